From an optimization exercise on the open Yosys and OpenROAD flow, aimed at small area; shortcuts taken in it are not production practice. RTL that was checked went through simulation tests only; none was proved equivalent to the original. Order is by start time. A run may have started before the one above it ended, and the first run may already hold edits. Not every run is shown, and edits may drop behaviour that the tests do not exercise. The RTL of runs 1, 2 and 4 to 9 was laid out without a check of its function. The flow treats the clock pin as an ideal source. Dropping or thinning the clock tree relies on that and would not hold on a real chip. Power figures rest on the tool's default switching activity, not on a simulated workload.

<file path="config.mk">
export PLATFORM = sky130hd
export DESIGN_NAME = filter_lut
export DESIGN_NICKNAME = filter_lut
export VERILOG_FILES = /design/flow/design.v
export SDC_FILE = /design/flow/constraint.sdc
export NUM_CORES = 4
export LEC_CHECK = 0
export CAP_MARGIN = 20
export CORE_MARGIN = 2
export CORE_UTILIZATION = 40
export SLEW_MARGIN = 20
</file>
<file path="constraint.sdc">
create_clock -name core_clock -period 10.0 [get_ports {clk}]
set_input_delay 2.0000 -clock core_clock [delete_from_list [all_inputs] [get_ports {clk}]]
set_output_delay 2.0000 -clock core_clock [all_outputs]
set_load 0.01 [all_outputs]
</file>
<file path="design.v">
`timescale 1ns / 1ps
module aoi_cell(output out,
					 input inl,
					 input inr,
					 input sl,
					 input sr);
assign out = ~((inl & sl) | (inr & sr));					 
endmodule
`timescale 1ns / 1ps
module nor_cell(output [11:0] prtprod,
					 input [11:0] shifted,
					 input rst);
assign prtprod = ~(shifted | {12{rst}});					 
endmodule
`timescale 1ns / 1ps
module encdec(output reg [7:0] address,
				  input [3:0] inp);
reg [2:0] enc;
always @(*) begin
	enc[0]= (~((~(inp[0] & inp[1])) & (~(inp[1] & inp[2])))) | ( ~((~(inp[2] & inp[3]))| inp[0]));
	enc[1]=  ~((~(inp[0] & inp[2])) & ((~(inp[1] & inp[3])) | inp[0]));
	enc[2]=  inp[0] & inp[3] ;
	case (enc)
	0: address=1;
	1: address=2;
	2: address=4;
	3: address=8;
	4: address=16;
	5: address=32;
	6: address=64;
	7: address=128;
	endcase
end
endmodule
`timescale 1ns / 1ps
module ctrl_ckt(output s0,
					 output s1,
					 output rst,
					 input [3:0] inp);
assign s0= ~((~(inp[1] | (~inp[2]))) | inp[0]);
assign s1= ~(inp[0] | inp[1]);
assign rst=  (~(inp[0] | inp[1])) & (~(inp[2] | inp[3])) ;
endmodule
`timescale 1ns / 1ps
module mem_arr(output reg [11:0] memwrd0,
					output reg [11:0] memwrd1,
					input [7:0] address0,
					input [7:0] address1,
					input [7:0] h);
wire [11:0] memory [7:0];
parameter z = 1'b0;
wire [11:0] a = {h[7],{4{z}},h[6:0]};
assign memory[0]= ~ a;
assign memory[1]= ~(3 * a);
assign memory[2]= ~(5 * a);
assign memory[3]= ~(7 * a);
assign memory[4]= ~(9 * a);
assign memory[5]= ~(11 * a);
assign memory[6]= ~(13 * a);
assign memory[7]= ~(15 * a);
always @(*) begin
	case (address1)
		1: memwrd1=memory[0];
		2: memwrd1=memory[1];
		4: memwrd1=memory[2];
		8: memwrd1=memory[3];
		16: memwrd1=memory[4];
		32: memwrd1=memory[5];
		64: memwrd1=memory[6];
		128: memwrd1=memory[7];
		default: memwrd1=0;
	endcase
	case (address0)
		1: memwrd0=memory[0];
		2: memwrd0=memory[1];
		4: memwrd0=memory[2];
		8: memwrd0=memory[3];
		16: memwrd0=memory[4];
		32: memwrd0=memory[5];
		64: memwrd0=memory[6];
		128: memwrd0=memory[7];
		default: memwrd0=0;
	endcase
end	
endmodule
`timescale 1ns / 1ps
module barrel_shift(output [11:0] shifted,
						  input [11:0] toshift,
						  input s0,
						  input s1);
wire [11:0] mid;
wire s0b = ~s0;
wire s1b = ~s1;
assign shifted[11]=toshift[11];
aoi_cell aoi_0_10(mid[10],toshift[10],toshift[9],s0b,s0);
aoi_cell aoi_0_9(mid[9],toshift[9],toshift[8],s0b,s0);
aoi_cell aoi_0_8(mid[8],toshift[8],toshift[7],s0b,s0);
aoi_cell aoi_0_7(mid[7],toshift[7],toshift[6],s0b,s0);
aoi_cell aoi_0_6(mid[6],toshift[6],toshift[5],s0b,s0);
aoi_cell aoi_0_5(mid[5],toshift[5],toshift[4],s0b,s0);
aoi_cell aoi_0_4(mid[4],toshift[4],toshift[3],s0b,s0);
aoi_cell aoi_0_3(mid[3],toshift[3],toshift[2],s0b,s0);
aoi_cell aoi_0_2(mid[2],toshift[2],toshift[1],s0b,s0);
aoi_cell aoi_0_1(mid[1],toshift[1],toshift[0],s0b,s0);
aoi_cell aoi_0_0(mid[0],toshift[0],s0,s0b,s0);
aoi_cell aoi_1_10(shifted[10],mid[10],mid[8],s1b,s1);
aoi_cell aoi_1_9(shifted[9],mid[9],mid[7],s1b,s1);
aoi_cell aoi_1_8(shifted[8],mid[8],mid[6],s1b,s1);
aoi_cell aoi_1_7(shifted[7],mid[7],mid[5],s1b,s1);
aoi_cell aoi_1_6(shifted[6],mid[6],mid[4],s1b,s1);
aoi_cell aoi_1_5(shifted[5],mid[5],mid[3],s1b,s1);
aoi_cell aoi_1_4(shifted[4],mid[4],mid[2],s1b,s1);
aoi_cell aoi_1_3(shifted[3],mid[3],mid[1],s1b,s1);
aoi_cell aoi_1_2(shifted[2],mid[2],mid[0],s1b,s1);
aoi_cell aoi_1_1(shifted[1],mid[1],s1b,s1b,s1);
aoi_cell aoi_1_0(shifted[0],mid[0],s1b,s1b,s1);
endmodule
`timescale 1ns / 1ps
module filter_lut(output reg [11:0] filtop,
						input [7:0] x,
						input clk);
parameter h0=8'b10001111,		 
			 h1=8'b10001010,		 
			 h2=8'b00001001,		 
			 h3=8'b00000101;		 
parameter zero=4'b0000;
wire [7:0] address0,address1;
wire [11:0] m0_0,m0_1,m1_0,m1_1,m2_0,m2_1,m3_0,m3_1;
wire [11:0] yp0_0,yp0_1,yp1_0,yp1_1,yp2_0,yp2_1,yp3_0,yp3_1;
wire [11:0] yps0_0,yps0_1,yps1_0,yps1_1,yps2_0,yps2_1,yps3_0,yps3_1;
wire [11:0] y0,y1,y2,y3;
reg [11:0] ry1,ry2,ry3;
wire s00,s01,s10,s11,rst0,rst1;
encdec encdec_0(address0,x[3:0]);
encdec encdec_1(address1,x[7:4]);
mem_arr mem_blk_0(m0_0,m0_1,address0,address1,h0);
mem_arr mem_blk_1(m1_0,m1_1,address0,address1,h1);
mem_arr mem_blk_2(m2_0,m2_1,address0,address1,h2);
mem_arr mem_blk_3(m3_0,m3_1,address0,address1,h3);
ctrl_ckt ctrl_ckt_0(s00,s01,rst0,x[3:0]);
ctrl_ckt ctrl_ckt_1(s10,s11,rst1,x[7:4]);
barrel_shift bs_0_0(yps0_0,m0_0,s00,s01);
barrel_shift bs_0_1(yps0_1,m0_1,s10,s11);
barrel_shift bs_1_0(yps1_0,m1_0,s00,s01);
barrel_shift bs_1_1(yps1_1,m1_1,s10,s11);
barrel_shift bs_2_0(yps2_0,m2_0,s00,s01);
barrel_shift bs_2_1(yps2_1,m2_1,s10,s11);
barrel_shift bs_3_0(yps3_0,m3_0,s00,s01);
barrel_shift bs_3_1(yps3_1,m3_1,s10,s11);
nor_cell nor_0_0(yp0_0,yps0_0,rst0);
nor_cell nor_0_1(yp0_1,yps0_1,rst1);
nor_cell nor_1_0(yp1_0,yps1_0,rst0);
nor_cell nor_1_1(yp1_1,yps1_1,rst1);
nor_cell nor_2_0(yp2_0,yps2_0,rst0);
nor_cell nor_2_1(yp2_1,yps2_1,rst1);
nor_cell nor_3_0(yp3_0,yps3_0,rst0);
nor_cell nor_3_1(yp3_1,yps3_1,rst1);
assign y0[11]=yp0_1[11] | yp0_0[11];
assign y0[10:0]={yp0_1[10:0],zero}+yp0_0[10:0];
assign y1[11]=yp1_1[11] | yp1_0[11];
assign y1[10:0]={yp1_1[10:0],zero}+yp1_0[10:0];
assign y2[11]=yp2_1[11] | yp2_0[11];
assign y2[10:0]={yp2_1[10:0],zero}+yp2_0[10:0];
assign y3[11]=yp3_1[11] |yp3_0[11];
assign y3[10:0]={yp3_1[10:0],zero}+yp3_0[10:0];
always @(posedge clk) begin
	ry3<=y3;
	if (ry3[11] != y2[11]) begin
		if (ry3[10:0]>y2[10:0]) begin
		ry2[10:0]<=ry3[10:0]+ ~(y2[10:0]) + 1;
		ry2[11]<=ry3[11];
		end	
		else begin
		ry2[10:0]<= y2[10:0] + ~(ry3[10:0]) + 1;
		ry2[11]<=y2[11];
		end
	end
	else begin
		ry2[10:0]<=ry3[10:0]+ y2[10:0];
		ry2[11]<=ry3[11];
	end
	if (ry2[11] != y1[11]) begin
		if (ry2[10:0]>y1[10:0]) begin
		ry1[10:0]<=ry2[10:0]+ ~(y1[10:0]) + 1;
		ry1[11]<=ry2[11];
		end	
		else begin
		ry1[10:0]<= y1[10:0] + ~(ry2[10:0]) + 1;
		ry1[11]<=y1[11];
		end
	end
	else begin
		ry1[10:0]<=ry2[10:0]+ y1[10:0];
		ry1[11]<=ry2[11];
	end	
end
always @(*) begin
	if (ry1[11] != y0[11]) begin
		if (ry1[10:0]>y0[10:0]) begin
		filtop[10:0]=ry1[10:0]+ ~(y0[10:0]) + 1;
		filtop[11]=ry1[11];
		end	
		else begin
		filtop[10:0]= y0[10:0] + ~(ry1[10:0]) + 1;
		filtop[11]=y0[11];
	end
	end
	else begin
		filtop[10:0]=ry1[10:0]+ y0[10:0];
		filtop[11]=ry1[11];
	end
end
endmodule
</file>
<file path="run.sh">
#!/bin/bash
# synth_recipe.tcl (not shown) runs the flow's synth.tcl, then flattens the netlist and writes it again
# the make line also repeats each setting of config.mk as NAME=value (left out here)
make -C /OpenROAD-flow-scripts/flow DESIGN_CONFIG=/design/flow/config.mk WORK_HOME=/design/flow/orfs CLKGATE_MAP_FILE= SYNTH_SCRIPT=/design/flow/synth_recipe.tcl finish
</file>
==> impl_metrics.py, run 1 <==
metrics = {
    "sta": {
        "setup_slack_ns": 0.862,
        "fin_worst_skew_ns": 0.00375,
        "drv_slew": 0,
        "hold_viol_final": 0,
        "grt_setup_unrepaired": "false",
        "tns_ns": 0,
        "period_share_pct": 91.4,
        "max-slew-margin-rel_pct": 36.6,
        "setup-violations-final": 0,
        "tightestPinTransition_ns": 0.928,
        "min_period_ns": 9.14,
        "fmax_ghz": 0.109,
    },
    "power": {
        "total_power_mw": 2.10,
        "p_seq_share_pct": 12.5,
        "p_leak_nw": 3.15,
        "p_sw_mw": 1.02,
        "power.share.clock_pct": 9.4,
        "pwr-share-comb_pct": 78.1,
        "peakVddDrop_mv": 0.130,
        "p_int_mw": 1.08,
        "powerDensity_mw_per_mm2": 314,
        "switching_share_pct": 48.4,
    },
    "logic_synthesis": {
        "synth_fa_ha_area_share_pct": 28.5,
        "synth_cell_type_count": 64,
        "ys_warn_count": 3,
        "syn_inst": 793,
        "synth_compound_area_share_pct": 22.8,
        "ys.flop_type": "dfxtp_1",
        "syn_area_per_cell_sq_um": 7.79,
        "synthXorXnorAreaFrac_pct": 9.92,
        "muxShareOfSynthArea_pct": 3.77,
        "ys_seq_area_share_pct": 11.7,
        "synth_top_family_by_area": "adder cells",
        "synth-simple-area-share_pct": 13.8,
        "synth_area_sq_mm": 0.00618,
        "ys_async_sr_fraction_pct": 0,
        "synth_edf_count": 0,
        "synth-seq-cells": 36,
    },
    "clocking": {
        "postCtsSetupRepairBufs": 0,
        "cts_repair_resize_count": 0,
        "cts_buffers": 5,
        "path_clk_slew_ns": 0.06,
        "postCtsHoldBufs": 0,
        "cts_sinks": 36,
        "clockBufferDepth": 2,
        "root_buffer": "clkbuf_16",
        "clkLatencyLatePin_ns": 0.29,
        "h-tree-depth": 2,
        "cts_tree": "yes",
    },
    "run_status": {
        "status": "finished clean",
    },
    "placed_design": {
        "routabilityCongestion": 0.883,
        "dp_slack_ns": 0.864,
        "place_hpwl_um": 11900,
        "dp.cells": 974,
        "portBuffers": 20,
    },
    "hold_path": {
        "hold_path_class": "reg -> reg",
    },
    "routing": {
        "drt-total-wl_um": 14700,
        "first_iter_violations": 273,
        "drt-pass1-iter-count": 5,
        "routedWlPerCell_um": 15.0,
        "num_vias": 5231,
        "routed_via_density": 5.33,
        "drc": 0,
        "ant_nets": 0,
    },
    "global_route": {
        "grt_max_degree": 20,
        "grt_overflow_total": 0,
        "grtUsageTotal_pct": 18.4,
        "grt_pass1_wl_um": 24700,
        "antenna_found_initial": 0,
        "grt_pass1_vias": 5175,
    },
    "finish": {
        "final_nets": 934,
        "drive_gt1_share_pct": 4.03,
        "fillCellCount": 1581,
        "area_growth_pct": 8.00,
        "antennaDiodeCount": 0,
        "final-instance-count-excl-fill": 982,
    },
    "critical_path": {
        "critPathRequiredTime_ns": 8.00,
        "end_kind": "output pin",
        "crit_type": "in -> out",
        "cp.arrival_ns": 7.14,
        "rrSetupSlack_ns": 6.59,
        "crit_fanout": 18,
        "critPathLaunchType": "input pin",
    },
    "floorplan": {
        "io_pins": 21,
        "die_h_um": 128,
        "core.rowCount": 45,
        "die_w_um": 128,
        "dieArea_sq_mm": 0.0165,
        "core_area_sq_mm": 0.0151,
        "initial_core_util_pct": 40.8,
    },
    "flow_run": {
        "drv_cap": 0,
    },
}
-- critical path, stage by stage --
cell and delay (ns):
clkdlybuf4s50_1 0.75, inv_1 0.22, o211ai_1 0.14, o21ai_0 0.20, fa_1 0.47, a21o_1 0.18, a21oi_1 0.27, o21bai_1 0.10
a21oi_1 0.18, xnor2_1 0.12, ha_1 0.38, and4_1 0.24, o211ai_1 0.09, a211oi_1 0.20, nor2_1 0.12, buf_4 0.22
o311ai_0 0.38, o31a_1 0.22, xnor2_1 0.11, clkdlybuf4s50_1 0.54
-- state kept, by name, summed over array words and instances (netlist names) --
name,flops
ry1,12
ry2,12
ry3,12
-- final cells by class --
cell class | instances | area (sq um) | share of cell area, %
Tap cell | 188 | 235 | 3.52
Multi-Input combinational cell | 622 | 4910 | 73.5
Sequential cell | 36 | 721 | 10.8
Timing Repair Buffer | 26 | 245 | 3.67
Clock buffer | 7 | 153 | 2.29
Clock inverter | 1 | 30.0 | 0.450
Inverter | 102 | 383 | 5.74
-- cells by family after synthesis --
kind of cell    Yosys count
compound gates          219
simple gates            166
flops                    36
mux                      22
buf+inv                 145
other cells               2
fa+ha+maj               133
xor+xnor                 70
-- layer usage --
metal	vias to the layer above	share of wire, %	global-route usage, %
li1	2706	-	-
met1	2411	48	23.8
met2	95	48	32.2
met3	19	3.3	2.25
met4	0	1.6	4.98
met5	-	0	0
-- Yosys cell counts (all sizes together) (4+ instances only) --
cell type	count	area, sq um
a21o	15	113
a21oi	79	399
a31oi	10	62.6
o21bai	16	120
o31ai	9	67.6
a211oi	5	42.5
xnor2	55	482
inv	102	383
nand2	31	116
nor4	5	31.3
ha	119	1490
nand3	10	55.1
and2	6	37.5
clkbuf	23	88.8
nand4	5	31.3
mux2i	15	150
nand2b	10	62.6
xor2	15	131
nor3	24	130
o21a	6	45.0
fa	13	260
o21ai	36	180
mux2	7	82.6
or3	7	43.8
o211ai	11	82.6
o311ai	4	35.0
buf	20	118
dfxtp	36	721
o41ai	8	70.1
nor2b	12	75.1
nor2	43	161
-- metrics by stage --
stage / area, sq um / utilization (%) / hold slack [ns]
final: 6680 / 44.1 / 0.554
after global routing: 6680 / 44.1 / 0.593
after CTS: 6680 / 44.1 / 0.548
after detailed placement: 6490 / 42.9 / 0.538
after global placement: 6490 / 42.9 / 0.536
after floorplan: 6220 / - / 0.484
-- cells in the final DEF, fill, tap and decap left out, types with 9 or more instances in the layout --
cell and n:
inv_1 101, nand2b_1 10, a21o_1 15, conb_1 12, dfxtp_1 36, xnor2_1 55, fa_1 13, mux2i_1 15
o31ai_1 9, o211ai_1 11, nand3_1 9, nor2_1 43, o21bai_1 16, a21oi_1 78, nor3_1 22, nor2b_1 12
xor2_1 15, a31oi_1 10, nand2_1 31, clkdlybuf4s50_1 20, o21ai_0 36, ha_1 119
-- power by group through the flow --
stage / clock [mW] / combinational, mW / sequential (mW)
floorplan: 0 / 1.24 / 0.248
global placement: 0 / 1.62 / 0.265
detailed placement: 0 / 1.62 / 0.265
CTS: 0.203 / 1.63 / 0.262
global route: 0.208 / 1.82 / 0.272
finish: 0.197 / 1.64 / 0.262
-- final timing paths --
path                                 startpoint               to  depth (start not counted)
worst max-delay path                       x[0]        filtop[6]                         20
worst min-delay path            ry2[11]$_DFF_P_  ry1[11]$_DFF_P_                          2
worst min register to register  ry2[11]$_DFF_P_  ry1[11]$_DFF_P_                          2
worst max register to register   ry2[4]$_DFF_P_  ry1[10]$_DFF_P_                         10
==> inputs of run 2 (changes only) <==
==> design.v (replaced) <==
module fa(input a, input b, input ci, output s, output co);
assign s = a ^ b ^ ci;
assign co = (a & b) | (a & ci) | (b & ci);
endmodule
module ha(input a, input b, output s, output co);
assign s = a ^ b;
assign co = a & b;
endmodule
module filter_lut(output [11:0] filtop,
                  input  [7:0]  x,
                  input         clk);
reg [7:0] x1, x2, x3;
always @(posedge clk) begin
  x1 <= x;
  x2 <= x1;
  x3 <= x2;
end
wire [7:0] x0n = ~x;
wire c1 = x1 >= 8'd205;   
wire c0 = x  >= 8'd137;   
wire s1, c2;
ha u_s1 (.a(x3[0]), .b(x2[0]), .s(s1), .co(c2));
wire s3, c4;
fa u_s3 (.a(x3[1]), .b(x2[1]), .ci(c2), .s(s3), .co(c4));
wire s5, c6;
fa u_s5 (.a(x3[0]), .b(x3[2]), .ci(x2[2]), .s(s5), .co(c6));
wire s7, c8;
ha u_s7 (.a(s5), .b(c4), .s(s7), .co(c8));
wire s9, c10;
fa u_s9 (.a(x2[0]), .b(x3[1]), .ci(x3[3]), .s(s9), .co(c10));
wire s11, c12;
fa u_s11 (.a(x2[3]), .b(c6), .ci(s9), .s(s11), .co(c12));
wire s13, c14;
ha u_s13 (.a(c8), .b(s11), .s(s13), .co(c14));
wire s15, c16;
fa u_s15 (.a(x2[1]), .b(x3[2]), .ci(x3[4]), .s(s15), .co(c16));
wire s17, c18;
fa u_s17 (.a(x2[4]), .b(c10), .ci(s15), .s(s17), .co(c18));
wire s19, c20;
fa u_s19 (.a(c12), .b(s17), .ci(c14), .s(s19), .co(c20));
wire s21, c22;
fa u_s21 (.a(x2[2]), .b(x3[3]), .ci(x3[5]), .s(s21), .co(c22));
wire s23, c24;
fa u_s23 (.a(x2[5]), .b(c16), .ci(s21), .s(s23), .co(c24));
wire s25, c26;
fa u_s25 (.a(c18), .b(s23), .ci(c20), .s(s25), .co(c26));
wire s27, c28;
fa u_s27 (.a(x2[3]), .b(x3[4]), .ci(x3[6]), .s(s27), .co(c28));
wire s29, c30;
fa u_s29 (.a(x2[6]), .b(c22), .ci(s27), .s(s29), .co(c30));
wire s31, c32;
fa u_s31 (.a(c24), .b(s29), .ci(c26), .s(s31), .co(c32));
wire s33, c34;
fa u_s33 (.a(x2[4]), .b(x3[5]), .ci(x3[7]), .s(s33), .co(c34));
wire s35, c36;
fa u_s35 (.a(x2[7]), .b(c28), .ci(s33), .s(s35), .co(c36));
wire s37, c38;
fa u_s37 (.a(c30), .b(s35), .ci(c32), .s(s37), .co(c38));
wire s39, c40;
fa u_s39 (.a(x2[5]), .b(x3[6]), .ci(c34), .s(s39), .co(c40));
wire s41, c42;
fa u_s41 (.a(c36), .b(s39), .ci(c38), .s(s41), .co(c42));
wire s43, c44;
fa u_s43 (.a(x2[6]), .b(x3[7]), .ci(c40), .s(s43), .co(c44));
wire s45, c46;
ha u_s45 (.a(s43), .b(c42), .s(s45), .co(c46));
wire s47 = x2[7] ^ c44 ^ c46;
wire tn0 = ~s1;
wire tn1 = ~s3;
wire tn2 = ~s7;
wire tn3 = ~s13;
wire tn4 = ~s19;
wire tn5 = ~s25;
wire tn6 = ~s31;
wire tn7 = ~s37;
wire tn8 = ~s41;
wire tn9 = ~s45;
wire tn10 = ~s47;
wire s48, c49;
ha u_s48 (.a(tn0), .b(x0n[0]), .s(s48), .co(c49));
wire s50, c51;
fa u_s50 (.a(x1[0]), .b(x0n[1]), .ci(tn1), .s(s50), .co(c51));
wire s52 = ~(c49 ^ s50);
wire c53 = c49 | s50;
wire s54, c55;
fa u_s54 (.a(x1[1]), .b(x0n[2]), .ci(tn2), .s(s54), .co(c55));
wire s56, c57;
fa u_s56 (.a(c51), .b(s54), .ci(c53), .s(s56), .co(c57));
wire s58, c59;
fa u_s58 (.a(x1[0]), .b(x1[2]), .ci(x0n[3]), .s(s58), .co(c59));
wire s60, c61;
fa u_s60 (.a(s58), .b(c55), .ci(tn3), .s(s60), .co(c61));
wire s62, c63;
ha u_s62 (.a(s60), .b(c57), .s(s62), .co(c63));
wire s64, c65;
fa u_s64 (.a(x1[1]), .b(x1[3]), .ci(x[0]), .s(s64), .co(c65));
wire s66, c67;
fa u_s66 (.a(x0n[4]), .b(c59), .ci(s64), .s(s66), .co(c67));
wire s68, c69;
fa u_s68 (.a(s66), .b(c61), .ci(tn4), .s(s68), .co(c69));
wire s70, c71;
ha u_s70 (.a(c63), .b(s68), .s(s70), .co(c71));
wire s72, c73;
fa u_s72 (.a(x1[2]), .b(x1[4]), .ci(x[1]), .s(s72), .co(c73));
wire s74, c75;
fa u_s74 (.a(x0n[5]), .b(c65), .ci(s72), .s(s74), .co(c75));
wire s76, c77;
fa u_s76 (.a(c67), .b(s74), .ci(c69), .s(s76), .co(c77));
wire s78, c79;
fa u_s78 (.a(tn5), .b(c71), .ci(s76), .s(s78), .co(c79));
wire s80, c81;
fa u_s80 (.a(x1[3]), .b(x1[5]), .ci(x[2]), .s(s80), .co(c81));
wire s82, c83;
fa u_s82 (.a(x0n[6]), .b(c73), .ci(s80), .s(s82), .co(c83));
wire s84, c85;
fa u_s84 (.a(c75), .b(s82), .ci(c77), .s(s84), .co(c85));
wire s86, c87;
fa u_s86 (.a(tn6), .b(c79), .ci(s84), .s(s86), .co(c87));
wire s88, c89;
fa u_s88 (.a(x1[4]), .b(x1[6]), .ci(x[3]), .s(s88), .co(c89));
wire s90, c91;
fa u_s90 (.a(x0n[7]), .b(c81), .ci(s88), .s(s90), .co(c91));
wire s92, c93;
fa u_s92 (.a(c83), .b(s90), .ci(c85), .s(s92), .co(c93));
wire s94, c95;
fa u_s94 (.a(tn7), .b(c87), .ci(s92), .s(s94), .co(c95));
wire s96, c97;
fa u_s96 (.a(x1[5]), .b(x1[7]), .ci(x[4]), .s(s96), .co(c97));
wire s98, c99;
fa u_s98 (.a(c89), .b(s96), .ci(c91), .s(s98), .co(c99));
wire s100, c101;
fa u_s100 (.a(s98), .b(c93), .ci(tn8), .s(s100), .co(c101));
wire s102 = ~(c95 ^ s100);
wire c103 = c95 | s100;
wire s104, c105;
fa u_s104 (.a(x1[6]), .b(x[5]), .ci(c97), .s(s104), .co(c105));
wire s106, c107;
fa u_s106 (.a(s104), .b(c99), .ci(tn9), .s(s106), .co(c107));
wire s108, c109;
fa u_s108 (.a(c101), .b(s106), .ci(c103), .s(s108), .co(c109));
wire s110 = ~s108;
wire s111, c112;
fa u_s111 (.a(x1[7]), .b(x[6]), .ci(c105), .s(s111), .co(c112));
wire s113, c114;
fa u_s113 (.a(s111), .b(c107), .ci(tn10), .s(s113), .co(c114));
wire s115, c116;
fa u_s115 (.a(c109), .b(s113), .ci(s108), .s(s115), .co(c116));
wire s117 = ~s115;
wire s118, c119;
fa u_s118 (.a(~c1), .b(x[7]), .ci(~c0), .s(s118), .co(c119));
wire s120, c121;
fa u_s120 (.a(s118), .b(c112), .ci(c114), .s(s120), .co(c121));
wire s122, c123;
fa u_s122 (.a(s120), .b(c116), .ci(s115), .s(s122), .co(c123));
wire s124 = c119 ^ c121 ^ c123;
wire [10:0] L = {s117, s110, s102, s94, s86, s78, s70, s62, s56, s52, s48};
wire fneg = s124;   
wire [10:0] lor;   
assign lor[0] = L[0];
genvar i;
generate for (i = 1; i < 11; i = i + 1) begin : g_or
  assign lor[i] = lor[i-1] | L[i];
end endgenerate
wire [10:0] mag = L ^ ({lor[9:0], 1'b0} & {11{fneg}});
wire f11 = s122;
assign filtop = {~fneg & (lor[10] | f11 | (x != 8'd0)), mag};
endmodule
--- a/config.mk
+++ b/config.mk
@@ -9,3 +9,5 @@
 export CORE_MARGIN = 2
 export CORE_UTILIZATION = 40
 export SLEW_MARGIN = 20
+export SYNTH_HIERARCHICAL = 1
+export SYNTH_MINIMUM_KEEP_SIZE = 0
==> impl_metrics.py, run 2 <==
metrics = {
    "run_status": {
        "status": "finished clean",
    },
    "logic_synthesis": {
        "ys.flop_type": "dfxtp_1",
        "synthTopCellsByArea": "fa_1, dfxtp_1, ha_1",
        "synth_edf_count": 0,
        "synth_top_area_share_pct": 50.4,
        "ys_async_sr_fraction_pct": 0,
        "ys_seq_area_share_pct": 23.7,
        "synth_area_sq_mm": 0.00203,
        "synth_cell_type_count": 24,
        "yosysMostFrequentCell": "fa_1",
        "synthTopCellsByCount": "fa_1, dfxtp_1, inv_1",
        "synth_top_cell_by_area": "fa_1",
        "syn_area_per_cell_sq_um": 13.9,
        "ys_warn_count": 7,
        "syn_inst": 146,
        "synth-seq-cells": 24,
    },
    "global_route": {
        "grt_pass1_wl_um": 6530,
        "antenna_found_initial": 0,
        "grtUsageTotal_pct": 15.8,
        "grt_pass1_vias": 1379,
        "grt_overflow_total": 0,
        "grt_max_degree": 13,
    },
    "sta": {
        "setup_slack_ns": 0.183,
        "period_share_pct": 98.2,
        "max-slew-margin-rel_pct": 27.1,
        "drv_slew": 0,
        "setup-violations-final": 0,
        "hold_viol_final": 0,
        "fin_worst_skew_ns": 0.00678,
        "tightestPinTransition_ns": 1.08,
        "fmax_ghz": 0.102,
        "min_period_ns": 9.82,
    },
    "critical_path": {
        "cp.arrival_ns": 7.82,
        "crit_fanout": 3,
        "critPathLaunchType": "input pin",
        "end_kind": "output pin",
        "crit_type": "in -> out",
        "critPathRequiredTime_ns": 8.00,
    },
    "placed_design": {
        "routabilityCongestion": 0.858,
        "portBuffers": 20,
        "dp_slack_ns": -0.622,
        "place_hpwl_um": 3340,
        "dp.cells": 241,
    },
    "finish": {
        "final-instance-count-excl-fill": 248,
        "mostFrequentLayoutCells": "fa_1, dfxtp_1, inv_1",
        "area_growth_pct": 20.6,
        "drive_gt1_share_pct": 24.3,
        "antennaDiodeCount": 0,
        "reg_top3": "x1 (8), x2 (8), x3 (8)",
        "mostFrequentLayoutCell": "fa_1",
        "final_nets": 252,
    },
    "routing": {
        "routed_via_density": 4.61,
        "drc": 0,
        "ant_nets": 0,
        "first_iter_violations": 41,
        "drt-pass1-iter-count": 4,
        "num_vias": 1144,
        "routedWlPerCell_um": 14.6,
        "drt-total-wl_um": 3630,
    },
    "floorplan": {
        "die_w_um": 75.2,
        "io_pins": 21,
        "initial_core_util_pct": 42.1,
        "core_area_sq_mm": 0.00482,
        "core.rowCount": 25,
        "dieArea_sq_mm": 0.00565,
        "die_h_um": 75.2,
    },
    "flow_run": {
        "drv_cap": 0,
    },
    "clocking": {
        "root_buffer": "clkbuf_8",
        "cts_tree": "yes",
        "cts_sinks": 24,
        "h-tree-depth": 1,
        "path_clk_slew_ns": 0.08,
        "cts_buffers": 3,
        "clockBufferDepth": 2,
        "clkLatencyLatePin_ns": 0.26,
    },
    "hold_path": {
        "hold_path_class": "reg -> reg",
    },
}
-- run 2: cell count changes in the layout (fill, tap and decap cells not counted), sizes merged, moves of 16 or more --
cell	previous run	this run
ha	119	9
a21oi	79	1
inv	102	24
xnor2	55	10
nor2	43	0
fa	13	51
o21ai	36	3
nand2	31	4
nor3	24	2
o21bai	16	0
-- run 2: final timing paths --
path | cells after the start | start | end | slack (ns)
max | 20 | x[3] | filtop[9] | 0.18
min | 0 | x2[0]$_DFF_P_ | x3[0]$_DFF_P_ | 0.40
max reg2reg | 0 | x1[4]$_DFF_P_ | x2[4]$_DFF_P_ | 9.46
min reg2reg | 0 | x2[0]$_DFF_P_ | x3[0]$_DFF_P_ | 0.40
-- run 2: final cells by class --
type                            instances  area, sq um
Timing Repair Buffer                   33          245
Multi-Input combinational cell         97         1500
Fill cell                             438         2370
Tap cell                               67         83.8
Clock buffer                            3         41.3
Sequential cell                        24          480
Inverter                               24         90.1
-- run 2: cells by family after synthesis --
logic type               after synthesis  share of synthesized area [%]
AO/OA/AOI/OAI                         11                           4.26
XOR/XNOR                              14                           7.47
adder cells (fa/ha/maj)               60                           55.9
buffers and inverters                 25                           4.82
flip-flops                            24                           23.7
AND/OR/NAND/NOR                       12                           3.83
-- run 2: through the flow --
| stage | instance area (sq um) | util [%] | TNS (ns) | hold WS [ns] |
|---|---|---|---|---|
| final | 2440 | 50.7 | 0 | 0.401 |
| after global routing | 2440 | 50.7 | -0.000223 | 0.427 |
| after CTS | 2420 | 50.3 | 0 | 0.407 |
| after detailed placement | 2370 | 49.2 | -5.49 | 0.396 |
| after global placement | 2370 | 49.2 | -3.71 | 0.395 |
| after floorplan | 2030 | - | 0 | 0.379 |
-- run 2: metal layers --
| metal | vias to the layer above | wire (um) | track usage, % |
|---|---|---|---|
| li1 | 532 | - | - |
| met1 | 593 | 1610 | 21.5 |
| met2 | 17 | 1890 | 27.5 |
| met3 | 2 | 113 | 3.21 |
| met4 | 0 | 12 | 1.75 |
| met5 | - | 0 | 0 |
-- run 2: repair_timing --
item	CTS	global route
resized for setup	48	9
hold endpoints to repair	0	0
endpoints found under the setup margin	11	11
hold buffers	0	0
pin swaps	10	4
buffers inserted	4	0
-- run 2: worst max-delay path: stages --
cell	delay (ns)
clkdlybuf4s50_1	0.50
inv_2	0.07
fa_2	0.34
fa_1	0.46
fa_2	0.35
fa_2	0.42
fa_2	0.35
fa_2	0.37
fa_1	0.38
inv_1	0.07
ha_1	0.14
inv_1	0.05
fa_1	0.54
fa_1	0.46
fa_2	0.38
buf_4	0.14
xnor3_2	0.28
a31oi_4	0.17
xnor2_1	0.16
buf_2	0.17
-- run 2: Yosys stat by module, one instance, submodules excluded --
module,area [sq um],flip-flops and latches
ha,12.5,0
fa,20.0,0
filter_lut,918,24
Power of run 2 is not shown: default switching activity piles up to over one toggle a cycle in this logic, so the estimate is an artifact.
==> inputs of run 3 (changes only) <==
==> design.v (replaced) <==
module fa(input a, input b, input ci, output s, output co);
assign s = a ^ b ^ ci;
assign co = (a & b) | (a & ci) | (b & ci);
endmodule
module ha(input a, input b, output s, output co);
assign s = a ^ b;
assign co = a & b;
endmodule
module filter_lut(output [11:0] filtop,
                  input  [7:0]  x,
                  input         clk);
reg [7:0] x1, x2, x3;
always @(posedge clk) begin
  x1 <= x;
  x2 <= x1;
  x3 <= x2;
end
wire [7:0] x1n = ~x1;
wire [7:0] x0n = ~x;
wire c1 = x1 >= 8'd205;   
wire c0 = x  >= 8'd137;   
wire s1, c2;
ha u_s1 (.a(x3[0]), .b(x2[0]), .s(s1), .co(c2));
wire s3, c4;
fa u_s3 (.a(x3[1]), .b(x2[1]), .ci(c2), .s(s3), .co(c4));
wire s5, c6;
fa u_s5 (.a(x3[0]), .b(x3[2]), .ci(x2[2]), .s(s5), .co(c6));
wire s7, c8;
ha u_s7 (.a(s5), .b(c4), .s(s7), .co(c8));
wire s9, c10;
fa u_s9 (.a(x2[0]), .b(x3[1]), .ci(x3[3]), .s(s9), .co(c10));
wire s11, c12;
fa u_s11 (.a(x2[3]), .b(c6), .ci(s9), .s(s11), .co(c12));
wire s13, c14;
ha u_s13 (.a(c8), .b(s11), .s(s13), .co(c14));
wire s15, c16;
fa u_s15 (.a(x2[1]), .b(x3[2]), .ci(x3[4]), .s(s15), .co(c16));
wire s17, c18;
fa u_s17 (.a(x2[4]), .b(c10), .ci(s15), .s(s17), .co(c18));
wire s19, c20;
fa u_s19 (.a(c12), .b(s17), .ci(c14), .s(s19), .co(c20));
wire s21, c22;
fa u_s21 (.a(x2[2]), .b(x3[3]), .ci(x3[5]), .s(s21), .co(c22));
wire s23, c24;
fa u_s23 (.a(x2[5]), .b(c16), .ci(s21), .s(s23), .co(c24));
wire s25, c26;
fa u_s25 (.a(c18), .b(s23), .ci(c20), .s(s25), .co(c26));
wire s27, c28;
fa u_s27 (.a(x2[3]), .b(x3[4]), .ci(x3[6]), .s(s27), .co(c28));
wire s29, c30;
fa u_s29 (.a(x2[6]), .b(c22), .ci(s27), .s(s29), .co(c30));
wire s31, c32;
fa u_s31 (.a(c24), .b(s29), .ci(c26), .s(s31), .co(c32));
wire s33, c34;
fa u_s33 (.a(x2[4]), .b(x3[5]), .ci(x3[7]), .s(s33), .co(c34));
wire s35, c36;
fa u_s35 (.a(x2[7]), .b(c28), .ci(s33), .s(s35), .co(c36));
wire s37, c38;
fa u_s37 (.a(c30), .b(s35), .ci(c32), .s(s37), .co(c38));
wire s39, c40;
fa u_s39 (.a(x2[5]), .b(x3[6]), .ci(c34), .s(s39), .co(c40));
wire s41, c42;
fa u_s41 (.a(c36), .b(s39), .ci(c38), .s(s41), .co(c42));
wire s43, c44;
fa u_s43 (.a(x2[6]), .b(x3[7]), .ci(c40), .s(s43), .co(c44));
wire s45, c46;
ha u_s45 (.a(s43), .b(c42), .s(s45), .co(c46));
wire s47 = x2[7] ^ c44 ^ c46;
wire s48, c49;
ha u_s48 (.a(s1), .b(x[0]), .s(s48), .co(c49));
wire s50, c51;
fa u_s50 (.a(x1n[0]), .b(x[1]), .ci(s3), .s(s50), .co(c51));
wire s52 = ~(c49 ^ s50);
wire c53 = c49 | s50;
wire s54, c55;
fa u_s54 (.a(x1n[1]), .b(x[2]), .ci(s7), .s(s54), .co(c55));
wire s56, c57;
fa u_s56 (.a(c51), .b(s54), .ci(c53), .s(s56), .co(c57));
wire s58, c59;
fa u_s58 (.a(x1n[0]), .b(x1n[2]), .ci(x[3]), .s(s58), .co(c59));
wire s60, c61;
fa u_s60 (.a(s58), .b(c55), .ci(s13), .s(s60), .co(c61));
wire s62 = ~(s60 ^ c57);
wire c63 = s60 | c57;
wire s64, c65;
fa u_s64 (.a(x1n[1]), .b(x1n[3]), .ci(x[4]), .s(s64), .co(c65));
wire s66, c67;
fa u_s66 (.a(x0n[0]), .b(c59), .ci(s64), .s(s66), .co(c67));
wire s68, c69;
fa u_s68 (.a(s66), .b(c61), .ci(s19), .s(s68), .co(c69));
wire s70 = ~(c63 ^ s68);
wire c71 = c63 | s68;
wire s72, c73;
fa u_s72 (.a(x1n[2]), .b(x1n[4]), .ci(x[5]), .s(s72), .co(c73));
wire s74, c75;
fa u_s74 (.a(x0n[1]), .b(c65), .ci(s72), .s(s74), .co(c75));
wire s76, c77;
fa u_s76 (.a(c67), .b(s74), .ci(s25), .s(s76), .co(c77));
wire s78, c79;
fa u_s78 (.a(c69), .b(c71), .ci(s76), .s(s78), .co(c79));
wire s80, c81;
fa u_s80 (.a(x1n[3]), .b(x1n[5]), .ci(x[6]), .s(s80), .co(c81));
wire s82, c83;
fa u_s82 (.a(x0n[2]), .b(c73), .ci(s80), .s(s82), .co(c83));
wire s84, c85;
fa u_s84 (.a(c75), .b(s82), .ci(s31), .s(s84), .co(c85));
wire s86, c87;
fa u_s86 (.a(c77), .b(c79), .ci(s84), .s(s86), .co(c87));
wire s88, c89;
fa u_s88 (.a(x1n[4]), .b(x1n[6]), .ci(x[7]), .s(s88), .co(c89));
wire s90, c91;
fa u_s90 (.a(x0n[3]), .b(c81), .ci(s88), .s(s90), .co(c91));
wire s92, c93;
fa u_s92 (.a(c83), .b(s90), .ci(s37), .s(s92), .co(c93));
wire s94, c95;
fa u_s94 (.a(c85), .b(c87), .ci(s92), .s(s94), .co(c95));
wire s96, c97;
fa u_s96 (.a(x1n[5]), .b(x1n[7]), .ci(x0n[4]), .s(s96), .co(c97));
wire s98, c99;
fa u_s98 (.a(c89), .b(s96), .ci(c91), .s(s98), .co(c99));
wire s100, c101;
fa u_s100 (.a(s98), .b(s41), .ci(c93), .s(s100), .co(c101));
wire s102, c103;
ha u_s102 (.a(c95), .b(s100), .s(s102), .co(c103));
wire s104, c105;
fa u_s104 (.a(x1n[6]), .b(x0n[5]), .ci(c97), .s(s104), .co(c105));
wire s106, c107;
fa u_s106 (.a(s104), .b(c99), .ci(s45), .s(s106), .co(c107));
wire s108, c109;
fa u_s108 (.a(c101), .b(s106), .ci(c103), .s(s108), .co(c109));
wire s110 = ~s108;
wire s111, c112;
fa u_s111 (.a(x1n[7]), .b(x0n[6]), .ci(c105), .s(s111), .co(c112));
wire s113, c114;
fa u_s113 (.a(s111), .b(c107), .ci(s47), .s(s113), .co(c114));
wire s115, c116;
fa u_s115 (.a(c109), .b(s113), .ci(s108), .s(s115), .co(c116));
wire s117 = ~s115;
wire s118, c119;
fa u_s118 (.a(c1), .b(x0n[7]), .ci(c0), .s(s118), .co(c119));
wire s120, c121;
fa u_s120 (.a(s118), .b(c112), .ci(c114), .s(s120), .co(c121));
wire s122, c123;
fa u_s122 (.a(s120), .b(c116), .ci(s115), .s(s122), .co(c123));
wire s124 = c119 ^ c121 ^ c123;
wire [10:0] L = {s117, s110, s102, s94, s86, s78, s70, s62, s56, s52, s48};
wire neg = s124;   
wire [10:0] lor;   
assign lor[0] = L[0];
genvar i;
generate for (i = 1; i < 11; i = i + 1) begin : g_or
  assign lor[i] = lor[i-1] | L[i];
end endgenerate
wire [10:0] mag = L ^ ({lor[9:0], 1'b0} & {11{neg}});
assign filtop = {neg | (~lor[10] & (x != 8'd0)), mag};
endmodule
==> impl_metrics.py, run 3 <==
metrics = {
    "critical_path": {
        "path_buf_inv": 6,
        "crit_fanout": 5,
        "critPathRequiredTime_ns": 8.00,
        "worstSetupStartpoint": "x[4]",
        "cp.arrival_ns": 7.72,
        "reg2reg_from": "x2[3]$_DFF_P_",
        "rrSetupSlack_ns": 9.47,
        "critPathLaunchType": "input pin",
        "path_delay_family": "adder cells",
        "cp_common_cell": "fa_1",
        "end_kind": "output pin",
        "crit_type": "in -> out",
        "path_cells": "clkdlybuf4s15_1 -> fa_1 -> fa_1 -> fa_1 -> inv_1 -> ha_1 -> inv_1 -> fa_2 -> fa_2 -> fa_1 -> ha_1 -> fa_1 -> fa_1 -> fa_2 -> xnor2_2 -> xnor2_2 -> buf_4 -> buf_4 -> nand2_1 -> xor2_1 -> dlygate4sd2_1",
        "slowest_delay_ns": 0.53,
        "crit_slowest_cell": "fa_1",
    },
    "sta": {
        "setup-violations-final": 0,
        "max-slew-margin-rel_pct": 75.7,
        "grt_setup_unrepaired": "false",
        "drv_slew": 0,
        "tightestPinTransition_ns": 0.362,
        "hold_ws_ns": 0.353,
        "min_period_ns": 9.72,
        "fmax_ghz": 0.103,
        "tns_ns": 0,
        "period_share_pct": 97.2,
        "hold_viol_final": 0,
        "fin_worst_skew_ns": 0.00652,
    },
    "routing": {
        "drt-total-wl_um": 3390,
        "routed_via_density": 4.48,
        "first_iter_violations": 27,
        "routedWlPerCell_um": 13.4,
        "num_vias": 1129,
        "drt-pass1-iter-count": 4,
        "ant_nets": 0,
        "drc": 0,
    },
    "floorplan": {
        "core_area_sq_mm": 0.00479,
        "initial_core_util_pct": 41.8,
        "io_pins": 21,
        "core.rowCount": 25,
        "dieArea_sq_mm": 0.00558,
        "die_w_um": 74.7,
        "die_h_um": 74.7,
    },
    "logic_synthesis": {
        "ys_warn_count": 7,
        "synth_top_cell_by_area": "fa_1",
        "synth-simple-area-share_pct": 4.76,
        "syn_inst": 149,
        "ys.flop_type": "dfxtp_1",
        "synth_top_area_share_pct": 51.1,
        "synth_fa_ha_area_share_pct": 56.7,
        "synth_top_family_by_area": "adder cells",
        "synth_area_sq_mm": 0.00200,
        "yosysMostFrequentCell": "fa_1",
        "synth-seq-cells": 24,
        "syn_area_per_cell_sq_um": 13.4,
        "synth_compound_area_share_pct": 3.44,
        "synthTopCellsByCount": "fa_1, dfxtp_1, inv_1",
        "synthTopCellsByArea": "fa_1, dfxtp_1, ha_1",
        "ys_async_sr_fraction_pct": 0,
        "synthXorXnorAreaFrac_pct": 6.13,
        "ys_seq_area_share_pct": 24.0,
        "synth_cell_type_count": 22,
        "muxShareOfSynthArea_pct": 0,
        "synth_edf_count": 0,
    },
    "clocking": {
        "h-tree-depth": 1,
        "clockBufferDepth": 2,
        "cts_tree": "yes",
        "root_buffer": "clkbuf_8",
        "path_clk_slew_ns": 0.07,
        "cts_buffers": 3,
        "cts_sinks": 24,
        "postCtsHoldBufs": 0,
        "clkLatencyLatePin_ns": 0.26,
    },
    "finish": {
        "post-route-util_pct": 50.9,
        "final_nets": 255,
        "mostFrequentLayoutCells": "fa_1, dfxtp_1, inv_1",
        "drive_gt1_share_pct": 15.1,
        "reg_top3": "x1 (8), x2 (8), x3 (8)",
        "fillCellCount": 426,
        "antennaDiodeCount": 0,
        "area_growth_pct": 21.8,
        "mostFrequentLayoutCell": "fa_1",
    },
    "global_route": {
        "grt_max_degree": 14,
        "grtUsageTotal_pct": 14.9,
        "grt_overflow_total": 0,
        "grt_pass1_wl_um": 6130,
        "grt_pass1_vias": 1293,
        "antenna_found_initial": 0,
    },
    "placed_design": {
        "place_hpwl_um": 3060,
        "portBuffers": 20,
        "routabilityCongestion": 0.859,
    },
    "hold_path": {
        "hold_path_class": "reg -> reg",
        "hold_start": "x1[5]$_DFF_P_",
    },
    "flow_run": {
        "drv_cap": 0,
    },
    "run_status": {
        "status": "finished clean",
    },
}
## run 3: cell types whose count changed in the layout (fill, tap and decap cells not counted), moves of 3 or more
cell,previous run,this run
dlygate4sd2_1,2,11
buf_2,8,1
fa_1,41,47
fa_2,10,4
o21ai_1,0,5
xnor2_1,10,7
xor2_1,2,5
## run 3: final timing paths
check                                endpoint  depth (start not counted)
worst max-delay path                filtop[1]                         21
worst min-delay path            x2[5]$_DFF_P_                          0
worst max register to register  x3[3]$_DFF_P_                          0
worst min register to register  x2[5]$_DFF_P_                          0
## run 3: cell type report
cell class | count | area, sq um | area share (%)
multi-input combinational | 100 | 1450 | 59.4
sequential | 24 | 480 | 19.7
tap | 67 | 83.8 | 3.44
clock buffer | 4 | 55.1 | 2.26
timing repair buffer | 34 | 284 | 11.7
inverter | 23 | 86.3 | 3.55
## run 3: cells by family (layout without fill, tap and decap cells)
logic type | Yosys count | in the layout
AO/OA/AOI/OAI | 10 | 10
XOR/XNOR | 14 | 14
adder cells (fa/ha/maj) | 60 | 60
buffers and inverters | 25 | 61
flip-flops | 24 | 24
AND/OR/NAND/NOR | 16 | 16
## run 3: per-module statistics from Yosys (local to each module, per instance)
| module | flops+latches | copies in the design | cell area [sq um] | cells |
|---|---|---|---|---|
| ha | 0 | 6 | 12.5 | 1 |
| filter_lut | 24 | 1 | 903 | 92 |
| fa | 0 | 51 | 20.0 | 1 |
## run 3: what timing repair did
item | 4_1_cts | 5_1_grt
gates cloned | 1 | 0
buffers inserted | 4 | 1
endpoints found under the setup margin | 11 | 11
pin swaps | 5 | 4
gates resized for setup | 17 | 8
endpoints found under the hold margin | 0 | 0
## run 3: stage by stage
step,setup WS (ns),area (sq um),std cells
floorplan,0.680,2000,149
global placement,-0.282,2330,242
detailed placement,-0.398,2330,242
CTS,0.00940,2420,251
global route,0.0253,2430,252
finish,0.278,2430,252
## run 3: layer usage
layer,vias up,GRT usage (%),share of wire (%)
li1,531,-,-
met1,579,21.2,45
met4,0,1.19,0
met2,19,24.6,51
met5,-,0,0
met3,0,3.35,4.0
Power of run 3 is left out for the same reason.
==> inputs of run 4 (changes only) <==
--- a/design.v
+++ b/design.v
@@ -69,43 +69,43 @@
 wire s48, c49;
 ha u_s48 (.a(s1), .b(x[0]), .s(s48), .co(c49));
 wire s50, c51;
-fa u_s50 (.a(x1n[0]), .b(x[1]), .ci(s3), .s(s50), .co(c51));
+fa u_s50 (.a(x1n[0]), .b(s3), .ci(x[1]), .s(s50), .co(c51));
 wire s52 = ~(c49 ^ s50);
 wire c53 = c49 | s50;
 wire s54, c55;
-fa u_s54 (.a(x1n[1]), .b(x[2]), .ci(s7), .s(s54), .co(c55));
+fa u_s54 (.a(x1n[1]), .b(s7), .ci(x[2]), .s(s54), .co(c55));
 wire s56, c57;
 fa u_s56 (.a(c51), .b(s54), .ci(c53), .s(s56), .co(c57));
 wire s58, c59;
-fa u_s58 (.a(x1n[0]), .b(x1n[2]), .ci(x[3]), .s(s58), .co(c59));
+fa u_s58 (.a(x1n[0]), .b(x1n[2]), .ci(s13), .s(s58), .co(c59));
 wire s60, c61;
-fa u_s60 (.a(s58), .b(c55), .ci(s13), .s(s60), .co(c61));
+fa u_s60 (.a(x[3]), .b(s58), .ci(c55), .s(s60), .co(c61));
 wire s62 = ~(s60 ^ c57);
 wire c63 = s60 | c57;
 wire s64, c65;
 fa u_s64 (.a(x1n[1]), .b(x1n[3]), .ci(x[4]), .s(s64), .co(c65));
 wire s66, c67;
-fa u_s66 (.a(x0n[0]), .b(c59), .ci(s64), .s(s66), .co(c67));
+fa u_s66 (.a(x0n[0]), .b(c59), .ci(s19), .s(s66), .co(c67));
 wire s68, c69;
-fa u_s68 (.a(s66), .b(c61), .ci(s19), .s(s68), .co(c69));
-wire s70 = ~(c63 ^ s68);
-wire c71 = c63 | s68;
+fa u_s68 (.a(s64), .b(s66), .ci(c61), .s(s68), .co(c69));
+wire s70 = ~(s68 ^ c63);
+wire c71 = s68 | c63;
 wire s72, c73;
 fa u_s72 (.a(x1n[2]), .b(x1n[4]), .ci(x[5]), .s(s72), .co(c73));
 wire s74, c75;
 fa u_s74 (.a(x0n[1]), .b(c65), .ci(s72), .s(s74), .co(c75));
 wire s76, c77;
-fa u_s76 (.a(c67), .b(s74), .ci(s25), .s(s76), .co(c77));
+fa u_s76 (.a(s25), .b(c67), .ci(s74), .s(s76), .co(c77));
 wire s78, c79;
-fa u_s78 (.a(c69), .b(c71), .ci(s76), .s(s78), .co(c79));
+fa u_s78 (.a(c69), .b(s76), .ci(c71), .s(s78), .co(c79));
 wire s80, c81;
 fa u_s80 (.a(x1n[3]), .b(x1n[5]), .ci(x[6]), .s(s80), .co(c81));
 wire s82, c83;
 fa u_s82 (.a(x0n[2]), .b(c73), .ci(s80), .s(s82), .co(c83));
 wire s84, c85;
-fa u_s84 (.a(c75), .b(s82), .ci(s31), .s(s84), .co(c85));
+fa u_s84 (.a(c75), .b(s31), .ci(s82), .s(s84), .co(c85));
 wire s86, c87;
-fa u_s86 (.a(c77), .b(c79), .ci(s84), .s(s86), .co(c87));
+fa u_s86 (.a(c77), .b(s84), .ci(c79), .s(s86), .co(c87));
 wire s88, c89;
 fa u_s88 (.a(x1n[4]), .b(x1n[6]), .ci(x[7]), .s(s88), .co(c89));
 wire s90, c91;
@@ -113,7 +113,7 @@
 wire s92, c93;
 fa u_s92 (.a(c83), .b(s90), .ci(s37), .s(s92), .co(c93));
 wire s94, c95;
-fa u_s94 (.a(c85), .b(c87), .ci(s92), .s(s94), .co(c95));
+fa u_s94 (.a(c85), .b(s92), .ci(c87), .s(s94), .co(c95));
 wire s96, c97;
 fa u_s96 (.a(x1n[5]), .b(x1n[7]), .ci(x0n[4]), .s(s96), .co(c97));
 wire s98, c99;
@@ -121,7 +121,7 @@
 wire s100, c101;
 fa u_s100 (.a(s98), .b(s41), .ci(c93), .s(s100), .co(c101));
 wire s102, c103;
-ha u_s102 (.a(c95), .b(s100), .s(s102), .co(c103));
+ha u_s102 (.a(s100), .b(c95), .s(s102), .co(c103));
 wire s104, c105;
 fa u_s104 (.a(x1n[6]), .b(x0n[5]), .ci(c97), .s(s104), .co(c105));
 wire s106, c107;
@@ -134,7 +134,7 @@
 wire s113, c114;
 fa u_s113 (.a(s111), .b(c107), .ci(s47), .s(s113), .co(c114));
 wire s115, c116;
-fa u_s115 (.a(c109), .b(s113), .ci(s108), .s(s115), .co(c116));
+fa u_s115 (.a(s113), .b(c109), .ci(s108), .s(s115), .co(c116));
 wire s117 = ~s115;
 wire s118, c119;
 fa u_s118 (.a(c1), .b(x0n[7]), .ci(c0), .s(s118), .co(c119));
==> impl_metrics.py, run 4 <==
metrics = {
    "clocking": {
        "h-tree-depth": 1,
        "cts_sinks": 24,
        "clkLatencyLatePin_ns": 0.26,
        "cts_tree": "yes",
        "postCtsHoldBufs": 0,
        "cts_buffers": 3,
        "path_clk_slew_ns": 0.07,
        "root_buffer": "clkbuf_8",
        "clockBufferDepth": 2,
    },
    "sta": {
        "fmax_ghz": 0.102,
        "drv_slew": 0,
        "period_share_pct": 97.8,
        "hold_ws_ns": 0.353,
        "hold_viol_final": 0,
        "fin_worst_skew_ns": 0.00695,
        "max-slew-margin-rel_pct": 70.5,
        "setup_slack_ns": 0.217,
        "min_period_ns": 9.78,
        "setup-violations-final": 0,
        "tightestPinTransition_ns": 0.439,
    },
    "finish": {
        "multi_input_area_sq_mm": 0.00142,
        "drive_gt1_share_pct": 9.94,
        "fin_area_sq_mm": 0.00239,
        "final_nets": 252,
        "reg_top3": "x1 (8), x2 (8), x3 (8)",
        "mostFrequentLayoutCell": "fa_1",
        "mostFrequentLayoutCells": "fa_1, dfxtp_1, inv_1",
        "fillCellCount": 439,
        "final-instance-count-excl-fill": 248,
        "area_growth_pct": 19.6,
        "seq_area_sq_um": 480,
        "antennaDiodeCount": 0,
    },
    "placed_design": {
        "routabilityCongestion": 0.824,
        "dp.cells": 241,
        "placed_area_sq_mm": 0.00232,
        "place_hpwl_um": 3080,
        "portBuffers": 20,
        "dp_slack_ns": -0.0281,
    },
    "routing": {
        "routedWlPerCell_um": 13.5,
        "drt-total-wl_um": 3350,
        "num_vias": 1119,
        "drt-pass1-iter-count": 4,
        "ant_nets": 0,
        "first_iter_violations": 29,
        "routed_via_density": 4.51,
        "drc": 0,
    },
    "global_route": {
        "grt_overflow_total": 0,
        "grt_max_degree": 13,
        "grt_pass1_vias": 1282,
        "grt_pass1_wl_um": 5760,
        "antenna_found_initial": 0,
        "grtUsageTotal_pct": 14.2,
    },
    "critical_path": {
        "end_kind": "output pin",
        "path_buf_inv": 4,
        "critPathLaunchType": "input pin",
        "path_cells": "clkdlybuf4s50_1 -> fa_1 -> fa_1 -> fa_1 -> fa_1 -> fa_1 -> fa_1 -> ha_1 -> fa_1 -> fa_1 -> fa_1 -> xnor2_1 -> xnor2_1 -> buf_4 -> buf_4 -> o21ai_1 -> xor2_1 -> dlygate4sd2_1",
        "slowest_delay_ns": 0.52,
        "cp.arrival_ns": 7.78,
        "crit_fanout": 6,
        "crit_type": "in -> out",
        "path_delay_family": "adder cells",
        "crit_slowest_cell": "fa_1",
        "cp_common_cell": "fa_1",
        "critPathRequiredTime_ns": 8.00,
        "rrSetupSlack_ns": 9.49,
    },
    "logic_synthesis": {
        "synthTopCellsByCount": "fa_1, dfxtp_1, inv_1",
        "ys_async_sr_fraction_pct": 0,
        "synthTopCellsByArea": "fa_1, dfxtp_1, ha_1",
        "yosysMostFrequentCell": "fa_1",
        "ys.flop_type": "dfxtp_1",
        "synth_top_cell_by_area": "fa_1",
        "syn_area_per_cell_sq_um": 13.4,
        "synth_top_area_share_pct": 51.1,
        "synth_edf_count": 0,
        "syn_inst": 149,
        "synth_area_sq_mm": 0.00200,
        "synth_cell_type_count": 22,
        "ys_seq_area_share_pct": 24.0,
        "ys_warn_count": 7,
        "synth-seq-cells": 24,
    },
    "floorplan": {
        "core_area_sq_mm": 0.00479,
        "core.rowCount": 25,
        "die_w_um": 74.7,
        "initial_core_util_pct": 41.8,
        "io_pins": 21,
        "dieArea_sq_mm": 0.00558,
        "die_h_um": 74.7,
    },
    "hold_path": {
        "hold_path_class": "reg -> reg",
    },
    "flow_run": {
        "drv_cap": 0,
    },
    "run_status": {
        "status": "finished clean",
    },
}
## run 4: cell counts after synthesis
Identical to the previous run, type by type.
## run 4: worst paths after layout
path / startpoint / endpoint / cells past startpoint
worst max register to register: x2[3]$_DFF_P_ / x3[3]$_DFF_P_ / 0
worst max-delay path: x[5] / filtop[4] / 18
worst min register to register: x1[4]$_DFF_P_ / x2[4]$_DFF_P_ / 0
worst min-delay path: x1[4]$_DFF_P_ / x2[4]$_DFF_P_ / 0
## run 4: cells by family (layout without fill, tap and decap cells)
family | Yosys count | count (layout) | synth area share (%)
XOR/XNOR | 14 | 14 | 6.13
buffers and inverters | 25 | 57 | 4.94
AND/OR/NAND/NOR | 16 | 16 | 4.76
AO/OA/AOI/OAI | 10 | 10 | 3.44
flip-flops | 24 | 24 | 24.0
adder cells (fa/ha/maj) | 60 | 60 | 56.7
## run 4: modules after synthesis, one instance, submodules excluded
| module | cells inside | area [sq um] | flops+latches |
|---|---|---|---|
| ha | 1 | 12.5 | 0 |
| filter_lut | 92 | 903 | 24 |
| fa | 1 | 20.0 | 0 |
## run 4: area by class of cell
cell class	instances	share of cell area, %
clock buffers	3	1.73
inverters	23	3.61
multi-input cells	100	59.4
flip-flops and latches	24	20.1
well taps	67	3.50
repair buffers	31	11.7
## run 4: layer usage
metal	GRT usage, %	wire length [um]	vias up
met1	19.2	1510	566
met5	0	0	-
met4	2.58	42	0
met3	3.48	143	4
li1	-	-	525
met2	23.9	1660	24
## run 4: stage by stage
step | TNS [ns] | utilization (%)
floorplan | 0 | -
global placement | 0 | 48.5
detailed placement | -0.0778 | 48.5
CTS | 0 | 49.2
global route | -0.00914 | 50.0
finish | 0 | 50.0
## run 4: what timing repair did
action | CTS | global route
buffers inserted | 0 | 4
gates resized for setup | 7 | 6
endpoints found under the hold margin | 0 | 0
endpoints found under the setup margin | 7 | 4
Power of run 4 is left out for the same reason.
==> inputs of run 5 (changes only) <==
--- a/config.mk
+++ b/config.mk
@@ -8,6 +8,7 @@
 export CAP_MARGIN = 20
 export CORE_MARGIN = 2
 export CORE_UTILIZATION = 40
+export GPL_TIMING_DRIVEN = 0
 export SLEW_MARGIN = 20
 export SYNTH_HIERARCHICAL = 1
 export SYNTH_MINIMUM_KEEP_SIZE = 0
==> impl_metrics.py, run 5 <==
metrics = {
    "placed_design": {
        "routabilityCongestion": 0.821,
        "portBuffers": 20,
        "place_hpwl_um": 3010,
        "dp.cells": 236,
        "dp_slack_ns": -0.279,
        "placed_area_sq_mm": 0.00228,
    },
    "routing": {
        "ant_nets": 0,
        "routedWlPerCell_um": 13.5,
        "num_vias": 1118,
        "routed_via_density": 4.62,
        "drc": 0,
        "drt-pass1-iter-count": 4,
        "first_iter_violations": 25,
        "drt-total-wl_um": 3260,
    },
    "logic_synthesis": {
        "ys_warn_count": 7,
        "synthTopCellsByArea": "fa_1, dfxtp_1, ha_1",
        "synth-seq-cells": 24,
        "yosysMostFrequentCell": "fa_1",
        "synth_top_area_share_pct": 51.1,
        "synth_area_sq_mm": 0.00200,
        "synth_top_cell_by_area": "fa_1",
        "synth_edf_count": 0,
        "ys_seq_area_share_pct": 24.0,
        "ys_async_sr_fraction_pct": 0,
        "synth_cell_type_count": 22,
        "syn_area_per_cell_sq_um": 13.4,
        "syn_inst": 149,
        "ys.flop_type": "dfxtp_1",
        "synthTopCellsByCount": "fa_1, dfxtp_1, inv_1",
    },
    "sta": {
        "tightestPinTransition_ns": 0.394,
        "hold_viol_final": 0,
        "fmax_ghz": 0.103,
        "period_share_pct": 97.3,
        "min_period_ns": 9.73,
        "setup_slack_ns": 0.270,
        "drv_slew": 0,
        "max-slew-margin-rel_pct": 73.5,
        "grt_setup_unrepaired": "false",
        "setup-violations-final": 0,
        "fin_worst_skew_ns": 0.000978,
        "hold_ws_ns": 0.353,
    },
    "finish": {
        "fillCellCount": 446,
        "area_growth_pct": 17.8,
        "antennaDiodeCount": 0,
        "mostFrequentLayoutCells": "fa_1, dfxtp_1, inv_1",
        "mostFrequentLayoutCell": "fa_1",
        "reg_top3": "x1 (8), x2 (8), x3 (8)",
        "final_nets": 246,
        "final-instance-count-excl-fill": 242,
        "drive_gt1_share_pct": 8.57,
        "fin_area_sq_mm": 0.00235,
    },
    "floorplan": {
        "io_pins": 21,
        "core.rowCount": 25,
        "die_w_um": 74.7,
        "die_h_um": 74.7,
        "initial_core_util_pct": 41.8,
        "dieArea_sq_mm": 0.00558,
        "core_area_sq_mm": 0.00479,
    },
    "global_route": {
        "grtUsageTotal_pct": 14.4,
        "grt_max_degree": 13,
        "grt_pass1_vias": 1304,
        "grt_pass1_wl_um": 5840,
        "grt_overflow_total": 0,
        "antenna_found_initial": 0,
    },
    "clocking": {
        "root_buffer": "clkbuf_8",
        "path_clk_slew_ns": 0.07,
        "clkLatencyLatePin_ns": 0.26,
        "cts_buffers": 3,
        "cts_tree": "yes",
        "cts_sinks": 24,
        "clockBufferDepth": 2,
        "postCtsHoldBufs": 0,
        "h-tree-depth": 1,
    },
    "critical_path": {
        "cp.arrival_ns": 7.73,
        "end_kind": "output pin",
        "crit_type": "in -> out",
        "critPathLaunchType": "input pin",
        "crit_fanout": 4,
        "critPathRequiredTime_ns": 8.00,
    },
    "hold_path": {
        "hold_path_class": "reg -> reg",
    },
    "flow_run": {
        "drv_cap": 0,
    },
    "run_status": {
        "status": "finished clean",
    },
}
==> run 5: cell counts after synthesis <==
No cell type changed its count.
==> run 5: critical path, stage by stage <==
cell	delay [ns]
dlygate4sd2_1	0.30
fa_1	0.41
fa_1	0.39
fa_1	0.43
inv_1	0.06
ha_1	0.13
inv_1	0.04
fa_1	0.37
fa_1	0.38
fa_1	0.37
ha_1	0.22
fa_2	0.57
fa_2	0.48
fa_2	0.37
xnor2_2	0.14
xnor2_1	0.12
buf_4	0.14
o21ai_1	0.08
xor2_1	0.15
clkdlybuf4s50_1	0.55
==> run 5: routing by layer <==
metal / track usage, % / up-vias / wire length [um]
li1: - / 512 / -
met1: 19.5 / 577 / 1400
met2: 23.8 / 25 / 1680
met3: 3.35 / 4 / 143
met4: 3.17 / 0 / 42
met5: 0 / - / 0
==> run 5: repair_timing <==
item | CTS | global route
buffers inserted | 2 | 0
pin swaps | 4 | 0
gates cloned | 1 | 0
setup endpoints to repair | 10 | 6
gates resized for setup | 17 | 4
==> run 5: cells by family (layout without fill, tap and decap cells) <==
logic type	Yosys count	after routing	share of synthesized area, %
fa+ha+maj	60	60	56.7
compound gates	10	10	3.44
flops	24	24	24.0
simple gates	16	16	4.76
xor+xnor	14	14	6.13
buf+inv	25	51	4.94
==> run 5: final timing paths <==
check	startpoint	to	slack, ns	cells past startpoint
worst min register to register	x1[4]$_DFF_P_	x2[4]$_DFF_P_	0.35	0
worst max-delay path	x[2]	filtop[10]	0.27	20
worst min-delay path	x1[4]$_DFF_P_	x2[4]$_DFF_P_	0.35	0
worst max register to register	x2[2]$_DFF_P_	x3[2]$_DFF_P_	9.48	0
==> run 5: cell type report <==
type	count	area, sq um	area share [%]
Multi-Input combinational cell	100	1440	60.9
Sequential cell	24	480	20.4
Timing Repair Buffer	23	213	9.03
Inverter	23	86.3	3.67
Tap cell	67	83.8	3.56
Clock buffer	3	41.3	1.75
Buffer	2	15.0	0.638
==> run 5: through the flow <==
step           TNS, ns  util (%)
5_1_grt              0      49.2
3_5_place_dp     -2.30      47.7
2_1_floorplan        0         -
6_report             0      49.2
4_1_cts              0      48.9
3_3_place_gp     -1.55      47.7
==> run 5: per-module statistics from Yosys (local to each module, per instance) <==
module | cells inside | flops+latches
fa | 1 | 0
filter_lut | 92 | 24
ha | 1 | 0
Power of run 5 is left out for the same reason.
==> inputs of run 6 (changes only) <==
--- a/config.mk
+++ b/config.mk
@@ -8,7 +8,7 @@
 export CAP_MARGIN = 20
 export CORE_MARGIN = 2
 export CORE_UTILIZATION = 40
-export GPL_TIMING_DRIVEN = 0
+export CTS_BUF_LIST = sky130_fd_sc_hd__clkbuf_4
 export SLEW_MARGIN = 20
 export SYNTH_HIERARCHICAL = 1
 export SYNTH_MINIMUM_KEEP_SIZE = 0
==> impl_metrics.py, run 6 <==
metrics = {
    "critical_path": {
        "slowest_delay_ns": 0.52,
        "crit_type": "in -> out",
        "critPathRequiredTime_ns": 8.00,
        "cp_common_cell": "fa_1",
        "crit_slowest_cell": "fa_1",
        "cp.arrival_ns": 7.78,
        "crit_fanout": 6,
        "path_buf_inv": 4,
        "path_cells": "clkdlybuf4s50_1 -> fa_1 -> fa_1 -> fa_1 -> fa_1 -> fa_1 -> fa_1 -> ha_1 -> fa_1 -> fa_1 -> fa_1 -> xnor2_1 -> xnor2_1 -> buf_4 -> buf_4 -> o21ai_1 -> xor2_1 -> dlygate4sd2_1",
        "path_delay_family": "adder cells",
        "end_kind": "output pin",
        "critPathLaunchType": "input pin",
    },
    "global_route": {
        "antenna_found_initial": 0,
        "grt_pass1_vias": 1278,
        "grt_overflow_total": 0,
        "grt_pass1_wl_um": 5790,
        "grtUsageTotal_pct": 14.4,
        "grt_max_degree": 13,
    },
    "placed_design": {
        "dp.cells": 241,
        "portBuffers": 20,
        "routabilityCongestion": 0.824,
        "dp_slack_ns": -0.0281,
        "place_hpwl_um": 3080,
    },
    "sta": {
        "fin_worst_skew_ns": 0.00729,
        "fmax_ghz": 0.102,
        "min_period_ns": 9.78,
        "period_share_pct": 97.8,
        "setup-violations-final": 0,
        "max-slew-margin-rel_pct": 70.5,
        "setup_slack_ns": 0.218,
        "tightestPinTransition_ns": 0.439,
        "drv_slew": 0,
        "hold_viol_final": 0,
    },
    "logic_synthesis": {
        "yosysMostFrequentCell": "fa_1",
        "ys_seq_area_share_pct": 24.0,
        "synth_top_area_share_pct": 51.1,
        "muxShareOfSynthArea_pct": 0,
        "ys_async_sr_fraction_pct": 0,
        "synth_fa_ha_area_share_pct": 56.7,
        "ys_warn_count": 7,
        "synth_compound_area_share_pct": 3.44,
        "synth_cell_type_count": 22,
        "synth-seq-cells": 24,
        "ys.flop_type": "dfxtp_1",
        "synth_area_sq_mm": 0.00200,
        "synth_top_family_by_area": "adder cells",
        "syn_area_per_cell_sq_um": 13.4,
        "synth_top_cell_by_area": "fa_1",
        "synthTopCellsByCount": "fa_1, dfxtp_1, inv_1",
        "synth_edf_count": 0,
        "syn_inst": 149,
        "synthXorXnorAreaFrac_pct": 6.13,
        "synth-simple-area-share_pct": 4.76,
        "synthTopCellsByArea": "fa_1, dfxtp_1, ha_1",
    },
    "run_status": {
        "status": "finished clean",
    },
    "routing": {
        "num_vias": 1121,
        "ant_nets": 0,
        "drt-pass1-iter-count": 4,
        "routedWlPerCell_um": 13.5,
        "drc": 0,
        "drt-total-wl_um": 3360,
        "first_iter_violations": 32,
        "routed_via_density": 4.52,
    },
    "finish": {
        "reg_top3": "x1 (8), x2 (8), x3 (8)",
        "final-instance-count-excl-fill": 248,
        "drive_gt1_share_pct": 9.94,
        "area_growth_pct": 18.7,
        "antennaDiodeCount": 0,
        "post-route-util_pct": 49.6,
        "final_nets": 252,
        "mostFrequentLayoutCell": "fa_1",
        "mostFrequentLayoutCells": "fa_1, dfxtp_1, inv_1",
    },
    "clocking": {
        "cts_buffers": 3,
        "path_clk_slew_ns": 0.11,
        "cts_sinks": 24,
        "postCtsHoldBufs": 0,
        "cts_tree": "yes",
        "h-tree-depth": 1,
        "clkLatencyLatePin_ns": 0.31,
        "root_buffer": "clkbuf_4",
        "clockBufferDepth": 2,
    },
    "floorplan": {
        "initial_core_util_pct": 41.8,
        "core_area_sq_mm": 0.00479,
        "die_h_um": 74.7,
        "core.rowCount": 25,
        "die_w_um": 74.7,
        "dieArea_sq_mm": 0.00558,
        "io_pins": 21,
    },
    "hold_path": {
        "hold_path_class": "reg -> reg",
    },
    "flow_run": {
        "drv_cap": 0,
    },
}
-- run 6: cell counts after synthesis --
No cell type changed its count.
-- run 6: metal layers --
layer  global-route usage (%)  up-vias  share of wire, %
met5                        0        -                 0
li1                         -      523                 -
met2                     23.9       24                50
met3                     3.48        6               4.4
met4                     3.77        0               1.6
met1                     19.2      568                44
-- run 6: cells by family after synthesis --
| group | Yosys count |
|---|---|
| xor+xnor | 14 |
| buf+inv | 25 |
| flops | 24 |
| simple gates | 16 |
| fa+ha+maj | 60 |
| compound gates | 10 |
-- run 6: area by class of cell --
cell class,instances,area [sq um]
fill,442,2410
multi-input combinational,100,1420
sequential,24,480
timing repair buffer,31,280
inverter,23,86.3
tap,67,83.8
clock buffer,3,22.5
-- run 6: final timing paths --
path,start,end,slack (ns),cells after the start
max,x[5],filtop[4],0.22,18
min,x1[4]$_DFF_P_,x2[4]$_DFF_P_,0.36,0
max reg2reg,x2[3]$_DFF_P_,x3[3]$_DFF_P_,9.47,0
min reg2reg,x1[4]$_DFF_P_,x2[4]$_DFF_P_,0.36,0
-- run 6: stage by stage --
stage	hold WS, ns	cell area [sq um]	TNS, ns
3_5_place_dp	0.339	2320	-0.0778
2_1_floorplan	0.331	2000	0
5_1_grt	0.370	2370	-0.00914
6_report	0.358	2370	0
3_3_place_gp	0.341	2320	0
4_1_cts	0.361	2340	0
-- run 6: Yosys stat by module, one instance, submodules excluded --
module,cells,times used
filter_lut,92,1
fa,1,51
ha,1,6
-- run 6: repair_timing --
| action | CTS | global route |
|---|---|---|
| gates resized for setup | 7 | 6 |
| hold endpoints to repair | 0 | 0 |
| cloned | 0 | 0 |
| setup endpoints to repair | 7 | 4 |
| buffers inserted | 0 | 4 |
Power of run 6 is left out for the same reason.
==> inputs of run 7 (changes only) <==
--- a/config.mk
+++ b/config.mk
@@ -9,6 +9,7 @@
 export CORE_MARGIN = 2
 export CORE_UTILIZATION = 40
 export CTS_BUF_LIST = sky130_fd_sc_hd__clkbuf_4
+export GPL_TIMING_DRIVEN = 0
 export SLEW_MARGIN = 20
 export SYNTH_HIERARCHICAL = 1
 export SYNTH_MINIMUM_KEEP_SIZE = 0
==> impl_metrics.py, run 7 <==
metrics = {
    "routing": {
        "drt-total-wl_um": 3280,
        "drt-pass1-iter-count": 4,
        "routed_via_density": 4.62,
        "first_iter_violations": 14,
        "routedWlPerCell_um": 13.5,
        "drc": 0,
        "num_vias": 1117,
        "ant_nets": 0,
    },
    "critical_path": {
        "cp_common_cell": "fa_1",
        "crit_slowest_cell": "fa_2",
        "crit_type": "in -> out",
        "cp-endpoint": "filtop[10]",
        "rrSetupSlack_ns": 9.47,
        "slowest_delay_ns": 0.57,
        "rr_worst_depth": 0,
        "critPathLaunchType": "input pin",
        "crit_fanout": 4,
        "end_kind": "output pin",
        "critPathRequiredTime_ns": 8.00,
        "path_cells": "dlygate4sd2_1 -> fa_1 -> fa_1 -> fa_1 -> inv_1 -> ha_1 -> inv_1 -> fa_1 -> fa_1 -> fa_1 -> ha_1 -> fa_2 -> fa_2 -> fa_2 -> xnor2_2 -> xnor2_1 -> buf_4 -> o21ai_1 -> xor2_1 -> clkdlybuf4s50_1",
        "path_buf_inv": 5,
        "cp.depth": 20,
        "worstSetupStartpoint": "x[2]",
        "cp.arrival_ns": 7.73,
        "path_delay_family": "adder cells",
        "reg2reg_from": "x2[4]$_DFF_P_",
        "r2r-end": "x3[4]$_DFF_P_",
    },
    "finish": {
        "fin_area_sq_mm": 0.00234,
        "mostFrequentLayoutCells": "fa_1, dfxtp_1, inv_1",
        "mostFrequentLayoutCell": "fa_1",
        "drive_gt1_share_pct": 8.57,
        "antennaDiodeCount": 0,
        "seq_area_sq_um": 480,
        "reg_top3": "x1 (8), x2 (8), x3 (8)",
        "area_growth_pct": 16.8,
        "final_nets": 246,
        "fillCellCount": 448,
        "multi_input_area_sq_mm": 0.00144,
    },
    "sta": {
        "drv_slew": 0,
        "max-slew-margin-rel_pct": 73.5,
        "fin_worst_skew_ns": 0.00410,
        "hold_viol_final": 0,
        "grt_setup_unrepaired": "false",
        "period_share_pct": 97.3,
        "tightestPinTransition_ns": 0.394,
        "fmax_ghz": 0.103,
        "setup-violations-final": 0,
        "min_period_ns": 9.73,
    },
    "clocking": {
        "path_clk_slew_ns": 0.12,
        "cts_sinks": 24,
        "root_buffer": "clkbuf_4",
        "cts_tree": "yes",
        "clkLatencyLatePin_ns": 0.30,
        "h-tree-depth": 1,
        "cts_buffers": 3,
        "clockBufferDepth": 2,
    },
    "logic_synthesis": {
        "ys_seq_area_share_pct": 24.0,
        "synth_area_sq_mm": 0.00200,
        "yosysMostFrequentCell": "fa_1",
        "synth_top_area_share_pct": 51.1,
        "synth_edf_count": 0,
        "synthTopCellsByCount": "fa_1, dfxtp_1, inv_1",
        "syn_area_per_cell_sq_um": 13.4,
        "synthTopCellsByArea": "fa_1, dfxtp_1, ha_1",
        "synth_cell_type_count": 22,
        "ys_warn_count": 7,
        "ys.flop_type": "dfxtp_1",
        "syn_inst": 149,
        "ys_async_sr_fraction_pct": 0,
        "synth_top_cell_by_area": "fa_1",
        "synth-seq-cells": 24,
    },
    "placed_design": {
        "portBuffers": 20,
        "routabilityCongestion": 0.821,
        "placed_area_sq_mm": 0.00228,
        "place_hpwl_um": 3010,
    },
    "run_status": {
        "status": "finished clean",
    },
    "floorplan": {
        "initial_core_util_pct": 41.8,
        "core_area_sq_mm": 0.00479,
        "core.rowCount": 25,
        "io_pins": 21,
        "die_w_um": 74.7,
        "dieArea_sq_mm": 0.00558,
        "die_h_um": 74.7,
    },
    "global_route": {
        "grt_max_degree": 13,
        "antenna_found_initial": 0,
        "grt_pass1_vias": 1307,
        "grt_overflow_total": 0,
        "grt_pass1_wl_um": 5850,
        "grtUsageTotal_pct": 14.4,
    },
    "hold_path": {
        "hold_start": "x1[4]$_DFF_P_",
        "hold_path_class": "reg -> reg",
    },
    "flow_run": {
        "drv_cap": 0,
    },
}
-- run 7: logic make-up after synthesis --
kind of cell	Yosys count	share of synthesized area, %
adders and majority gates	60	56.7
AOI/OAI and AO/OA	10	3.44
DFF	24	24.0
buffers and inverters	25	4.94
and+or+nand+nor	16	4.76
xor gates and xnor gates	14	6.13
-- run 7: per-module statistics from Yosys, one instance, submodules excluded --
module | flops+latches | times used | cell area [sq um] | cells inside
fa | 0 | 51 | 20.0 | 1
filter_lut | 24 | 1 | 903 | 92
ha | 0 | 6 | 12.5 | 1
-- run 7: layer usage --
layer | share of wire (%) | global-route usage [%] | vias to the layer above
met1 | 42 | 19.6 | 572
met3 | 4.8 | 3.35 | 4
met4 | 1.3 | 3.17 | 0
li1 | - | - | 514
met5 | 0 | 0 | -
met2 | 51 | 23.8 | 27
-- run 7: layout make-up --
type | count | share of cell area [%]
plain buffers | 2 | 0.643
clock buffers | 3 | 0.964
inverters | 23 | 3.70
multi-input cells | 100 | 61.4
flip-flops and latches | 24 | 20.6
well taps | 67 | 3.59
repair buffers | 23 | 9.11
-- run 7: how the worst min path moves through the flow --
stage | endpoint | cells past startpoint | slack (ns)
finish | x2[4]$_DFF_P_ | 0 | 0.36
global route | x2[5]$_DFF_P_ | 0 | 0.37
CTS | x2[4]$_DFF_P_ | 0 | 0.36
detailed placement | x2[5]$_DFF_P_ | 0 | 0.34
global placement | x2[4]$_DFF_P_ | 0 | 0.34
floorplan | x2[4]$_DFF_P_ | 0 | 0.33
-- run 7: stage by stage --
stage	utilization, %	hold slack, ns	cells	worst slack (ns)	setup TNS [ns]
after global routing	48.8	0.367	242	0.0231	0
after global placement	47.7	0.341	236	-0.193	-1.55
after detailed placement	47.7	0.339	236	-0.279	-2.30
after floorplan	-	0.331	149	1.01	0
after CTS	48.5	0.361	242	0.0411	0
final	48.8	0.359	242	0.270	0
-- run 7: repair_timing --
| action | 4_1_cts | 5_1_grt |
|---|---|---|
| setup buffers | 2 | 0 |
| resized for setup | 17 | 4 |
| hold buffers | 0 | 0 |
| cloned | 1 | 0 |
| setup endpoints to repair | 10 | 6 |
| pin swaps | 4 | 0 |
Power of run 7 is left out for the same reason.
==> inputs of run 8 (changes only) <==
==> flow/run.sh (new file) <==
#!/bin/bash
# The standard ORFS layout (standard.sh), except that the port buffers that
# buffer_ports inserts on every input and output use the smallest buffer cell
# (buf_1) instead of the delay-buffer cell it picks by default.
set -euo pipefail
export BUFFER_PORTS_ARGS="-buffer_cell sky130_fd_sc_hd__buf_1"
bash standard.sh > standard.log 2>&1
==> standard.sh (new file) <==
#!/bin/bash
# synth_recipe.tcl (not shown) runs the flow's synth.tcl, then flattens the netlist and writes it again
# the make line also repeats each setting of config.mk as NAME=value (left out here)
make -C /OpenROAD-flow-scripts/flow DESIGN_CONFIG=/design/flow/config.mk WORK_HOME=/design/flow/orfs CLKGATE_MAP_FILE= SYNTH_SCRIPT=/design/flow/synth_recipe.tcl "${@:-finish}"
--- a/config.mk
+++ b/config.mk
@@ -8,7 +8,6 @@
 export CAP_MARGIN = 20
 export CORE_MARGIN = 2
 export CORE_UTILIZATION = 40
-export CTS_BUF_LIST = sky130_fd_sc_hd__clkbuf_4
 export GPL_TIMING_DRIVEN = 0
 export SLEW_MARGIN = 20
 export SYNTH_HIERARCHICAL = 1
removed: run.sh
==> impl_metrics.py, run 8 <==
metrics = {
    "logic_synthesis": {
        "synth_top_area_share_pct": 51.1,
        "synthTopCellsByArea": "fa_1, dfxtp_1, ha_1",
        "synth_edf_count": 0,
        "muxShareOfSynthArea_pct": 0,
        "ys_warn_count": 7,
        "syn_area_per_cell_sq_um": 13.4,
        "synth_top_cell_by_area": "fa_1",
        "ys_seq_area_share_pct": 24.0,
        "synth_top_family_by_area": "adder cells",
        "synthTopCellsByCount": "fa_1, dfxtp_1, inv_1",
        "synth-simple-area-share_pct": 4.76,
        "ys.flop_type": "dfxtp_1",
        "synth_cell_type_count": 22,
        "synth_fa_ha_area_share_pct": 56.7,
        "yosysMostFrequentCell": "fa_1",
        "synth-seq-cells": 24,
        "ys_async_sr_fraction_pct": 0,
        "synth_compound_area_share_pct": 3.44,
        "synthXorXnorAreaFrac_pct": 6.13,
        "synth_area_sq_mm": 0.00200,
        "syn_inst": 149,
    },
    "critical_path": {
        "crit_slowest_cell": "fa_1",
        "cp_common_cell": "fa_1",
        "cp.arrival_ns": 7.49,
        "critPathRequiredTime_ns": 8.00,
        "path_delay_family": "adder cells",
        "end_kind": "output pin",
        "path_cells": "buf_1 -> fa_1 -> fa_1 -> fa_1 -> fa_1 -> fa_1 -> fa_1 -> ha_1 -> fa_1 -> fa_1 -> fa_1 -> xnor2_1 -> xnor2_1 -> buf_2 -> o21ai_1 -> xnor2_1 -> buf_1",
        "path_buf_inv": 3,
        "crit_type": "in -> out",
        "slowest_delay_ns": 0.58,
        "critPathLaunchType": "input pin",
        "crit_fanout": 10,
    },
    "clocking": {
        "postCtsSetupRepairBufs": 0,
        "h-tree-depth": 1,
        "clkLatencyLatePin_ns": 0.26,
        "cts_buffers": 3,
        "cts_repair_resize_count": 0,
        "cts_sinks": 24,
        "cts_tree": "yes",
        "clockBufferDepth": 2,
        "path_clk_slew_ns": 0.08,
        "postCtsHoldBufs": 0,
        "root_buffer": "clkbuf_8",
    },
    "routing": {
        "drt-pass1-iter-count": 4,
        "routed_via_density": 4.65,
        "num_vias": 1112,
        "first_iter_violations": 19,
        "ant_nets": 0,
        "drc": 0,
        "routedWlPerCell_um": 13.8,
        "drt-total-wl_um": 3290,
    },
    "placed_design": {
        "place_hpwl_um": 3070,
        "dp.cells": 236,
        "portBuffers": 20,
        "routabilityCongestion": 0.819,
        "placed_area_sq_mm": 0.00216,
    },
    "sta": {
        "max-slew-margin-rel_pct": 75.4,
        "tightestPinTransition_ns": 0.366,
        "tns_ns": 0,
        "min_period_ns": 9.49,
        "hold_ws_ns": 0.356,
        "fin_worst_skew_ns": 0.00537,
        "drv_slew": 0,
        "grt_setup_unrepaired": "false",
        "setup-violations-final": 0,
        "hold_viol_final": 0,
        "fmax_ghz": 0.105,
        "period_share_pct": 94.9,
    },
    "floorplan": {
        "core_area_sq_mm": 0.00479,
        "io_pins": 21,
        "dieArea_sq_mm": 0.00558,
        "die_w_um": 74.7,
        "die_h_um": 74.7,
        "core.rowCount": 25,
        "initial_core_util_pct": 41.8,
    },
    "finish": {
        "reg_top3": "x1 (8), x2 (8), x3 (8)",
        "antennaDiodeCount": 0,
        "mostFrequentLayoutCell": "fa_1",
        "fin_area_sq_mm": 0.00220,
        "mostFrequentLayoutCells": "fa_1, dfxtp_1, inv_1",
        "drive_gt1_share_pct": 4.65,
        "final_nets": 243,
        "area_growth_pct": 10.0,
        "final-instance-count-excl-fill": 239,
    },
    "hold_path": {
        "hold_path_class": "reg -> reg",
    },
    "global_route": {
        "grtUsageTotal_pct": 14.6,
        "grt_pass1_vias": 1269,
        "grt_max_degree": 13,
        "grt_overflow_total": 0,
        "antenna_found_initial": 0,
        "grt_pass1_wl_um": 5930,
    },
    "flow_run": {
        "drv_cap": 0,
    },
    "run_status": {
        "status": "finished clean",
    },
}
## run 8: cell counts after synthesis
No cell type changed its count.
## run 8: per-layer routing
metal / vias up / share of wire (%) / track usage (%)
met5: - / 0 / 0
met4: 0 / 0.67 / 2.98
met3: 2 / 4.0 / 3.61
met2: 20 / 53 / 24.9
met1: 585 / 42 / 19.2
li1: 505 / - / -
## run 8: final cells by class
type | count | area [sq um]
inverters | 23 | 86.3
fillers | 457 | 2590
multi-input cells | 100 | 1420
repair buffers | 20 | 75.1
plain buffers | 2 | 12.5
well taps | 67 | 83.8
clock buffers | 3 | 41.3
flip-flops and latches | 24 | 480
## run 8: per-stage QoR
| step | utilization [%] | setup slack [ns] |
|---|---|---|
| floorplan | - | 1.01 |
| global placement | 45.1 | 0.563 |
| detailed placement | 45.1 | 0.464 |
| CTS | 46.0 | 0.455 |
| global route | 46.0 | 0.186 |
| finish | 46.0 | 0.508 |
## run 8: cells by family (layout without fill, tap and decap cells)
kind of cell | count (synthesis) | count (layout)
compound gates | 10 | 10
xor+xnor | 14 | 14
fa+ha+maj | 60 | 60
buf+inv | 25 | 48
flops | 24 | 24
simple gates | 16 | 16
## run 8: worst paths after layout
kind,from,to,slack [ns],cells past startpoint
setup / recovery,x[5],filtop[6],0.51,17
hold / removal,x1[4]$_DFF_P_,x2[4]$_DFF_P_,0.36,0
setup reg to reg,x2[4]$_DFF_P_,x3[4]$_DFF_P_,9.47,0
hold reg to reg,x1[4]$_DFF_P_,x2[4]$_DFF_P_,0.36,0
## run 8: modules after synthesis, one instance, submodules excluded
| module | times used | area (sq um) | flip-flops and latches | cells |
|---|---|---|---|---|
| filter_lut | 1 | 903 | 24 | 92 |
| ha | 6 | 12.5 | 0 | 1 |
| fa | 51 | 20.0 | 0 | 1 |
Power of run 8 is left out for the same reason.
==> inputs of run 9 (changes only) <==
--- a/config.mk
+++ b/config.mk
@@ -8,6 +8,9 @@
 export CAP_MARGIN = 20
 export CORE_MARGIN = 2
 export CORE_UTILIZATION = 40
+export CTS_BUF_LIST = sky130_fd_sc_hd__clkbuf_8
+export CTS_CLUSTER_DIAMETER = 200
+export CTS_CLUSTER_SIZE = 30
 export GPL_TIMING_DRIVEN = 0
 export SLEW_MARGIN = 20
 export SYNTH_HIERARCHICAL = 1
==> impl_metrics.py, run 9 <==
metrics = {
    "run_status": {
        "status": "finished clean",
    },
    "floorplan": {
        "initial_core_util_pct": 41.8,
        "core_area_sq_mm": 0.00479,
        "io_pins": 21,
        "die_w_um": 74.7,
        "core.rowCount": 25,
        "dieArea_sq_mm": 0.00558,
        "die_h_um": 74.7,
    },
    "logic_synthesis": {
        "yosysMostFrequentCell": "fa_1",
        "syn_inst": 149,
        "synthTopCellsByCount": "fa_1, dfxtp_1, inv_1",
        "synth-simple-area-share_pct": 4.76,
        "syn_area_per_cell_sq_um": 13.4,
        "ys_warn_count": 7,
        "synthTopCellsByArea": "fa_1, dfxtp_1, ha_1",
        "synth_area_sq_mm": 0.00200,
        "synth_top_area_share_pct": 51.1,
        "synth_edf_count": 0,
        "synth_compound_area_share_pct": 3.44,
        "synth_fa_ha_area_share_pct": 56.7,
        "synthXorXnorAreaFrac_pct": 6.13,
        "muxShareOfSynthArea_pct": 0,
        "synth_top_cell_by_area": "fa_1",
        "synth_top_family_by_area": "adder cells",
        "ys_async_sr_fraction_pct": 0,
        "ys.flop_type": "dfxtp_1",
        "synth-seq-cells": 24,
        "synth_cell_type_count": 22,
        "ys_seq_area_share_pct": 24.0,
    },
    "finish": {
        "fin_area_sq_mm": 0.00220,
        "mostFrequentLayoutCells": "fa_1, dfxtp_1, inv_1",
        "antennaDiodeCount": 0,
        "final_nets": 243,
        "reg_top3": "x1 (8), x2 (8), x3 (8)",
        "mostFrequentLayoutCell": "fa_1",
        "seq_area_sq_um": 480,
        "area_growth_pct": 10.0,
        "drive_gt1_share_pct": 4.65,
        "multi_input_area_sq_mm": 0.00142,
        "fillCellCount": 457,
    },
    "clocking": {
        "clockBufferDepth": 2,
        "h-tree-depth": 1,
        "postCtsHoldBufs": 0,
        "root_buffer": "clkbuf_8",
        "clkLatencyLatePin_ns": 0.26,
        "cts_repair_resize_count": 0,
        "cts_buffers": 3,
        "cts_tree": "yes",
        "path_clk_slew_ns": 0.08,
        "cts_sinks": 24,
        "postCtsSetupRepairBufs": 0,
    },
    "critical_path": {
        "critPathLaunchType": "input pin",
        "crit_type": "in -> out",
        "end_kind": "output pin",
        "rr_worst_depth": 0,
        "r2r-end": "x3[4]$_DFF_P_",
        "cp_common_cell": "fa_1",
        "reg2reg_from": "x2[4]$_DFF_P_",
        "critPathRequiredTime_ns": 8.00,
        "crit_slowest_cell": "fa_1",
        "slowest_delay_ns": 0.58,
        "cp.arrival_ns": 7.49,
        "path_cells": "buf_1 -> fa_1 -> fa_1 -> fa_1 -> fa_1 -> fa_1 -> fa_1 -> ha_1 -> fa_1 -> fa_1 -> fa_1 -> xnor2_1 -> xnor2_1 -> buf_2 -> o21ai_1 -> xnor2_1 -> buf_1",
        "crit_fanout": 10,
        "rrSetupSlack_ns": 9.47,
    },
    "sta": {
        "hold_viol_final": 0,
        "setup_slack_ns": 0.508,
        "fin_worst_skew_ns": 0.00537,
        "tightestPinTransition_ns": 0.366,
        "fmax_ghz": 0.105,
        "grt_setup_unrepaired": "false",
        "period_share_pct": 94.9,
        "drv_slew": 0,
        "max-slew-margin-rel_pct": 75.4,
        "tns_ns": 0,
        "min_period_ns": 9.49,
        "setup-violations-final": 0,
    },
    "global_route": {
        "grt_max_degree": 13,
        "grt_overflow_total": 0,
        "grt_pass1_vias": 1269,
        "grt_pass1_wl_um": 5930,
        "antenna_found_initial": 0,
        "grtUsageTotal_pct": 14.6,
    },
    "hold_path": {
        "hold_path_class": "reg -> reg",
        "worstHoldEndpoint": "x2[4]$_DFF_P_",
        "hold_start": "x1[4]$_DFF_P_",
        "holdPathStages": 0,
    },
    "placed_design": {
        "portBuffers": 20,
        "place_hpwl_um": 3070,
        "routabilityCongestion": 0.819,
        "dp_slack_ns": 0.464,
        "placed_area_sq_mm": 0.00216,
    },
    "flow_run": {
        "drv_cap": 0,
    },
    "routing": {
        "routedWlPerCell_um": 13.8,
        "ant_nets": 0,
        "num_vias": 1112,
        "drt-pass1-iter-count": 4,
        "first_iter_violations": 19,
        "routed_via_density": 4.65,
        "drc": 0,
        "drt-total-wl_um": 3290,
    },
}
## run 9: cell counts after synthesis
No cell type changed its count.
## run 9: per-layer routing
| layer | vias up | wire [um] | global-route usage, % |
|---|---|---|---|
| met2 | 20 | 1740 | 24.9 |
| met5 | - | 0 | 0 |
| met3 | 2 | 132 | 3.61 |
| met1 | 585 | 1390 | 19.2 |
| li1 | 505 | - | - |
| met4 | 0 | 22 | 2.98 |
## run 9: stage by stage
step | instances | hold slack (ns) | utilization, %
2_1_floorplan | 149 | 0.331 | -
3_3_place_gp | 236 | 0.340 | 45.1
3_5_place_dp | 236 | 0.343 | 45.1
4_1_cts | 239 | 0.358 | 46.0
5_1_grt | 239 | 0.367 | 46.0
6_report | 239 | 0.356 | 46.0
## run 9: logic make-up (layout without fill, tap and decap cells)
logic type                 Yosys count  after routing
adders and majority gates           60             60
buffers and inverters               25             48
DFF                                 24             24
and+or+nand+nor                     16             16
xor gates and xnor gates            14             14
AOI/OAI and AO/OA                   10             10
## run 9: worst max path at each step
stage,depth (start not counted),to,slack [ns],from
after global routing,23,filtop[9],0.19,x[1]
after global placement,17,filtop[4],0.56,x[5]
after floorplan,15,filtop[6],1.01,x[5]
after detailed placement,17,filtop[6],0.46,x[5]
after CTS,23,filtop[6],0.46,x[1]
final,17,filtop[6],0.51,x[5]
## run 9: modules after synthesis, one instance, submodules excluded
module / area (sq um) / flops+latches / cells inside
filter_lut: 903 / 24 / 92
fa: 20.0 / 0 / 1
ha: 12.5 / 0 / 1
## run 9: area by class of cell
cell class / instances / area share [%]
Buffer: 2 / 0.569
Clock buffer: 3 / 1.88
Inverter: 23 / 3.92
Multi-Input combinational cell: 100 / 64.6
Sequential cell: 24 / 21.8
Tap cell: 67 / 3.81
Timing Repair Buffer: 20 / 3.41
## run 9: critical path, delay by kind of cell
family	cells	cell delay, ns
compound gates	1	0.11
xor+xnor	3	0.47
fa+ha+maj	10	4.29
buf+inv	3	0.60
Power of run 9 is left out for the same reason.
==> inputs of run 10 (changes only) <==
==> design.v (replaced) <==
module fa(input a, input b, input ci, output s, output co);
assign s = a ^ b ^ ci;
assign co = (a & b) | (a & ci) | (b & ci);
endmodule
module ha(input a, input b, output s, output co);
assign s = a ^ b;
assign co = a & b;
endmodule
module filter_lut(output [11:0] filtop,
                  input  [7:0]  x,
                  input         clk);
reg [7:0] x1, x2, x3;
always @(posedge clk) begin
  x1 <= x;
  x2 <= x1;
  x3 <= x2;
end
wire c1 = x1 >= 8'd205;   
wire c0 = x  >= 8'd137;   
wire s1, c2;
ha u_s1 (.a(x3[0]), .b(x2[0]), .s(s1), .co(c2));
wire s3, c4;
fa u_s3 (.a(x3[1]), .b(x2[1]), .ci(c2), .s(s3), .co(c4));
wire s5, c6;
fa u_s5 (.a(x3[0]), .b(x3[2]), .ci(x2[2]), .s(s5), .co(c6));
wire s7, c8;
ha u_s7 (.a(s5), .b(c4), .s(s7), .co(c8));
wire s9, c10;
fa u_s9 (.a(x2[0]), .b(x3[1]), .ci(x3[3]), .s(s9), .co(c10));
wire s11, c12;
fa u_s11 (.a(x2[3]), .b(c6), .ci(s9), .s(s11), .co(c12));
wire s13, c14;
ha u_s13 (.a(c8), .b(s11), .s(s13), .co(c14));
wire s15, c16;
fa u_s15 (.a(x2[1]), .b(x3[2]), .ci(x3[4]), .s(s15), .co(c16));
wire s17, c18;
fa u_s17 (.a(x2[4]), .b(c10), .ci(s15), .s(s17), .co(c18));
wire s19, c20;
fa u_s19 (.a(c12), .b(s17), .ci(c14), .s(s19), .co(c20));
wire s21, c22;
fa u_s21 (.a(x2[2]), .b(x3[3]), .ci(x3[5]), .s(s21), .co(c22));
wire s23, c24;
fa u_s23 (.a(x2[5]), .b(c16), .ci(s21), .s(s23), .co(c24));
wire s25, c26;
fa u_s25 (.a(c18), .b(s23), .ci(c20), .s(s25), .co(c26));
wire s27, c28;
fa u_s27 (.a(x2[3]), .b(x3[4]), .ci(x3[6]), .s(s27), .co(c28));
wire s29, c30;
fa u_s29 (.a(x2[6]), .b(c22), .ci(s27), .s(s29), .co(c30));
wire s31, c32;
fa u_s31 (.a(c24), .b(s29), .ci(c26), .s(s31), .co(c32));
wire s33, c34;
fa u_s33 (.a(x2[4]), .b(x3[5]), .ci(x3[7]), .s(s33), .co(c34));
wire s35, c36;
fa u_s35 (.a(x2[7]), .b(c28), .ci(s33), .s(s35), .co(c36));
wire s37, c38;
fa u_s37 (.a(c30), .b(s35), .ci(c32), .s(s37), .co(c38));
wire s39, c40;
fa u_s39 (.a(x2[5]), .b(x3[6]), .ci(c34), .s(s39), .co(c40));
wire s41, c42;
fa u_s41 (.a(c36), .b(s39), .ci(c38), .s(s41), .co(c42));
wire s43, c44;
fa u_s43 (.a(x2[6]), .b(x3[7]), .ci(c40), .s(s43), .co(c44));
wire s45, c46;
ha u_s45 (.a(s43), .b(c42), .s(s45), .co(c46));
wire s47 = x2[7] ^ c44 ^ c46;
wire s48, c49;
ha u_s48 (.a(x1[0]), .b(x1[2]), .s(s48), .co(c49));
wire s50, c51;
fa u_s50 (.a(x1[1]), .b(x1[3]), .ci(c49), .s(s50), .co(c51));
wire s52, c53;
ha u_s52 (.a(s50), .b(x[0]), .s(s52), .co(c53));
wire s54, c55;
fa u_s54 (.a(x1[2]), .b(x1[4]), .ci(c51), .s(s54), .co(c55));
wire s56, c57;
fa u_s56 (.a(s54), .b(x[1]), .ci(c53), .s(s56), .co(c57));
wire s58, c59;
fa u_s58 (.a(x1[3]), .b(x1[5]), .ci(c55), .s(s58), .co(c59));
wire s60, c61;
fa u_s60 (.a(s58), .b(x[2]), .ci(c57), .s(s60), .co(c61));
wire s62, c63;
fa u_s62 (.a(x1[4]), .b(x1[6]), .ci(c59), .s(s62), .co(c63));
wire s64, c65;
fa u_s64 (.a(x[3]), .b(s62), .ci(c61), .s(s64), .co(c65));
wire s66, c67;
fa u_s66 (.a(x1[5]), .b(x1[7]), .ci(x[4]), .s(s66), .co(c67));
wire s68, c69;
fa u_s68 (.a(c63), .b(s66), .ci(c65), .s(s68), .co(c69));
wire s70, c71;
fa u_s70 (.a(x1[6]), .b(x[5]), .ci(c67), .s(s70), .co(c71));
wire s72, c73;
ha u_s72 (.a(s70), .b(c69), .s(s72), .co(c73));
wire s74, c75;
fa u_s74 (.a(x1[7]), .b(x[6]), .ci(c71), .s(s74), .co(c75));
wire s76, c77;
ha u_s76 (.a(s74), .b(c73), .s(s76), .co(c77));
wire s78, c79;
fa u_s78 (.a(x[7]), .b(c75), .ci(c77), .s(s78), .co(c79));
wire nn1 = ~x1[0];
wire nn2 = ~x1[1];
wire nn3 = ~s48;
wire nn4 = ~s52;
wire nn5 = ~s56;
wire nn6 = ~s60;
wire nn7 = ~s64;
wire nn8 = ~s68;
wire nn9 = ~s72;
wire nn10 = ~s76;
wire nn11 = ~s78;
wire nn12 = ~c79;
wire s80, c81;
ha u_s80 (.a(s1), .b(x[0]), .s(s80), .co(c81));
wire s82, c83;
fa u_s82 (.a(nn1), .b(s3), .ci(x[1]), .s(s82), .co(c83));
wire s84 = ~(c81 ^ s82);
wire c85 = c81 | s82;
wire s86, c87;
fa u_s86 (.a(nn2), .b(s7), .ci(x[2]), .s(s86), .co(c87));
wire s88, c89;
fa u_s88 (.a(c83), .b(s86), .ci(c85), .s(s88), .co(c89));
wire s90, c91;
fa u_s90 (.a(nn3), .b(s13), .ci(x[3]), .s(s90), .co(c91));
wire s92, c93;
fa u_s92 (.a(c87), .b(s90), .ci(c89), .s(s92), .co(c93));
wire s94, c95;
fa u_s94 (.a(x[4]), .b(s19), .ci(nn4), .s(s94), .co(c95));
wire s96, c97;
fa u_s96 (.a(c91), .b(s94), .ci(c93), .s(s96), .co(c97));
wire s98, c99;
fa u_s98 (.a(x[5]), .b(s25), .ci(c95), .s(s98), .co(c99));
wire s100, c101;
fa u_s100 (.a(nn5), .b(s98), .ci(c97), .s(s100), .co(c101));
wire s102, c103;
fa u_s102 (.a(x[6]), .b(s31), .ci(c99), .s(s102), .co(c103));
wire s104, c105;
fa u_s104 (.a(nn6), .b(s102), .ci(c101), .s(s104), .co(c105));
wire s106, c107;
fa u_s106 (.a(x[7]), .b(s37), .ci(c103), .s(s106), .co(c107));
wire s108, c109;
fa u_s108 (.a(nn7), .b(s106), .ci(c105), .s(s108), .co(c109));
wire s110, c111;
fa u_s110 (.a(s41), .b(c107), .ci(nn8), .s(s110), .co(c111));
wire s112, c113;
ha u_s112 (.a(s110), .b(c109), .s(s112), .co(c113));
wire s114, c115;
fa u_s114 (.a(s45), .b(nn9), .ci(c111), .s(s114), .co(c115));
wire s116, c117;
ha u_s116 (.a(s114), .b(c113), .s(s116), .co(c117));
wire s118, c119;
fa u_s118 (.a(s47), .b(nn10), .ci(c115), .s(s118), .co(c119));
wire s120, c121;
ha u_s120 (.a(s118), .b(c117), .s(s120), .co(c121));
wire s122, c123;
fa u_s122 (.a(c1), .b(c0), .ci(nn11), .s(s122), .co(c123));
wire s124, c125;
fa u_s124 (.a(c119), .b(s122), .ci(c121), .s(s124), .co(c125));
wire s126 = nn12 ^ c123 ^ c125;
wire [10:0] L = {s120, s116, s112, s108, s104, s100, s96, s92, s88, s84, s80};
wire neg = s126;   
wire [10:0] lor;   
assign lor[0] = L[0];
genvar i;
generate for (i = 1; i < 11; i = i + 1) begin : g_or
  assign lor[i] = lor[i-1] | L[i];
end endgenerate
wire [10:0] mag = L ^ ({lor[9:0], 1'b0} & {11{neg}});
assign filtop = {neg | (~lor[10] & (x != 8'd0)), mag};
endmodule
--- a/config.mk
+++ b/config.mk
@@ -8,9 +8,6 @@
 export CAP_MARGIN = 20
 export CORE_MARGIN = 2
 export CORE_UTILIZATION = 40
-export CTS_BUF_LIST = sky130_fd_sc_hd__clkbuf_8
-export CTS_CLUSTER_DIAMETER = 200
-export CTS_CLUSTER_SIZE = 30
 export GPL_TIMING_DRIVEN = 0
 export SLEW_MARGIN = 20
 export SYNTH_HIERARCHICAL = 1
==> impl_metrics.py, run 10 <==
metrics = {
    "run_status": {
        "status": "finished clean",
    },
    "hold_path": {
        "hold_start": "x1[0]$_DFF_P_",
        "hold_path_class": "reg -> reg",
        "worstHoldEndpoint": "x2[0]$_DFF_P_",
        "holdPathStages": 0,
    },
    "logic_synthesis": {
        "ys.flop_type": "dfxtp_1",
        "yosysMostFrequentCell": "fa_1",
        "synth_cell_type_count": 22,
        "synthXorXnorAreaFrac_pct": 6.21,
        "ys_seq_area_share_pct": 24.3,
        "synthTopCellsByArea": "fa_1, dfxtp_1, ha_1",
        "synth-simple-area-share_pct": 4.43,
        "synth_top_cell_by_area": "fa_1",
        "synth_edf_count": 0,
        "syn_area_per_cell_sq_um": 14.0,
        "muxShareOfSynthArea_pct": 0,
        "ys_warn_count": 7,
        "synth_compound_area_share_pct": 3.74,
        "synth-seq-cells": 24,
        "synth_top_family_by_area": "adder cells",
        "synth_top_area_share_pct": 49.7,
        "ys_async_sr_fraction_pct": 0,
        "synth_fa_ha_area_share_pct": 57.9,
        "synth_area_sq_mm": 0.00198,
        "syn_inst": 141,
        "synthTopCellsByCount": "fa_1, dfxtp_1, inv_1",
    },
    "clocking": {
        "postCtsHoldBufs": 0,
        "clockBufferDepth": 2,
        "cts_buffers": 3,
        "cts_sinks": 24,
        "cts_repair_resize_count": 0,
        "path_clk_slew_ns": 0.08,
        "h-tree-depth": 1,
        "postCtsSetupRepairBufs": 0,
        "cts_tree": "yes",
        "root_buffer": "clkbuf_8",
        "clkLatencyLatePin_ns": 0.27,
    },
    "global_route": {
        "grt_pass1_vias": 1361,
        "antenna_found_initial": 0,
        "grt_max_degree": 14,
        "grt_pass1_wl_um": 6110,
        "grt_overflow_total": 0,
        "grtUsageTotal_pct": 15.1,
    },
    "routing": {
        "drt-pass1-iter-count": 4,
        "num_vias": 1094,
        "drc": 0,
        "ant_nets": 0,
        "routed_via_density": 4.72,
        "first_iter_violations": 31,
        "drt-total-wl_um": 3360,
        "routedWlPerCell_um": 14.5,
    },
    "critical_path": {
        "slowest_delay_ns": 0.46,
        "end_kind": "output pin",
        "rrSetupSlack_ns": 9.44,
        "rr_worst_depth": 0,
        "critPathRequiredTime_ns": 8.00,
        "reg2reg_from": "x1[3]$_DFF_P_",
        "cp.depth": 21,
        "path_cells": "buf_1 -> fa_1 -> inv_1 -> ha_1 -> inv_1 -> fa_1 -> fa_1 -> fa_1 -> fa_1 -> fa_1 -> fa_1 -> ha_1 -> ha_1 -> ha_1 -> fa_1 -> xor2_1 -> xnor2_1 -> clkbuf_1 -> o21ai_0 -> xnor2_1 -> buf_1",
        "worstSetupStartpoint": "x[1]",
        "cp_common_cell": "fa_1",
        "critPathLaunchType": "input pin",
        "cp.arrival_ns": 7.47,
        "r2r-end": "x2[3]$_DFF_P_",
        "path_buf_inv": 5,
        "crit_slowest_cell": "fa_1",
        "crit_type": "in -> out",
        "path_delay_family": "adder cells",
        "crit_fanout": 10,
    },
    "finish": {
        "drive_gt1_share_pct": 4.85,
        "mostFrequentLayoutCell": "fa_1",
        "fillCellCount": 466,
        "mostFrequentLayoutCells": "fa_1, dfxtp_1, buf_1",
        "antennaDiodeCount": 0,
        "final_nets": 237,
        "reg_top3": "x1 (8), x2 (8), x3 (8)",
        "area_growth_pct": 10.8,
    },
    "sta": {
        "tns_ns": 0,
        "grt_setup_unrepaired": "false",
        "min_period_ns": 9.47,
        "tightestPinTransition_ns": 0.451,
        "setup-violations-final": 0,
        "fmax_ghz": 0.106,
        "fin_worst_skew_ns": 0.00147,
        "hold_viol_final": 0,
        "max-slew-margin-rel_pct": 70.0,
        "drv_slew": 0,
        "period_share_pct": 94.7,
    },
    "floorplan": {
        "core_area_sq_mm": 0.00475,
        "die_h_um": 74.3,
        "initial_core_util_pct": 41.6,
        "die_w_um": 74.3,
        "io_pins": 21,
        "dieArea_sq_mm": 0.00552,
        "core.rowCount": 25,
    },
    "placed_design": {
        "portBuffers": 20,
        "routabilityCongestion": 0.839,
        "place_hpwl_um": 3110,
    },
    "flow_run": {
        "drv_cap": 0,
    },
}
-- run 10: cell count changes after synthesis, moves of 4 or more --
| cell | before | now |
|---|---|---|
| ha_1 | 9 | 13 |
| inv_1 | 23 | 15 |
| xnor2_1 | 9 | 13 |
| xor2_1 | 5 | 1 |
-- run 10: routing by layer --
layer / GRT usage [%] / share of wire, % / vias to the layer above
li1: - / - / 495
met1: 18.2 / 40 / 570
met2: 27.7 / 55 / 23
met3: 3.25 / 3.7 / 6
met4: 3.57 / 1.3 / 0
met5: 0 / 0 / -
-- run 10: final cells by class --
type	instances	area (sq um)	area share, %
buffer	2	11.3	0.514
inverter	15	56.3	2.57
timing repair buffer	20	75.1	3.43
clock buffer	4	55.1	2.51
multi-input combinational	100	1430	65.2
tap	67	83.8	3.83
sequential	24	480	21.9
-- run 10: kinds of logic (layout without fill, tap and decap cells) --
logic type | Yosys count | after routing
and+or+nand+nor | 14 | 14
AOI/OAI and AO/OA | 10 | 10
adders and majority gates | 62 | 62
buffers and inverters | 17 | 41
DFF | 24 | 24
xor gates and xnor gates | 14 | 14
-- run 10: modules after synthesis (local to each module, per instance) --
module | flip-flops and latches | copies in the design | cell area, sq um
ha | 0 | 12 | 12.5
filter_lut | 24 | 1 | 845
fa | 0 | 49 | 20.0
-- run 10: stage by stage --
step	instance area, sq um	cells	setup WS, ns	util [%]	hold WS [ns]
finish	2190	232	0.528	46.1	0.405
global route	2190	232	0.171	46.1	0.425
CTS	2190	232	0.463	46.1	0.407
detailed placement	2130	228	0.475	44.9	0.393
global placement	2130	228	0.620	44.9	0.396
floorplan	1980	141	1.16	-	0.368
-- run 10: worst max path at each step --
stage	end	slack, ns
floorplan	filtop[2]	1.16
global placement	filtop[2]	0.62
detailed placement	filtop[2]	0.48
CTS	filtop[2]	0.46
global route	filtop[2]	0.17
finish	filtop[2]	0.53
Power of run 10 is left out for the same reason.
==> inputs of run 11 (changes only) <==
--- a/config.mk
+++ b/config.mk
@@ -8,6 +8,7 @@
 export CAP_MARGIN = 20
 export CORE_MARGIN = 2
 export CORE_UTILIZATION = 40
+export CTS_BUF_LIST = sky130_fd_sc_hd__clkbuf_4 sky130_fd_sc_hd__clkbuf_8
 export GPL_TIMING_DRIVEN = 0
 export SLEW_MARGIN = 20
 export SYNTH_HIERARCHICAL = 1
==> impl_metrics.py, run 11 <==
metrics = {
    "run_status": {
        "status": "finished clean",
    },
    "critical_path": {
        "path_buf_inv": 5,
        "path_delay_family": "adder cells",
        "end_kind": "output pin",
        "path_cells": "buf_1 -> fa_1 -> inv_1 -> ha_1 -> inv_1 -> fa_1 -> fa_1 -> fa_1 -> fa_1 -> fa_1 -> fa_1 -> ha_1 -> ha_1 -> ha_1 -> fa_1 -> xor2_1 -> xnor2_1 -> clkbuf_1 -> o21ai_0 -> xnor2_1 -> buf_1",
        "slowest_delay_ns": 0.46,
        "critPathLaunchType": "input pin",
        "crit_type": "in -> out",
        "critPathRequiredTime_ns": 8.00,
        "cp_common_cell": "fa_1",
        "cp.arrival_ns": 7.47,
        "crit_slowest_cell": "fa_1",
        "crit_fanout": 10,
    },
    "routing": {
        "drt-total-wl_um": 3360,
        "ant_nets": 0,
        "drc": 0,
        "num_vias": 1094,
        "first_iter_violations": 31,
        "drt-pass1-iter-count": 4,
        "routed_via_density": 4.72,
        "routedWlPerCell_um": 14.5,
    },
    "sta": {
        "drv_slew": 0,
        "setup-violations-final": 0,
        "grt_setup_unrepaired": "false",
        "max-slew-margin-rel_pct": 70.0,
        "tns_ns": 0,
        "hold_viol_final": 0,
        "fmax_ghz": 0.106,
        "tightestPinTransition_ns": 0.451,
        "min_period_ns": 9.47,
        "fin_worst_skew_ns": 0.00147,
        "period_share_pct": 94.7,
    },
    "logic_synthesis": {
        "ys.flop_type": "dfxtp_1",
        "synth-seq-cells": 24,
        "syn_inst": 141,
        "syn_area_per_cell_sq_um": 14.0,
        "ys_async_sr_fraction_pct": 0,
        "synth_edf_count": 0,
        "yosysMostFrequentCell": "fa_1",
        "ys_seq_area_share_pct": 24.3,
        "synth_area_sq_mm": 0.00198,
        "ys_warn_count": 7,
        "synth_top_area_share_pct": 49.7,
        "synthTopCellsByCount": "fa_1, dfxtp_1, inv_1",
        "synthTopCellsByArea": "fa_1, dfxtp_1, ha_1",
        "synth_cell_type_count": 22,
        "synth_top_cell_by_area": "fa_1",
    },
    "global_route": {
        "grt_pass1_vias": 1361,
        "grt_pass1_wl_um": 6110,
        "grt_overflow_total": 0,
        "grtUsageTotal_pct": 15.1,
        "antenna_found_initial": 0,
        "grt_max_degree": 14,
    },
    "clocking": {
        "h-tree-depth": 1,
        "clockBufferDepth": 2,
        "clkLatencyLatePin_ns": 0.27,
        "postCtsSetupRepairBufs": 0,
        "root_buffer": "clkbuf_8",
        "cts_buffers": 3,
        "cts_repair_resize_count": 0,
        "path_clk_slew_ns": 0.08,
        "cts_tree": "yes",
        "cts_sinks": 24,
        "postCtsHoldBufs": 0,
    },
    "floorplan": {
        "die_h_um": 74.3,
        "core_area_sq_mm": 0.00475,
        "dieArea_sq_mm": 0.00552,
        "die_w_um": 74.3,
        "core.rowCount": 25,
        "io_pins": 21,
        "initial_core_util_pct": 41.6,
    },
    "finish": {
        "drive_gt1_share_pct": 4.85,
        "mostFrequentLayoutCell": "fa_1",
        "area_growth_pct": 10.8,
        "reg_top3": "x1 (8), x2 (8), x3 (8)",
        "mostFrequentLayoutCells": "fa_1, dfxtp_1, buf_1",
        "fillCellCount": 466,
        "antennaDiodeCount": 0,
        "final_nets": 237,
        "final-instance-count-excl-fill": 232,
    },
    "placed_design": {
        "dp.cells": 228,
        "portBuffers": 20,
        "place_hpwl_um": 3110,
        "routabilityCongestion": 0.839,
    },
    "flow_run": {
        "drv_cap": 0,
    },
    "hold_path": {
        "hold_path_class": "reg -> reg",
    },
}
-- run 11: cell counts in the layout (fill, tap and decap cells not counted) --
Identical to the previous run, type by type.
-- run 11: area by class of cell --
cell class	instances	area [sq um]	area share, %
multi-input cells	100	1430	65.2
repair buffers	20	75.1	3.43
plain buffers	2	11.3	0.514
flip-flops and latches	24	480	21.9
inverters	15	56.3	2.57
clock buffers	4	55.1	2.51
well taps	67	83.8	3.83
-- run 11: kinds of logic (layout without fill, tap and decap cells) --
logic type,Yosys count,after routing,synth area share [%]
adders and majority gates,62,62,57.9
buffers and inverters,17,41,3.42
DFF,24,24,24.3
xor gates and xnor gates,14,14,6.21
and+or+nand+nor,14,14,4.43
AOI/OAI and AO/OA,10,10,3.74
-- run 11: per-layer routing --
metal / vias up / share of wire (%) / GRT usage [%]
met5: - / 0 / 0
li1: 495 / - / -
met2: 23 / 55 / 27.7
met1: 570 / 40 / 18.2
met4: 0 / 1.3 / 3.57
met3: 6 / 3.7 / 3.25
-- run 11: per-module statistics from Yosys, one instance, submodules excluded --
module / flip-flops and latches / cells
fa: 0 / 1
filter_lut: 24 / 80
ha: 0 / 1
-- run 11: path summary, 6_finish.rpt --
check,start,end,slack [ns],cells past startpoint
worst max register to register,x1[3]$_DFF_P_,x2[3]$_DFF_P_,9.44,0
worst min register to register,x1[0]$_DFF_P_,x2[0]$_DFF_P_,0.41,0
worst min-delay path,x1[0]$_DFF_P_,x2[0]$_DFF_P_,0.41,0
worst max-delay path,x[1],filtop[2],0.53,21
-- run 11: through the flow --
| stage | setup WS, ns | hold slack (ns) | utilization, % | area, sq um |
|---|---|---|---|---|
| 6_report | 0.528 | 0.405 | 46.1 | 2190 |
| 3_5_place_dp | 0.475 | 0.393 | 44.9 | 2130 |
| 5_1_grt | 0.171 | 0.425 | 46.1 | 2190 |
| 3_3_place_gp | 0.620 | 0.396 | 44.9 | 2130 |
| 4_1_cts | 0.463 | 0.407 | 46.1 | 2190 |
| 2_1_floorplan | 1.16 | 0.368 | - | 1980 |
Power of run 11 is left out for the same reason.
==> inputs of run 12 (changes only) <==
==> flow/run.sh (replaced) <==
#!/bin/bash
# The standard ORFS layout (standard.sh) with three changes:
#  - the port buffers that buffer_ports puts on every input and output use the
#    smallest buffer cell (buf_1) instead of the delay-buffer cell it picks by
#    default;
#  - the buffers ABC inserted are removed at floorplan (REMOVE_ABC_BUFFERS);
#  - after floorplan, cells that ABC upsized are set back to their smallest
#    drive strength (flow/downsize.tcl); later repair steps size up as needed.
set -euo pipefail
here=$(pwd)
export BUFFER_PORTS_ARGS="-buffer_cell sky130_fd_sc_hd__buf_1"
export REMOVE_ABC_BUFFERS=1
export POST_FLOORPLAN_TCL="$here/flow/downsize.tcl"
bash standard.sh > standard.log 2>&1
==> flow/downsize.tcl (new file) <==
# POST_FLOORPLAN hook: give every combinational cell that synthesis (ABC)
# upsized the smallest cell of the same function (same name, lowest drive
# strength), and let the later repair steps size up what timing needs.
set n 0
foreach inst [get_cells *] {
  set master [get_property $inst ref_name]
  if { ![regexp {^(sky130_fd_sc_hd__[a-z0-9]+)_([0-9]+)$} $master -> base drive] } { continue }
  if { [regexp {df|dl|sdf|edf|clk|conb|tap|fill|decap} $base] } { continue }
  set best $master
  set best_area [get_property [get_lib_cells */$master] area]
  foreach d {0 1 2} {
    if { $d >= $drive } { break }
    set cand ${base}_$d
    set lc [get_lib_cells -quiet */$cand]
    if { [llength $lc] == 0 } { continue }
    set a [get_property $lc area]
    if { $a < $best_area } { set best $cand; set best_area $a }
  }
  if { $best ne $master } {
    puts "downsize [get_full_name $inst]: $master -> $best"
    replace_cell $inst $best
    incr n
  }
}
puts "downsized $n cells"
--- a/config.mk
+++ b/config.mk
@@ -8,7 +8,6 @@
 export CAP_MARGIN = 20
 export CORE_MARGIN = 2
 export CORE_UTILIZATION = 40
-export CTS_BUF_LIST = sky130_fd_sc_hd__clkbuf_4 sky130_fd_sc_hd__clkbuf_8
 export GPL_TIMING_DRIVEN = 0
 export SLEW_MARGIN = 20
 export SYNTH_HIERARCHICAL = 1
==> impl_metrics.py, run 12 <==
metrics = {
    "sta": {
        "period_share_pct": 93.1,
        "hold_ws_ns": 0.412,
        "setup-violations-final": 0,
        "drv_slew": 0,
        "fmax_ghz": 0.107,
        "min_period_ns": 9.31,
        "tns_ns": 0,
        "max-slew-margin-rel_pct": 66.4,
        "fin_worst_skew_ns": 0.00431,
        "tightestPinTransition_ns": 0.501,
        "hold_viol_final": 0,
        "grt_setup_unrepaired": "false",
    },
    "logic_synthesis": {
        "yosysMostFrequentCell": "fa_1",
        "synth_cell_type_count": 22,
        "synth_top_area_share_pct": 49.7,
        "ys_warn_count": 7,
        "synthTopCellsByArea": "fa_1, dfxtp_1, ha_1",
        "ys_seq_area_share_pct": 24.3,
        "ys_async_sr_fraction_pct": 0,
        "synth_edf_count": 0,
        "syn_inst": 141,
        "synthTopCellsByCount": "fa_1, dfxtp_1, inv_1",
        "synth_area_sq_mm": 0.00198,
        "synth-seq-cells": 24,
        "ys.flop_type": "dfxtp_1",
        "syn_area_per_cell_sq_um": 14.0,
        "synth_top_cell_by_area": "fa_1",
    },
    "finish": {
        "area_growth_pct": 8.87,
        "mostFrequentLayoutCell": "fa_1",
        "mostFrequentLayoutCells": "fa_1, dfxtp_1, buf_1",
        "final_nets": 235,
        "reg_top3": "x1 (8), x2 (8), x3 (8)",
        "drive_gt1_share_pct": 2.47,
        "antennaDiodeCount": 0,
        "fin_area_sq_mm": 0.00215,
        "fillCellCount": 460,
    },
    "critical_path": {
        "crit_slowest_cell": "fa_1",
        "critPathRequiredTime_ns": 8.00,
        "rrSetupSlack_ns": 9.47,
        "crit_fanout": 11,
        "r2r-end": "x2[6]$_DFF_P_",
        "rr_worst_depth": 0,
        "path_cells": "buf_1 -> fa_1 -> inv_1 -> ha_1 -> inv_1 -> fa_1 -> fa_1 -> fa_1 -> fa_1 -> fa_1 -> fa_1 -> ha_1 -> ha_1 -> ha_1 -> fa_1 -> xor2_1 -> xnor2_2 -> o21ai_0 -> xnor2_1 -> buf_1",
        "reg2reg_from": "x1[6]$_DFF_P_",
        "crit_type": "in -> out",
        "end_kind": "output pin",
        "cp.arrival_ns": 7.31,
        "cp_common_cell": "fa_1",
        "slowest_delay_ns": 0.44,
        "critPathLaunchType": "input pin",
    },
    "global_route": {
        "grt_pass1_wl_um": 5750,
        "grt_max_degree": 13,
        "grt_pass1_vias": 1225,
        "antenna_found_initial": 0,
        "grtUsageTotal_pct": 14.4,
        "grt_overflow_total": 0,
    },
    "routing": {
        "drc": 0,
        "ant_nets": 0,
        "first_iter_violations": 26,
        "drt-total-wl_um": 3120,
        "num_vias": 1058,
        "drt-pass1-iter-count": 3,
        "routed_via_density": 4.62,
        "routedWlPerCell_um": 13.6,
    },
    "clocking": {
        "clkLatencyLatePin_ns": 0.26,
        "root_buffer": "clkbuf_8",
        "path_clk_slew_ns": 0.08,
        "clockBufferDepth": 2,
        "cts_sinks": 24,
        "postCtsHoldBufs": 0,
        "postCtsSetupRepairBufs": 0,
        "cts_tree": "yes",
        "cts_buffers": 3,
        "h-tree-depth": 1,
    },
    "placed_design": {
        "routabilityCongestion": 0.831,
        "portBuffers": 20,
        "placed_area_sq_mm": 0.00210,
        "place_hpwl_um": 2910,
    },
    "hold_path": {
        "holdPathStages": 0,
        "hold_start": "x2[0]$_DFF_P_",
        "worstHoldEndpoint": "x3[0]$_DFF_P_",
        "hold_path_class": "reg -> reg",
    },
    "floorplan": {
        "die_h_um": 74.3,
        "io_pins": 21,
        "dieArea_sq_mm": 0.00552,
        "die_w_um": 74.3,
        "core_area_sq_mm": 0.00475,
        "initial_core_util_pct": 41.6,
        "core.rowCount": 25,
    },
    "run_status": {
        "status": "finished clean",
    },
    "flow_run": {
        "drv_cap": 0,
    },
}
run 12: cell counts after synthesis:
Identical to the previous run, type by type.
run 12: Yosys stat by module, one instance, submodules excluded:
module | flops+latches | copies in the design | area, sq um | cells
fa | 0 | 49 | 20.0 | 1
ha | 0 | 12 | 12.5 | 1
filter_lut | 24 | 1 | 845 | 80
run 12: layer usage:
metal  GRT usage, %  share of wire [%]
met1           18.2                 42
met2           24.2                 52
met4           4.56                1.8
met5              0                  0
met3           4.34                4.0
run 12: how the worst max path moves through the flow:
| stage | slack, ns | startpoint | end | cells past startpoint |
|---|---|---|---|---|
| after floorplan | 1.01 | x[1] | filtop[2] | 18 |
| after global placement | 0.54 | x[1] | filtop[2] | 20 |
| after detailed placement | 0.33 | x[1] | filtop[2] | 20 |
| after CTS | 0.33 | x[1] | filtop[2] | 20 |
| after global routing | 0.26 | x[1] | filtop[2] | 20 |
| final | 0.69 | x[1] | filtop[2] | 20 |
run 12: final cells by class:
class                   count  area (sq um)  share of cell area, %
multi-input cells         100          1410                   65.7
flip-flops and latches     24           480                   22.3
well taps                  67          83.8                   3.90
repair buffers             20          75.1                   3.49
inverters                  15          56.3                   2.62
clock buffers               3          41.3                   1.92
run 12: worst max-delay path, delay by kind of cell:
family / cells / cell delay, ns
AO/OA/AOI/OAI: 1 / 0.22
buffers and inverters: 4 / 0.47
adder cells (fa/ha/maj): 12 / 3.82
XOR/XNOR: 3 / 0.78
run 12: logic make-up (layout without fill, tap and decap cells):
| kind of cell | count (synthesis) | after routing | synth area share [%] |
|---|---|---|---|
| buffers and inverters | 17 | 38 | 3.42 |
| adders and majority gates | 62 | 62 | 57.9 |
| xor gates and xnor gates | 14 | 14 | 6.21 |
| DFF | 24 | 24 | 24.3 |
| AOI/OAI and AO/OA | 10 | 10 | 3.74 |
| and+or+nand+nor | 14 | 14 | 4.43 |
run 12: repair_timing:
action | 4_1_cts | 5_1_grt
setup endpoints to repair | 0 | 2
gates resized for setup | 0 | 1
hold endpoints to repair | 0 | 0
run 12: metrics by stage:
step	setup WS, ns	cells	utilization [%]
5_1_grt	0.257	229	45.2
6_report	0.689	229	45.2
2_1_floorplan	1.01	139	-
3_3_place_gp	0.536	226	44.2
3_5_place_dp	0.335	226	44.2
4_1_cts	0.328	229	45.1
Power of run 12 is not shown: the default activity estimate is doubtful for this run.
==> inputs of run 13 (changes only) <==
==> flow/run.sh (replaced) <==
#!/bin/bash
# The standard ORFS layout (standard.sh) with these changes:
#  - the port buffers that buffer_ports puts on every input and output use the
#    smallest buffer cell (buf_1) instead of the delay-buffer cell it picks by
#    default;
#  - the buffers ABC inserted are removed at floorplan (REMOVE_ABC_BUFFERS);
#  - after floorplan, cells that ABC upsized are set back to their smallest
#    drive strength (flow/downsize.tcl); later repair steps size up as needed;
#  - the clock tree (24 flip-flops) is one clkbuf_16 driven by the clock port
#    (flow/onebuf.tcl, after CTS) instead of a root and two leaf buffers.
set -euo pipefail
here=$(pwd)
export BUFFER_PORTS_ARGS="-buffer_cell sky130_fd_sc_hd__buf_1"
export REMOVE_ABC_BUFFERS=1
export POST_FLOORPLAN_TCL="$here/flow/downsize.tcl"
export CTS_ARGS="-sink_clustering_enable -repair_clock_nets -dont_use_dummy_load"
export POST_CTS_TCL="$here/flow/onebuf.tcl"
bash standard.sh > standard.log 2>&1
==> flow/onebuf.tcl (new file) <==
# POST_CTS hook.
# Collapse the clock tree CTS built into one buffer: every flip-flop clock pin
# is moved to the output of the root buffer, the other clock buffers (and any
# dummy loads) are deleted, and the root buffer is sized to drive them all.
set block [ord::get_db_block]
set clkport [$block findBTerm clk]
set rootnet [$clkport getNet]
set root ""
foreach it [$rootnet getITerms] {
  if { [$it isInputSignal] } { set root [$it getInst] }
}
set n_roots 0
foreach it [$rootnet getITerms] { incr n_roots }
puts "clock port feeds $n_roots pins; root buffer [$root getName] ([[$root getMaster] getName])"
set rootout ""
foreach it [$root getITerms] {
  if { [$it isOutputSignal] } { set rootout [$it getNet] }
}
# walk the tree below the root
set bufs {}
set sinks {}
set todo [list $rootout]
while { [llength $todo] } {
  set net [lindex $todo 0]
  set todo [lrange $todo 1 end]
  foreach it [$net getITerms] {
    if { [$it isOutputSignal] } { continue }
    set inst [$it getInst]
    set m [[$inst getMaster] getName]
    if { [string match "*clkbuf*" $m] || [string match "*clkinv*" $m] } {
      lappend bufs $inst
      foreach o [$inst getITerms] {
        if { [$o isOutputSignal] && [$o getNet] ne "NULL" } { lappend todo [$o getNet] }
      }
    } else {
      lappend sinks $it
    }
  }
}
puts "tree: [llength $bufs] buffers below the root, [llength $sinks] sinks"
foreach it $sinks {
  if { [$it getNet] ne $rootout } {
    $it disconnect
    $it connect $rootout
  }
}
foreach inst $bufs {
  set nets {}
  foreach o [$inst getITerms] {
    if { [$o isOutputSignal] && [$o getNet] ne "NULL" } { lappend nets [$o getNet] }
  }
  odb::dbInst_destroy $inst
  foreach net $nets {
    if { [llength [$net getITerms]] == 0 } { odb::dbNet_destroy $net }
  }
}
replace_cell [get_cells [$root getName]] sky130_fd_sc_hd__clkbuf_16
detailed_placement
estimate_parasitics -placement
set mx 0
foreach p [get_pins -hierarchical */CLK] {
  set s [get_property $p slew_max]
  if { $s > $mx } { set mx $s }
}
puts "one clock buffer: largest flip-flop clock-pin slew $mx"
==> impl_metrics.py, run 13 <==
metrics = {
    "run_status": {
        "status": "finished clean",
    },
    "routing": {
        "ant_nets": 0,
        "drc": 0,
        "first_iter_violations": 85,
        "routed_via_density": 4.74,
        "drt-total-wl_um": 3150,
        "routedWlPerCell_um": 13.9,
        "drt-pass1-iter-count": 4,
        "num_vias": 1076,
    },
    "logic_synthesis": {
        "yosysMostFrequentCell": "fa_1",
        "ys_seq_area_share_pct": 24.3,
        "syn_inst": 141,
        "synthTopCellsByArea": "fa_1, dfxtp_1, ha_1",
        "synth_compound_area_share_pct": 3.74,
        "synthTopCellsByCount": "fa_1, dfxtp_1, inv_1",
        "ys_warn_count": 7,
        "synthXorXnorAreaFrac_pct": 6.21,
        "synth_edf_count": 0,
        "muxShareOfSynthArea_pct": 0,
        "synth_area_sq_mm": 0.00198,
        "ys.flop_type": "dfxtp_1",
        "synth_top_area_share_pct": 49.7,
        "synth_cell_type_count": 22,
        "synth_top_family_by_area": "adder cells",
        "syn_area_per_cell_sq_um": 14.0,
        "synth_fa_ha_area_share_pct": 57.9,
        "ys_async_sr_fraction_pct": 0,
        "synth-seq-cells": 24,
        "synth-simple-area-share_pct": 4.43,
        "synth_top_cell_by_area": "fa_1",
    },
    "sta": {
        "fmax_ghz": 0.107,
        "tightestPinTransition_ns": 0.501,
        "hold_ws_ns": 0.414,
        "max-slew-margin-rel_pct": 66.4,
        "min_period_ns": 9.32,
        "drv_slew": 0,
        "period_share_pct": 93.2,
        "setup-violations-final": 0,
        "fin_worst_skew_ns": 0.000928,
        "grt_setup_unrepaired": "false",
        "hold_viol_final": 0,
        "tns_ns": 0,
    },
    "floorplan": {
        "io_pins": 21,
        "dieArea_sq_mm": 0.00552,
        "initial_core_util_pct": 41.6,
        "die_w_um": 74.3,
        "core_area_sq_mm": 0.00475,
        "core.rowCount": 25,
        "die_h_um": 74.3,
    },
    "clocking": {
        "clkLatencyLatePin_ns": 0.15,
        "path_clk_slew_ns": 0.09,
        "cts_sinks": 24,
    },
    "finish": {
        "drive_gt1_share_pct": 1.25,
        "mostFrequentLayoutCells": "fa_1, dfxtp_1, buf_1",
        "seq_area_sq_um": 480,
        "mostFrequentLayoutCell": "fa_1",
        "multi_input_area_sq_mm": 0.00141,
        "fin_area_sq_mm": 0.00213,
        "area_growth_pct": 8.04,
        "fillCellCount": 465,
        "reg_top3": "x1 (8), x2 (8), x3 (8)",
        "antennaDiodeCount": 0,
        "final_nets": 233,
    },
    "critical_path": {
        "cp_common_cell": "fa_1",
        "path_cells": "buf_1 -> fa_1 -> inv_1 -> ha_1 -> inv_1 -> fa_1 -> fa_1 -> fa_1 -> fa_1 -> fa_1 -> fa_1 -> ha_1 -> ha_1 -> ha_1 -> fa_1 -> xor2_1 -> xnor2_2 -> o21ai_0 -> xnor2_1 -> buf_1",
        "crit_type": "in -> out",
        "critPathLaunchType": "input pin",
        "crit_slowest_cell": "fa_1",
        "end_kind": "output pin",
        "critPathRequiredTime_ns": 8.00,
        "crit_fanout": 11,
        "cp.arrival_ns": 7.32,
        "slowest_delay_ns": 0.45,
    },
    "flow_run": {
        "drv_cap": 0,
    },
    "placed_design": {
        "routabilityCongestion": 0.831,
        "portBuffers": 20,
        "placed_area_sq_mm": 0.00210,
        "place_hpwl_um": 2910,
    },
    "global_route": {
        "grt_pass1_vias": 1208,
        "antenna_found_initial": 0,
        "grt_pass1_wl_um": 5710,
        "grt_overflow_total": 0,
        "grt_max_degree": 25,
        "grtUsageTotal_pct": 15.3,
    },
    "hold_path": {
        "hold_path_class": "reg -> reg",
    },
}
==> run 13: cell counts after synthesis <==
No cell type changed its count.
==> run 13: Yosys stat by module, one instance, submodules excluded <==
module	copies in the design	area [sq um]	cells
fa	49	20.0	1
ha	12	12.5	1
filter_lut	1	845	80
==> run 13: cells by family after synthesis <==
family / Yosys count
adder cells (fa/ha/maj): 62
XOR/XNOR: 14
flip-flops: 24
AND/OR/NAND/NOR: 14
buffers and inverters: 17
AO/OA/AOI/OAI: 10
==> run 13: final timing paths <==
kind / from / endpoint / cells after the start / slack (ns)
min: x2[0]$_DFF_P_ / x3[0]$_DFF_P_ / 0 / 0.41
max: x[1] / filtop[2] / 20 / 0.68
max reg2reg: x1[6]$_DFF_P_ / x2[6]$_DFF_P_ / 0 / 9.46
min reg2reg: x2[0]$_DFF_P_ / x3[0]$_DFF_P_ / 0 / 0.41
==> run 13: per-stage QoR <==
stage               setup slack (ns)  utilization (%)  cells
detailed placement             0.335             44.2    226
floorplan                       1.01                -    139
finish                         0.682             44.9    227
global route                   0.257             44.9    227
global placement               0.536             44.2    226
==> run 13: worst max-delay path, delay by kind of cell <==
family	cells	cell delay [ns]
buffers and inverters	4	0.48
AOI/OAI and AO/OA	1	0.22
xor gates and xnor gates	3	0.78
adders and majority gates	12	3.83
==> run 13: metal layers <==
| metal | track usage, % | up-vias | wire length, um |
|---|---|---|---|
| met5 | 0 | - | 0 |
| met3 | 2.30 | 4 | 149 |
| met1 | 20.9 | 558 | 1270 |
| li1 | - | 485 | - |
| met2 | 26.4 | 29 | 1680 |
| met4 | 2.78 | 0 | 40 |
==> run 13: final cells by class <==
type / instances / share of cell area [%]
clock buffers: 1 / 1.17
inverters: 15 / 2.64
multi-input cells: 100 / 66.2
flip-flops and latches: 24 / 22.5
well taps: 67 / 3.93
repair buffers: 20 / 3.52
Power of run 13 is not shown: the default activity estimate is doubtful for this run.
==> inputs of run 14 (changes only) <==
--- a/config.mk
+++ b/config.mk
@@ -7,7 +7,7 @@
 export LEC_CHECK = 0
 export CAP_MARGIN = 20
 export CORE_MARGIN = 2
-export CORE_UTILIZATION = 40
+export CORE_UTILIZATION = 60
 export GPL_TIMING_DRIVEN = 0
 export SLEW_MARGIN = 20
 export SYNTH_HIERARCHICAL = 1
==> impl_metrics.py, run 14 <==
metrics = {
    "routing": {
        "drc": 0,
        "drt-total-wl_um": 2860,
        "routed_via_density": 5.24,
        "num_vias": 1069,
        "ant_nets": 0,
        "routedWlPerCell_um": 14.0,
        "drt-pass1-iter-count": 7,
        "first_iter_violations": 71,
    },
    "critical_path": {
        "path_cells": "buf_1 -> fa_1 -> inv_1 -> ha_1 -> inv_1 -> fa_1 -> fa_1 -> fa_1 -> fa_1 -> fa_1 -> fa_1 -> ha_1 -> ha_1 -> ha_1 -> fa_1 -> xor2_1 -> xnor2_1 -> o21ai_0 -> xnor2_1 -> buf_1",
        "critPathRequiredTime_ns": 8.00,
        "cp_common_cell": "fa_1",
        "cp.depth": 20,
        "crit_type": "in -> out",
        "path_delay_family": "adder cells",
        "critPathLaunchType": "input pin",
        "path_buf_inv": 4,
        "crit_slowest_cell": "xnor2_1",
        "cp.arrival_ns": 7.47,
        "crit_fanout": 11,
        "slowest_delay_ns": 0.60,
        "end_kind": "output pin",
        "rr_worst_depth": 0,
    },
    "placed_design": {
        "place_hpwl_um": 2710,
        "portBuffers": 20,
        "dp.cells": 203,
        "routabilityCongestion": 0.749,
    },
    "floorplan": {
        "dieArea_sq_mm": 0.00377,
        "core.rowCount": 20,
        "initial_core_util_pct": 63.7,
        "die_h_um": 61.4,
        "die_w_um": 61.4,
        "core_area_sq_mm": 0.00310,
        "io_pins": 21,
    },
    "finish": {
        "final-instance-count-excl-fill": 204,
        "seq_area_sq_um": 480,
        "drive_gt1_share_pct": 0.625,
        "reg_top3": "x1 (8), x2 (8), x3 (8)",
        "mostFrequentLayoutCell": "fa_1",
        "mostFrequentLayoutCells": "fa_1, dfxtp_1, buf_1",
        "multi_input_area_sq_mm": 0.00141,
        "final_nets": 233,
        "antennaDiodeCount": 0,
        "fillCellCount": 265,
        "area_growth_pct": 6.21,
    },
    "logic_synthesis": {
        "ys.flop_type": "dfxtp_1",
        "ys_seq_area_share_pct": 24.3,
        "ys_warn_count": 7,
        "synth_top_area_share_pct": 49.7,
        "syn_inst": 141,
        "synth_top_cell_by_area": "fa_1",
        "synthTopCellsByArea": "fa_1, dfxtp_1, ha_1",
        "synth-seq-cells": 24,
        "syn_area_per_cell_sq_um": 14.0,
        "yosysMostFrequentCell": "fa_1",
        "synthTopCellsByCount": "fa_1, dfxtp_1, inv_1",
        "synth_cell_type_count": 22,
        "synth_area_sq_mm": 0.00198,
        "synth_edf_count": 0,
        "ys_async_sr_fraction_pct": 0,
    },
    "sta": {
        "tns_ns": 0,
        "period_share_pct": 94.7,
        "max-slew-margin-rel_pct": 49.5,
        "drv_slew": 0,
        "fmax_ghz": 0.106,
        "grt_setup_unrepaired": "false",
        "tightestPinTransition_ns": 0.752,
        "hold_viol_final": 0,
        "min_period_ns": 9.47,
        "fin_worst_skew_ns": 0.00128,
        "setup-violations-final": 0,
    },
    "clocking": {
        "cts_sinks": 24,
        "clkLatencyLatePin_ns": 0.15,
        "path_clk_slew_ns": 0.09,
    },
    "hold_path": {
        "holdPathStages": 0,
        "hold_path_class": "reg -> reg",
    },
    "global_route": {
        "grt_overflow_total": 0,
        "grt_pass1_wl_um": 5040,
        "grt_pass1_vias": 1125,
        "antenna_found_initial": 0,
        "grt_max_degree": 25,
        "grtUsageTotal_pct": 20.4,
    },
    "flow_run": {
        "drv_cap": 0,
    },
    "run_status": {
        "status": "finished clean",
    },
}
[run 14: cell counts after synthesis]
No cell type changed its count.
[run 14: logic make-up after synthesis]
kind of cell	after synthesis	synth area share [%]
and+or+nand+nor	14	4.43
buffers and inverters	17	3.42
AOI/OAI and AO/OA	10	3.74
adders and majority gates	62	57.9
xor gates and xnor gates	14	6.21
DFF	24	24.3
[run 14: path summary, 6_finish.rpt]
check                     start  slack, ns            end
setup reg to reg  x2[4]$_DFF_P_       9.47  x3[4]$_DFF_P_
hold / removal    x2[0]$_DFF_P_       0.40  x3[0]$_DFF_P_
setup / recovery           x[1]       0.53      filtop[2]
hold reg to reg   x2[0]$_DFF_P_       0.40  x3[0]$_DFF_P_
[run 14: per-module statistics from Yosys, one instance, submodules excluded]
module	flops+latches	cells
fa	0	1
filter_lut	24	80
ha	0	1
[run 14: metrics by stage]
step | setup slack (ns) | hold WS, ns | instance area (sq um) | utilization (%)
finish | 0.531 | 0.402 | 2100 | 67.6
global placement | 0.603 | 0.390 | 2070 | 66.8
floorplan | 1.01 | 0.368 | 1960 | -
global route | 0.133 | 0.427 | 2100 | 67.6
detailed placement | 0.488 | 0.394 | 2070 | 66.8
[run 14: routing by layer]
metal | track usage (%) | share of wire [%]
met1 | 28.8 | 40
met2 | 35.6 | 54
met3 | 2.31 | 4.6
met4 | 2.74 | 1.2
met5 | 0 | 0
[run 14: cell type report]
type                    count  share of cell area (%)
multi-input cells         100                    67.0
flip-flops and latches     24                    22.9
repair buffers             20                    3.58
clock buffers               1                    1.19
inverters                  15                    2.68
well taps                  44                    2.62
Power of run 14 is not shown: the default activity estimate is doubtful for this run.
==> inputs of run 15 (changes only) <==
--- a/config.mk
+++ b/config.mk
@@ -7,7 +7,7 @@
 export LEC_CHECK = 0
 export CAP_MARGIN = 20
 export CORE_MARGIN = 2
-export CORE_UTILIZATION = 60
+export CORE_UTILIZATION = 75
 export GPL_TIMING_DRIVEN = 0
 export SLEW_MARGIN = 20
 export SYNTH_HIERARCHICAL = 1
==> impl_metrics.py, run 15 <==
metrics = {
    "critical_path": {
        "cp_common_cell": "fa_1",
        "crit_type": "in -> out",
        "cp.arrival_ns": 7.46,
        "crit_slowest_cell": "fa_1",
        "critPathLaunchType": "input pin",
        "crit_fanout": 11,
        "path_cells": "buf_1 -> fa_1 -> inv_1 -> ha_1 -> inv_1 -> fa_1 -> fa_1 -> fa_1 -> fa_1 -> fa_1 -> fa_1 -> ha_1 -> ha_1 -> ha_1 -> fa_1 -> xor2_1 -> xnor2_2 -> o21ai_0 -> xnor2_1 -> buf_1",
        "end_kind": "output pin",
        "critPathRequiredTime_ns": 8.00,
        "slowest_delay_ns": 0.46,
    },
    "floorplan": {
        "initial_core_util_pct": 79.7,
        "core_area_sq_mm": 0.00248,
        "die_w_um": 55.3,
        "io_pins": 21,
        "die_h_um": 55.3,
        "core.rowCount": 18,
        "dieArea_sq_mm": 0.00306,
    },
    "clocking": {
        "clkLatencyLatePin_ns": 0.15,
        "cts_sinks": 24,
        "path_clk_slew_ns": 0.09,
    },
    "logic_synthesis": {
        "synth-seq-cells": 24,
        "ys_warn_count": 7,
        "synth_top_area_share_pct": 49.7,
        "synthTopCellsByCount": "fa_1, dfxtp_1, inv_1",
        "yosysMostFrequentCell": "fa_1",
        "synth_area_sq_mm": 0.00198,
        "syn_inst": 141,
        "syn_area_per_cell_sq_um": 14.0,
        "synth_edf_count": 0,
        "ys_seq_area_share_pct": 24.3,
        "ys_async_sr_fraction_pct": 0,
        "synth_top_cell_by_area": "fa_1",
        "synth_cell_type_count": 22,
        "synthTopCellsByArea": "fa_1, dfxtp_1, ha_1",
        "ys.flop_type": "dfxtp_1",
    },
    "routing": {
        "drt-pass1-iter-count": 4,
        "drc": 0,
        "ant_nets": 0,
        "routed_via_density": 6.07,
        "num_vias": 1153,
        "drt-total-wl_um": 3550,
        "routedWlPerCell_um": 18.7,
        "first_iter_violations": 78,
    },
    "hold_path": {
        "hold_path_class": "reg -> reg",
    },
    "finish": {
        "final_nets": 233,
        "drive_gt1_share_pct": 1.25,
        "reg_top3": "x1 (8), x2 (8), x3 (8)",
        "area_growth_pct": 5.70,
        "mostFrequentLayoutCells": "fa_1, dfxtp_1, buf_1",
        "mostFrequentLayoutCell": "fa_1",
        "antennaDiodeCount": 0,
        "fillCellCount": 138,
    },
    "run_status": {
        "status": "finished clean",
    },
    "sta": {
        "tns_ns": 0,
        "hold_viol_final": 0,
        "fin_worst_skew_ns": 0.000753,
        "tightestPinTransition_ns": 0.493,
        "min_period_ns": 9.46,
        "setup-violations-final": 0,
        "fmax_ghz": 0.106,
        "max-slew-margin-rel_pct": 66.9,
        "period_share_pct": 94.6,
        "grt_setup_unrepaired": "false",
        "drv_slew": 0,
    },
    "placed_design": {
        "place_hpwl_um": 3130,
        "portBuffers": 20,
        "routabilityCongestion": 0.806,
    },
    "global_route": {
        "grt_pass1_wl_um": 6290,
        "grt_pass1_vias": 1329,
        "antenna_found_initial": 0,
        "grtUsageTotal_pct": 29.5,
        "grt_max_degree": 25,
        "grt_overflow_total": 0,
    },
    "flow_run": {
        "drv_cap": 0,
    },
}
[run 15: cell counts after synthesis]
No cell type changed its count.
[run 15: cell families (layout without fill, tap and decap cells)]
group | Yosys count | count (layout) | synth area share [%]
adders and majority gates | 62 | 62 | 57.9
DFF | 24 | 24 | 24.3
buffers and inverters | 17 | 36 | 3.42
xor gates and xnor gates | 14 | 14 | 6.21
and+or+nand+nor | 14 | 14 | 4.43
AOI/OAI and AO/OA | 10 | 10 | 3.74
[run 15: worst max-delay path, delay by kind of cell]
family / cells / cell delay [ns]
buf+inv: 4 / 0.52
compound gates: 1 / 0.24
xor+xnor: 3 / 0.85
fa+ha+maj: 12 / 3.86
[run 15: routing by layer]
metal,wire (um),track usage (%),share of wire [%]
met1,1250,40.2,35
met2,2010,51.0,57
met3,179,2.81,5.0
met4,114,8.71,3.2
met5,0,0,0
[run 15: stage by stage]
stage | area [sq um] | std cells | hold WS (ns) | util [%] | worst slack (ns)
5_1_grt | 2090 | 190 | 0.429 | 84.3 | 0.200
3_3_place_gp | 2060 | 189 | 0.388 | 83.0 | 0.638
2_1_floorplan | 1960 | 139 | 0.368 | - | 1.01
3_5_place_dp | 2060 | 189 | 0.400 | 83.0 | 0.263
6_report | 2090 | 190 | 0.411 | 84.3 | 0.537
[run 15: area by class of cell]
cell class / instances / area (sq um) / area share [%]
clock buffers: 1 / 25.0 / 1.20
inverters: 15 / 56.3 / 2.70
multi-input cells: 100 / 1410 / 67.7
flip-flops and latches: 24 / 480 / 23.0
well taps: 30 / 37.5 / 1.80
repair buffers: 20 / 75.1 / 3.59
[run 15: worst paths after layout]
| kind | end | startpoint | slack [ns] | depth (start not counted) |
|---|---|---|---|---|
| min reg2reg | x3[0]$_DFF_P_ | x2[0]$_DFF_P_ | 0.41 | 0 |
| max | filtop[5] | x[1] | 0.54 | 20 |
| max reg2reg | x2[3]$_DFF_P_ | x1[3]$_DFF_P_ | 9.46 | 0 |
| min | x3[0]$_DFF_P_ | x2[0]$_DFF_P_ | 0.41 | 0 |
[run 15: Yosys stat by module, one instance, submodules excluded]
module | area, sq um | cells inside | times used | flops+latches
ha | 12.5 | 1 | 12 | 0
fa | 20.0 | 1 | 49 | 0
filter_lut | 845 | 80 | 1 | 24
Power of run 15 is left out: the tool's default activity adds up to more than one toggle a clock period on the data nets, which glitch-free logic cannot reach.
==> inputs of run 16 (changes only) <==
--- a/config.mk
+++ b/config.mk
@@ -7,8 +7,9 @@
 export LEC_CHECK = 0
 export CAP_MARGIN = 20
 export CORE_MARGIN = 2
-export CORE_UTILIZATION = 75
+export CORE_UTILIZATION = 40
 export GPL_TIMING_DRIVEN = 0
+export SETUP_SLACK_MARGIN = -0.3
 export SLEW_MARGIN = 20
 export SYNTH_HIERARCHICAL = 1
 export SYNTH_MINIMUM_KEEP_SIZE = 0
==> impl_metrics.py, run 16 <==
metrics = {
    "logic_synthesis": {
        "ys_async_sr_fraction_pct": 0,
        "yosysMostFrequentCell": "fa_1",
        "muxShareOfSynthArea_pct": 0,
        "synthTopCellsByCount": "fa_1, dfxtp_1, inv_1",
        "synth_top_cell_by_area": "fa_1",
        "ys_seq_area_share_pct": 24.3,
        "synthTopCellsByArea": "fa_1, dfxtp_1, ha_1",
        "synth_edf_count": 0,
        "ys.flop_type": "dfxtp_1",
        "synth-seq-cells": 24,
        "synth_fa_ha_area_share_pct": 57.9,
        "synth_top_family_by_area": "adder cells",
        "synth_top_area_share_pct": 49.7,
        "ys_warn_count": 7,
        "synth_area_sq_mm": 0.00198,
        "synthXorXnorAreaFrac_pct": 6.21,
        "syn_area_per_cell_sq_um": 14.0,
        "synth_compound_area_share_pct": 3.74,
        "synth-simple-area-share_pct": 4.43,
        "syn_inst": 141,
        "synth_cell_type_count": 22,
    },
    "finish": {
        "mostFrequentLayoutCells": "fa_1, dfxtp_1, buf_1",
        "fin_area_sq_mm": 0.00213,
        "final_nets": 233,
        "mostFrequentLayoutCell": "fa_1",
        "area_growth_pct": 7.66,
        "reg_top3": "x1 (8), x2 (8), x3 (8)",
        "antennaDiodeCount": 0,
        "drive_gt1_share_pct": 0.625,
    },
    "global_route": {
        "grt_max_degree": 25,
        "grt_pass1_vias": 1208,
        "grt_overflow_total": 0,
        "grtUsageTotal_pct": 15.3,
        "antenna_found_initial": 0,
        "grt_pass1_wl_um": 5710,
    },
    "sta": {
        "tightestPinTransition_ns": 0.815,
        "fmax_ghz": 0.104,
        "hold_ws_ns": 0.414,
        "tns_ns": 0,
        "setup-violations-final": 0,
        "min_period_ns": 9.59,
        "hold_viol_final": 0,
        "period_share_pct": 95.9,
        "max-slew-margin-rel_pct": 45.2,
        "fin_worst_skew_ns": 0.000948,
        "drv_slew": 0,
        "setup_slack_ns": 0.406,
    },
    "critical_path": {
        "critPathRequiredTime_ns": 8.00,
        "crit_fanout": 11,
        "end_kind": "output pin",
        "crit_type": "in -> out",
        "cp.arrival_ns": 7.59,
        "critPathLaunchType": "input pin",
    },
    "routing": {
        "drt-pass1-iter-count": 4,
        "drt-total-wl_um": 3110,
        "wl_met2_um": 1650,
        "drc": 0,
        "first_iter_violations": 85,
        "routed.top_layer": "met4",
        "wl_met1_um": 1280,
        "num_vias": 1075,
        "routedWlPerCell_um": 13.7,
        "dr_wl_met3_um": 149,
        "routed_via_density": 4.74,
        "ant_nets": 0,
    },
    "hold_path": {
        "hold_path_class": "reg -> reg",
    },
    "placed_design": {
        "routabilityCongestion": 0.831,
        "place_hpwl_um": 2910,
        "placed_area_sq_mm": 0.00210,
        "dp_slack_ns": 0.335,
        "portBuffers": 20,
    },
    "floorplan": {
        "die_w_um": 74.3,
        "core.rowCount": 25,
        "initial_core_util_pct": 41.6,
        "core_area_sq_mm": 0.00475,
        "dieArea_sq_mm": 0.00552,
        "io_pins": 21,
        "die_h_um": 74.3,
    },
    "clocking": {
        "clkLatencyLatePin_ns": 0.15,
        "path_clk_slew_ns": 0.09,
        "cts_sinks": 24,
    },
    "flow_run": {
        "drv_cap": 0,
    },
    "run_status": {
        "status": "finished clean",
    },
}
## run 16: cell types whose count changed in the layout (fill, tap and decap cells not counted)
cell	previous run	this run
xnor2_1	12	13
xnor2_2	1	0
## run 16: critical path: stages
cell and delay [ns]:
buf_1 0.20, fa_1 0.45, inv_1 0.07, ha_1 0.14, inv_1 0.05, fa_1 0.37
fa_1 0.39, fa_1 0.39, fa_1 0.39, fa_1 0.39, fa_1 0.38, ha_1 0.20
ha_1 0.18, ha_1 0.19, fa_1 0.37, xor2_1 0.16, xnor2_1 0.65, o21ai_0 0.27
xnor2_1 0.20, buf_1 0.17
## run 16: worst paths after layout
kind	start	endpoint	slack (ns)	depth (start not counted)
min reg2reg	x2[0]$_DFF_P_	x3[0]$_DFF_P_	0.41	0
max reg2reg	x1[6]$_DFF_P_	x2[6]$_DFF_P_	9.47	0
max	x[1]	filtop[2]	0.41	20
min	x2[0]$_DFF_P_	x3[0]$_DFF_P_	0.41	0
## run 16: final cells by class
type,count,area (sq um)
well taps,67,83.8
fillers,465,2630
inverters,15,56.3
repair buffers,20,75.1
clock buffers,1,25.0
flip-flops and latches,24,480
multi-input cells,100,1410
## run 16: cells by family (layout without fill, tap and decap cells)
logic type	after synthesis	count (layout)
fa+ha+maj	62	62
flops	24	24
buf+inv	17	36
xor+xnor	14	14
simple gates	14	14
compound gates	10	10
## run 16: through the flow
stage | util (%) | std cells
final | 44.7 | 227
after global routing | 44.7 | 227
after detailed placement | 44.2 | 226
after global placement | 44.2 | 226
after floorplan | - | 139
## run 16: Yosys stat by module (local to each module, per instance)
| module | area, sq um | cells |
|---|---|---|
| fa | 20.0 | 1 |
| ha | 12.5 | 1 |
| filter_lut | 845 | 80 |
## run 16: layer usage
metal	global-route usage (%)	vias to the layer above
li1	-	485
met1	20.9	555
met2	26.4	31
met3	2.30	4
met4	2.78	0
met5	0	-
Power of run 16 is not shown: the default activity estimate is doubtful for this run.
==> inputs of run 17 (changes only) <==
==> design.v (replaced) <==
module fa(input a, input b, input ci, output s, output co);
assign s = a ^ b ^ ci;
assign co = (a & b) | (a & ci) | (b & ci);
endmodule
module ha(input a, input b, output s, output co);
assign s = a ^ b;
assign co = a & b;
endmodule
module filter_lut(output [11:0] filtop,
                  input  [7:0]  x,
                  input         clk);
reg  [7:0]  x1;       
reg  [10:0] ra, rb;   
wire [10:0] u;        
always @(posedge clk) begin
  x1 <= x;
  ra <= u;
  rb <= ra;
end
wire c1 = x1 >= 8'd205;   
wire c0 = x  >= 8'd137;   
wire s1, c2;
ha u_s1 (.a(x1[0]), .b(x1[2]), .s(s1), .co(c2));
wire s3, c4;
fa u_s3 (.a(x1[1]), .b(x1[3]), .ci(c2), .s(s3), .co(c4));
wire s5, c6;
ha u_s5 (.a(s3), .b(x[0]), .s(s5), .co(c6));
wire s7, c8;
fa u_s7 (.a(x1[2]), .b(x1[4]), .ci(c4), .s(s7), .co(c8));
wire s9, c10;
fa u_s9 (.a(s7), .b(x[1]), .ci(c6), .s(s9), .co(c10));
wire s11, c12;
fa u_s11 (.a(x1[3]), .b(x1[5]), .ci(c8), .s(s11), .co(c12));
wire s13, c14;
fa u_s13 (.a(s11), .b(x[2]), .ci(c10), .s(s13), .co(c14));
wire s15, c16;
fa u_s15 (.a(x1[4]), .b(x1[6]), .ci(c12), .s(s15), .co(c16));
wire s17, c18;
fa u_s17 (.a(x[3]), .b(s15), .ci(c14), .s(s17), .co(c18));
wire s19, c20;
fa u_s19 (.a(x1[5]), .b(x1[7]), .ci(x[4]), .s(s19), .co(c20));
wire s21, c22;
fa u_s21 (.a(c16), .b(s19), .ci(c18), .s(s21), .co(c22));
wire s23, c24;
fa u_s23 (.a(x1[6]), .b(x[5]), .ci(c20), .s(s23), .co(c24));
wire s25, c26;
ha u_s25 (.a(s23), .b(c22), .s(s25), .co(c26));
wire s27, c28;
fa u_s27 (.a(x1[7]), .b(x[6]), .ci(c24), .s(s27), .co(c28));
wire s29, c30;
ha u_s29 (.a(s27), .b(c26), .s(s29), .co(c30));
wire s31, c32;
fa u_s31 (.a(x[7]), .b(c28), .ci(c30), .s(s31), .co(c32));
wire s33, c34;
ha u_s33 (.a(x1[0]), .b(x[0]), .s(s33), .co(c34));
wire s35, c36;
fa u_s35 (.a(x1[1]), .b(x[1]), .ci(c34), .s(s35), .co(c36));
wire s37, c38;
fa u_s37 (.a(s1), .b(x[2]), .ci(c36), .s(s37), .co(c38));
wire s39, c40;
fa u_s39 (.a(x[3]), .b(s5), .ci(c38), .s(s39), .co(c40));
wire s41, c42;
fa u_s41 (.a(x[4]), .b(s9), .ci(c40), .s(s41), .co(c42));
wire s43, c44;
fa u_s43 (.a(x[5]), .b(s13), .ci(c42), .s(s43), .co(c44));
wire s45, c46;
fa u_s45 (.a(x[6]), .b(s17), .ci(c44), .s(s45), .co(c46));
wire s47, c48;
fa u_s47 (.a(x[7]), .b(s21), .ci(c46), .s(s47), .co(c48));
wire s49, c50;
ha u_s49 (.a(s25), .b(c48), .s(s49), .co(c50));
wire s51, c52;
ha u_s51 (.a(s29), .b(c50), .s(s51), .co(c52));
wire s53 = s31 ^ c52;
wire s54, c55;
ha u_s54 (.a(rb[0]), .b(x[0]), .s(s54), .co(c55));
wire s56, c57;
fa u_s56 (.a(rb[1]), .b(nn1), .ci(x[1]), .s(s56), .co(c57));
wire s58 = ~(c55 ^ s56);
wire c59 = c55 | s56;
wire s60, c61;
fa u_s60 (.a(rb[2]), .b(nn2), .ci(x[2]), .s(s60), .co(c61));
wire s62, c63;
fa u_s62 (.a(c57), .b(s60), .ci(c59), .s(s62), .co(c63));
wire s64, c65;
fa u_s64 (.a(rb[3]), .b(nn3), .ci(x[3]), .s(s64), .co(c65));
wire s66, c67;
fa u_s66 (.a(c61), .b(s64), .ci(c63), .s(s66), .co(c67));
wire s68, c69;
fa u_s68 (.a(rb[4]), .b(x[4]), .ci(nn4), .s(s68), .co(c69));
wire s70, c71;
fa u_s70 (.a(c65), .b(s68), .ci(c67), .s(s70), .co(c71));
wire s72, c73;
fa u_s72 (.a(rb[5]), .b(x[5]), .ci(c69), .s(s72), .co(c73));
wire s74, c75;
fa u_s74 (.a(nn5), .b(s72), .ci(c71), .s(s74), .co(c75));
wire s76, c77;
fa u_s76 (.a(rb[6]), .b(x[6]), .ci(c73), .s(s76), .co(c77));
wire s78, c79;
fa u_s78 (.a(nn6), .b(s76), .ci(c75), .s(s78), .co(c79));
wire s80, c81;
fa u_s80 (.a(rb[7]), .b(x[7]), .ci(c77), .s(s80), .co(c81));
wire s82, c83;
fa u_s82 (.a(nn7), .b(s80), .ci(c79), .s(s82), .co(c83));
wire s84, c85;
fa u_s84 (.a(rb[8]), .b(c81), .ci(nn8), .s(s84), .co(c85));
wire s86, c87;
ha u_s86 (.a(s84), .b(c83), .s(s86), .co(c87));
wire s88, c89;
fa u_s88 (.a(rb[9]), .b(nn9), .ci(c85), .s(s88), .co(c89));
wire s90, c91;
ha u_s90 (.a(s88), .b(c87), .s(s90), .co(c91));
wire s92, c93;
fa u_s92 (.a(rb[10]), .b(nn10), .ci(c89), .s(s92), .co(c93));
wire s94, c95;
ha u_s94 (.a(s92), .b(c91), .s(s94), .co(c95));
wire s96, c97;
fa u_s96 (.a(c1), .b(c0), .ci(nn11), .s(s96), .co(c97));
wire s98, c99;
fa u_s98 (.a(c93), .b(s96), .ci(c95), .s(s98), .co(c99));
wire s100 = nn12 ^ c97 ^ c99;
wire nn1 = ~x1[0];
wire nn2 = ~x1[1];
wire nn3 = ~s1;
wire nn4 = ~s5;
wire nn5 = ~s9;
wire nn6 = ~s13;
wire nn7 = ~s17;
wire nn8 = ~s21;
wire nn9 = ~s25;
wire nn10 = ~s29;
wire nn11 = ~s31;
wire nn12 = ~c32;
assign u = {s53, s51, s49, s47, s45, s43, s41, s39, s37, s35, s33};
wire [10:0] L = {s94, s90, s86, s82, s78, s74, s70, s66, s62, s58, s54};   
wire neg = s100;   
wire [10:0] lor;   
assign lor[0] = L[0];
genvar i;
generate for (i = 1; i < 11; i = i + 1) begin : g_or
  assign lor[i] = lor[i-1] | L[i];
end endgenerate
wire [10:0] mag = L ^ ({lor[9:0], 1'b0} & {11{neg}});
assign filtop = {neg | (~lor[10] & (x != 8'd0)), mag};
endmodule
--- a/config.mk
+++ b/config.mk
@@ -9,7 +9,6 @@
 export CORE_MARGIN = 2
 export CORE_UTILIZATION = 40
 export GPL_TIMING_DRIVEN = 0
-export SETUP_SLACK_MARGIN = -0.3
 export SLEW_MARGIN = 20
 export SYNTH_HIERARCHICAL = 1
 export SYNTH_MINIMUM_KEEP_SIZE = 0
==> impl_metrics.py, run 17 <==
metrics = {
    "placed_design": {
        "routabilityCongestion": 0.763,
        "portBuffers": 20,
        "placed_area_sq_mm": 0.00196,
        "place_hpwl_um": 2560,
        "dp.cells": 206,
    },
    "critical_path": {
        "crit_type": "in -> out",
        "end_kind": "output pin",
        "crit_fanout": 9,
        "critPathLaunchType": "input pin",
        "critPathRequiredTime_ns": 8.00,
        "cp.arrival_ns": 7.45,
    },
    "logic_synthesis": {
        "synth_area_sq_mm": 0.00184,
        "synth_edf_count": 0,
        "syn_area_per_cell_sq_um": 13.6,
        "synth_cell_type_count": 21,
        "synthTopCellsByCount": "fa_1, dfxtp_1, inv_1",
        "synthTopCellsByArea": "fa_1, dfxtp_1, ha_1",
        "synth_top_cell_by_area": "fa_1",
        "ys.flop_type": "dfxtp_1",
        "syn_inst": 135,
        "synth_top_area_share_pct": 40.4,
        "ys_async_sr_fraction_pct": 0,
        "ys_warn_count": 7,
        "ys_seq_area_share_pct": 32.7,
        "synth-seq-cells": 30,
        "yosysMostFrequentCell": "fa_1",
    },
    "global_route": {
        "grt_pass1_wl_um": 5060,
        "grtUsageTotal_pct": 14.3,
        "grt_overflow_total": 0,
        "grt_pass1_vias": 1117,
        "antenna_found_initial": 0,
        "grt_max_degree": 31,
    },
    "routing": {
        "routedWlPerCell_um": 13.7,
        "ant_nets": 0,
        "drt-pass1-iter-count": 7,
        "first_iter_violations": 45,
        "drt-total-wl_um": 2830,
        "routed_via_density": 4.98,
        "drc": 0,
        "num_vias": 1030,
    },
    "finish": {
        "mostFrequentLayoutCells": "fa_1, dfxtp_1, buf_1",
        "seq_area_sq_um": 601,
        "fillCellCount": 412,
        "drive_gt1_share_pct": 1.29,
        "area_growth_pct": 8.38,
        "antennaDiodeCount": 0,
        "fin_area_sq_mm": 0.00199,
        "final_nets": 215,
        "mostFrequentLayoutCell": "fa_1",
        "multi_input_area_sq_mm": 0.00117,
        "reg_top3": "ra (11), rb (11), x1 (8)",
        "post-route-util_pct": 45.4,
        "final-instance-count-excl-fill": 207,
    },
    "floorplan": {
        "initial_core_util_pct": 41.9,
        "die_w_um": 71.7,
        "core_area_sq_mm": 0.00438,
        "die_h_um": 71.7,
        "dieArea_sq_mm": 0.00515,
        "io_pins": 21,
        "core.rowCount": 24,
    },
    "clocking": {
        "cts_sinks": 30,
        "path_clk_slew_ns": 0.10,
        "clkLatencyLatePin_ns": 0.16,
    },
    "sta": {
        "drv_slew": 0,
        "max-slew-margin-rel_pct": 69.5,
        "fmax_ghz": 0.106,
        "fin_worst_skew_ns": 0.00225,
        "period_share_pct": 94.5,
        "setup-violations-final": 0,
        "grt_setup_unrepaired": "false",
        "tns_ns": 0,
        "min_period_ns": 9.45,
        "tightestPinTransition_ns": 0.457,
        "hold_viol_final": 0,
    },
    "run_status": {
        "status": "finished clean",
    },
    "hold_path": {
        "hold_path_class": "reg -> reg",
    },
    "flow_run": {
        "drv_cap": 0,
    },
}
[run 17: final timing paths]
| kind | from | to | slack, ns | cells past startpoint |
|---|---|---|---|---|
| hold reg to reg | ra[6]$_DFF_P_ | rb[6]$_DFF_P_ | 0.34 | 0 |
| setup reg to reg | x1[0]$_DFF_P_ | ra[10]$_DFF_P_ | 5.79 | 11 |
| setup / recovery | x[1] | filtop[2] | 0.55 | 20 |
| hold / removal | ra[6]$_DFF_P_ | rb[6]$_DFF_P_ | 0.34 | 0 |
[run 17: logic make-up (layout without fill, tap and decap cells)]
logic type	after synthesis	after routing	share of synthesized area [%]
adders and majority gates	49	49	48.5
DFF	30	30	32.7
and+or+nand+nor	16	16	5.18
buffers and inverters	16	36	3.48
xor gates and xnor gates	14	14	6.68
AOI/OAI and AO/OA	10	10	3.41
[run 17: metal layers]
layer  up-vias  track usage (%)  wire, um
li1        466                -         -
met1       521             21.5      1240
met2        37             22.3      1400
met3         6             1.27       131
met4         0             3.77        61
met5         -                0         0
[run 17: modules after synthesis, one instance, submodules excluded]
module,times used,cells inside,flip-flops and latches,cell area [sq um]
filter_lut,1,87,30,957
ha,11,1,0,12.5
fa,37,1,0,20.0
[run 17: cell type report]
cell class / count / area share (%)
multi-input combinational: 89 / 58.7
tap: 52 / 3.27
sequential: 30 / 30.2
timing repair buffer: 20 / 3.77
inverter: 15 / 2.83
clock buffer: 1 / 1.26
[run 17: critical path: stages]
cell and delay (ns):
buf_1 0.27, fa_1 0.49, inv_1 0.07, ha_1 0.13, inv_1 0.05, fa_1 0.39
fa_1 0.40, fa_1 0.39, fa_1 0.39, fa_1 0.39, fa_1 0.37, ha_1 0.20
ha_1 0.18, ha_1 0.19, fa_1 0.37, xnor2_1 0.32, xor2_2 0.34, o21ai_0 0.18
xnor2_1 0.17, buf_1 0.17
[run 17: through the flow]
| step | worst slack (ns) | hold slack [ns] |
|---|---|---|
| final | 0.548 | 0.339 |
| after global routing | 0.158 | 0.341 |
| after detailed placement | 0.329 | 0.312 |
| after global placement | 0.483 | 0.310 |
| after floorplan | 1.08 | 0.310 |
Power of run 17 is left out: the tool's default activity adds up to more than one toggle a clock period on the data nets, which glitch-free logic cannot reach.
==> inputs of run 18 (changes only) <==
--- a/config.mk
+++ b/config.mk
@@ -9,6 +9,7 @@
 export CORE_MARGIN = 2
 export CORE_UTILIZATION = 40
 export GPL_TIMING_DRIVEN = 0
+export SETUP_SLACK_MARGIN = -0.3
 export SLEW_MARGIN = 20
 export SYNTH_HIERARCHICAL = 1
 export SYNTH_MINIMUM_KEEP_SIZE = 0
==> impl_metrics.py, run 18 <==
metrics = {
    "logic_synthesis": {
        "synth_edf_count": 0,
        "ys_warn_count": 7,
        "synth_area_sq_mm": 0.00184,
        "synthTopCellsByArea": "fa_1, dfxtp_1, ha_1",
        "syn_inst": 135,
        "yosysMostFrequentCell": "fa_1",
        "synthTopCellsByCount": "fa_1, dfxtp_1, inv_1",
        "synth_cell_type_count": 21,
        "ys_async_sr_fraction_pct": 0,
        "synth_top_area_share_pct": 40.4,
        "ys_seq_area_share_pct": 32.7,
        "synth_top_cell_by_area": "fa_1",
        "syn_area_per_cell_sq_um": 13.6,
        "synth-seq-cells": 30,
        "ys.flop_type": "dfxtp_1",
    },
    "critical_path": {
        "critPathLaunchType": "input pin",
        "r2r-end": "ra[10]$_DFF_P_",
        "crit_type": "in -> out",
        "rr_worst_depth": 11,
        "crit_slowest_cell": "fa_1",
        "cp_common_cell": "fa_1",
        "crit_fanout": 9,
        "end_kind": "output pin",
        "reg2reg_from": "x1[0]$_DFF_P_",
        "slowest_delay_ns": 0.49,
        "path_cells": "buf_1 -> fa_1 -> inv_1 -> ha_1 -> inv_1 -> fa_1 -> fa_1 -> fa_1 -> fa_1 -> fa_1 -> fa_1 -> ha_1 -> ha_1 -> ha_1 -> fa_1 -> xnor2_1 -> xor2_1 -> o21ai_0 -> xnor2_1 -> buf_1",
        "rrSetupSlack_ns": 5.79,
        "worstSetupStartpoint": "x[1]",
        "cp.arrival_ns": 7.59,
        "critPathRequiredTime_ns": 8.00,
    },
    "finish": {
        "mostFrequentLayoutCell": "fa_1",
        "reg_top3": "ra (11), rb (11), x1 (8)",
        "fin_area_sq_mm": 0.00198,
        "area_growth_pct": 7.98,
        "antennaDiodeCount": 0,
        "fillCellCount": 414,
        "final_nets": 215,
        "drive_gt1_share_pct": 0.645,
        "mostFrequentLayoutCells": "fa_1, dfxtp_1, buf_1",
    },
    "clocking": {
        "path_clk_slew_ns": 0.10,
        "clkLatencyLatePin_ns": 0.16,
        "cts_sinks": 30,
    },
    "placed_design": {
        "routabilityCongestion": 0.763,
        "portBuffers": 20,
        "placed_area_sq_mm": 0.00196,
        "dp_slack_ns": 0.329,
        "place_hpwl_um": 2560,
    },
    "hold_path": {
        "hold_path_class": "reg -> reg",
        "holdPathStages": 0,
        "worstHoldEndpoint": "rb[6]$_DFF_P_",
        "hold_start": "ra[6]$_DFF_P_",
    },
    "floorplan": {
        "die_w_um": 71.7,
        "initial_core_util_pct": 41.9,
        "core_area_sq_mm": 0.00438,
        "die_h_um": 71.7,
        "core.rowCount": 24,
        "dieArea_sq_mm": 0.00515,
        "io_pins": 21,
    },
    "flow_run": {
        "drv_cap": 0,
    },
    "global_route": {
        "grt_pass1_vias": 1117,
        "grt_max_degree": 31,
        "antenna_found_initial": 0,
        "grtUsageTotal_pct": 14.3,
        "grt_overflow_total": 0,
        "grt_pass1_wl_um": 5060,
    },
    "routing": {
        "routed_via_density": 4.99,
        "first_iter_violations": 45,
        "ant_nets": 0,
        "drt-pass1-iter-count": 7,
        "drt-total-wl_um": 2830,
        "num_vias": 1032,
        "routedWlPerCell_um": 13.7,
        "drc": 0,
    },
    "sta": {
        "hold_viol_final": 0,
        "max-slew-margin-rel_pct": 65.1,
        "period_share_pct": 95.9,
        "drv_slew": 0,
        "setup-violations-final": 0,
        "tightestPinTransition_ns": 0.522,
        "setup_slack_ns": 0.415,
        "tns_ns": 0,
        "min_period_ns": 9.59,
        "fmax_ghz": 0.104,
        "fin_worst_skew_ns": 0.00225,
    },
    "run_status": {
        "status": "finished clean",
    },
}
[run 18: cell counts after synthesis]
No cell type changed its count.
[run 18: worst max-delay path by stage]
| stage | slack, ns | cells after the start | to |
|---|---|---|---|
| 3_5_place_dp | 0.33 | 20 | filtop[2] |
| 3_3_place_gp | 0.48 | 20 | filtop[10] |
| 2_1_floorplan | 1.08 | 18 | filtop[10] |
| 6_report | 0.41 | 20 | filtop[2] |
| 5_1_grt | -0.04 | 20 | filtop[2] |
[run 18: final cells by class]
cell class	count	area (sq um)	share of cell area (%)
Multi-Input combinational cell	89	1160	58.5
Inverter	15	56.3	2.84
Tap cell	52	65.1	3.28
Sequential cell	30	601	30.3
Timing Repair Buffer	20	75.1	3.79
Clock buffer	1	25.0	1.26
[run 18: critical path: cells and delay by family]
kind	cells	cell delay [ns]
fa+ha+maj	12	3.89
xor+xnor	3	0.92
compound gates	1	0.22
buf+inv	4	0.56
[run 18: logic make-up (layout without fill, tap and decap cells)]
family	after synthesis	count (layout)	synth area share [%]
AOI/OAI and AO/OA	10	10	3.41
buffers and inverters	16	36	3.48
xor gates and xnor gates	14	14	6.68
and+or+nand+nor	16	16	5.18
adders and majority gates	49	49	48.5
DFF	30	30	32.7
[run 18: per-layer routing]
| metal | global-route usage, % | share of wire (%) |
|---|---|---|
| met5 | 0 | 0 |
| met4 | 3.77 | 2.2 |
| met3 | 1.27 | 4.6 |
| met2 | 22.3 | 49 |
| met1 | 21.5 | 44 |
[run 18: stage by stage]
step | hold WS [ns] | utilization [%] | cells
finish | 0.339 | 45.2 | 207
global route | 0.341 | 45.2 | 207
detailed placement | 0.312 | 44.6 | 206
global placement | 0.310 | 44.6 | 206
floorplan | 0.310 | - | 134
[run 18: modules after synthesis (local to each module, per instance)]
module	cells inside	times used	flops+latches	cell area, sq um
ha	1	11	0	12.5
fa	1	37	0	20.0
filter_lut	87	1	30	957
Power of run 18 is left out for the same reason.

static timing again, ports no longer ideal:
How much do the figures lean on ideal ports? The routed layouts below were timed once more, with nothing changed but the port constraints.
Step 1 assumes that a clkbuf_16 drives the clock port and a buf_2 every other input.
Step 2 also shifts input and output timing later by t, the mid clock arrival at the registers, as if the neighbouring blocks saw the same clock.
a / b / c = no drivers / after step 1 / after step 2; a / b = the first two.
run | t, ns | setup WS [ns] | hold WS [ns] | worst setup path after step 2 | slew at the worst register clock pin (ns)
run 1 | 0.325 | 0.862 / 0.840 / 0.840 | 0.554 / 0.554 / 0.554 | input to output | 0.06 / 0.06
run 2 | 0.281 | 0.183 / 0.159 / 0.159 | 0.401 / 0.401 / 0.401 | input to output | 0.08 / 0.08
run 3 | 0.279 | 0.278 / 0.253 / 0.253 | 0.353 / 0.353 / 0.353 | input to output | 0.08 / 0.08
run 4 | 0.278 | 0.217 / 0.188 / 0.188 | 0.353 / 0.353 / 0.353 | input to output | 0.08 / 0.08
run 5 | 0.279 | 0.270 / 0.247 / 0.247 | 0.353 / 0.353 / 0.353 | input to output | 0.07 / 0.07
run 6 | 0.327 | 0.218 / 0.189 / 0.189 | 0.358 / 0.358 / 0.358 | input to output | 0.12 / 0.12
run 7 | 0.322 | 0.270 / 0.247 / 0.247 | 0.359 / 0.359 / 0.359 | input to output | 0.12 / 0.12
run 8 | 0.284 | 0.508 / 0.484 / 0.484 | 0.356 / 0.356 / 0.356 | input to output | 0.08 / 0.08
run 9 | 0.284 | 0.508 / 0.484 / 0.484 | 0.356 / 0.356 / 0.356 | input to output | 0.08 / 0.08
run 10 | 0.288 | 0.528 / 0.500 / 0.500 | 0.405 / 0.405 / 0.405 | input to output | 0.08 / 0.08
run 11 | 0.288 | 0.528 / 0.500 / 0.500 | 0.405 / 0.405 / 0.405 | input to output | 0.08 / 0.08
run 12 | 0.285 | 0.689 / 0.665 / 0.665 | 0.412 / 0.412 / 0.412 | input to output | 0.08 / 0.08
run 13 | 0.179 | 0.682 / 0.659 / 0.659 | 0.414 / 0.414 / 0.414 | input to output | 0.09 / 0.09
run 14 | 0.174 | 0.531 / 0.508 / 0.508 | 0.402 / 0.402 / 0.402 | input to output | 0.09 / 0.09
run 15 | 0.176 | 0.537 / 0.508 / 0.508 | 0.411 / 0.411 / 0.411 | input to output | 0.09 / 0.09
run 16 | 0.179 | 0.406 / 0.383 / 0.383 | 0.414 / 0.414 / 0.414 | input to output | 0.09 / 0.09
run 17 | 0.189 | 0.548 / 0.525 / 0.525 | 0.339 / 0.339 / 0.339 | input to output | 0.10 / 0.10
run 18 | 0.189 | 0.415 / 0.391 / 0.391 | 0.339 / 0.339 / 0.339 | input to output | 0.10 / 0.10
After both steps every run listed still meets setup and hold.
